What follows belongs to an exercise in optimizing a design on an open flow for small area; a production flow would make more cautious choices.
At most, simulation tests tie the RTL to the original design; equivalence was not proved.
The runs stand in the order in which they began. Some may have run side by side, so a run need not build on the results above it, and the first need not be the original design.
The series may have gaps, and a smaller design here may also do less where the tests do not look.
For runs 4 and 5, only the layout was checked, not whether the RTL still works.
The clock port is modelled as an ideal driver, which makes a skipped or thinned clock tree look cheaper than it is; a real chip needs a root buffer or a tree.

[flow/design.v]
module sram #(parameter ADDR_WIDTH      =  8,
                        DATA_WIDTH      =  16)
            (
                rddata_o        ,
                wraddr_i        ,
                rdaddr_i        ,
                wrdata_i        ,
                wren_i          ,
                rden_i          ,
                wrclk           ,
                rdclk
            );
    parameter   MEM_DEPTH               =       2 ** ADDR_WIDTH                 ;
    output      [DATA_WIDTH-1           :0]         rddata_o                    ;                    
    input       [DATA_WIDTH-1           :0]         wrdata_i                    ;                    
    input       [ADDR_WIDTH-1           :0]         wraddr_i                    ;                    
    input       [ADDR_WIDTH-1           :0]         rdaddr_i                    ;                    
    input                                           wren_i                      ;                    
    input                                           rden_i                      ;                    
    input                                           wrclk                       ;                    
    input                                           rdclk                       ;                    
    reg         [DATA_WIDTH-1           :0]         rddata_o;
    reg         [DATA_WIDTH-1           :0]         mem         [MEM_DEPTH-1:0] ;                    
    always@(posedge wrclk)  begin
        if(wren_i) begin
            mem[wraddr_i] <= wrdata_i;
        end
    end
    always@(posedge rdclk)  begin
        if(rden_i) begin
            rddata_o <= mem[rdaddr_i];
        end   
    end
endmodule
module min #(parameter DATADEPTH  = 13
            )
            ( op1,
              op2,
              op3,
              op4,
              min);
    input  [DATADEPTH - 1       :0]              op1;
    input  [DATADEPTH - 1       :0]              op2;
    input  [DATADEPTH - 1       :0]              op3;
    input  [DATADEPTH - 1       :0]              op4;
    output [DATADEPTH - 1       :0]              min;
    wire   [DATADEPTH - 1       :0]              comp_result1_w;
    wire   [DATADEPTH - 1       :0]              comp_result2_w;
    assign comp_result1_w = op1 > op2?op2:op1;
    assign comp_result2_w = op3 > op4?op4:op3;
    assign min = comp_result1_w > comp_result2_w ? comp_result2_w : comp_result1_w;
endmodule
`timescale 1ns/1ps
module sram_controller #(parameter   NUM = 5,
                                     DATADEPTH = 12,
                                     IMG_WIDTH = 1920,
                                     IMG_HEIGHT = 1080
                        ) 
                        (                       clk,
                                              rst_n,
                                              vsync,
                                              hsync,
                                             data_i,
                                             data_o,
                                   through_valid_lt,
                                   through_valid_rd,
                                         full_valid,
                                              pos_y,
                                               en_o
                        );
    parameter ADDR        =      $clog2(IMG_WIDTH);                                                
    parameter STATE_NUM   =                      5;                                                
    parameter IDLE        =                 3'b000;                                                
    parameter RW_CORNER   =                 3'b001;                                                
    parameter RW_TURN     =                 3'b010;                                                
    parameter R_TURN      =                 3'b011;                                                
    input                                                             clk  ;                       
    input                                                           rst_n  ;                       
    input                                                           vsync  ;                       
    input                                                           hsync  ;                       
    input   [DATADEPTH - 1             : 0]                         data_i ;                       
    output  reg [NUM*DATADEPTH - 1     : 0]                         data_o ;                       
    output  reg [$clog2(NUM) - 1       : 0]                          pos_y ;                       
    output  reg                                           through_valid_lt ;                       
    output  reg                                           through_valid_rd ;
    output  reg                                                 full_valid ;                       
    output  reg                                                       en_o ;                       
    reg     [$clog2(STATE_NUM) - 1    : 0]               state_r, nstate_r ;                       
    reg     [NUM - 1                  : 0]                     mem_wr_en_r ;                       
    reg     [NUM - 1                  : 0]                     mem_rd_en_r ;                       
    reg     [NUM * ADDR - 1           : 0]                   mem_wr_addr_r ;                       
    reg     [NUM * ADDR - 1           : 0]                   mem_rd_addr_r ;                       
    reg     [NUM * DATADEPTH - 1      : 0]                   mem_wr_data_r ;                       
    wire    [NUM * DATADEPTH - 1      : 0]                   mem_rd_data_r ;                       
    reg     [$clog2(IMG_HEIGHT) - 1   : 0]                       count_y_r ;                       
    reg     [ADDR - 1    : 0]                                    count_x_r ;                       
    always@(posedge clk or negedge rst_n)begin
        if(!rst_n)
            state_r <= IDLE;
        else 
            state_r <= nstate_r;
    end
    always@(*)begin
        case(state_r)
            IDLE: begin
                    if(vsync && hsync)    
                        nstate_r = RW_CORNER;
                    else
                        nstate_r = IDLE;
            end
            RW_CORNER: begin    
                    if((count_y_r == IMG_HEIGHT) && (count_x_r == 0))   
                        nstate_r = R_TURN;
                    else if(state_r != RW_CORNER)   
                        nstate_r = RW_CORNER;
                    else                   
                        nstate_r = RW_TURN;     
            end
            RW_TURN: begin     
                    if((count_x_r == IMG_WIDTH - 1))  
                        nstate_r = RW_CORNER;
                    else       
                        nstate_r = RW_TURN;  
            end
            R_TURN: begin     
                    if((count_x_r == 0) && (count_y_r == IMG_HEIGHT))  
                        nstate_r = IDLE;
                    else
                        nstate_r = R_TURN;  
            end
            default: nstate_r = IDLE;
        endcase
    end
    always@(posedge clk or negedge rst_n)begin
        if(!rst_n)
            count_x_r <= 0;
        else begin
            case(nstate_r)
                IDLE:           
                    count_x_r <= 0;
                RW_CORNER:      
                    count_x_r <= 0;
                R_TURN:begin    
                    if(state_r == RW_CORNER)   
                       count_x_r <= IMG_WIDTH - NUM/2;
                    else if(count_x_r == IMG_WIDTH - 1)   
                       count_x_r <= 0; 
                    else                                  
                       count_x_r <= count_x_r + 1'b1;      
                end
                RW_TURN:begin  
                    if(count_x_r == IMG_WIDTH - 1)        
                       count_x_r <= 0; 
                    else
                       count_x_r <= count_x_r + 1'b1;     
                end
                default: count_x_r <= 0;
            endcase
        end
    end
    always@(posedge clk or negedge rst_n)begin
        if(!rst_n)
            count_y_r <= 0;
        else begin
            case(nstate_r)
                IDLE:       
                     count_y_r <= 0;
                R_TURN: begin   
                     if(state_r == RW_CORNER)
                        count_y_r <= IMG_HEIGHT - 3;
                     else if(count_x_r == IMG_WIDTH - 1)
                        count_y_r <= count_y_r + 1'b1;
                end
                RW_CORNER,RW_TURN: begin  
                     if(count_x_r == IMG_WIDTH - 1)
                        count_y_r <= count_y_r + 1'b1;
                end
                default: count_y_r <= 0;
            endcase
        end
    end
    wire[2:0] write_pos = count_y_r % NUM;   
    always@(*)begin
        if(!rst_n)
            mem_wr_en_r = 0;
        else begin
            case(nstate_r)
                IDLE,R_TURN: mem_wr_en_r = 0;    
                RW_CORNER,RW_TURN:begin          
                    mem_wr_en_r = 1 << write_pos;
                end
                default: mem_wr_en_r = 0;
            endcase
        end
    end
    always@(posedge clk or negedge rst_n)begin
        if(!rst_n)
            mem_rd_en_r <= 0;
        else begin
            case(nstate_r)
                 IDLE:
                      mem_rd_en_r <= 0;  
                 RW_CORNER: begin  
                    if(state_r == IDLE)
                      mem_rd_en_r <= 0;
                 end
                 default: mem_rd_en_r <={NUM{1'b1}};
            endcase
        end
    end
    genvar i,k;
    generate
    for(i = 0; i < NUM ; i = i + 1)begin:mem_rd_addr_loop
        always@(*)begin
            if(!rst_n)begin
                mem_rd_addr_r[i*ADDR+:ADDR] = 0;    
            end
            else begin
                case(nstate_r)
                    IDLE: begin   
                        if(state_r == R_TURN)
                            mem_rd_addr_r[i*ADDR+:ADDR] = 0;
                        else
                            mem_rd_addr_r[i*ADDR+:ADDR] = 0;
                    end
                    RW_CORNER:  
                            mem_rd_addr_r[i*ADDR+:ADDR] = count_x_r - 1'b1;
                    RW_TURN:    
                        if(state_r == RW_CORNER)
                            mem_rd_addr_r[i*ADDR+:ADDR] = IMG_WIDTH - 1'b1;
                        else
                            mem_rd_addr_r[i*ADDR+:ADDR] = count_x_r - 1'b1;
                    R_TURN:     
                        if(state_r == RW_CORNER)
                            mem_rd_addr_r[i*ADDR+:ADDR] = IMG_WIDTH - 1'b1;
                        else
                            mem_rd_addr_r[i*ADDR+:ADDR] = count_x_r;
                    default: mem_rd_addr_r[i*ADDR+:ADDR] = 0;
                endcase
            end
        end
    end
    endgenerate
    generate
        for(i = 0; i < NUM ; i = i + 1)begin:mem_wr_addr_loop
                always@(*)begin
                    if(!rst_n)
                        mem_wr_addr_r[i * ADDR +: ADDR] = 0;
                    else begin
                        case(nstate_r)
                            IDLE: 
                                mem_wr_addr_r[i * ADDR +: ADDR] = 0;  
                            R_TURN: 
                                mem_wr_addr_r[i * ADDR +: ADDR] = 0;  
                            RW_CORNER: 
                                mem_wr_addr_r[i * ADDR +: ADDR] = count_x_r;  
                            RW_TURN:  
                                mem_wr_addr_r[i * ADDR +: ADDR] = count_x_r;  
                            default: mem_wr_addr_r[i * ADDR +: ADDR] = 0;
                        endcase
                    end
                end
        end
    endgenerate
    generate
    for(i = 0; i < NUM ; i = i + 1)begin:mem_wr_data_loop
    always@(posedge clk or negedge rst_n)begin
        if(!rst_n)
                mem_wr_data_r[i * DATADEPTH +: DATADEPTH] <= 0;
        else begin
            case(nstate_r)
                IDLE,R_TURN:  
                    mem_wr_data_r[i * DATADEPTH +: DATADEPTH] <= 0;
                RW_CORNER,RW_TURN:   
                    mem_wr_data_r[i * DATADEPTH +: DATADEPTH] <= data_i;
                default: mem_wr_data_r[i * DATADEPTH +: DATADEPTH] <= 0;
            endcase
        end
    end
    end
    endgenerate
    always@(posedge clk or negedge rst_n)begin
        if(!rst_n)
            en_o <= 0;
        else begin
            case(nstate_r)
                IDLE: en_o <= 1'b0;
                RW_TURN,RW_CORNER: begin
                    if(((count_y_r == 2) && (count_x_r >= 1)) || (count_y_r > 2))         
                        en_o <= 1'b1;
                    else
                        en_o <= 1'b0;
                end
                R_TURN:
                        en_o <= 1'b1;
                default: en_o <= 1'b0;
            endcase
        end
    end
    integer j;
    always@(*)begin
        if(!rst_n)
            for(j = 0 ; j < NUM; j = j + 1)begin
                data_o[j * DATADEPTH +: DATADEPTH] = 0;  
            end
        else begin
            case(nstate_r) 
                IDLE : begin
                    if(state_r == R_TURN)
                        data_o = {mem_rd_data_r[0 * DATADEPTH +: DATADEPTH],mem_rd_data_r[1 * DATADEPTH +: DATADEPTH],
                                    mem_rd_data_r[2 * DATADEPTH +: DATADEPTH],mem_rd_data_r[3 * DATADEPTH +: DATADEPTH],
                                    mem_rd_data_r[4 * DATADEPTH +: DATADEPTH]};
                    else
                        data_o = 0;
                end
                RW_TURN, RW_CORNER: begin   
                    if(count_y_r <= 4)begin    
                            data_o = {mem_rd_data_r[0 * DATADEPTH +: DATADEPTH],mem_rd_data_r[1 * DATADEPTH +: DATADEPTH],
                                                mem_rd_data_r[2 * DATADEPTH +: DATADEPTH],mem_rd_data_r[3 * DATADEPTH +: DATADEPTH],
                                                mem_rd_data_r[4 * DATADEPTH +: DATADEPTH]};
                    end
                    else begin
                        if(count_x_r <= 1)begin  
                            case(write_pos)
                                    3'd1: data_o = {mem_rd_data_r[1 * DATADEPTH +: DATADEPTH],mem_rd_data_r[2 * DATADEPTH +: DATADEPTH],
                                                        mem_rd_data_r[3 * DATADEPTH +: DATADEPTH],mem_rd_data_r[4 * DATADEPTH +: DATADEPTH],
                                                        mem_rd_data_r[0 * DATADEPTH +: DATADEPTH]};
                                    3'd2: data_o = {mem_rd_data_r[2 * DATADEPTH +: DATADEPTH],mem_rd_data_r[3 * DATADEPTH +: DATADEPTH],
                                                        mem_rd_data_r[4 * DATADEPTH +: DATADEPTH],mem_rd_data_r[0 * DATADEPTH +: DATADEPTH],
                                                        mem_rd_data_r[1 * DATADEPTH +: DATADEPTH]};
                                    3'd3: data_o = {mem_rd_data_r[3 * DATADEPTH +: DATADEPTH],mem_rd_data_r[4 * DATADEPTH +: DATADEPTH],
                                                        mem_rd_data_r[0 * DATADEPTH +: DATADEPTH],mem_rd_data_r[1 * DATADEPTH +: DATADEPTH],
                                                        mem_rd_data_r[2 * DATADEPTH +: DATADEPTH]};
                                    3'd4: data_o = {mem_rd_data_r[4 * DATADEPTH +: DATADEPTH],mem_rd_data_r[0 * DATADEPTH +: DATADEPTH],
                                                        mem_rd_data_r[1 * DATADEPTH +: DATADEPTH],mem_rd_data_r[2 * DATADEPTH +: DATADEPTH],
                                                        mem_rd_data_r[3 * DATADEPTH +: DATADEPTH]};
                                    3'd0: data_o = {mem_rd_data_r[0 * DATADEPTH +: DATADEPTH],mem_rd_data_r[ 1 * DATADEPTH +: DATADEPTH],
                                                        mem_rd_data_r[2 * DATADEPTH +: DATADEPTH],mem_rd_data_r[3 * DATADEPTH +: DATADEPTH],
                                                        mem_rd_data_r[4 * DATADEPTH +: DATADEPTH]};
                                    default: data_o = 0;
                            endcase
                        end
                        else begin
                            case(write_pos)
                                    3'd1: data_o = {mem_rd_data_r[2 * DATADEPTH +: DATADEPTH],mem_rd_data_r[3 * DATADEPTH +: DATADEPTH],
                                                        mem_rd_data_r[4 * DATADEPTH +: DATADEPTH],mem_rd_data_r[0 * DATADEPTH +: DATADEPTH],
                                                        mem_rd_data_r[1 * DATADEPTH +: DATADEPTH]};
                                    3'd2: data_o = {mem_rd_data_r[3 * DATADEPTH +: DATADEPTH],mem_rd_data_r[4 * DATADEPTH +: DATADEPTH],
                                                        mem_rd_data_r[0 * DATADEPTH +: DATADEPTH],mem_rd_data_r[1 * DATADEPTH +: DATADEPTH],
                                                        mem_rd_data_r[2 * DATADEPTH +: DATADEPTH]};
                                    3'd3: data_o = {mem_rd_data_r[4 * DATADEPTH +: DATADEPTH],mem_rd_data_r[0 * DATADEPTH +: DATADEPTH],
                                                        mem_rd_data_r[1 * DATADEPTH +: DATADEPTH],mem_rd_data_r[2 * DATADEPTH +: DATADEPTH],
                                                        mem_rd_data_r[3 * DATADEPTH +: DATADEPTH]};
                                    3'd4: data_o = {mem_rd_data_r[0 * DATADEPTH +: DATADEPTH],mem_rd_data_r[1 * DATADEPTH +: DATADEPTH],
                                                        mem_rd_data_r[2 * DATADEPTH +: DATADEPTH],mem_rd_data_r[3 * DATADEPTH +: DATADEPTH],
                                                        mem_rd_data_r[4 * DATADEPTH +: DATADEPTH]};
                                    3'd0: data_o = {mem_rd_data_r[1 * DATADEPTH +: DATADEPTH],mem_rd_data_r[ 2 * DATADEPTH +: DATADEPTH],
                                                        mem_rd_data_r[3 * DATADEPTH +: DATADEPTH],mem_rd_data_r[4 * DATADEPTH +: DATADEPTH],
                                                        mem_rd_data_r[0 * DATADEPTH +: DATADEPTH]};
                                    default: data_o = 0;
                            endcase
                        end
                    end
                end
                R_TURN: begin    
                        data_o = {mem_rd_data_r[0 * DATADEPTH +: DATADEPTH],mem_rd_data_r[1 * DATADEPTH +: DATADEPTH],
                                    mem_rd_data_r[2 * DATADEPTH +: DATADEPTH],mem_rd_data_r[3 * DATADEPTH +: DATADEPTH],
                                    mem_rd_data_r[4 * DATADEPTH +: DATADEPTH]};
                end   
                default:  data_o = 0;
            endcase
        end
    end
    generate 
        for(i = 0;i < NUM ; i = i + 1)begin: mem_inst_loop
            sram #(.ADDR_WIDTH(ADDR),.DATA_WIDTH(DATADEPTH)) inst
            (.rddata_o(mem_rd_data_r[i * DATADEPTH +: DATADEPTH]),.wraddr_i(mem_wr_addr_r[i * ADDR +: ADDR]),
            .rdaddr_i(mem_rd_addr_r[i * ADDR +: ADDR]),.wrdata_i(mem_wr_data_r[i * DATADEPTH +: DATADEPTH]),
            .wren_i(mem_wr_en_r[i]),.rden_i(mem_rd_en_r[i]),.wrclk(clk),.rdclk(clk));
        end
    endgenerate
    always@(posedge clk or negedge rst_n)begin
        if(!rst_n)
            pos_y <= 0;
        else begin
            case(nstate_r)
                IDLE: begin
                    if(state_r == R_TURN)  
                         pos_y <= 4;
                    else  
                         pos_y <= 0;
                end                  
                RW_CORNER,RW_TURN:begin    
                    if(((count_y_r == 2) && (count_x_r > 0))) 
                        pos_y <= 0;
                    else if(((count_y_r == 3) && (count_x_r > 0))) 
                        pos_y <= 1;
                    else if((count_y_r == 4) && (count_x_r > 0))
                        pos_y <= 2;
                end
                R_TURN:begin   
                    if(state_r == RW_CORNER)
                        pos_y <= (IMG_HEIGHT - 1 - NUM/2) % NUM;
                    else
                        pos_y <= count_y_r % NUM;
                end
                default: pos_y <= 0;
            endcase
        end
    end
    always@(*)begin
        if(!rst_n)
            through_valid_lt = 1'b0;
        else begin
            case(nstate_r)
                IDLE: through_valid_lt = 1'b0;
                RW_CORNER,RW_TURN: begin    
                    if(((count_y_r == 2) && (count_x_r >= 1))  || (count_y_r == 3) || ((count_y_r == 4) && (count_x_r <= 2))) begin
                        through_valid_lt = 1'b1; 
                    end
                    else begin
                        through_valid_lt = 1'b0;
                    end
                end
                default: through_valid_lt = 1'b0;
            endcase
        end
    end
    always@(posedge clk or negedge rst_n)begin
        if(!rst_n)
            through_valid_rd <= 1'b0;
        else begin
            case(nstate_r)
                R_TURN:begin
                    if(state_r == RW_CORNER)
                        through_valid_rd <= 1'b0;
                    else
                        through_valid_rd <= 1'b1; 
                end
                default: through_valid_rd <= 1'b0;
            endcase
        end
    end
    always@(posedge clk or negedge rst_n)begin
        if(!rst_n)
            full_valid<=1'b0;
        else begin
            case(nstate_r)
                IDLE,R_TURN: full_valid <= 1'b0;
                RW_TURN,RW_CORNER:begin
                    if((count_y_r > 4) && ((count_x_r <= NUM) && (count_x_r >= 1)))
                        full_valid <= 1'b1; 
                    else
                        full_valid <= 1'b0;
                end
                default: full_valid <= 1'b0;
            endcase
        end
    end
endmodule
`timescale 1ns/1ps
module sp_noise_removal # (parameter  DATADEPTH =    12,
                                      BWIDTH    =     5,
                                      SIGMA     =   160)
                         (
                                      clk              ,
                                      rst_n            ,
                                      en_i             ,
                                      data_i           ,
                                      lt_through       ,
                                      rd_through       ,
                                      center_through   ,
                                      data_o           ,
                                      pos_y            ,
                                      en_o       
                         );
    parameter QUAN_WIDTH = $clog2(68);
    parameter THRE_WIDTH = QUAN_WIDTH + $clog2(SIGMA);
    input                                                                          clk;       
    input                                                                        rst_n;       
    input                                                                         en_i;       
    input           [BWIDTH * DATADEPTH - 1         :0]                         data_i;       
    input                                                                   lt_through;       
    input                                                                   rd_through;       
    input                                                               center_through;       
    input           [2                              :0]                          pos_y;       
    output reg      [DATADEPTH - 1                  :0]                         data_o;       
    output reg                                                                    en_o;      
    reg             [DATADEPTH - 1                          :0]   grad_h_r1, grad_h_r2;       
    reg             [DATADEPTH - 1                          :0]   grad_v_r1, grad_v_r2;       
    reg             [DATADEPTH - 1                          :0]   grad_d_r1, grad_d_r2;       
    reg             [DATADEPTH - 1                          :0]   grad_z_r1, grad_z_r2;       
    reg             [DATADEPTH                              :0]   grad_h_r;                   
    reg             [DATADEPTH                              :0]   grad_v_r;                   
    reg             [DATADEPTH                              :0]   grad_d_r;                   
    reg             [DATADEPTH                              :0]   grad_z_r;                   
    wire            [DATADEPTH                              :0]   grad_min;                   
    reg             [DATADEPTH                              :0]   h_intp1_r1, h_intp1_r2;     
    reg             [DATADEPTH                              :0]   v_intp1_r1, v_intp1_r2;     
    reg             [DATADEPTH                              :0]   d_intp1_r1, d_intp1_r2;     
    reg             [DATADEPTH                              :0]   z_intp1_r1, z_intp1_r2;     
    reg             [DATADEPTH                              :0]   intp_h_r;                   
    reg             [DATADEPTH                              :0]   intp_v_r;                   
    reg             [DATADEPTH                              :0]   intp_d_r;                   
    reg             [DATADEPTH                              :0]   intp_z_r;                   
    reg             [DATADEPTH                              :0]   intp_result;                
    wire            [DATADEPTH  - 1                         :0]   intp_cliped;                
    reg             [DATADEPTH  - 1                         :0]   intp_cliped_r;
    wire            [THRE_WIDTH - 1                         :0]   thre_w;                     
    reg             [BWIDTH * DATADEPTH-1                   :0]   cal_block_r  [0    :BWIDTH - 1];   
    reg                                                           lt_out_valid [0:6];
    reg             [DATADEPTH  - 1                         :0]   lt_out_data  [0:6];
    reg                                                           rd_out_valid [0:3];
    reg             [DATADEPTH  - 1                         :0]   rd_out_data  [0:3];
    reg                                                           center_out_valid[0:2];
    reg             [DATADEPTH  - 1                         :0]   center_out_data[0:2];
    reg             [DATADEPTH  - 1                         :0]   center_out_r6;
    reg             [DATADEPTH  - 1                         :0]   window_out;
    genvar i,j;
        generate 
            for(i = 0; i < BWIDTH; i = i + 1)begin: out_window_refresh_loop     
                for(j = 1; j<= BWIDTH; j = j + 1)begin: inner_wnidow_refresh_loop
                always@(posedge clk or negedge rst_n)begin
                    if(!rst_n)
                        cal_block_r[i][((j + 1) * DATADEPTH - 1)-:DATADEPTH] <= 0;
                    else 
                        cal_block_r[i][((j + 1) * DATADEPTH - 1)-:DATADEPTH] <= cal_block_r[i][(j * DATADEPTH - 1)-:DATADEPTH];
                end
            end
            end
        endgenerate
        generate 
            for(i = 0;i < BWIDTH; i = i + 1)begin
                always@(posedge clk or negedge rst_n)begin
                    if(!rst_n)begin
                        cal_block_r[i][DATADEPTH - 1 :0] <= 0;
                    end
                    else 
                        cal_block_r[i][DATADEPTH - 1 :0] <= data_i[((BWIDTH - i) * DATADEPTH - 1)-:DATADEPTH];
                end
            end
        endgenerate
        always@(posedge clk or negedge rst_n)begin
            if(!rst_n)
                center_out_r6 <= 0;
            else              
                center_out_r6 <= cal_block_r[2][(5 * DATADEPTH - 1)-:DATADEPTH];
        end
        always@(posedge clk or negedge rst_n)begin
            if(!rst_n)begin
                grad_h_r1 <= 0;
                grad_h_r2 <= 0;
            end
            else begin
                grad_h_r1 <= abs (cal_block_r[BWIDTH/2][DATADEPTH - 1:0],cal_block_r[BWIDTH/2][(BWIDTH*DATADEPTH - 1)-:DATADEPTH]);   
                grad_h_r2 <= abs (cal_block_r[BWIDTH/2][(2 * DATADEPTH - 1)-:DATADEPTH],cal_block_r[BWIDTH/2][((BWIDTH - 1) *DATADEPTH - 1)-:DATADEPTH]);  
            end
        end
        always@(posedge clk or negedge rst_n)begin
            if(!rst_n)begin          
                grad_v_r1 <= 0;
                grad_v_r2 <= 0;
            end
            else begin     
                grad_v_r1 <= abs(cal_block_r[0][((BWIDTH/2 + 1) * DATADEPTH - 1)-:DATADEPTH],cal_block_r[BWIDTH - 1][((BWIDTH/2 + 1) * DATADEPTH - 1)-:DATADEPTH]);  
                grad_v_r2 <= abs(cal_block_r[1][((BWIDTH/2 + 1) * DATADEPTH - 1)-:DATADEPTH],cal_block_r[BWIDTH - 2][((BWIDTH/2 + 1) * DATADEPTH - 1)-:DATADEPTH]);  
            end
        end
        always@(posedge clk or negedge rst_n)begin
            if(!rst_n)begin  
                grad_d_r1 <= 0;
                grad_d_r2 <= 0;
            end
            else begin                                                         
                grad_d_r1 <= abs(cal_block_r[0][(DATADEPTH - 1)-:DATADEPTH],cal_block_r[BWIDTH - 1][(BWIDTH * DATADEPTH - 1)-:DATADEPTH]);  
                grad_d_r2 <= abs(cal_block_r[1][(2*DATADEPTH - 1)-:DATADEPTH],cal_block_r[BWIDTH - 2][((BWIDTH - 1) * DATADEPTH - 1)-:DATADEPTH]);  
            end 
        end
        always@(posedge clk or negedge rst_n)begin
            if(!rst_n)begin 
                grad_z_r1 <= 0;
                grad_z_r2 <= 0;
            end
            else begin
                grad_z_r1 <= abs(cal_block_r[0][(BWIDTH*DATADEPTH - 1)-:DATADEPTH],cal_block_r[BWIDTH - 1][(DATADEPTH - 1)-:DATADEPTH]);  
                grad_z_r2 <= abs(cal_block_r[1][((BWIDTH - 1) *DATADEPTH - 1)-:DATADEPTH],cal_block_r[BWIDTH - 2][(2 * DATADEPTH - 1)-:DATADEPTH]);  
            end
        end 
    always@(posedge clk or negedge rst_n)begin
            if(!rst_n)begin
                h_intp1_r1 <= 0;
                h_intp1_r2 <= 0;
            end
            else begin
                h_intp1_r1 <= (cal_block_r[BWIDTH/2][DATADEPTH - 1:0] + cal_block_r[BWIDTH/2][(BWIDTH*DATADEPTH - 1)-:DATADEPTH] + 1)/2;  
                h_intp1_r2 <= (abs(cal_block_r[BWIDTH/2][(2 * DATADEPTH - 1)-:DATADEPTH],cal_block_r[BWIDTH/2][((BWIDTH - 1) *DATADEPTH - 1)-:DATADEPTH]) + 1)/2;  
            end
        end
        always@(posedge clk or negedge rst_n)begin
            if(!rst_n)begin
                v_intp1_r1 <= 0;
                v_intp1_r2 <= 0;
            end
            else begin
                v_intp1_r1 <= (cal_block_r[0][((BWIDTH/2 + 1) * DATADEPTH - 1)-:DATADEPTH] + cal_block_r[BWIDTH - 1][((BWIDTH/2 + 1) * DATADEPTH - 1)-:DATADEPTH] + 1)/2;  
                v_intp1_r2 <= (abs(cal_block_r[1][((BWIDTH/2 + 1) * DATADEPTH - 1)-:DATADEPTH],cal_block_r[BWIDTH - 2][((BWIDTH/2 + 1) * DATADEPTH - 1)-:DATADEPTH]) + 1)/2;   
            end
        end
        always@(posedge clk or negedge rst_n)begin
            if(!rst_n)begin
                d_intp1_r1 <= 0;
                d_intp1_r2 <= 0;
            end
            else begin
                d_intp1_r1 <= (cal_block_r[0][(DATADEPTH - 1)-:DATADEPTH] + cal_block_r[BWIDTH - 1][(BWIDTH * DATADEPTH - 1)-:DATADEPTH] + 1)/2;  
                d_intp1_r2 <= (abs(cal_block_r[1][(2*DATADEPTH - 1)-:DATADEPTH],cal_block_r[BWIDTH - 2][((BWIDTH - 1) * DATADEPTH - 1)-:DATADEPTH]) + 1)/2;   
            end
        end
        always@(posedge clk or negedge rst_n)begin
            if(!rst_n)begin
                z_intp1_r1 <= 0;
                z_intp1_r2 <= 0;
            end
            else begin
                z_intp1_r1 <= (cal_block_r[0][(BWIDTH*DATADEPTH - 1)-:DATADEPTH] + cal_block_r[BWIDTH - 1][(DATADEPTH - 1)-:DATADEPTH] + 1)/2;  
                z_intp1_r2 <= (abs(cal_block_r[1][((BWIDTH - 1) *DATADEPTH - 1)-:DATADEPTH],cal_block_r[BWIDTH - 2][(2 * DATADEPTH - 1)-:DATADEPTH]) + 1)/2;  
            end
        end
        always@(posedge clk or negedge rst_n)begin
            if(!rst_n) begin
                grad_h_r <= 0;
                grad_v_r <= 0;
                grad_d_r <= 0;
                grad_z_r <= 0;
            end
            else  begin
                grad_h_r <= grad_h_r1 + grad_h_r2;
                grad_v_r <= grad_v_r1 + grad_v_r2;
                grad_d_r <= grad_d_r1 + grad_d_r2;
                grad_z_r <= grad_z_r1 + grad_z_r2;
            end
        end
        always@(posedge clk or negedge rst_n)begin
            if(!rst_n) begin
                intp_h_r <= 0;
                intp_v_r <= 0;
                intp_d_r <= 0;
                intp_z_r <= 0;
            end
            else begin
                intp_h_r <= h_intp1_r1 + h_intp1_r2;
                intp_v_r <= v_intp1_r1 + v_intp1_r2;
                intp_d_r <= d_intp1_r1 + d_intp1_r2;
                intp_z_r <= z_intp1_r1 + z_intp1_r2;
            end
        end
        min#(.DATADEPTH(DATADEPTH + 1))inst1(.op1(grad_h_r), .op2(grad_v_r), .op3(grad_d_r),.op4(grad_z_r),.min(grad_min));
        always@(*)begin
            case(grad_min)
            grad_h_r:
                intp_result =   intp_h_r;
            grad_v_r:
                intp_result =   intp_v_r;
            grad_d_r:
                intp_result =   intp_d_r;
            grad_z_r:
                intp_result =   intp_z_r;
            default:
                intp_result =          0;
            endcase
        end
        assign intp_cliped = intp_result > 4095?4095:intp_result;
        assign thre_w = (SIGMA * 68) >> 4;
        always@(posedge clk or negedge rst_n)begin
            if(!rst_n)
                intp_cliped_r <= 0;
            else 
                intp_cliped_r <= intp_cliped;
        end
        always@(*)begin
            window_out = cal_block_r[2][(3*DATADEPTH - 1)-:DATADEPTH];    
        end
        function [DATADEPTH:0]  abs;
            input [DATADEPTH-1:0] op1;
            input [DATADEPTH-1:0] op2;
            abs = op1 > op2 ? op1 - op2:op2 - op1;
        endfunction
        generate
            for(i = 1; i < 7 ; i = i + 1)begin:lt_valid_loop
                always@(posedge clk or negedge rst_n)begin
                    if(!rst_n)begin
                        lt_out_valid[i] <= 0;
                    end
                    else begin
                        lt_out_valid[i] <=  lt_out_valid[i - 1]; 
                    end
                end 
            end
        endgenerate
        always@(posedge clk or negedge rst_n)begin
                if(!rst_n)begin
                    lt_out_valid[0] <= 0;
                end
                else begin
                    lt_out_valid[0] <=  lt_through; 
                end
        end
        generate
            for(i = 1; i < 7; i = i + 1)begin:lt_data_loop
                always@(posedge clk or negedge rst_n)begin
                    if(!rst_n)begin
                        lt_out_data[i][(DATADEPTH - 1)-:DATADEPTH] <= 0;
                    end
                    else begin
                        lt_out_data[i][(DATADEPTH - 1)-:DATADEPTH] <= lt_out_data[i - 1][(DATADEPTH - 1)-:DATADEPTH];
                    end
                end 
            end
        endgenerate
        always@(posedge clk or negedge rst_n)begin
            if(!rst_n)begin
                lt_out_data[0][(DATADEPTH - 1)-:DATADEPTH] <= 0;
            end
            else begin
                lt_out_data[0][(DATADEPTH - 1)-:DATADEPTH] <= data_i[((BWIDTH - pos_y)*DATADEPTH - 1)-:DATADEPTH];
            end
        end
        generate
            for(i = 1; i < 3 ; i = i + 1)begin: center_valid_loop
                always@(posedge clk or negedge rst_n)begin
                    if(!rst_n)begin
                        center_out_valid[i] <= 0;
                    end
                    else begin
                        center_out_valid[i] <=  center_out_valid[i - 1]; 
                    end
                end 
            end
        endgenerate
        always@(posedge clk or negedge rst_n)begin
                if(!rst_n)begin
                    center_out_valid[0] <= 0;
                end
                else begin
                    center_out_valid[0] <=  center_through; 
                end
        end
        generate
            for(i = 1; i < 3; i = i + 1)begin: center_data_loop
                always@(posedge clk or negedge rst_n)begin
                    if(!rst_n)begin
                        center_out_data[i][(DATADEPTH - 1)-:DATADEPTH] <= 0;
                    end
                    else begin
                        center_out_data[i][(DATADEPTH - 1)-:DATADEPTH] <= center_out_data[i - 1][(DATADEPTH - 1)-:DATADEPTH];
                    end
                end 
            end
        endgenerate
        always@(posedge clk or negedge rst_n)begin
            if(!rst_n)begin
                center_out_data[0][(DATADEPTH - 1)-:DATADEPTH] <= 0;
            end
            else begin
                center_out_data[0][(DATADEPTH - 1)-:DATADEPTH] <= cal_block_r[2][(3*DATADEPTH - 1)-:DATADEPTH];
            end
        end
         generate
            for(i = 1; i < 4 ; i = i + 1)begin: rd_valid_loop
                always@(posedge clk or negedge rst_n)begin
                    if(!rst_n)begin
                        rd_out_valid[i] <= 0;
                    end
                    else begin
                        rd_out_valid[i] <=  rd_out_valid[i - 1]; 
                    end
                end 
            end
        endgenerate
        always@(posedge clk or negedge rst_n)begin
                if(!rst_n)begin
                    rd_out_valid[0] <= 0;
                end
                else begin
                    rd_out_valid[0] <= rd_through; 
                end
        end
        generate
            for(i = 1; i < 4; i = i + 1)begin: rd_data_loop
                always@(posedge clk or negedge rst_n)begin
                    if(!rst_n)begin
                        rd_out_data[i][(DATADEPTH - 1)-:DATADEPTH] <= 0;
                    end
                    else begin
                        rd_out_data[i][(DATADEPTH - 1)-:DATADEPTH] <= rd_out_data[i - 1][(DATADEPTH - 1)-:DATADEPTH];
                    end
                end 
            end
        endgenerate
        always@(posedge clk or negedge rst_n)begin
            if(!rst_n)begin
                rd_out_data[0][(DATADEPTH - 1)-:DATADEPTH] <= 0;
            end
            else begin
                rd_out_data[0][(DATADEPTH - 1)-:DATADEPTH] <= data_i[((BWIDTH - pos_y)*DATADEPTH - 1)-:DATADEPTH];
            end
        end
    reg [DATADEPTH - 1 :0] window_out_r1, window_out_r2, window_out_r3;
    always@(posedge clk or negedge rst_n)begin
        if(!rst_n)begin
            {window_out_r1 , window_out_r2, window_out_r3} <= 0;
        end
        else begin
            {window_out_r1 , window_out_r2, window_out_r3} <= {window_out, window_out_r1, window_out_r2};
        end
    end
    reg [DATADEPTH - 1:0] Mux_out;
    always@(*)begin
        if(lt_out_valid[6])  
            Mux_out = lt_out_data[5][(DATADEPTH - 1)-:DATADEPTH];
        else if(rd_out_valid[3]) 
            Mux_out = rd_out_data[3][(DATADEPTH - 1)-:DATADEPTH];
        else if(center_out_valid[2])  
            Mux_out = center_out_data[2][(DATADEPTH - 1)-:DATADEPTH];
        else begin
            if((((center_out_r6 == 4095) || (center_out_r6 == 0)) && (abs(intp_cliped_r,center_out_r6) > thre_w)))
                Mux_out = intp_cliped_r;
            else
                Mux_out = window_out_r3;
        end
    end
    integer k;
    reg en_o_r[0:5];
    always@(posedge clk or negedge rst_n)begin
        if(!rst_n)
            for(k = 0 ;k < 6 ;k = k + 1)begin
                en_o_r[k]<= 0;
            end
        else begin
            en_o_r[0] <= en_i;
            for(k = 1 ;k < 6 ;k = k + 1)begin
                en_o_r[k]<= en_o_r[k - 1];
            end
        end
    end
    reg down;
    wire rd_fall_edge;
    assign rd_fall_edge = ~rd_out_valid[2] && rd_out_valid[3];
    always@(posedge clk or negedge rst_n)begin
            if(!rst_n)
                down <= 0;
            else if(rd_fall_edge)
                down <= 1;
            else if(lt_through)
                down <= 0;
    end
    always@(*)begin
         en_o = en_o_r[5] && !down;
    end
    always@(*)begin
         data_o = en_o?Mux_out:0;
    end
endmodule
`timescale 1ns/1ps
module sp_top #(parameter NUM        = 5,
                          DATADEPTH  = 12,
                          IMG_WIDTH  = 40,
                          IMG_HEIGHT = 30)
               (
                          input                      clk,
                          input                      rst_n,
                          input                      vsync,
                          input                      hsync,
                          input  [DATADEPTH - 1 : 0] data_i,
                          output [DATADEPTH - 1 : 0] data_o,
                          output                     en_o
               );
    wire [NUM * DATADEPTH - 1 : 0] col_data;
    wire [$clog2(NUM) - 1     : 0] pos_y;
    wire                           through_valid_lt;
    wire                           through_valid_rd;
    wire                           full_valid;
    wire                           col_en;
    sram_controller #(.NUM(NUM),
                      .DATADEPTH(DATADEPTH),
                      .IMG_WIDTH(IMG_WIDTH),
                      .IMG_HEIGHT(IMG_HEIGHT))
    u_sram_controller (
                      .clk(clk),
                      .rst_n(rst_n),
                      .vsync(vsync),
                      .hsync(hsync),
                      .data_i(data_i),
                      .data_o(col_data),
                      .through_valid_lt(through_valid_lt),
                      .through_valid_rd(through_valid_rd),
                      .full_valid(full_valid),
                      .pos_y(pos_y),
                      .en_o(col_en)
    );
    sp_noise_removal #(.DATADEPTH(DATADEPTH),
                       .BWIDTH(NUM),
                       .SIGMA(160))
    u_sp_noise_removal (
                      .clk(clk),
                      .rst_n(rst_n),
                      .en_i(col_en),
                      .data_i(col_data),
                      .lt_through(through_valid_lt),
                      .rd_through(through_valid_rd),
                      .center_through(full_valid),
                      .pos_y(pos_y),
                      .data_o(data_o),
                      .en_o(en_o)
    );
endmodule
[flow/run.sh]
#!/bin/bash
# synth_recipe.tcl (not shown) runs the flow's synth.tcl, then flattens the netlist and writes it again
# the make line also repeats each setting of config.mk as NAME=value (left out here)
make -C /OpenROAD-flow-scripts/flow DESIGN_CONFIG=/design/flow/config.mk WORK_HOME=/design/flow/orfs CLKGATE_MAP_FILE= SYNTH_SCRIPT=/design/flow/synth_recipe.tcl finish
[flow/config.mk]
export PLATFORM = sky130hd
export DESIGN_NAME = sp_top
export DESIGN_NICKNAME = sp_top
export VERILOG_FILES = /design/flow/design.v
export SDC_FILE = /design/flow/constraint.sdc
export NUM_CORES = 4
export LEC_CHECK = 0
export CAP_MARGIN = 20
export CORE_MARGIN = 2
export CORE_UTILIZATION = 40
export PLACE_DENSITY = 0.6
export SLEW_MARGIN = 20
[flow/constraint.sdc]
create_clock -name core_clock -period 10.0 [get_ports {clk}]
set_input_delay 2.0000 -clock core_clock [delete_from_list [all_inputs] [get_ports {clk}]]
set_output_delay 2.0000 -clock core_clock [all_outputs]
set_load 0.01 [all_outputs]
==> impl_metrics.toml, run 1 <==
[timing]
period_share_pct = 81.18
rsz0062_at_grt = "no"
report.final.slew_viol_count = 0
hold_viol_final = 0
finClkSkew_ns = 0.1165
slew_headroom_pct = 13.40
timing.fmax_mhz = 123.2
fin_setup_tns_ns = 0
finalSetupViolCount = 0
period_minus_slack_ns = 8.118
whs_ns = 0.3194
worst_pin_slew_ns = 1.288

[placement]
dp_cells = 22980
place.gp.congestion = 0.9396
port_buffers = 28
dp_hpwl_um = 393000

[yosys]
ys_seq_elements = 4629
ys.flop_type = "edfxtp_1"
synth_area_per_cell_um2 = 12.10
synthTopCellsByArea = "edfxtp_1 (57%), dfrtp_1 (9.0%), nand2_1 (4.4%)"
synth_largest_area_cell = "edfxtp_1"
synthArstFlopShare_pct = 15.75
synth_edf_count = 3900
ys_seq_area_share_pct = 66.41
synthCells = 16850
synth_area_um2 = 203800
yosysWarnings = 31
yosysTopAreaCellShare_pct = 57.46
synthDistinctLibCells = 109

[cells_and_area]
fin_cells = 23870
layout-drive-gt1-share_pct = 8.671
fillers = 45750
nets = 17190
multi_input_area_um2 = 62420
regArea_um2 = 135400
synthToLayoutAreaGrowth_pct = 12.31
fin_util_pct = 45.02

[worst_setup_path]
crit_buf_inv = 1
critPathArrivalTime_ns = 8.94
crit_family = "compound AO/OA/AOI/OAI gates"
r2r_start = "u_sp_noise_removal.grad_z_r[5]$_DFF_PN0_"
crit_chain = "inv_1 > ha_1 > nand4_1 > nor2_1 > o31ai_1 > a211oi_1 > nand2_1 > a21oi_1 > ha_1 > nand3_1 > a21oi_1 > o311ai_0 > and3_1 > nor4_4 > a211oi_1 > o21a_1 > nor4_1 > nand4_1 > o2111a_1 > a2111oi_4 > o32ai_1"
cp.required_ns = 10.83
end_kind = "register"
critPathMaxFanout = 17
startpoint = "u_sp_noise_removal.grad_z_r[5]$_DFF_PN0_"
cpPeakStageDelay_ns = 0.94
start_kind = "register"
crit_path_top_delay_cell = "nor4_4"
crit_type = "reg2reg"

[drt]
drt_iter0_markers = 16400
wl_um = 627500
dr.pass1.iters = 7
via_per_inst = 5.886
drc = 0
wl_per_cell_um = 26.29
vias = 140500
ant_nets = 0

[global_routing]
grt_first_pass_wirelength_um = 918100
grt_use_met2_pct = 36.62
grt_start_max_net_pins = 202
use_met3_pct = 4.270
antenna_found_initial = 26
grt_busiest_layer = "met2"
grt_use_total_pct = 23.47
grt_pass1_vias = 132600
grt_overflow = 0
grtUsageMet1_pct = 32.88

[cts]
post_cts_resized = 0
cts_buffers = 471
clk_pin_slew_ns = 0.06
cts_hold_buf = 0
cts_tree = "built"
htreeDepth = 5
post-cts-setup-buffers = 0
worstSkewPairLatency_ns = 1.09
clockBufferDepth = 4
clock-root-buffer = "clkbuf_16"
cts_sinks = 4629

[worst_hold_path]
hold_path_class = "reg2reg"
worstHoldStart = "u_sp_noise_removal.cal_block_r[1][6]$_DFF_PN0_"

[die]
die_y_um = 717.8
dieArea_um2 = 515300
die_x_um = 717.8
rows = 262
core_um2 = 508400
initial_core_util_pct = 40.09
io_pins = 29

[run_status]
status = "timing/DRC/antenna clean"

[job]
max_cap_viol_count = 0
## metal layers
| metal | wire, um | share of wire, % |
|---|---|---|
| met5 | 88 | 0.014 |
| met4 | 25280 | 4.0 |
| met3 | 53740 | 8.6 |
| met2 | 286300 | 46 |
| met1 | 262100 | 42 |
## synthesized netlist by cell type, types with 31 or more instances
cell type / n
a211oi_1: 263
o21ai_0: 256
o21a_1: 32
nor2b_1: 106
nand3_1: 575
xnor2_1: 234
o21bai_1: 55
nand4_1: 81
xor2_1: 73
mux2i_1: 66
a21o_1: 96
a21oi_1: 557
o22ai_1: 49
dfrtp_1: 729
o311ai_0: 244
inv_1: 497
ha_1: 425
and2_1: 71
a2111oi_0: 34
and3_1: 273
or2_2: 31
or3_1: 257
nand2b_1: 68
a21boi_0: 49
edfxtp_1: 3900
o31ai_1: 263
nor2_1: 1334
o221ai_1: 41
a221oi_1: 36
o211ai_1: 356
nand2_1: 2375
buf_2: 44
a22oi_1: 52
nor4_1: 33
a311oi_1: 486
clkbuf_1: 1056
buf_1: 86
nor3_1: 1293
## cells in the final DEF (no fill, tap or decap), drive strengths merged, types with 246 or more instances in the layout
cell	count
a211oi	265
a21oi	559
a311oi	486
and3	273
buf	585
clkbuf	597
dfrtp	729
edfxtp	3900
ha	425
inv	509
nand2	2376
nand3	577
nor2	1335
nor3	1295
o211ai	356
o21ai	264
o311ai	246
o31ai	264
or3	257
## final timing paths
path                                                                       to  slack (ns)  depth (start not counted)
setup / recovery                u_sp_noise_removal.intp_cliped_r[3]$_DFF_PN0_        1.88                         21
hold / removal                u_sp_noise_removal.cal_block_r[1][18]$_DFF_PN0_        0.32                          0
setup reg to reg                u_sp_noise_removal.intp_cliped_r[3]$_DFF_PN0_        1.88                         21
hold reg to reg               u_sp_noise_removal.cal_block_r[1][18]$_DFF_PN0_        0.32                          0
max in group asynchronous       u_sram_controller.mem_wr_data_r[55]$_DFF_PN0_        6.12                          4
min in group asynchronous  u_sp_noise_removal.center_out_data[2][3]$_DFF_PN0_        0.91                          1
## kinds of logic after synthesis
| group | after synthesis | synth area share (%) |
|---|---|---|
| DFF | 4629 | 66.41 |
| muxes | 90 | 0.4899 |
| adders and majority gates | 455 | 2.904 |
| xor gates and xnor gates | 307 | 1.319 |
| and+or+nand+nor | 6552 | 14.49 |
| AOI/OAI and AO/OA | 3108 | 11.18 |
| buffers and inverters | 1704 | 3.211 |
## cell type report
| cell class | instances | area share (%) |
|---|---|---|
| multi-input combinational | 10510 | 27.27 |
| tap | 6732 | 3.680 |
| timing repair buffer | 612 | 2.465 |
| antenna | 11 | 0.01203 |
| inverter | 497 | 0.8150 |
| clock inverter | 280 | 1.131 |
| clock buffer | 597 | 5.473 |
| sequential | 4629 | 59.15 |
## state kept, by name (all words and copies together) (netlist names), 36 cells and up
| signal | count |
|---|---|
| u_sp_noise_removal.center_out_data | 36 |
| u_sp_noise_removal.lt_out_data | 36 |
| u_sram_controller.mem_inst_loop.inst.rddata_o | 60 |
| u_sram_controller.mem_inst_loop.inst.mem | 3840 |
| u_sp_noise_removal.cal_block_r | 252 |
| u_sp_noise_removal.rd_out_data | 36 |
## worst reg2reg max path: stages (launching register included)
cell and delay, ns:
dfrtp_1 0.50, inv_1 0.16, ha_1 0.30, nand4_1 0.12, nor2_1 0.12, o31ai_1 0.10, a211oi_1 0.60, nand2_1 0.60
a21oi_1 0.57, ha_1 0.22, nand3_1 0.10, a21oi_1 0.12, o311ai_0 0.12, and3_1 0.24, nor4_4 0.94, a211oi_1 0.36
o21a_1 0.28, nor4_1 0.50, nand4_1 0.35, o2111a_1 0.53, a2111oi_4 0.81, o32ai_1 0.27
## stage by stage
step                      instance area [um^2]  setup slack [ns]
final                                   228900             1.882
after global routing                    228900             1.423
after CTS                               228700             1.906
after global placement                  213300             1.361
after detailed placement                213600             1.303
after floorplan                         203800             4.302
Power of run 1 is not shown: the default activity estimate is doubtful for this run.
==> inputs of run 2 (changes only) <==
==> flow/design.v (replaced) <==
`timescale 1ns/1ps
module sp_top (
    input             clk,
    input             rst_n,
    input             vsync,
    input             hsync,
    input      [11:0] data_i,
    output reg [11:0] data_o,
    output reg        en_o
);
    localparam W = 40;
    localparam N = 4 * W + 5;           
    reg [11:0] d [0:N-1];
    integer k;
    always @(posedge clk) begin
        d[0] <= data_i;
        for (k = 1; k < N; k = k + 1)
            d[k] <= d[k-1];
    end
    wire [11:0] ta [-2:2][-2:2];
    genvar gy, gx;
    generate
        for (gy = -2; gy <= 2; gy = gy + 1) begin : g_ty
            for (gx = -2; gx <= 2; gx = gx + 1) begin : g_tx
                localparam integer P = 2 * W + 1 - W * gy - gx;
                if (P < 0) begin : g_in
                    assign ta[gy][gx] = data_i;
                end else begin : g_reg
                    assign ta[gy][gx] = d[P];
                end
            end
        end
    endgenerate
    function [11:0] absd;
        input [11:0] a, b;
        absd = (a > b) ? a - b : b - a;
    endfunction
    wire [12:0] gh = absd(ta[0][-2], ta[0][2])  + absd(ta[0][-1], ta[0][1]);
    wire [12:0] gv = absd(ta[-2][0], ta[2][0])  + absd(ta[-1][0], ta[1][0]);
    wire [12:0] gd = absd(ta[-2][2], ta[2][-2]) + absd(ta[-1][1], ta[1][-1]);
    wire [12:0] gz = absd(ta[-2][-2], ta[2][2]) + absd(ta[-1][-1], ta[1][1]);
    wire        s1 = gv < gh;              
    wire        s2 = gz < gd;              
    wire [12:0] m1 = s1 ? gv : gh;
    wire [12:0] m2 = s2 ? gz : gd;
    wire        s3 = m2 < m1;
    reg  [1:0]  dir;                       
    always @(posedge clk)
        dir <= s3 ? {1'b1, s2} : {1'b0, s1};
    localparam C = 2 * W + 2;              
    reg [11:0] p1, p2, q1, q2;
    always @(*) begin
        case (dir)
        2'd0: begin p1 = d[C+2];     p2 = d[C-2];     q1 = d[C+1];     q2 = d[C-1];     end
        2'd1: begin p1 = d[C+2*W];   p2 = d[C-2*W];   q1 = d[C+W];     q2 = d[C-W];     end
        2'd2: begin p1 = d[C+2*W-2]; p2 = d[C-2*W+2]; q1 = d[C+W-1];   q2 = d[C-W+1];   end
        default: begin p1 = d[C+2*W+2]; p2 = d[C-2*W-2]; q1 = d[C+W+1]; q2 = d[C-W-1]; end
        endcase
    end
    wire [12:0] ps  = p1 + p2 + 13'd1;
    wire [11:0] qa  = absd(q1, q2);
    wire [12:0] qh  = {1'b0, qa} + 13'd1;
    wire [12:0] e13 = ps[12:1] + qh[12:1];
    wire [11:0] e   = e13[12] ? 12'd4095 : e13[11:0];
    wire [11:0] c   = d[C];
    wire        hit = (c == 12'd0) ? (e > 12'd680) :
                      (c == 12'd4095) ? (e < 12'd3415) : 1'b0;
    reg        busy;
    reg [5:0]  rowc;
    reg [5:0]  col;
    always @(posedge clk or negedge rst_n) begin
        if (!rst_n)
            busy <= 1'b0;
        else if (!busy)
            busy <= vsync & hsync;
        else if (rowc == 6'd32 && col == 6'd39)
            busy <= 1'b0;
    end
    always @(posedge clk) begin
        if (!busy) begin
            rowc <= 6'd0;
            col  <= 6'd38;
        end else if (col == 6'd39) begin
            rowc <= rowc + 6'd1;
            col  <= 6'd0;
        end else
            col  <= col + 6'd1;
    end
    wire filt = (rowc >= 6'd5 && rowc <= 6'd30 && col >= 6'd2 && col <= 6'd36) ||
                (rowc == 6'd30 && col == 6'd37);
    always @(posedge clk or negedge rst_n) begin
        if (!rst_n)
            en_o <= 1'b0;
        else
            en_o <= busy && rowc >= 6'd3;
    end
    always @(posedge clk)
        data_o <= (filt && hit) ? e : c;
endmodule
==> run 2 against run 1 <==
  * Still clean
  * Wire length shrank 84%
  * Utilization increased by 1.4 points
  * Register-to-register slack got worse by 0.43 ns
  * Non-clock buffer count fell by 570
  * Final area decreased by 72%
  * Clock skew fell by 0.058 ns
  * Worst hold slack got worse by 0.025 ns
  * Sequential share of layout area is 3.2 points higher
  * Highest routed layer unchanged
==> impl_metrics.toml, run 2 <==
[yosys]
ys_seq_elements = 2008
ys.flop_type = "dfxtp_1"
synth_edf_count = 0
ys_seq_area_share_pct = 72.03
synth_largest_area_cell = "dfxtp_1"
synthCells = 4070
synth_area_um2 = 55820
synth.most_common_cell = "dfxtp_1"
synthTopCellsByCount = "dfxtp_1 (2006), ha_1 (323), inv_1 (312)"
synthTopCellsByArea = "dfxtp_1 (72%), ha_1 (7.2%), inv_1 (2.1%)"
synthDistinctLibCells = 91
yosysTopAreaCellShare_pct = 71.94
synth_area_per_cell_um2 = 13.72
synthArstFlopShare_pct = 0.09960
yosysWarnings = 2

[cells_and_area]
nets = 4590
reg_top3 = "d: 1980 flops, data_o: 12 flops"
mostFrequentLayoutCells = "dfxtp_1 (2004), ha_1 (323), inv_1 (312)"
largest-register = "d"
regArea_um2 = 40210
multi_input_area_um2 = 14130
synthToLayoutAreaGrowth_pct = 15.62
fillers = 12220
largest_reg_flops = 1980
layout-drive-gt1-share_pct = 10.32
layout_commonest_cell = "dfxtp_1"

[timing]
worst_pin_slew_ns = 1.101
slew_headroom_pct = 26.60
fin_setup_tns_ns = 0
whs_ns = 0.2943
report.final.slew_viol_count = 0
timing.fmax_mhz = 115.4
finalSetupViolCount = 0
finalWorstSetupSlack_ns = 1.333
rsz0062_at_grt = "no"
finClkSkew_ns = 0.05876
hold_viol_final = 0
period_share_pct = 86.67
period_minus_slack_ns = 8.667

[global_routing]
antenna_found_initial = 18
grt_first_pass_wirelength_um = 158700
grt_use_total_pct = 14.66
grt_pass1_vias = 28030
grt_start_max_net_pins = 37
grt_overflow = 0

[drt]
drt_iter0_markers = 1580
wl_um = 103200
wl_per_cell_um = 16.50
ant_nets = 0
vias = 28040
drc = 0
via_per_inst = 4.482
dr.pass1.iters = 5

[cts]
cts_tree = "built"
worstSkewPairLatency_ns = 0.79
cts_buffers = 179
htreeDepth = 4
cts_hold_buf = 0
cts_sinks = 2008
post_cts_resized = 0
clockBufferDepth = 3
post-cts-setup-buffers = 0
clock-root-buffer = "clkbuf_16"
clk_pin_slew_ns = 0.07

[worst_setup_path]
cp.required_ns = 10.65
start_kind = "input port"
crit_type = "in2reg"
end_kind = "register"
critPathArrivalTime_ns = 9.32
cpPeakStageDelay_ns = 0.53
crit_family = "compound AO/OA/AOI/OAI gates"
cp_common_cell = "a21oi_1"
crit_path_top_delay_cell = "clkdlybuf4s50_1"
crit_buf_inv = 4
critPathMaxFanout = 21

[run_status]
status = "timing/DRC/antenna clean"

[placement]
port_buffers = 28
post-place-ws_ns = 0.5164
dp_hpwl_um = 73300
place.gp.congestion = 0.9081

[die]
initial_core_util_pct = 40.15
die_x_um = 377.6
rows = 137
dieArea_um2 = 142600
io_pins = 29
die_y_um = 377.6
core_um2 = 139000

[job]
max_cap_viol_count = 0

[worst_hold_path]
hold_path_class = "reg2reg"
## run 2: cell types whose count changed in the layout (fill, tap and decap cells not counted), moves of 713 or more
| cell | previous run | this run |
|---|---|---|
| dfxtp_1 | 0 | 2004 |
| dfrtp_1 | 715 | 2 |
| nand2_1 | 2372 | 108 |
| nor2_1 | 1246 | 115 |
| edfxtp_1 | 3900 | 0 |
| nor3_1 | 1291 | 27 |
## run 2: final timing paths
kind | slack [ns] | depth (start not counted) | startpoint | to
worst min-delay path | 0.29 | 0 | d[89][7]$_DFF_P_ | d[90][7]$_DFF_P_
worst min register to register | 0.29 | 0 | d[89][7]$_DFF_P_ | d[90][7]$_DFF_P_
worst max register to register | 1.45 | 30 | d[41][9]$_DFF_P_ | dir[0]$_DFF_P_
worst max-delay path | 1.33 | 33 | data_i[0] | dir[0]$_DFF_P_
max in group asynchronous | 8.46 | 1 | rst_n | busy$_DFF_PN0_
min in group asynchronous | 1.42 | 1 | rst_n | en_o$_DFF_PN0_
## run 2: area by class of cell
class	count	share of cell area (%)
multi-input cells	1684	21.90
diodes	1	0.003877
well taps	1876	3.637
flip-flops and latches	2008	62.30
inverters	312	1.814
clock inverters	95	1.892
clock buffers	237	7.851
repair buffers	42	0.5971
## run 2: logic make-up (layout without fill, tap and decap cells)
group	after synthesis	in the layout	synth area share, %
XOR/XNOR	161	161	2.526
AO/OA/AOI/OAI	577	577	6.809
multiplexers	152	152	3.898
buffers and inverters	378	686	2.658
AND/OR/NAND/NOR	447	447	3.978
adder cells (fa/ha/maj)	347	347	8.100
other	0	1	0
flip-flops	2008	2008	72.03
## run 2: worst reg2reg max path, delay by kind of cell, from the launching register on
kind | cells | cell delay [ns]
adder cells (fa/ha/maj) | 4 | 1.42
AO/OA/AOI/OAI | 16 | 4.19
XOR/XNOR | 2 | 0.43
flip-flops | 1 | 0.41
buffers and inverters | 2 | 0.37
multiplexers | 2 | 0.57
AND/OR/NAND/NOR | 4 | 1.10
## run 2: metrics by stage
stage | cell area, um^2 | std cells | util, %
3_3_place_gp | 58250 | 5922 | 41.90
4_1_cts | 64540 | 6254 | 46.43
3_5_place_dp | 58250 | 5922 | 41.90
6_report | 64540 | 6255 | 46.43
2_1_floorplan | 55820 | 4070 | -
5_1_grt | 64540 | 6254 | 46.43
## run 2: layer usage
layer	wire, um	share of wire, %	vias to the layer above	GRT usage, %
met5	23	0.022	-	0
met4	3252	3.2	4	5.668
met3	6029	5.8	211	3.474
met2	42390	41	611	21.29
met1	51510	50	13330	21.00
li1	-	-	13880	-
Power of run 2 is not shown: the default activity estimate is doubtful for this run.
==> inputs of run 3 (changes only) <==
--- a/flow/config.mk
+++ b/flow/config.mk
@@ -9,4 +9,6 @@
 export CORE_MARGIN = 2
-export CORE_UTILIZATION = 40
-export PLACE_DENSITY = 0.6
+export CORE_UTILIZATION = 60
+export CTS_BUF_LIST = sky130_fd_sc_hd__clkbuf_8
+export CTS_CLUSTER_SIZE = 24
+export PLACE_DENSITY = 0.75
 export SLEW_MARGIN = 20
==> run 3 against run 2 <==
  * Synthesized cell count did not move
  * Critical endpoint unchanged
  * Sequential share of layout area rose by 1.2 points
  * Wire length did not move
  * Still clean on timing, DRC and antenna
  * Cell count fell by 7.4%
==> impl_metrics.toml, run 3 <==
[run_status]
status = "timing/DRC/antenna clean"

[cells_and_area]
fillers = 6211
synthToLayoutAreaGrowth_pct = 13.51
largest-register = "d"
mostFrequentLayoutCells = "dfxtp_1 (2004), inv_1 (401), clkbuf_8 (368)"
layout_commonest_cell = "dfxtp_1"
reg_top3 = "d: 1980 flops, data_o: 12 flops"
largest_reg_flops = 1980
nets = 4710
layout-drive-gt1-share_pct = 12.12

[yosys]
ys_seq_elements = 2008
synthTopCellsByCount = "dfxtp_1 (2006), ha_1 (323), inv_1 (312)"
synthArstFlopShare_pct = 0.09960
synthCells = 4070
yosysTopAreaCellShare_pct = 71.94
synth_area_um2 = 55820
ys.flop_type = "dfxtp_1"
synth_largest_area_cell = "dfxtp_1"
synthDistinctLibCells = 91
synthTopCellsByArea = "dfxtp_1 (72%), ha_1 (7.2%), inv_1 (2.1%)"
yosysWarnings = 2
synth_edf_count = 0
synth_area_per_cell_um2 = 13.72
ys_seq_area_share_pct = 72.03
synth.most_common_cell = "dfxtp_1"

[job]
max_cap_viol_count = 0

[timing]
finClkSkew_ns = 0.05722
fin_setup_tns_ns = 0
timing.fmax_mhz = 116.8
slew_headroom_pct = 31.96
report.final.slew_viol_count = 0
finalSetupViolCount = 0
period_minus_slack_ns = 8.564
hold_viol_final = 0
period_share_pct = 85.64
rsz0062_at_grt = "no"
worst_pin_slew_ns = 1.012

[global_routing]
grt_pass1_vias = 29810
grt_overflow = 0
grt_start_max_net_pins = 48
antenna_found_initial = 9
grt_first_pass_wirelength_um = 161000
grt_use_total_pct = 22.08

[die]
dieArea_um2 = 95490
initial_core_util_pct = 60.72
core_um2 = 91940
io_pins = 29
die_y_um = 309.0
rows = 111
die_x_um = 309.0

[cts]
clockBufferDepth = 4
cts_tree = "built"
worstSkewPairLatency_ns = 0.94
clock-root-buffer = "clkbuf_8"
cts_sinks = 2008
cts_hold_buf = 0
clk_pin_slew_ns = 0.06
post-cts-setup-buffers = 0
htreeDepth = 5
cts_buffers = 303
post_cts_resized = 0

[placement]
place.gp.congestion = 0.9189
dp_hpwl_um = 69500
port_buffers = 28

[worst_setup_path]
crit_type = "reg2reg"
crit_end = "dir[0]$_DFF_P_"
cpPeakStageDelay_ns = 0.67
startpoint = "d[1][9]$_DFF_P_"
rrSetupSlack_ns = 1.44
critPathArrivalTime_ns = 9.37
crit_path_top_delay_cell = "o21ai_0"
r2r_end = "dir[0]$_DFF_P_"
critPathMaxFanout = 21
cp.required_ns = 10.80
r2r_start = "d[1][9]$_DFF_P_"
reg2regPathDepth = 30
start_kind = "register"
end_kind = "register"

[drt]
wl_um = 103200
ant_nets = 0
via_per_inst = 4.998
drt_iter0_markers = 1770
wl_per_cell_um = 17.81
dr.pass1.iters = 5
vias = 28960
drc = 0

[worst_hold_path]
hold_path_class = "reg2reg"
min_path_cells = 0
## run 3: layer usage
layer / global-route usage (%) / vias up / wire length [um]
li1: - / 14150 / -
met5: 0 / - / 0
met3: 4.789 / 211 / 6558
met1: 30.22 / 13800 / 47730
met2: 34.57 / 806 / 46280
met4: 8.320 / 0 / 2633
## run 3: cells by family after synthesis
| logic type | count (synthesis) | synth area share (%) |
|---|---|---|
| AO/OA/AOI/OAI | 577 | 6.809 |
| XOR/XNOR | 161 | 2.526 |
| adder cells (fa/ha/maj) | 347 | 8.100 |
| buffers and inverters | 378 | 2.658 |
| flip-flops | 2008 | 72.03 |
| multiplexers | 152 | 3.898 |
| AND/OR/NAND/NOR | 447 | 3.978 |
## run 3: worst min-delay path by stage
stage,start,end
2_1_floorplan,d[99][0]$_DFF_P_,d[100][0]$_DFF_P_
3_3_place_gp,d[100][4]$_DFF_P_,d[101][4]$_DFF_P_
3_5_place_dp,d[111][11]$_DFF_P_,d[112][11]$_DFF_P_
4_1_cts,d[33][8]$_DFF_P_,d[34][8]$_DFF_P_
5_1_grt,d[33][8]$_DFF_P_,d[34][8]$_DFF_P_
6_report,d[33][8]$_DFF_P_,d[34][8]$_DFF_P_
## run 3: final cells by class
class                   instances  area, um^2  area share (%)
inverters                     312        1171           1.848
multi-input cells            1684       14130           22.31
clock buffers                 368        5065           7.994
repair buffers                 38       355.3          0.5608
clock inverters               135       849.6           1.341
well taps                    1243        1555           2.455
diodes                          7       17.52         0.02765
flip-flops and latches       2008       40210           63.47
## run 3: stage by stage
step | util (%) | area (um^2) | hold WS (ns) | instances | worst slack (ns)
2_1_floorplan | - | 55820 | 0.3096 | 4070 | 1.764
3_3_place_gp | 62.46 | 57430 | 0.3095 | 5285 | 0.8402
3_5_place_dp | 62.46 | 57430 | 0.3121 | 5285 | 0.6848
4_1_cts | 68.90 | 63340 | 0.2544 | 5788 | 1.551
5_1_grt | 68.90 | 63350 | 0.2707 | 5790 | 0.9497
6_report | 68.92 | 63360 | 0.2712 | 5795 | 1.436
## run 3: worst max-delay path, delay by kind of cell (launching register included)
kind | cells | cell delay (ns)
flops | 1 | 0.45
compound gates | 16 | 4.01
mux | 2 | 0.57
simple gates | 4 | 1.20
buf+inv | 2 | 0.36
fa+ha+maj | 4 | 1.44
xor+xnor | 2 | 0.39
Power of run 3 is not shown: the default activity estimate is doubtful for this run.
==> inputs of run 4 (changes only) <==
==> flow/design.v (replaced) <==
`timescale 1ns/1ps
module sp_top (
    input             clk,
    input             rst_n,
    input             vsync,
    input             hsync,
    input      [11:0] data_i,
    output reg [11:0] data_o,
    output            en_o
);
    localparam W  = 40;
    localparam N  = 4 * W + 6;             
    localparam NI = 2 * W + 2;             
    reg [11:0] d [0:N-1];
    integer k;
    always @(posedge clk) begin
        d[0] <= data_i;
        for (k = 1; k < N; k = k + 1)
            d[k] <= (k == NI) ? ~d[k-1] : d[k-1];
    end
    wire [11:0] win [0:2][-2:2][-2:2];
    genvar gs, gy, gx;
    generate
        for (gs = 0; gs < 3; gs = gs + 1) begin : g_st
            for (gy = -2; gy <= 2; gy = gy + 1) begin : g_ty
                for (gx = -2; gx <= 2; gx = gx + 1) begin : g_tx
                    localparam integer P = 2 * W + 1 + gs - W * gy - gx;
                    if (P < 0) begin : g_in
                        assign win[gs][gy][gx] = data_i;
                    end else begin : g_reg
                        assign win[gs][gy][gx] = d[P];
                    end
                end
            end
        end
    endgenerate
    function integer pdy;                  
        input integer j;
        case (j)
        0: pdy = 0;  1: pdy = 0;  2: pdy = -2; 3: pdy = -1;
        4: pdy = -2; 5: pdy = -1; 6: pdy = -2; default: pdy = -1;
        endcase
    endfunction
    function integer pdx;                  
        input integer j;
        case (j)
        0: pdx = -2; 1: pdx = -1; 2: pdx = 0;  3: pdx = 0;
        4: pdx = 2;  5: pdx = 1;  6: pdx = -2; default: pdx = -1;
        endcase
    endfunction
    function [12:0] add12;
        input [11:0] a, b;
        input        cin;
        integer i;
        reg c;
        begin
            c = cin;
            for (i = 0; i < 12; i = i + 1) begin
                add12[i] = a[i] ^ b[i] ^ c;
                c = (a[i] & b[i]) | (a[i] & c) | (b[i] & c);
            end
            add12[12] = c;
        end
    endfunction
    function lt13;
        input [12:0] a, b;
        integer i;
        reg c;
        begin
            c = 1'b0;
            for (i = 0; i < 13; i = i + 1)
                c = (b[i] & ~a[i]) | (b[i] & c) | (~a[i] & c);
            lt13 = c;
        end
    endfunction
    reg  [7:0] gt_b;                       
    genvar gj;
    generate
        for (gj = 0; gj < 8; gj = gj + 1) begin : g_sa
            localparam integer DY = pdy(gj);
            localparam integer DX = pdx(gj);
            wire [12:0] r = add12(win[0][DY][DX], win[0][-DY][-DX], 1'b1);
            always @(posedge clk)
                gt_b[gj] <= ~r[12];
        end
    endgenerate
    wire [11:0] ad [0:7];                  
    generate
        for (gj = 0; gj < 8; gj = gj + 1) begin : g_sb
            localparam integer DY = pdy(gj);
            localparam integer DX = pdx(gj);
            wire [12:0] r = add12(win[1][DY][DX], win[1][-DY][-DX], ~gt_b[gj]);
            assign ad[gj] = r[11:0] ^ {12{gt_b[gj]}};
        end
    endgenerate
    wire [12:0] gh = add12(ad[0], ad[1], 1'b0);
    wire [12:0] gv = add12(ad[2], ad[3], 1'b0);
    wire [12:0] gd = add12(ad[4], ad[5], 1'b0);
    wire [12:0] gz = add12(ad[6], ad[7], 1'b0);
    wire v_h = lt13(gv, gh), d_h = lt13(gd, gh), z_h = lt13(gz, gh);
    wire d_v = lt13(gd, gv), z_v = lt13(gz, gv), z_d = lt13(gz, gd);
    wire sel_v = v_h & ~d_v & ~z_v;
    wire sel_d = d_h & d_v & ~z_d;
    wire sel_z = z_h & z_v & z_d;
    wire [1:0] dir_b = {sel_d | sel_z, sel_v | sel_z};
    reg  [1:0]  dir_c;                     
    reg  [11:0] qa_c;                      
    always @(posedge clk) begin
        dir_c <= dir_b;
        case (dir_b)
        2'd0: qa_c <= ad[1];
        2'd1: qa_c <= ad[3];
        2'd2: qa_c <= ad[5];
        default: qa_c <= ad[7];
        endcase
    end
    reg [11:0] p1, p2;                     
    always @(*) begin
        case (dir_c)
        2'd0: begin p1 = ~win[2][0][-2];  p2 = win[2][0][2];   end
        2'd1: begin p1 = ~win[2][-2][0];  p2 = win[2][2][0];   end
        2'd2: begin p1 = ~win[2][-2][2];  p2 = win[2][2][-2];  end
        default: begin p1 = ~win[2][-2][-2]; p2 = win[2][2][2]; end
        endcase
    end
    reg [12:0] e13;
    reg [11:0] cs_s, cs_c;
    reg        cc;
    integer i;
    always @(*) begin
        cs_c[0] = p1[0] | p2[0];
        for (i = 0; i < 11; i = i + 1) begin
            cs_s[i]   = p1[i+1] ^ p2[i+1] ^ qa_c[i+1];
            cs_c[i+1] = (p1[i+1] & p2[i+1]) | (p1[i+1] & qa_c[i+1]) | (p2[i+1] & qa_c[i+1]);
        end
        cs_s[11] = 1'b0;
        cc = qa_c[0];
        for (i = 0; i < 12; i = i + 1) begin
            e13[i] = cs_s[i] ^ cs_c[i] ^ cc;
            cc = (cs_s[i] & cs_c[i]) | (cs_s[i] & cc) | (cs_c[i] & cc);
        end
        e13[12] = cc;
    end
    wire [11:0] c     = ~win[2][0][0];
    wire        c_lo  = (c == 12'd0);
    wire        c_hi  = (c == 12'd4095);
    wire        e_big = e13 > 13'd680;
    wire        e_sml = e13 < 13'd3415;
    wire [11:0] e     = e13[12] ? 12'd4095 : e13[11:0];
    reg        busy;
    reg [5:0]  rowc;
    reg [5:0]  col;
    always @(posedge clk or negedge rst_n) begin
        if (!rst_n)
            busy <= 1'b0;
        else if (!busy)
            busy <= vsync & hsync;
        else if (rowc == 6'd32 && col == 6'd39)
            busy <= 1'b0;
    end
    always @(posedge clk) begin
        if (!busy) begin
            rowc <= 6'd0;
            col  <= 6'd36;
        end else if (col == 6'd39) begin
            rowc <= rowc + 6'd1;
            col  <= 6'd0;
        end else
            col  <= col + 6'd1;
    end
    wire filt = (rowc >= 6'd5 && rowc <= 6'd30 && col >= 6'd1 && col <= 6'd35) ||
                (rowc == 6'd30 && col == 6'd36);
    assign en_o = busy && rowc >= 6'd3;
    always @(posedge clk)
        data_o <= (filt && ((c_lo && e_big) || (c_hi && e_sml))) ? e : c;
endmodule
--- a/flow/config.mk
+++ b/flow/config.mk
@@ -9,6 +9,6 @@
 export CORE_MARGIN = 2
-export CORE_UTILIZATION = 60
-export CTS_BUF_LIST = sky130_fd_sc_hd__clkbuf_8
-export CTS_CLUSTER_SIZE = 24
-export PLACE_DENSITY = 0.75
+export CORE_UTILIZATION = 55
+export CTS_CLUSTER_DIAMETER = 80
+export CTS_CLUSTER_SIZE = 30
+export PLACE_DENSITY = 0.7
 export SLEW_MARGIN = 20
==> run 4 against run 3 <==
  * Critical endpoint is now qa_c[6]$_DFF_P_
  * Final area decreased by 14%
  * Die area decreased by 1.9%
  * Highest routed layer is now met5
  * Maximum frequency decreased by 7.4%
  * Still clean
==> impl_metrics.toml, run 4 <==
[timing]
finClkSkew_ns = 0.02468
period_minus_slack_ns = 9.253
rsz0062_at_grt = "no"
period_share_pct = 92.53
hold_viol_final = 0
report.final.slew_viol_count = 0
finalSetupViolCount = 0
worst_pin_slew_ns = 0.7548
fin_setup_tns_ns = 0
timing.fmax_mhz = 108.1
slew_headroom_pct = 49.32

[yosys]
synthDistinctLibCells = 77
yosysTopAreaCellShare_pct = 81.29
synthTopCellsByCount = "dfxtp_1 (2038), inv_1 (285), fa_1 (151)"
synth_area_per_cell_um2 = 15.94
synth_edf_count = 0
synth.most_common_cell = "dfxtp_1"
synthTopCellsByArea = "dfxtp_1 (81%), fa_1 (6.0%), inv_1 (2.1%)"
synthCells = 3149
synth_area_um2 = 50190
synth_largest_area_cell = "dfxtp_1"
ys_seq_area_share_pct = 81.34
ys.flop_type = "dfxtp_1"
ys_seq_elements = 2039
synthArstFlopShare_pct = 0.04904
yosysWarnings = 2

[die]
die_y_um = 306.1
dieArea_um2 = 93690
initial_core_util_pct = 55.59
die_x_um = 306.1
io_pins = 29
core_um2 = 90290
rows = 110

[worst_setup_path]
rrSetupSlack_ns = 0.75
start_kind = "register"
cpPeakStageDelay_ns = 0.61
crit_type = "reg2reg"
crit_buf_inv = 4
critPathMaxFanout = 10
end_kind = "register"
crit_path_top_delay_cell = "mux2i_2"
cp.required_ns = 10.59
cp_common_cell = "fa_1"
crit_family = "adder cells"
critPathArrivalTime_ns = 9.84

[drt]
dr.pass1.iters = 7
vias = 20520
via_per_inst = 4.610
drc = 0
ant_nets = 0
wl_um = 82180
drt_iter0_markers = 1185
wl_per_cell_um = 18.47

[global_routing]
grt_pass1_vias = 21630
grt_start_max_net_pins = 31
grt_overflow = 0
grt_first_pass_wirelength_um = 126000
antenna_found_initial = 8
grt_use_total_pct = 17.90

[cts]
htreeDepth = 3
worstSkewPairLatency_ns = 0.68
cts_buffers = 83
cts_sinks = 2039
post-cts-setup-buffers = 0
clockBufferDepth = 3
clk_pin_slew_ns = 0.10
cts_hold_buf = 0
cts_tree = "built"
clock-root-buffer = "clkbuf_16"
post_cts_resized = 0

[run_status]
status = "timing/DRC/antenna clean"

[placement]
port_buffers = 28
dp_hpwl_um = 57380
place.gp.congestion = 0.8531

[worst_hold_path]
hold_path_class = "reg2reg"

[job]
max_cap_viol_count = 0

[cells_and_area]
reg_top3 = "d: 1992 flops, data_o: 12 flops, qa_c: 12 flops"
largest-register = "d"
layout_commonest_cell = "dfxtp_1"
mostFrequentLayoutCells = "dfxtp_1 (2038), inv_1 (285), fa_1 (151)"
layout-drive-gt1-share_pct = 4.736
synthToLayoutAreaGrowth_pct = 8.434
largest_reg_flops = 1992
nets = 3438
fillers = 6652
==> run 4: cells by family after synthesis <==
kind of cell	Yosys count	share of synthesized area, %
flops	2039	81.34
buf+inv	310	2.346
simple gates	213	2.154
compound gates	207	3.106
fa+ha+maj	200	7.083
xor+xnor	126	2.331
mux	54	1.638
==> run 4: area by class of cell <==
| type | count | area [um^2] | share of cell area (%) |
|---|---|---|---|
| diodes | 1 | 2.502 | 0.004598 |
| clock buffers | 86 | 2120 | 3.895 |
| clock inverters | 16 | 335.3 | 0.6162 |
| inverters | 288 | 1081 | 1.986 |
| multi-input cells | 800 | 8187 | 15.04 |
| flip-flops and latches | 2039 | 40820 | 75.02 |
| well taps | 1176 | 1471 | 2.704 |
| repair buffers | 44 | 400.4 | 0.7357 |
==> run 4: path summary, 6_finish.rpt <==
kind	cells past startpoint	end	startpoint
setup / recovery	25	qa_c[6]$_DFF_P_	d[42][0]$_DFF_P_
hold reg to reg	0	d[153][0]$_DFF_P_	d[152][0]$_DFF_P_
setup reg to reg	25	qa_c[6]$_DFF_P_	d[42][0]$_DFF_P_
min in group asynchronous	1	busy$_DFF_PN0_	rst_n
max in group asynchronous	1	busy$_DFF_PN0_	rst_n
hold / removal	0	d[153][0]$_DFF_P_	d[152][0]$_DFF_P_
==> run 4: routing by layer <==
| layer | vias up | share of wire, % | GRT usage, % |
|---|---|---|---|
| met3 | 107 | 3.3 | 2.502 |
| met1 | 10050 | 49 | 25.42 |
| met5 | - | 0.032 | 0 |
| met4 | 4 | 2.1 | 5.039 |
| li1 | 10070 | - | - |
| met2 | 278 | 46 | 28.97 |
==> run 4: metrics by stage <==
step | instances | util (%) | hold slack (ns) | cell area, um^2 | setup slack, ns
finish | 4450 | 60.28 | 0.3134 | 54420 | 0.7473
global route | 4449 | 60.27 | 0.3194 | 54420 | 0.3092
CTS | 4449 | 60.27 | 0.3189 | 54420 | 0.6988
detailed placement | 4347 | 57.55 | 0.3121 | 51960 | 0.7284
global placement | 4347 | 57.55 | 0.3096 | 51960 | 0.8728
floorplan | 3149 | - | 0.3096 | 50190 | 1.367
Power of run 4 is not shown: the default activity estimate is doubtful for this run.
==> inputs of run 5 (changes only) <==
--- a/flow/config.mk
+++ b/flow/config.mk
@@ -9,6 +9,6 @@
 export CORE_MARGIN = 2
-export CORE_UTILIZATION = 55
-export CTS_CLUSTER_DIAMETER = 80
+export CORE_UTILIZATION = 40
+export CTS_CLUSTER_DIAMETER = 100
 export CTS_CLUSTER_SIZE = 30
-export PLACE_DENSITY = 0.7
+export PLACE_DENSITY = 0.6
 export SLEW_MARGIN = 20
==> run 5 against run 4 <==
  * Clock-buffer cell count fell by 5
  * Via count fell by 0.58%
  * Sequential share of layout area fell by 0.52 points
  * Cell count rose by 10%
  * Register-to-register slack improved by 0.14 ns
  * Worst hold slack got worse by 0.0032 ns
  * Synthesized area did not move
  * Clock skew rose by 0.012 ns
  * Critical path type unchanged
  * Critical endpoint is now qa_c[11]$_DFF_P_
  * Largest cell class unchanged
==> impl_metrics.toml, run 5 <==
[run_status]
status = "timing/DRC/antenna clean"

[cells_and_area]
largest_reg_flops = 1992
reg_top3 = "d: 1992 flops, data_o: 12 flops, qa_c: 12 flops"
largest-register = "d"
synthToLayoutAreaGrowth_pct = 9.197
nets = 3436
layout_commonest_cell = "dfxtp_1"
layout-drive-gt1-share_pct = 4.591
mostFrequentLayoutCells = "dfxtp_1 (2038), inv_1 (285), fa_1 (151)"

[global_routing]
grt_overflow = 0
antenna_found_initial = 1
grt_first_pass_wirelength_um = 119800
grt_pass1_vias = 20400
grt_start_max_net_pins = 31
grt_use_total_pct = 12.40

[cts]
cts_buffers = 80
clk_pin_slew_ns = 0.11
cts_hold_buf = 0
clockBufferDepth = 3
cts_tree = "built"
post-cts-setup-buffers = 0
cts_sinks = 2039
htreeDepth = 3
clock-root-buffer = "clkbuf_16"
post_cts_resized = 0
worstSkewPairLatency_ns = 0.69

[worst_setup_path]
cpPeakStageDelay_ns = 0.55
cp.required_ns = 10.57
start_kind = "register"
crit_type = "reg2reg"
reg2regPathDepth = 25
end_kind = "register"
cp_common_cell = "fa_1"
critPathArrivalTime_ns = 9.68
critPathMaxFanout = 10
crit_path_top_delay_cell = "fa_1"

[yosys]
ys_seq_elements = 2039
synthArstFlopShare_pct = 0.04904
ys.flop_type = "dfxtp_1"
synthCells = 3149
synth.most_common_cell = "dfxtp_1"
synthTopCellsByCount = "dfxtp_1 (2038), inv_1 (285), fa_1 (151)"
synth_largest_area_cell = "dfxtp_1"
yosysWarnings = 2
yosysTopAreaCellShare_pct = 81.29
synthTopCellsByArea = "dfxtp_1 (81%), fa_1 (6.0%), inv_1 (2.1%)"
synth_area_per_cell_um2 = 15.94
synthDistinctLibCells = 77
ys_seq_area_share_pct = 81.34
synth_edf_count = 0
synth_area_um2 = 50190

[placement]
place.gp.congestion = 0.8603
dp_hpwl_um = 55390
port_buffers = 28

[drt]
vias = 20400
dr.pass1.iters = 5
ant_nets = 0
via_per_inst = 4.155
wl_per_cell_um = 15.97
drt_iter0_markers = 1255
drc = 0
wl_um = 78420

[timing]
period_share_pct = 91.11
worst_pin_slew_ns = 0.7593
finClkSkew_ns = 0.03635
report.final.slew_viol_count = 0
slew_headroom_pct = 49.02
period_minus_slack_ns = 9.111
hold_viol_final = 0
fin_setup_tns_ns = 0
timing.fmax_mhz = 109.8
rsz0062_at_grt = "no"
finalSetupViolCount = 0

[worst_hold_path]
hold_path_class = "reg2reg"
min_path_cells = 0

[die]
dieArea_um2 = 128300
core_um2 = 124100
rows = 129
initial_core_util_pct = 40.44
die_y_um = 358.2
die_x_um = 358.2
io_pins = 29

[job]
max_cap_viol_count = 0
==> run 5: cell counts after synthesis <==
Identical to the previous run, type by type.
==> run 5: final cells by class <==
class | count | area [um^2]
fillers | 10950 | 69320
multi-input cells | 800 | 8187
well taps | 1637 | 2048
flip-flops and latches | 2039 | 40820
clock inverters | 14 | 216.5
inverters | 288 | 1081
repair buffers | 45 | 407.9
clock buffers | 81 | 2027
diodes | 5 | 12.51
==> run 5: critical path: cells and delay by family, from the launching register on <==
| family | cells | cell delay (ns) |
|---|---|---|
| flops | 1 | 0.45 |
| compound gates | 4 | 1.30 |
| simple gates | 1 | 0.14 |
| buf+inv | 4 | 0.59 |
| mux | 3 | 0.57 |
| fa+ha+maj | 12 | 5.52 |
| xor+xnor | 1 | 0.42 |
==> run 5: routing by layer <==
layer / track usage, % / wire length, um / share of wire, %
met4: 4.167 / 2064 / 2.6
met5: 0 / 0 / 0
met3: 1.929 / 2581 / 3.3
met2: 19.10 / 34130 / 44
met1: 17.85 / 39640 / 51
==> run 5: logic make-up (layout without fill, tap and decap cells) <==
logic type / count (synthesis) / after routing / synth area share, %
AND/OR/NAND/NOR: 213 / 213 / 2.154
AO/OA/AOI/OAI: 207 / 207 / 3.106
XOR/XNOR: 126 / 126 / 2.331
flip-flops: 2039 / 2039 / 81.34
buffers and inverters: 310 / 428 / 2.346
other: 0 / 5 / 0
adder cells (fa/ha/maj): 200 / 200 / 7.083
multiplexers: 54 / 54 / 1.638
==> run 5: path summary, 6_finish.rpt <==
path                                   start                 to  slack (ns)
max                         d[83][0]$_DFF_P_   qa_c[11]$_DFF_P_        0.89
min                        d[154][1]$_DFF_P_  d[155][1]$_DFF_P_        0.31
max reg2reg                 d[83][0]$_DFF_P_   qa_c[11]$_DFF_P_        0.89
min reg2reg                d[154][1]$_DFF_P_  d[155][1]$_DFF_P_        0.31
max in group asynchronous              rst_n     busy$_DFF_PN0_        8.47
min in group asynchronous              rst_n     busy$_DFF_PN0_        1.44
==> run 5: stage by stage <==
stage	area (um^2)	util [%]	hold slack (ns)	cells	setup slack, ns
floorplan	50190	-	0.3096	3149	1.367
global placement	52550	42.34	0.3096	4809	1.009
detailed placement	52550	42.34	0.3121	4809	0.9452
CTS	54790	44.14	0.3084	4904	0.9211
global route	54790	44.14	0.3151	4904	0.3748
finish	54800	44.15	0.3102	4909	0.8892
Power of run 5 is not shown: the default activity estimate is doubtful for this run.
==> inputs of run 6 (changes only) <==
--- a/flow/design.v
+++ b/flow/design.v
@@ -1,2 +1,31 @@
 `timescale 1ns/1ps
+module sp_fa (input a, input b, input c, output s, output co);
+    assign s  = a ^ b ^ c;
+    assign co = (a & b) | (c & (a | b));
+endmodule
+module sp_maj (input a, input b, input c, output y);
+    assign y = (a & b) | (c & (a | b));
+endmodule
+module sp_add12 (input [11:0] a, input [11:0] b, input cin, output [12:0] s);
+    wire [11:0] c;
+    assign c[0] = cin;
+    genvar i;
+    generate
+        for (i = 0; i < 11; i = i + 1) begin : g_bit
+            sp_fa u_fa (.a(a[i]), .b(b[i]), .c(c[i]), .s(s[i]), .co(c[i+1]));
+        end
+    endgenerate
+    sp_fa u_msb (.a(a[11]), .b(b[11]), .c(c[11]), .s(s[11]), .co(s[12]));
+endmodule
+module sp_carry13 (input [12:0] a, input [12:0] b, input cin, output co);
+    wire [12:0] c;
+    assign c[0] = cin;
+    genvar i;
+    generate
+        for (i = 0; i < 12; i = i + 1) begin : g_bit
+            sp_maj u_maj (.a(a[i]), .b(b[i]), .c(c[i]), .y(c[i+1]));
+        end
+    endgenerate
+    sp_maj u_msb (.a(a[12]), .b(b[12]), .c(c[12]), .y(co));
+endmodule
 module sp_top (
@@ -50,29 +79,4 @@
     endfunction
-    function [12:0] add12;
-        input [11:0] a, b;
-        input        cin;
-        integer i;
-        reg c;
-        begin
-            c = cin;
-            for (i = 0; i < 12; i = i + 1) begin
-                add12[i] = a[i] ^ b[i] ^ c;
-                c = (a[i] & b[i]) | (a[i] & c) | (b[i] & c);
-            end
-            add12[12] = c;
-        end
-    endfunction
-    function lt13;
-        input [12:0] a, b;
-        integer i;
-        reg c;
-        begin
-            c = 1'b0;
-            for (i = 0; i < 13; i = i + 1)
-                c = (b[i] & ~a[i]) | (b[i] & c) | (~a[i] & c);
-            lt13 = c;
-        end
-    endfunction
-    reg  [7:0] gt_b;                       
-    genvar gj;
+    reg  [7:0] le_b;                       
+    genvar gj, gb;
     generate
@@ -81,5 +85,11 @@
             localparam integer DX = pdx(gj);
-            wire [12:0] r = add12(win[0][DY][DX], win[0][-DY][-DX], 1'b1);
+            wire [11:0] fi = win[0][DY][DX];
+            wire [11:0] s  = win[0][-DY][-DX];
+            wire [12:0] c;
+            assign c[1] = fi[0] | s[0];
+            for (gb = 1; gb < 12; gb = gb + 1) begin : g_bit
+                sp_maj u_maj (.a(fi[gb]), .b(s[gb]), .c(c[gb]), .y(c[gb+1]));
+            end
             always @(posedge clk)
-                gt_b[gj] <= ~r[12];
+                le_b[gj] <= c[12];
         end
@@ -91,12 +101,20 @@
             localparam integer DX = pdx(gj);
-            wire [12:0] r = add12(win[1][DY][DX], win[1][-DY][-DX], ~gt_b[gj]);
-            assign ad[gj] = r[11:0] ^ {12{gt_b[gj]}};
+            wire [12:0] r;
+            sp_add12 u_sub (.a(win[1][DY][DX]), .b(win[1][-DY][-DX]), .cin(le_b[gj]), .s(r));
+            assign ad[gj] = r[11:0] ^ {12{~le_b[gj]}};
         end
     endgenerate
-    wire [12:0] gh = add12(ad[0], ad[1], 1'b0);
-    wire [12:0] gv = add12(ad[2], ad[3], 1'b0);
-    wire [12:0] gd = add12(ad[4], ad[5], 1'b0);
-    wire [12:0] gz = add12(ad[6], ad[7], 1'b0);
-    wire v_h = lt13(gv, gh), d_h = lt13(gd, gh), z_h = lt13(gz, gh);
-    wire d_v = lt13(gd, gv), z_v = lt13(gz, gv), z_d = lt13(gz, gd);
+    wire [12:0] gh, gd, gz, gvn;
+    sp_add12 u_gh (.a(ad[0]),  .b(ad[1]),  .cin(1'b0), .s(gh));
+    sp_add12 u_gv (.a(~ad[2]), .b(~ad[3]), .cin(1'b1), .s(gvn));
+    sp_add12 u_gd (.a(ad[4]),  .b(ad[5]),  .cin(1'b0), .s(gd));
+    sp_add12 u_gz (.a(ad[6]),  .b(ad[7]),  .cin(1'b0), .s(gz));
+    wire v_h, d_h, z_h, d_vn, z_vn, z_d;
+    sp_carry13 u_vh (.a(gh), .b(gvn), .cin(1'b0), .co(v_h));
+    sp_carry13 u_dh (.a(gh), .b(~gd), .cin(1'b0), .co(d_h));
+    sp_carry13 u_zh (.a(gh), .b(~gz), .cin(1'b0), .co(z_h));
+    sp_carry13 u_dv (.a(gd), .b(gvn), .cin(1'b1), .co(d_vn));
+    sp_carry13 u_zv (.a(gz), .b(gvn), .cin(1'b1), .co(z_vn));
+    sp_carry13 u_zd (.a(gd), .b(~gz), .cin(1'b0), .co(z_d));
+    wire d_v = ~d_vn, z_v = ~z_vn;
     wire sel_v = v_h & ~d_v & ~z_v;
@@ -125,20 +143,12 @@
     end
-    reg [12:0] e13;
-    reg [11:0] cs_s, cs_c;
-    reg        cc;
-    integer i;
-    always @(*) begin
-        cs_c[0] = p1[0] | p2[0];
-        for (i = 0; i < 11; i = i + 1) begin
-            cs_s[i]   = p1[i+1] ^ p2[i+1] ^ qa_c[i+1];
-            cs_c[i+1] = (p1[i+1] & p2[i+1]) | (p1[i+1] & qa_c[i+1]) | (p2[i+1] & qa_c[i+1]);
+    wire [11:0] cs_s, cs_c;
+    assign cs_c[0]  = p1[0] | p2[0];
+    assign cs_s[11] = 1'b0;
+    generate
+        for (gb = 0; gb < 11; gb = gb + 1) begin : g_csa
+            sp_fa u_fa (.a(p1[gb+1]), .b(p2[gb+1]), .c(qa_c[gb+1]), .s(cs_s[gb]), .co(cs_c[gb+1]));
         end
-        cs_s[11] = 1'b0;
-        cc = qa_c[0];
-        for (i = 0; i < 12; i = i + 1) begin
-            e13[i] = cs_s[i] ^ cs_c[i] ^ cc;
-            cc = (cs_s[i] & cs_c[i]) | (cs_s[i] & cc) | (cs_c[i] & cc);
-        end
-        e13[12] = cc;
-    end
+    endgenerate
+    wire [12:0] e13;
+    sp_add12 u_e (.a(cs_s), .b(cs_c), .cin(qa_c[0]), .s(e13));
     wire [11:0] c     = ~win[2][0][0];
--- a/flow/config.mk
+++ b/flow/config.mk
@@ -14 +14,3 @@
 export SLEW_MARGIN = 20
+export SYNTH_HIERARCHICAL = 1
+export SYNTH_MINIMUM_KEEP_SIZE = 0
==> run 6 against run 5 <==
  * Synthesized area shrank 2.6%
  * Clock skew shrank 0.0086 ns
  * Utilization shrank 0.22 points
  * Synthesized cell count shrank 12%
  * Cell count shrank 8.1%
  * Worst setup slack gained 0.35 ns
  * Sequential cell count is the same
  * Register-to-register slack gained 0.35 ns
  * Non-clock buffer count shrank 6
  * First-iteration DRC count shrank 18%
==> impl_metrics.toml, run 6 <==
[run_status]
status = "timing/DRC/antenna clean"

[global_routing]
grt_use_total_pct = 11.37
grt_start_max_net_pins = 32
grt_pass1_vias = 18210
grt_overflow = 0
antenna_found_initial = 10
grt_first_pass_wirelength_um = 108600

[timing]
report.final.slew_viol_count = 0
finClkSkew_ns = 0.02772
period_share_pct = 87.65
slew_headroom_pct = 52.85
fin_setup_tns_ns = 0
finalSetupViolCount = 0
timing.fmax_mhz = 114.1
hold_viol_final = 0
period_minus_slack_ns = 8.765
worst_pin_slew_ns = 0.7063
rsz0062_at_grt = "no"

[worst_setup_path]
cp.required_ns = 10.62
start_kind = "register"
cp_common_cell = "fa_1"
critPathArrivalTime_ns = 9.38
end_kind = "register"
crit_type = "reg2reg"
critPathMaxFanout = 26
reg2regPathDepth = 22
crit_chain = "fa_1 > xnor2_1 > fa_1 > fa_1 > fa_1 > fa_1 > fa_1 > fa_1 > fa_1 > fa_1 > fa_1 > fa_1 > fa_1 > fa_1 > maj3_2 > maj3_2 > nand3b_1 > buf_4 > and2_1 > and2_1 > a21oi_1 > a21oi_1"
startpoint = "le_b[0]$_DFF_P_"
cpPeakStageDelay_ns = 0.79
r2r_start = "le_b[0]$_DFF_P_"
crit_path_top_delay_cell = "dfxtp_1"

[yosys]
synth_largest_area_cell = "dfxtp_1"
synthTopCellsByCount = "dfxtp_1 (2038), fa_1 (167), maj3_2 (166)"
synth_edf_count = 0
synthDistinctLibCells = 46
yosysTopAreaCellShare_pct = 83.42
yosysWarnings = 9
ys_seq_elements = 2039
synthCells = 2765
ys.flop_type = "dfxtp_1"
synth.most_common_cell = "dfxtp_1"
synth_area_um2 = 48910
synthArstFlopShare_pct = 0.04904
synth_area_per_cell_um2 = 17.69
ys_seq_area_share_pct = 83.48
synthTopCellsByArea = "dfxtp_1 (83%), fa_1 (6.8%), maj3_2 (3.8%)"

[drt]
wl_per_cell_um = 15.43
drc = 0
ant_nets = 0
dr.pass1.iters = 5
vias = 17800
drt_iter0_markers = 1025
wl_um = 69660
via_per_inst = 3.944

[cells_and_area]
largest_reg_flops = 1992
mostFrequentLayoutCells = "dfxtp_1 (2038), fa_1 (167), maj3_2 (166)"
reg_top3 = "d: 1992 flops, data_o: 12 flops, qa_c: 12 flops"
synthToLayoutAreaGrowth_pct = 9.197
layout_commonest_cell = "dfxtp_1"
layout-drive-gt1-share_pct = 10.45
nets = 3062
largest-register = "d"

[cts]
clk_pin_slew_ns = 0.12
post-cts-setup-buffers = 0
clock-root-buffer = "clkbuf_16"
htreeDepth = 3
clockBufferDepth = 3
worstSkewPairLatency_ns = 0.67
cts_tree = "built"
cts_hold_buf = 0
post_cts_resized = 0
cts_buffers = 79
cts_sinks = 2039

[die]
die_y_um = 353.7
initial_core_util_pct = 40.23
rows = 128
dieArea_um2 = 125100
io_pins = 29
core_um2 = 121600
die_x_um = 353.7

[worst_hold_path]
hold_path_class = "reg2reg"
min_path_cells = 0
worstHoldStart = "d[142][6]$_DFF_P_"

[placement]
port_buffers = 28
place.gp.congestion = 0.8348
dp_hpwl_um = 48470

[job]
max_cap_viol_count = 0
==> run 6: cell count changes after synthesis, moves of 23 or more <==
cell	before	now
nand2_1	54	15
maj3_2	3	166
nand2b_1	25	2
xor2_1	59	25
inv_1	285	56
a221oi_1	23	0
maj3_1	31	0
==> run 6: cell type report <==
cell class                      instances  area (um^2)
Antenna cell                            7        17.52
Clock buffer                           81         1984
Clock inverter                         11        186.4
Fill cell                           10590        68150
Inverter                               56        210.2
Multi-Input combinational cell        655         7785
Sequential cell                      2039        40820
Tap cell                             1625         2033
Timing Repair Buffer                   39        362.8
==> run 6: modules after synthesis, one instance, submodules excluded, excerpt <==
module  cell area, um^2  flops+latches
sp_fa             20.02              0
sp_maj            11.26              0
sp_top            43690           2039
==> run 6: through the flow <==
stage	hold WS [ns]	setup slack [ns]	util, %	cell area [um^2]	instances
2_1_floorplan	0.3096	2.377	-	48940	2774
4_1_cts	0.3129	1.313	43.92	53390	4506
6_report	0.3095	1.235	43.93	53400	4513
5_1_grt	0.2993	0.7759	43.92	53390	4506
3_5_place_dp	0.3121	1.286	42.13	51220	4414
3_3_place_gp	0.3095	1.426	42.13	51220	4414
==> run 6: layer usage <==
| metal | vias to the layer above | global-route usage [%] | part of all wire (%) |
|---|---|---|---|
| li1 | 8858 | - | - |
| met1 | 8635 | 16.34 | 51 |
| met2 | 195 | 17.43 | 43 |
| met3 | 109 | 1.948 | 3.3 |
| met4 | 4 | 3.821 | 2.8 |
| met5 | - | 0 | 0.039 |
==> run 6: final timing paths <==
check / endpoint / slack, ns
worst max-delay path: qa_c[1]$_DFF_P_ / 1.24
worst min-delay path: d[143][6]$_DFF_P_ / 0.31
worst max register to register: qa_c[1]$_DFF_P_ / 1.24
worst min register to register: d[143][6]$_DFF_P_ / 0.31
max in group asynchronous: busy$_DFF_PN0_ / 8.44
min in group asynchronous: busy$_DFF_PN0_ / 1.46
==> run 6: logic make-up (layout without fill, tap and decap cells) <==
family,after synthesis,after routing,share of synthesized area (%)
other cells,2,18,0.01536
simple gates,109,109,1.138
compound gates,53,53,0.6473
flops,2039,2039,83.48
xor+xnor,105,105,1.880
mux,35,35,1.279
buf+inv,80,187,0.6754
fa+ha+maj,342,342,10.89
==> run 6: worst max-delay path: cells and delay by family (launching register included) <==
kind                       cells  cell delay [ns]
adders and majority gates     15             6.04
and+or+nand+nor                3             1.11
DFF                            1             0.79
AOI/OAI and AO/OA              2             0.32
buffers and inverters          1             0.28
xor gates and xnor gates       1             0.17
Power of run 6 is not shown: the default activity estimate is doubtful for this run.
==> inputs of run 7 (changes only) <==
==> flow/flow/run.sh (new file) <==
#!/bin/bash
# Layout flow: the standard ORFS flow (standard.sh), with three changes
# made through ORFS's own variables and step hooks:
#  - clock tree: sinks clustered 30 to a clkbuf_16, no dummy loads;
#  - port buffers: buf_1 instead of ORFS's default choice;
#  - after floorplan, majority gates that synthesis sized _2 go back to _1
#    (repair steps later upsize whatever timing needs).
# Each tool's output stays in orfs/logs; make's output goes to flow_make.log.
set -euo pipefail
W=$(pwd)
export CTS_ARGS="-sink_clustering_enable -repair_clock_nets -dont_use_dummy_load -sink_clustering_size 30 -sink_clustering_max_diameter 100 -buf_list sky130_fd_sc_hd__clkbuf_16"
export BUFFER_PORTS_ARGS="-buffer_cell sky130_fd_sc_hd__buf_1"
export POST_FLOORPLAN_TCL="$W/flow/post_floorplan.tcl"
bash standard.sh > "$W/flow_make.log" 2>&1
==> flow/flow/post_floorplan.tcl (new file) <==
# Downsize cells that synthesis picked a larger drive for than needed;
# later repair steps size up any that timing needs.
set swaps {sky130_fd_sc_hd__maj3_2 sky130_fd_sc_hd__maj3_1}
set db [ord::get_db]
set n 0
foreach inst [[ord::get_db_block] getInsts] {
  set m [[$inst getMaster] getName]
  if {[dict exists $swaps $m]} {
    $inst swapMaster [$db findMaster [dict get $swaps $m]]
    incr n
  }
}
puts "post_floorplan: downsized $n cells"
==> flow/standard.sh (new file) <==
#!/bin/bash
# synth_recipe.tcl (not shown) runs the flow's synth.tcl, then flattens the netlist and writes it again
# the make line also repeats each setting of config.mk as NAME=value (left out here)
make -C /OpenROAD-flow-scripts/flow DESIGN_CONFIG=/design/flow/config.mk WORK_HOME=/design/flow/orfs CLKGATE_MAP_FILE= SYNTH_SCRIPT=/design/flow/synth_recipe.tcl "${@:-finish}"
removed: flow/run.sh
==> run 7 against run 6 <==
  * First-iteration DRC count shrank 4.2%
  * Worst setup slack gained 0.27 ns
  * Final area shrank 1.1%
  * Worst hold slack lost 0.024 ns
  * Utilization shrank 0.49 points
  * Synthesized area is the same
  * Via count shrank 0.61%
  * Wire length shrank 0.78%
  * Largest cell class unchanged
==> impl_metrics.toml, run 7 <==
[cells_and_area]
largest-register = "d"
fillers = 10650
mostFrequentLayoutCells = "dfxtp_1 (2037), fa_1 (167), maj3_1 (166)"
nets = 3063
layout_commonest_cell = "dfxtp_1"
multi_input_area_um2 = 7577
synthToLayoutAreaGrowth_pct = 7.969
reg_top3 = "d: 1992 flops, data_o: 12 flops, qa_c: 12 flops"
layout-drive-gt1-share_pct = 4.392
largest_reg_flops = 1992
regArea_um2 = 40830

[drt]
wl_per_cell_um = 15.38
drc = 0
ant_nets = 0
via_per_inst = 3.936
vias = 17690
dr.pass1.iters = 6
drt_iter0_markers = 982
wl_um = 69110

[worst_setup_path]
end_kind = "register"
critPathMaxFanout = 26
crit_path_top_delay_cell = "dfxtp_1"
crit_buf_inv = 2
cp_common_cell = "fa_1"
cpPeakStageDelay_ns = 0.52
crit_family = "adder cells"
crit_type = "reg2reg"
crit_chain = "fa_1 > xnor2_1 > fa_1 > fa_1 > fa_1 > fa_1 > fa_1 > fa_1 > fa_1 > fa_1 > fa_1 > fa_1 > fa_1 > fa_1 > maj3_1 > maj3_1 > nand3b_1 > buf_4 > and2_1 > buf_4 > and2_1 > a21oi_1 > a21oi_1"
critPathArrivalTime_ns = 9.07
cp.required_ns = 10.58
start_kind = "register"

[cts]
htreeDepth = 3
clock-root-buffer = "clkbuf_16"
cts_hold_buf = 0
post_cts_resized = 0
cts_sinks = 2039
post-cts-setup-buffers = 0
worstSkewPairLatency_ns = 0.68
cts_tree = "built"
clockBufferDepth = 3
cts_buffers = 78
clk_pin_slew_ns = 0.11

[global_routing]
grt_first_pass_wirelength_um = 106800
grt_use_total_pct = 11.23
grt_start_max_net_pins = 31
antenna_found_initial = 4
grt_pass1_vias = 17990
grt_overflow = 0

[yosys]
synth_area_um2 = 48910
synthCells = 2765
synth_largest_area_cell = "dfxtp_1"
synthDistinctLibCells = 46
yosysTopAreaCellShare_pct = 83.42
ys_seq_elements = 2039
yosysWarnings = 9
synthTopCellsByCount = "dfxtp_1 (2038), fa_1 (167), maj3_2 (166)"
ys.flop_type = "dfxtp_1"
synthArstFlopShare_pct = 0.04904
synthTopCellsByArea = "dfxtp_1 (83%), fa_1 (6.8%), maj3_2 (3.8%)"
synth_area_per_cell_um2 = 17.69
ys_seq_area_share_pct = 83.48
synth_edf_count = 0
synth.most_common_cell = "dfxtp_1"

[timing]
hold_viol_final = 0
rsz0062_at_grt = "no"
whs_ns = 0.2853
finClkSkew_ns = 0.05441
report.final.slew_viol_count = 0
fin_setup_tns_ns = 0
worst_pin_slew_ns = 0.5714
period_minus_slack_ns = 8.495
finalSetupViolCount = 0
timing.fmax_mhz = 117.7
period_share_pct = 84.95
slew_headroom_pct = 61.91

[run_status]
status = "timing/DRC/antenna clean"

[placement]
place.gp.congestion = 0.8595
dp_hpwl_um = 48120
port_buffers = 28

[die]
rows = 128
die_y_um = 353.7
core_um2 = 121600
dieArea_um2 = 125100
io_pins = 29
die_x_um = 353.7
initial_core_util_pct = 40.23

[job]
max_cap_viol_count = 0

[worst_hold_path]
hold_path_class = "reg2reg"
## run 7: cell counts after synthesis
No cell type changed its count.
## run 7: per-layer routing
layer  vias to the layer above  wire length, um  track usage (%)
li1                       8841                -                -
met1                      8524            34780            16.13
met2                       199            29110            16.77
met3                       128             2080            1.727
met4                         0             3139            5.098
met5                         -                0                0
## run 7: logic make-up (layout without fill, tap and decap cells)
| logic type | count (synthesis) | count (layout) | share of synthesized area, % |
|---|---|---|---|
| AO/OA/AOI/OAI | 53 | 53 | 0.6473 |
| AND/OR/NAND/NOR | 109 | 109 | 1.138 |
| multiplexers | 35 | 35 | 1.279 |
| other | 2 | 12 | 0.01536 |
| flip-flops | 2039 | 2039 | 83.48 |
| adder cells (fa/ha/maj) | 342 | 342 | 10.89 |
| XOR/XNOR | 105 | 105 | 1.880 |
| buffers and inverters | 80 | 175 | 0.6754 |
## run 7: Yosys stat by module, one instance, submodules excluded, a selection
module,flops+latches,cells
sp_fa,0,1
sp_maj,0,1
sp_top,2039,2432
## run 7: cell type report
type	instances	area share [%]
multi-input cells	655	14.35
well taps	1625	3.851
clock buffers	78	3.697
flip-flops and latches	2039	77.32
diodes	1	0.004739
inverters	56	0.3981
repair buffers	41	0.3839
## run 7: through the flow
stage | util, % | instance area (um^2) | setup slack (ns) | cells
floorplan | - | 48940 | 2.377 | 2774
global placement | 41.83 | 50850 | 1.244 | 4416
detailed placement | 41.83 | 50850 | 1.197 | 4416
CTS | 43.44 | 52800 | 1.188 | 4494
global route | 43.44 | 52800 | 1.084 | 4494
finish | 43.44 | 52800 | 1.505 | 4495
## run 7: worst reg2reg max path, delay by kind of cell (launching register included)
kind	cells	cell delay (ns)
XOR/XNOR	1	0.21
adder cells (fa/ha/maj)	15	6.16
AND/OR/NAND/NOR	3	0.74
buffers and inverters	2	0.51
AO/OA/AOI/OAI	2	0.29
flip-flops	1	0.52
## run 7: final timing paths
check	startpoint	end	slack [ns]	depth (start not counted)
worst max-delay path	le_b[4]$_DFF_P_	qa_c[9]$_DFF_P_	1.50	23
worst min-delay path	d[25][10]$_DFF_P_	d[26][10]$_DFF_P_	0.29	0
worst max register to register	le_b[4]$_DFF_P_	qa_c[9]$_DFF_P_	1.50	23
worst min register to register	d[25][10]$_DFF_P_	d[26][10]$_DFF_P_	0.29	0
max in group asynchronous	rst_n	busy$_DFF_PN0_	8.81	1
min in group asynchronous	rst_n	busy$_DFF_PN0_	1.09	1
Power of run 7 is not shown: the default activity estimate is doubtful for this run.
==> inputs of run 8 (changes only) <==
--- a/flow/config.mk
+++ b/flow/config.mk
@@ -9,6 +9,4 @@
 export CORE_MARGIN = 2
-export CORE_UTILIZATION = 40
-export CTS_CLUSTER_DIAMETER = 100
-export CTS_CLUSTER_SIZE = 30
-export PLACE_DENSITY = 0.6
+export CORE_UTILIZATION = 70
+export PLACE_DENSITY = 0.85
 export SLEW_MARGIN = 20
==> run 8 against run 7 <==
  * Wire length rose by 28%
  * Still clean on timing, DRC and antenna
  * Global-route usage increased by 14 points
  * Sequential share of layout area up 1.3 points
  * Synthesized cell count unchanged
  * First-iteration DRC count increased by 4.3%
  * Critical path depth unchanged
  * Cell count shrank 15%
==> impl_metrics.toml, run 8 <==
[run_status]
status = "timing/DRC/antenna clean"

[cts]
clk_pin_slew_ns = 0.12
clockBufferDepth = 3
post_cts_resized = 0
clock-root-buffer = "clkbuf_16"
htreeDepth = 3
worstSkewPairLatency_ns = 0.67
post-cts-setup-buffers = 0
cts_hold_buf = 0
cts_buffers = 78
cts_tree = "built"
cts_sinks = 2039

[timing]
period_minus_slack_ns = 8.968
report.final.slew_viol_count = 0
fin_setup_tns_ns = 0
finalSetupViolCount = 0
finClkSkew_ns = 0.07170
timing.fmax_mhz = 111.5
worst_pin_slew_ns = 0.6399
period_share_pct = 89.68
rsz0062_at_grt = "no"
hold_viol_final = 0
slew_headroom_pct = 57.22

[yosys]
ys.flop_type = "dfxtp_1"
yosysTopAreaCellShare_pct = 83.42
synthCells = 2765
synthDistinctLibCells = 46
synth.most_common_cell = "dfxtp_1"
synth_area_per_cell_um2 = 17.69
synthTopCellsByArea = "dfxtp_1 (83%), fa_1 (6.8%), maj3_2 (3.8%)"
synth_largest_area_cell = "dfxtp_1"
ys_seq_elements = 2039
synthTopCellsByCount = "dfxtp_1 (2038), fa_1 (167), maj3_2 (166)"
synth_edf_count = 0
yosysWarnings = 9
synthArstFlopShare_pct = 0.04904
ys_seq_area_share_pct = 83.48
synth_area_um2 = 48910

[die]
dieArea_um2 = 72000
rows = 96
die_y_um = 268.3
core_um2 = 68830
io_pins = 29
initial_core_util_pct = 71.06
die_x_um = 268.3

[cells_and_area]
largest_reg_flops = 1992
nets = 3065
layout_commonest_cell = "dfxtp_1"
largest-register = "d"
mostFrequentLayoutCells = "dfxtp_1 (2038), fa_1 (167), maj3_1 (166)"
synthToLayoutAreaGrowth_pct = 6.227
layout-drive-gt1-share_pct = 4.424
reg_top3 = "d: 1992 flops, data_o: 12 flops, qa_c: 12 flops"

[worst_hold_path]
worstHoldStart = "d[115][7]$_DFF_P_"
hold_path_class = "reg2reg"

[worst_setup_path]
start_kind = "register"
startpoint = "d[121][0]$_DFF_P_"
critPathMaxFanout = 26
r2r_start = "d[121][0]$_DFF_P_"
crit_type = "reg2reg"
cp.required_ns = 10.54
critPathArrivalTime_ns = 9.51
end_kind = "register"

[global_routing]
grt_first_pass_wirelength_um = 132600
grt_pass1_vias = 21040
grt_start_max_net_pins = 31
grt_overflow = 0
grt_use_total_pct = 25.63
antenna_found_initial = 4

[drt]
dr.pass1.iters = 5
drt_iter0_markers = 1024
wl_per_cell_um = 23.20
drc = 0
ant_nets = 0
vias = 18650
wl_um = 88260
via_per_inst = 4.903

[placement]
place.gp.congestion = 0.8599
dp_hpwl_um = 57340
port_buffers = 28

[job]
max_cap_viol_count = 0
## run 8: cell counts after synthesis
No cell type changed its count.
## run 8: final timing paths
check | to | slack [ns] | depth (start not counted)
min in group asynchronous | busy$_DFF_PN0_ | 1.11 | 1
max in group asynchronous | busy$_DFF_PN0_ | 8.79 | 1
hold reg to reg | d[116][7]$_DFF_P_ | 0.29 | 0
setup reg to reg | qa_c[10]$_DFF_P_ | 1.03 | 23
setup / recovery | qa_c[10]$_DFF_P_ | 1.03 | 23
hold / removal | d[116][7]$_DFF_P_ | 0.29 | 0
## run 8: cells by family after synthesis
logic type	count (synthesis)	share of synthesized area, %
adders and majority gates	342	10.89
AOI/OAI and AO/OA	53	0.6473
other	2	0.01536
muxes	35	1.279
xor gates and xnor gates	105	1.880
DFF	2039	83.48
and+or+nand+nor	109	1.138
buffers and inverters	80	0.6754
## run 8: cell type report
class,instances,area (um^2)
inverter,56,210.2
timing repair buffer,43,217.7
tap,931,1165
sequential,2039,40820
antenna,2,5.005
fill,3625,16870
clock buffer,78,1952
multi-input combinational,655,7577
## run 8: modules after synthesis (local to each module, per instance), a selection
module / cells inside / area, um^2 / times used / flip-flops and latches
sp_fa: 1 / 20.02 / 167 / 0
sp_maj: 1 / 11.26 / 166 / 0
sp_top: 2432 / 43690 / 1 / 2039
## run 8: worst max-delay path, stage by stage (launching register included)
cell	delay, ns
dfxtp_1	0.36
fa_1	0.48
fa_1	0.45
fa_1	0.43
fa_1	0.41
fa_1	0.42
fa_1	0.43
fa_1	0.41
fa_1	0.41
fa_1	0.39
fa_1	0.42
fa_1	0.42
fa_1	0.45
xnor2_1	0.48
fa_1	0.60
maj3_1	0.38
maj3_1	0.41
nand3b_1	0.15
buf_4	0.29
and2_1	0.18
buf_4	0.19
and2_1	0.43
a21oi_1	0.12
a21oi_1	0.15
## run 8: per-layer routing
metal  vias up  GRT usage [%]  wire (um)
li1       8860              -          -
met1      9274          30.57      34890
met2       345          46.52      46630
met4         0          9.950       3750
met5         -              0          0
met3       172          4.151       2989
## run 8: per-stage QoR
step           setup WS, ns  hold slack (ns)  cells  instance area [um^2]  util (%)
5_1_grt              0.8119           0.2745   3802                 51950     75.47
3_5_place_dp          1.308           0.3121   3724                 49990     72.64
3_3_place_gp          1.459           0.3096   3724                 49990     72.64
2_1_floorplan         2.377           0.3096   2774                 48940         -
6_report              1.032           0.2857   3804                 51950     75.48
4_1_cts               1.011           0.2742   3802                 51950     75.47
Power of run 8 is not shown: the default activity estimate is doubtful for this run.
==> inputs of run 9 (changes only) <==
--- a/flow/design.v
+++ b/flow/design.v
@@ -19,8 +19,19 @@
 endmodule
-module sp_carry13 (input [12:0] a, input [12:0] b, input cin, output co);
-    wire [12:0] c;
-    assign c[0] = cin;
+module sp_add11 (input [11:1] a, input [11:1] b, input cin, output [12:1] s);
+    wire [11:1] c;
+    assign c[1] = cin;
     genvar i;
     generate
-        for (i = 0; i < 12; i = i + 1) begin : g_bit
+        for (i = 1; i < 11; i = i + 1) begin : g_bit
+            sp_fa u_fa (.a(a[i]), .b(b[i]), .c(c[i]), .s(s[i]), .co(c[i+1]));
+        end
+    endgenerate
+    sp_fa u_msb (.a(a[11]), .b(b[11]), .c(c[11]), .s(s[11]), .co(s[12]));
+endmodule
+module sp_carry12 (input [12:1] a, input [12:1] b, input cin, output co);
+    wire [12:1] c;
+    assign c[1] = cin;
+    genvar i;
+    generate
+        for (i = 1; i < 12; i = i + 1) begin : g_bit
             sp_maj u_maj (.a(a[i]), .b(b[i]), .c(c[i]), .y(c[i+1]));
@@ -107,13 +118,19 @@
     wire [12:0] gh, gd, gz, gvn;
-    sp_add12 u_gh (.a(ad[0]),  .b(ad[1]),  .cin(1'b0), .s(gh));
-    sp_add12 u_gv (.a(~ad[2]), .b(~ad[3]), .cin(1'b1), .s(gvn));
-    sp_add12 u_gd (.a(ad[4]),  .b(ad[5]),  .cin(1'b0), .s(gd));
-    sp_add12 u_gz (.a(ad[6]),  .b(ad[7]),  .cin(1'b0), .s(gz));
+    wire [11:0] a2n = ~ad[2], a3n = ~ad[3];
+    assign gh[0]  = ad[0][0] ^ ad[1][0];
+    assign gd[0]  = ad[4][0] ^ ad[5][0];
+    assign gz[0]  = ad[6][0] ^ ad[7][0];
+    assign gvn[0] = ~(a2n[0] ^ a3n[0]);
+    sp_add11 u_gh (.a(ad[0][11:1]), .b(ad[1][11:1]), .cin(ad[0][0] & ad[1][0]), .s(gh[12:1]));
+    sp_add11 u_gv (.a(a2n[11:1]),   .b(a3n[11:1]),   .cin(a2n[0] | a3n[0]),     .s(gvn[12:1]));
+    sp_add11 u_gd (.a(ad[4][11:1]), .b(ad[5][11:1]), .cin(ad[4][0] & ad[5][0]), .s(gd[12:1]));
+    sp_add11 u_gz (.a(ad[6][11:1]), .b(ad[7][11:1]), .cin(ad[6][0] & ad[7][0]), .s(gz[12:1]));
+    wire [12:0] gdn = ~gd, gzn = ~gz;
     wire v_h, d_h, z_h, d_vn, z_vn, z_d;
-    sp_carry13 u_vh (.a(gh), .b(gvn), .cin(1'b0), .co(v_h));
-    sp_carry13 u_dh (.a(gh), .b(~gd), .cin(1'b0), .co(d_h));
-    sp_carry13 u_zh (.a(gh), .b(~gz), .cin(1'b0), .co(z_h));
-    sp_carry13 u_dv (.a(gd), .b(gvn), .cin(1'b1), .co(d_vn));
-    sp_carry13 u_zv (.a(gz), .b(gvn), .cin(1'b1), .co(z_vn));
-    sp_carry13 u_zd (.a(gd), .b(~gz), .cin(1'b0), .co(z_d));
+    sp_carry12 u_vh (.a(gh[12:1]), .b(gvn[12:1]), .cin(gh[0] & gvn[0]), .co(v_h));
+    sp_carry12 u_dh (.a(gh[12:1]), .b(gdn[12:1]), .cin(gh[0] & gdn[0]), .co(d_h));
+    sp_carry12 u_zh (.a(gh[12:1]), .b(gzn[12:1]), .cin(gh[0] & gzn[0]), .co(z_h));
+    sp_carry12 u_dv (.a(gd[12:1]), .b(gvn[12:1]), .cin(gd[0] | gvn[0]), .co(d_vn));
+    sp_carry12 u_zv (.a(gz[12:1]), .b(gvn[12:1]), .cin(gz[0] | gvn[0]), .co(z_vn));
+    sp_carry12 u_zd (.a(gd[12:1]), .b(gzn[12:1]), .cin(gd[0] & gzn[0]), .co(z_d));
     wire d_v = ~d_vn, z_v = ~z_vn;
@@ -124,3 +141,3 @@
     reg  [1:0]  dir_c;                     
-    reg  [11:0] qa_c;                      
+    reg  [11:0] qn_c;                      
     always @(posedge clk) begin
@@ -128,33 +145,35 @@
         case (dir_b)
-        2'd0: qa_c <= ad[1];
-        2'd1: qa_c <= ad[3];
-        2'd2: qa_c <= ad[5];
-        default: qa_c <= ad[7];
-        endcase
-    end
-    reg [11:0] p1, p2;                     
+        2'd0: qn_c <= ~ad[1];
+        2'd1: qn_c <= a3n;
+        2'd2: qn_c <= ~ad[5];
+        default: qn_c <= ~ad[7];
+        endcase
+    end
+    reg [11:0] p1n, p2;                    
     always @(*) begin
         case (dir_c)
-        2'd0: begin p1 = ~win[2][0][-2];  p2 = win[2][0][2];   end
-        2'd1: begin p1 = ~win[2][-2][0];  p2 = win[2][2][0];   end
-        2'd2: begin p1 = ~win[2][-2][2];  p2 = win[2][2][-2];  end
-        default: begin p1 = ~win[2][-2][-2]; p2 = win[2][2][2]; end
-        endcase
-    end
-    wire [11:0] cs_s, cs_c;
-    assign cs_c[0]  = p1[0] | p2[0];
-    assign cs_s[11] = 1'b0;
+        2'd0: begin p1n = win[2][0][-2];  p2 = win[2][0][2];   end
+        2'd1: begin p1n = win[2][-2][0];  p2 = win[2][2][0];   end
+        2'd2: begin p1n = win[2][-2][2];  p2 = win[2][2][-2];  end
+        default: begin p1n = win[2][-2][-2]; p2 = win[2][2][2]; end
+        endcase
+    end
+    wire [11:0] p2n = ~p2;
+    wire [11:0] sn, cn;
+    assign cn[0]  = p1n[0] & p2n[0];
+    assign sn[11] = 1'b1;
     generate
         for (gb = 0; gb < 11; gb = gb + 1) begin : g_csa
-            sp_fa u_fa (.a(p1[gb+1]), .b(p2[gb+1]), .c(qa_c[gb+1]), .s(cs_s[gb]), .co(cs_c[gb+1]));
-        end
-    endgenerate
-    wire [12:0] e13;
-    sp_add12 u_e (.a(cs_s), .b(cs_c), .cin(qa_c[0]), .s(e13));
-    wire [11:0] c     = ~win[2][0][0];
-    wire        c_lo  = (c == 12'd0);
-    wire        c_hi  = (c == 12'd4095);
+            sp_fa u_fa (.a(p1n[gb+1]), .b(p2n[gb+1]), .c(qn_c[gb+1]), .s(sn[gb]), .co(cn[gb+1]));
+        end
+    endgenerate
+    wire [12:0] en13;
+    sp_add12 u_e (.a(sn), .b(cn), .cin(qn_c[0]), .s(en13));
+    wire [12:0] e13   = ~en13;
+    wire [11:0] cn_   = win[2][0][0];      
+    wire        c_lo  = (cn_ == 12'd4095);
+    wire        c_hi  = (cn_ == 12'd0);
     wire        e_big = e13 > 13'd680;
     wire        e_sml = e13 < 13'd3415;
-    wire [11:0] e     = e13[12] ? 12'd4095 : e13[11:0];
+    wire [11:0] e_n   = e13[12] ? 12'd0 : en13[11:0];    
     reg        busy;
@@ -184,3 +203,3 @@
     always @(posedge clk)
-        data_o <= (filt && ((c_lo && e_big) || (c_hi && e_sml))) ? e : c;
-endmodule
+        data_o <= ~((filt && ((c_lo && e_big) || (c_hi && e_sml))) ? e_n : cn_);
+endmodule
--- a/flow/flow/run.sh
+++ b/flow/flow/run.sh
@@ -3,3 +3,3 @@
 # made through ORFS's own variables and step hooks:
-#  - clock tree: sinks clustered 30 to a clkbuf_16, no dummy loads;
+#  - clock tree: sinks clustered 32 to a clkbuf_16, no dummy loads;
 #  - port buffers: buf_1 instead of ORFS's default choice;
@@ -10,3 +10,3 @@
 W=$(pwd)
-export CTS_ARGS="-sink_clustering_enable -repair_clock_nets -dont_use_dummy_load -sink_clustering_size 30 -sink_clustering_max_diameter 100 -buf_list sky130_fd_sc_hd__clkbuf_16"
+export CTS_ARGS="-sink_clustering_enable -repair_clock_nets -dont_use_dummy_load -sink_clustering_size 32 -sink_clustering_max_diameter 100 -buf_list sky130_fd_sc_hd__clkbuf_16"
 export BUFFER_PORTS_ARGS="-buffer_cell sky130_fd_sc_hd__buf_1"
==> run 9 against run 8 <==
  * Still clean on timing, DRC and antenna
  * Worst hold slack improved by 0.0084 ns
  * Non-clock buffer count fell by 3
  * Synthesized area is essentially flat
  * Critical path depth is the same
  * Clock skew is 0.0030 ns lower
  * Sequential cell count stayed put
  * Clock-buffer cell count down 5
  * Wire length decreased by 3.8%
  * First-iteration DRC count is 7.3% lower
  * Sequential share of layout area is 0.29 points higher
  * Register-to-register slack better by 0.25 ns
  * Critical path type unchanged
  * Largest cell class unchanged
==> impl_metrics.toml, run 9 <==
[run_status]
status = "timing/DRC/antenna clean"

[yosys]
synthCells = 2747
yosysTopAreaCellShare_pct = 83.47
synth_largest_area_cell = "dfxtp_1"
synthTopCellsByArea = "dfxtp_1 (83%), fa_1 (6.7%), maj3_2 (3.7%)"
ys.flop_type = "dfxtp_1"
ys_seq_area_share_pct = 83.52
synth_area_um2 = 48880
synth_edf_count = 0
synthDistinctLibCells = 56
synth_area_per_cell_um2 = 17.79
synth.most_common_cell = "dfxtp_1"
synthArstFlopShare_pct = 0.04904
synthTopCellsByCount = "dfxtp_1 (2038), fa_1 (163), maj3_2 (160)"
yosysWarnings = 9
ys_seq_elements = 2039

[placement]
dp_hpwl_um = 55810
port_buffers = 28
place.gp.congestion = 0.8638

[drt]
drc = 0
vias = 18170
ant_nets = 0
wl_per_cell_um = 22.51
via_per_inst = 4.818
wl_um = 84880
drt_iter0_markers = 949
dr.pass1.iters = 4

[cts]
cts_hold_buf = 0
htreeDepth = 3
cts_sinks = 2039
cts_tree = "built"
post_cts_resized = 0
clockBufferDepth = 3
clock-root-buffer = "clkbuf_16"
worstSkewPairLatency_ns = 0.67
post-cts-setup-buffers = 0
cts_buffers = 73
clk_pin_slew_ns = 0.12

[cells_and_area]
fin_util_pct = 75.21
mostFrequentLayoutCells = "dfxtp_1 (2038), fa_1 (163), maj3_1 (160)"
synthToLayoutAreaGrowth_pct = 5.892
largest_reg_flops = 1992
nets = 3032
reg_top3 = "d: 1992 flops, data_o: 12 flops, qn_c: 12 flops"
largest-register = "d"
layout_commonest_cell = "dfxtp_1"
fillers = 3776
layout-drive-gt1-share_pct = 4.299

[global_routing]
grt_pass1_vias = 20320
grt_busiest_layer = "met2"
grtUsageMet1_pct = 30.61
antenna_found_initial = 8
grt_use_total_pct = 24.74
grt_overflow = 0
grt_use_met2_pct = 45.12
use_met3_pct = 3.363
grt_start_max_net_pins = 33
grt_first_pass_wirelength_um = 128600

[timing]
slew_headroom_pct = 57.14
finalSetupViolCount = 0
rsz0062_at_grt = "no"
worst_pin_slew_ns = 0.6405
timing.fmax_mhz = 114.8
period_minus_slack_ns = 8.714
finClkSkew_ns = 0.06869
fin_setup_tns_ns = 0
hold_viol_final = 0
period_share_pct = 87.14
report.final.slew_viol_count = 0

[worst_setup_path]
end_kind = "register"
crit_buf_inv = 2
crit_family = "adder cells"
critPathArrivalTime_ns = 9.19
cp.depth = 23
crit_path_top_delay_cell = "fa_1"
crit_type = "reg2reg"
cpPeakStageDelay_ns = 0.59
start_kind = "register"
reg2regPathDepth = 23
cp_common_cell = "fa_1"
crit_chain = "buf_4 > fa_1 > fa_1 > fa_1 > fa_1 > fa_1 > fa_1 > fa_1 > fa_1 > fa_1 > fa_1 > fa_1 > fa_1 > xnor2_1 > fa_1 > inv_1 > maj3_1 > maj3_1 > nor2_1 > and2_1 > nor3_1 > a2111oi_0 > a21oi_1"
critPathMaxFanout = 13
cp.required_ns = 10.48

[worst_hold_path]
min_path_cells = 0
hold_path_class = "reg2reg"

[die]
core_um2 = 68830
die_y_um = 268.3
initial_core_util_pct = 71.02
die_x_um = 268.3
io_pins = 29
dieArea_um2 = 71960
rows = 96

[job]
max_cap_viol_count = 0
run 9: cell count changes after synthesis, sizes merged, moves of 7 or more:
cell,change
a21oi,-18
nor2,-17
and2,+16
nand3,-12
o21ai,-12
nand2,+7
run 9: modules after synthesis, one instance, submodules excluded, excerpt:
| module | cells inside | flip-flops and latches |
|---|---|---|
| sp_maj | 1 | 0 |
| sp_fa | 1 | 0 |
| sp_top | 2424 | 2039 |
run 9: per-layer routing:
metal / part of all wire (%) / vias to the layer above
met1: 41 / 9005
li1: - / 8757
met2: 53 / 278
met5: 0.016 / -
met3: 2.7 / 127
met4: 3.1 / 2
run 9: worst paths after layout:
kind                                   from          endpoint  slack (ns)
max reg2reg                 le_b[6]$_DFF_P_   qn_c[6]$_DFF_P_        1.29
max in group asynchronous             rst_n    busy$_DFF_PN0_        8.79
min reg2reg                d[22][5]$_DFF_P_  d[23][5]$_DFF_P_        0.29
min in group asynchronous             rst_n    busy$_DFF_PN0_        1.10
min                        d[22][5]$_DFF_P_  d[23][5]$_DFF_P_        0.29
max                         le_b[6]$_DFF_P_   qn_c[6]$_DFF_P_        1.29
run 9: cell families after synthesis:
kind of cell	count (synthesis)	share of synthesized area [%]
fa+ha+maj	336	10.69
other cells	1	0.007672
xor+xnor	105	1.881
buf+inv	77	0.6502
flops	2039	83.52
mux	35	1.280
compound gates	40	0.6630
simple gates	114	1.305
run 9: through the flow:
step	std cells	hold slack [ns]	area [um^2]	worst slack (ns)
global route	3769	0.2992	51760	1.057
CTS	3769	0.2898	51760	1.306
floorplan	2747	0.3096	48880	2.414
detailed placement	3696	0.3121	49930	1.401
finish	3771	0.2940	51760	1.286
global placement	3696	0.3095	49930	1.289
run 9: final cells by class:
cell class | count | area, um^2 | share of cell area (%)
sequential | 2039 | 40820 | 78.87
multi-input combinational | 631 | 7538 | 14.56
clock buffer | 73 | 1827 | 3.529
tap | 931 | 1165 | 2.250
inverter | 55 | 206.4 | 0.3988
timing repair buffer | 40 | 195.2 | 0.3771
antenna | 2 | 5.005 | 0.009669
Power of run 9 is not shown: the default activity estimate is doubtful for this run.
==> inputs of run 10 (changes only) <==
--- a/flow/design.v
+++ b/flow/design.v
@@ -47,3 +47,3 @@
     input      [11:0] data_i,
-    output reg [11:0] data_o,
+    output     [11:0] data_o,
     output            en_o
@@ -192,3 +192,3 @@
             rowc <= 6'd0;
-            col  <= 6'd36;
+            col  <= 6'd37;
         end else if (col == 6'd39) begin
@@ -199,7 +199,6 @@
     end
-    wire filt = (rowc >= 6'd5 && rowc <= 6'd30 && col >= 6'd1 && col <= 6'd35) ||
-                (rowc == 6'd30 && col == 6'd36);
-    assign en_o = busy && rowc >= 6'd3;
-    always @(posedge clk)
-        data_o <= ~((filt && ((c_lo && e_big) || (c_hi && e_sml))) ? e_n : cn_);
-endmodule
+    wire filt = (rowc >= 6'd5 && rowc <= 6'd30 && col >= 6'd2 && col <= 6'd36) ||
+                (rowc == 6'd30 && col == 6'd37);
+    assign en_o   = busy && rowc >= 6'd3;
+    assign data_o = ~((filt && ((c_lo && e_big) || (c_hi && e_sml))) ? e_n : cn_);
+endmodule
==> run 10 against run 9 <==
  * Still clean on timing, DRC and antenna
  * Synthesized cell count fell by 0.66%
  * Sequential cell count is 12 lower
  * Synthesized area fell by 0.63%
  * Global-route usage increased by 0.32 points
  * Worst hold slack worse by 0.0017 ns
  * Die area down 0.62%
  * First-iteration DRC count increased by 19%
  * Critical endpoint is now data_o[3]
==> impl_metrics.toml, run 10 <==
[worst_setup_path]
start_kind = "register"
cp.required_ns = 8.00
crit_chain = "mux4_2 > inv_1 > fa_1 > fa_2 > fa_2 > fa_2 > fa_2 > fa_2 > fa_2 > fa_2 > fa_1 > fa_2 > fa_2 > fa_2 > fa_2 > o311a_1 > o211ai_1 > a22oi_4 > buf_12 > mux2i_4 > buf_6"
crit_path_top_delay_cell = "fa_2"
end_kind = "primary output"
cpPeakStageDelay_ns = 0.61
cp_common_cell = "fa_2"
critPathMaxFanout = 6
critPathArrivalTime_ns = 7.77
crit_type = "reg2out"

[die]
io_pins = 29
dieArea_um2 = 71510
initial_core_util_pct = 70.70
die_y_um = 267.4
rows = 96
die_x_um = 267.4
core_um2 = 68710

[drt]
ant_nets = 0
vias = 18350
wl_um = 86240
drc = 0
dr.pass1.iters = 4
wl_per_cell_um = 22.96
via_per_inst = 4.884
drt_iter0_markers = 1131

[yosys]
synthDistinctLibCells = 51
muxShareOfSynthArea_pct = 1.267
ys_seq_area_share_pct = 83.55
synth.most_common_cell = "dfxtp_1"
synth_edf_count = 0
yosysWarnings = 9
synth_area_um2 = 48570
ys_seq_elements = 2027
ys.flop_type = "dfxtp_1"
synth_area_per_cell_um2 = 17.80
synth_simple_gate_area_share_pct = 1.043
yosysTopAreaCellShare_pct = 83.50
synthCells = 2729
synth_largest_area_cell = "dfxtp_1"
synth_compound_area_share_pct = 0.8501
synth_xor_xnor_area_share_pct = 1.893
synthTopCellsByCount = "dfxtp_1 (2026), fa_1 (163), maj3_2 (160)"
synthTopCellsByArea = "dfxtp_1 (84%), fa_1 (6.7%), maj3_2 (3.7%)"
synthAdderAreaFrac_pct = 10.74
synthArstFlopShare_pct = 0.04933
synth_top_family_by_area = "adder cells"

[timing]
rsz0062_at_grt = "no"
fin_setup_tns_ns = 0
worst_pin_slew_ns = 0.6046
finClkSkew_ns = 0.05993
hold_viol_final = 0
slew_headroom_pct = 59.64
timing.fmax_mhz = 102.3
period_share_pct = 97.73
finalSetupViolCount = 0
whs_ns = 0.2923
report.final.slew_viol_count = 0
period_minus_slack_ns = 9.773

[run_status]
status = "timing/DRC/antenna clean"

[global_routing]
grt_overflow = 0
antenna_found_initial = 5
grt_pass1_vias = 20830
grt_use_total_pct = 25.05
grt_start_max_net_pins = 33
grt_first_pass_wirelength_um = 129400

[cells_and_area]
fin_util_pct = 75.11
synthToLayoutAreaGrowth_pct = 6.249
mostFrequentLayoutCells = "dfxtp_1 (2025), maj3_1 (160), fa_1 (152)"
fillers = 3783
nets = 3016
largest_reg_flops = 1992
largest-register = "d"
layout-drive-gt1-share_pct = 5.172
fin_cells = 3756
reg_top3 = "d: 1992 flops, qn_c: 12 flops, le_b: 8 flops"
layout_commonest_cell = "dfxtp_1"

[placement]
dp_cells = 3680
dp_hpwl_um = 56250
place.gp.congestion = 0.8882
port_buffers = 28

[cts]
clk_pin_slew_ns = 0.11
cts_sinks = 2027
clock-root-buffer = "clkbuf_16"
cts_tree = "built"
clockBufferDepth = 3
htreeDepth = 3
cts_buffers = 73
worstSkewPairLatency_ns = 0.66

[job]
max_cap_viol_count = 0

[worst_hold_path]
hold_path_class = "reg2reg"
## run 10: changes by cell type after synthesis, moves of 6 or more
| cell | delta |
|---|---|
| dfxtp_1 | -12 |
| a21boi_0 | +9 |
| a21oi_1 | +8 |
| o211ai_1 | +8 |
| nand2_1 | -7 |
| o21ai_0 | +6 |
| or3_1 | -6 |
## run 10: per-layer routing
layer	vias to the layer above	global-route usage (%)	wire [um]
met1	9134	29.90	34540
met5	-	0	0
met3	155	3.531	2659
met4	0	9.376	3263
li1	8739	-	-
met2	317	46.04	45770
## run 10: through the flow
stage / worst slack (ns) / area, um^2
finish: 0.2265 / 51610
global route: 0.001679 / 51600
CTS: 0.04443 / 51560
detailed placement: 0.2240 / 49640
global placement: 0.4101 / 49640
floorplan: 0.4409 / 48570
## run 10: path summary, 6_finish.rpt
path / start / cells past startpoint / slack [ns] / to
min: d[67][6]$_DFF_P_ / 0 / 0.29 / d[68][6]$_DFF_P_
max reg2reg: le_b[3]$_DFF_P_ / 21 / 1.22 / qn_c[0]$_DFF_P_
max: dir_c[0]$_DFF_P_ / 21 / 0.23 / data_o[3]
max in group asynchronous: rst_n / 1 / 8.73 / busy$_DFF_PN0_
min reg2reg: d[67][6]$_DFF_P_ / 0 / 0.29 / d[68][6]$_DFF_P_
min in group asynchronous: rst_n / 1 / 1.13 / busy$_DFF_PN0_
## run 10: area by class of cell
class | count | area [um^2] | area share (%)
multi-input cells | 625 | 7551 | 14.63
flip-flops and latches | 2027 | 40590 | 78.65
repair buffers | 44 | 270.3 | 0.5237
diodes | 2 | 5.005 | 0.009698
clock buffers | 73 | 1827 | 3.540
well taps | 931 | 1165 | 2.257
inverters | 54 | 202.7 | 0.3928
## run 10: worst max-delay path, delay by kind of cell (launching register included)
| kind | cells | cell delay (ns) |
|---|---|---|
| mux | 2 | 0.76 |
| compound gates | 3 | 0.53 |
| buf+inv | 3 | 0.42 |
| flops | 1 | 0.39 |
| fa+ha+maj | 13 | 5.03 |
## run 10: what timing repair did
| item | CTS | global route |
|---|---|---|
| gates resized for setup | 25 | 11 |
| hold buffers | 0 | 0 |
| setup buffers | 0 | 1 |
| pin swaps | 2 | 3 |
| setup endpoints to repair | 12 | 12 |
## run 10: cell families after synthesis
kind of cell / count (synthesis)
flip-flops: 2027
other: 1
adder cells (fa/ha/maj): 335
AO/OA/AOI/OAI: 58
buffers and inverters: 77
XOR/XNOR: 105
multiplexers: 34
AND/OR/NAND/NOR: 92
## run 10: per-module statistics from Yosys, one instance, submodules excluded, a selection
| module | cells inside | flops+latches |
|---|---|---|
| sp_top | 2406 | 2027 |
| sp_maj | 1 | 0 |
| sp_fa | 1 | 0 |
Power of run 10 is not shown: the default activity estimate is doubtful for this run.
==> inputs of run 11 (changes only) <==
--- a/flow/config.mk
+++ b/flow/config.mk
@@ -10,2 +10,3 @@
 export CORE_UTILIZATION = 70
+export GPL_TIMING_DRIVEN = 0
 export PLACE_DENSITY = 0.85
==> run 11 against run 10 <==
  * Now fails the layout checks on setup timing
  * Critical path depth is 3 higher
  * Die area unchanged
  * Synthesized area did not move
  * Wire length decreased by 1.7%
  * Synthesized cell count is the same
  * Critical path type unchanged
  * Largest cell class unchanged
  * Highest routed layer unchanged
==> impl_metrics.toml, run 11 <==
[yosys]
synthTopCellsByCount = "dfxtp_1 (2026), fa_1 (163), maj3_2 (160)"
ys_seq_area_share_pct = 83.55
synthCells = 2729
synth_largest_area_cell = "dfxtp_1"
synth_area_um2 = 48570
yosysTopAreaCellShare_pct = 83.50
ys_seq_elements = 2027
synth_area_per_cell_um2 = 17.80
yosysWarnings = 9
synthArstFlopShare_pct = 0.04933
synth_edf_count = 0
synthTopCellsByArea = "dfxtp_1 (84%), fa_1 (6.7%), maj3_2 (3.7%)"
synthDistinctLibCells = 51
ys.flop_type = "dfxtp_1"
synth.most_common_cell = "dfxtp_1"

[cts]
cts_tree = "built"
clk_pin_slew_ns = 0.12
cts_sinks = 2027
cts_buffers = 73
htreeDepth = 3
clock-root-buffer = "clkbuf_16"
worstSkewPairLatency_ns = 0.68
clockBufferDepth = 3

[drt]
vias = 18170
ant_nets = 0
drc = 0
via_per_inst = 4.817
dr.pass1.iters = 5
drt_iter0_markers = 994
wl_um = 84790
wl_per_cell_um = 22.47

[worst_setup_path]
cp.required_ns = 8.00
r2r_end = "qn_c[8]$_DFF_P_"
critPathMaxFanout = 6
r2r_start = "le_b[4]$_DFF_P_"
critPathArrivalTime_ns = 8.10
end_kind = "primary output"
rrSetupSlack_ns = 0.95
reg2regPathDepth = 23
crit_type = "reg2out"
start_kind = "register"

[placement]
port_buffers = 28
post-place-ws_ns = -1.139
dp_hpwl_um = 55770
place.gp.congestion = 0.8630

[die]
core_um2 = 68710
initial_core_util_pct = 70.70
io_pins = 29
die_x_um = 267.4
die_y_um = 267.4
dieArea_um2 = 71510
rows = 96

[cells_and_area]
mostFrequentLayoutCells = "dfxtp_1 (2024), maj3_1 (160), fa_1 (151)"
layout_commonest_cell = "dfxtp_1"
largest-register = "d"
synthToLayoutAreaGrowth_pct = 6.754
nets = 3031
layout-drive-gt1-share_pct = 5.884
reg_top3 = "d: 1992 flops, qn_c: 12 flops, le_b: 8 flops"
largest_reg_flops = 1992

[global_routing]
antenna_found_initial = 6
grt_start_max_net_pins = 33
grt_use_total_pct = 24.85
grt_pass1_vias = 20800
grt_first_pass_wirelength_um = 128900
grt_overflow = 0

[timing]
period_minus_slack_ns = 10.10
finClkSkew_ns = 0.07018
worst_pin_slew_ns = 0.8062
hold_viol_final = 0
report.final.slew_viol_count = 0
slew_headroom_pct = 46.25
timing.fmax_mhz = 98.99
finalSetupViolCount = 11
rsz0062_at_grt = "yes"
finalWorstSetupSlack_ns = -0.1016
whs_ns = 0.2788
period_share_pct = 101.0

[run_status]
status = "finished with violations"
so.violations = "setup timing"

[job]
max_cap_viol_count = 0

[worst_hold_path]
hold_path_class = "reg2reg"
min_path_cells = 0
worstHoldStart = "d[74][8]$_DFF_P_"
min_to = "d[75][8]$_DFF_P_"
==> run 11: cell counts after synthesis <==
No cell type changed its count.
==> run 11: layout make-up <==
| class | count | area, um^2 |
|---|---|---|
| well taps | 931 | 1165 |
| flip-flops and latches | 2027 | 40590 |
| plain buffers | 22 | 151.4 |
| diodes | 4 | 10.01 |
| inverters | 54 | 202.7 |
| clock buffers | 73 | 1827 |
| repair buffers | 37 | 240.2 |
| fillers | 3747 | 16850 |
| multi-input cells | 625 | 7669 |
==> run 11: layer usage <==
layer / global-route usage [%] / wire, um / vias to the layer above / part of all wire, %
li1: - / - / 8763 / -
met1: 30.42 / 34550 / 8977 / 41
met2: 44.30 / 43990 / 282 / 52
met3: 4.092 / 2859 / 152 / 3.4
met4: 9.452 / 3391 / 0 / 4.0
met5: 0 / 0 / - / 0
==> run 11: worst max-delay path by stage <==
| stage | to | slack, ns | from |
|---|---|---|---|
| after floorplan | data_o[10] | 0.44 | dir_c[0]$_DFF_P_ |
| after global placement | data_o[5] | -1.07 | dir_c[1]$_DFF_P_ |
| after detailed placement | data_o[5] | -1.14 | dir_c[1]$_DFF_P_ |
| after CTS | data_o[5] | -0.20 | dir_c[0]$_DFF_P_ |
| after global routing | data_o[9] | -0.27 | dir_c[0]$_DFF_P_ |
| final | data_o[9] | -0.10 | dir_c[0]$_DFF_P_ |
==> run 11: metrics by stage <==
stage | cells | utilization [%] | instance area, um^2 | setup TNS (ns)
6_report | 3773 | 75.47 | 51850 | -0.8491
5_1_grt | 3769 | 75.46 | 51840 | -2.932
4_1_cts | 3769 | 75.46 | 51840 | -2.079
3_5_place_dp | 3688 | 72.25 | 49640 | -12.70
3_3_place_gp | 3688 | 72.25 | 49640 | -11.94
2_1_floorplan | 2729 | - | 48570 | 0
==> run 11: timing repair <==
action                     CTS  global route
setup endpoints to repair   12            12
gates resized for setup     76             4
gates cloned                 1             0
hold buffers                 0             0
buffers inserted             8             2
pin swaps                    9             2
==> run 11: Yosys stat by module (local to each module, per instance), excerpt <==
| module | copies in the design | flip-flops and latches | cells | area, um^2 |
|---|---|---|---|---|
| sp_fa | 163 | 0 | 1 | 20.02 |
| sp_maj | 160 | 0 | 1 | 11.26 |
| sp_top | 1 | 2027 | 2406 | 43510 |
==> run 11: worst max-delay path: stages, from the launching register on <==
cell and delay (ns):
dfxtp_2 0.36, buf_12 0.13, buf_12 0.12, mux4_2 0.52
fa_1 0.47, fa_2 0.37, fa_2 0.35, fa_2 0.39
fa_2 0.35, fa_2 0.37, fa_2 0.37, fa_2 0.35
fa_2 0.35, fa_2 0.34, fa_2 0.36, fa_2 0.39
fa_2 0.58, nor2_1 0.06, nand3_1 0.15, o211ai_1 0.17
a22oi_4 0.24, buf_6 0.15, buf_12 0.15, mux2i_4 0.25
buf_2 0.16
==> run 11: cell families after synthesis <==
kind of cell,Yosys count,synth area share (%)
buf+inv,77,0.6491
simple gates,92,1.043
xor+xnor,105,1.893
other cells,1,0.007720
flops,2027,83.55
compound gates,58,0.8501
fa+ha+maj,335,10.74
mux,34,1.267
Power of run 11 is not shown: the default activity estimate is doubtful for this run.
==> inputs of run 12 (changes only) <==
==> flow/flow/run.sh (replaced) <==
#!/bin/bash
set -euo pipefail
W=$(pwd)
export CTS_ARGS="-sink_clustering_enable -repair_clock_nets -dont_use_dummy_load -sink_clustering_size 32 -sink_clustering_max_diameter 100 -buf_list sky130_fd_sc_hd__clkbuf_16"
export BUFFER_PORTS_ARGS="-buffer_cell sky130_fd_sc_hd__buf_1"
export POST_FLOORPLAN_TCL="$W/flow/post_floorplan.tcl"
export POST_CTS_TCL="$W/flow/post_cts.tcl"
bash standard.sh > "$W/flow_make.log" 2>&1
==> flow/flow/post_cts.tcl (new file) <==
set block [ord::get_db_block]
set clknet [[$block findBTerm clk] getNet]
proc bt_loads {net} {
  set l {}
  foreach it [$net getITerms] { if {[$it isInputSignal]} { lappend l $it } }
  return $l
}
set port_loads [bt_loads $clknet]
if {[llength $port_loads] == 1} {
  set root [[lindex $port_loads 0] getInst]
  set rootout [[$root findITerm X] getNet]
  set branches {}
  foreach it [bt_loads $rootout] { lappend branches [$it getInst] }
  set ok 1
  foreach b $branches {
    if {![string match "sky130_fd_sc_hd__clkbuf*" [[$b getMaster] getName]]} { set ok 0 }
  }
  if {$ok && [llength $branches] >= 2} {
    while {[llength $branches] > 4} {
      # nearest pair
      set best {}
      set bd 1e18
      for {set i 0} {$i < [llength $branches]} {incr i} {
        for {set j [expr {$i + 1}]} {$j < [llength $branches]} {incr j} {
          set a [lindex [[lindex $branches $i] getLocation] 0]
          set b [lindex [[lindex $branches $i] getLocation] 1]
          set c [lindex [[lindex $branches $j] getLocation] 0]
          set d [lindex [[lindex $branches $j] getLocation] 1]
          set dist [expr {abs($a - $c) + abs($b - $d)}]
          if {$dist < $bd} { set bd $dist; set best [list $i $j] }
        }
      }
      set keep [lindex $branches [lindex $best 0]]
      set drop [lindex $branches [lindex $best 1]]
      set knet [[$keep findITerm X] getNet]
      set dnet [[$drop findITerm X] getNet]
      foreach it [bt_loads $dnet] { $it disconnect; $it connect $knet }
      [$drop findITerm A] disconnect
      [$drop findITerm X] disconnect
      odb::dbInst_destroy $drop
      odb::dbNet_destroy $dnet
      set branches [lreplace $branches [lindex $best 1] [lindex $best 1]]
    }
    foreach b $branches {
      [$b findITerm A] disconnect
      [$b findITerm A] connect $clknet
    }
    [$root findITerm A] disconnect
    [$root findITerm X] disconnect
    odb::dbInst_destroy $root
    odb::dbNet_destroy $rootout
    puts "post_cts: clock port now drives [llength $branches] branch buffers"
  }
}
--- a/flow/config.mk
+++ b/flow/config.mk
@@ -10,3 +10,2 @@
 export CORE_UTILIZATION = 70
-export GPL_TIMING_DRIVEN = 0
 export PLACE_DENSITY = 0.85
==> run 12 against run 11 <==
  * Now clean on timing, DRC and antenna
  * Sequential cell count unchanged
  * Clock skew up 0.0038 ns
  * Via count up 0.62%
  * Register-to-register slack better by 0.33 ns
  * Maximum frequency up 3.3%
  * Wire length up 1.2%
  * Synthesized cell count unchanged
  * Utilization down 0.59 points
  * Sequential share of layout area up 0.61 points
  * Global-route usage about the same
  * Critical endpoint is now data_o[2]
  * Non-clock buffer count down 16
  * Worst setup slack better by 0.33 ns
==> impl_metrics.toml, run 12 <==
[timing]
whs_ns = 0.2661
finClkSkew_ns = 0.07400
period_minus_slack_ns = 9.775
report.final.slew_viol_count = 0
hold_viol_final = 0
fin_setup_tns_ns = 0
finalSetupViolCount = 0
period_share_pct = 97.75
slew_headroom_pct = 59.81
rsz0062_at_grt = "no"
timing.fmax_mhz = 102.3
worst_pin_slew_ns = 0.6020

[global_routing]
grt_first_pass_wirelength_um = 129800
grt_use_total_pct = 24.89
grt_pass1_vias = 20780
grt_start_max_net_pins = 33
grt_overflow = 0
antenna_found_initial = 4

[cts]
worstSkewPairLatency_ns = 0.53
cts_sinks = 2027
clk_pin_slew_ns = 0.11

[yosys]
yosysTopAreaCellShare_pct = 83.50
ys_seq_area_share_pct = 83.55
synth_area_um2 = 48570
synth.most_common_cell = "dfxtp_1"
synthArstFlopShare_pct = 0.04933
ys_seq_elements = 2027
synthTopCellsByCount = "dfxtp_1 (2026), fa_1 (163), maj3_2 (160)"
synthTopCellsByArea = "dfxtp_1 (84%), fa_1 (6.7%), maj3_2 (3.7%)"
synth_edf_count = 0
synthCells = 2729
yosysWarnings = 9
synthDistinctLibCells = 51
synth_area_per_cell_um2 = 17.80
synth_largest_area_cell = "dfxtp_1"
ys.flop_type = "dfxtp_1"

[worst_setup_path]
critPathArrivalTime_ns = 7.78
critPathMaxFanout = 6
start_kind = "register"
crit_type = "reg2out"
end_kind = "primary output"
cp.required_ns = 8.00

[cells_and_area]
largest-register = "d"
layout-drive-gt1-share_pct = 4.757
nets = 3010
layout_commonest_cell = "dfxtp_1"
mostFrequentLayoutCells = "dfxtp_1 (2025), maj3_1 (160), fa_1 (157)"
largest_reg_flops = 1992
reg_top3 = "d: 1992 flops, qn_c: 12 flops, le_b: 8 flops"
regArea_um2 = 40590
multi_input_area_um2 = 7538
fin_cells = 3750
fillers = 3799
stdcell_area_um2 = 51450
synthToLayoutAreaGrowth_pct = 5.922

[placement]
port_buffers = 28
dp_hpwl_um = 56250
dp_cells = 3680
place.gp.congestion = 0.8882
dpl_cell_area_um2 = 49640

[die]
io_pins = 29
rows = 96
die_x_um = 267.4
dieArea_um2 = 71510
die_y_um = 267.4
core_um2 = 68710
initial_core_util_pct = 70.70

[drt]
ant_nets = 0
drt_iter0_markers = 1130
wl_per_cell_um = 22.89
vias = 18290
via_per_inst = 4.877
drc = 0
dr.pass1.iters = 4
wl_um = 85850

[worst_hold_path]
hold_path_class = "reg2reg"

[run_status]
status = "timing/DRC/antenna clean"

[job]
max_cap_viol_count = 0
run 12: layout make-up:
cell class | count | area share [%]
inverter | 54 | 0.3940
clock buffer | 68 | 3.307
timing repair buffer | 43 | 0.4840
multi-input combinational | 625 | 14.65
sequential | 2027 | 78.89
tap | 931 | 2.264
antenna | 2 | 0.009728
run 12: kinds of logic after synthesis:
kind of cell / Yosys count / share of synthesized area, %
mux: 34 / 1.267
xor+xnor: 105 / 1.893
fa+ha+maj: 335 / 10.74
flops: 2027 / 83.55
compound gates: 58 / 0.8501
other cells: 1 / 0.007720
simple gates: 92 / 1.043
buf+inv: 77 / 0.6491
run 12: worst max-delay path, stage by stage, from the launching register on:
cell	delay [ns]
dfxtp_4	0.40
mux4_2	0.49
inv_1	0.09
fa_1	0.44
fa_1	0.45
fa_2	0.36
fa_2	0.35
fa_2	0.35
fa_2	0.35
fa_1	0.39
fa_1	0.39
fa_1	0.38
fa_1	0.39
fa_1	0.40
fa_2	0.36
fa_2	0.57
o311a_1	0.18
o211ai_1	0.13
a22oi_4	0.19
buf_12	0.18
mux2i_4	0.26
buf_2	0.17
run 12: through the flow:
stage                     util [%]  setup WS (ns)
after detailed placement     72.25         0.2240
after global placement       72.25         0.4101
after global routing         74.88       0.001908
after floorplan                  -         0.4409
final                        74.88         0.2250
run 12: Yosys stat by module (local to each module, per instance), excerpt:
module | cells inside | copies in the design
sp_top | 2406 | 1
sp_fa | 1 | 163
sp_maj | 1 | 160
run 12: worst paths after layout:
path / start / to / slack, ns / depth (start not counted)
max: dir_c[0]$_DFF_P_ / data_o[2] / 0.22 / 21
max in group asynchronous: rst_n / busy$_DFF_PN0_ / 8.59 / 1
min: d[18][5]$_DFF_P_ / d[19][5]$_DFF_P_ / 0.27 / 0
min in group asynchronous: rst_n / busy$_DFF_PN0_ / 1.28 / 1
max reg2reg: le_b[7]$_DFF_P_ / qn_c[0]$_DFF_P_ / 1.28 / 22
min reg2reg: d[18][5]$_DFF_P_ / d[19][5]$_DFF_P_ / 0.27 / 0
run 12: layer usage:
layer	up-vias	track usage, %	share of wire (%)
met1	9170	30.59	41
met5	-	0	0
met3	113	2.243	2.4
met2	274	47.03	54
li1	8730	-	-
met4	0	6.538	2.5
Power of run 12 is not shown: the default activity estimate is doubtful for this run.
==> inputs of run 13 (changes only) <==
--- a/flow/flow/run.sh
+++ b/flow/flow/run.sh
@@ -1,2 +1,11 @@
 #!/bin/bash
+# Layout flow: the standard ORFS flow (standard.sh), with four changes
+# made through ORFS's own variables and step hooks:
+#  - clock tree: sinks clustered 32 to a clkbuf_16, no dummy loads;
+#  - port buffers: buf_1 instead of ORFS's default choice;
+#  - after floorplan, majority gates that synthesis sized _2 go back to _1
+#    (repair steps later upsize whatever timing needs);
+#  - after CTS, the tree's lightly loaded branch buffers are merged in
+#    pairs down to 4.
+# Each tool's output stays in orfs/logs; make's output goes to flow_make.log.
 set -euo pipefail
--- a/flow/flow/post_cts.tcl
+++ b/flow/flow/post_cts.tcl
@@ -1 +1,5 @@
+# Clock tree top: CTS makes clk -> one root buffer -> a level of 8 branch
+# buffers -> leaf buffers, where each branch buffer drives only a handful of
+# leaf buffers. Merge the nearest branch buffers in pairs (one takes over the
+# other's leaf buffers) until 4 are left; the tree keeps its three levels.
 set block [ord::get_db_block]
@@ -43,11 +47,3 @@
     }
-    foreach b $branches {
-      [$b findITerm A] disconnect
-      [$b findITerm A] connect $clknet
-    }
-    [$root findITerm A] disconnect
-    [$root findITerm X] disconnect
-    odb::dbInst_destroy $root
-    odb::dbNet_destroy $rootout
-    puts "post_cts: clock port now drives [llength $branches] branch buffers"
+    puts "post_cts: root buffer now drives [llength $branches] branch buffers"
   }
==> run 13 against run 12 <==
  * Largest cell class unchanged
  * Sequential share of layout area is 0.096 points lower
  * Global-route usage up 0.084 points
  * Clock skew fell by 0.0024 ns
  * Register-to-register slack worse by 0.06 ns
  * Sequential cell count did not move
  * Critical path depth decreased by 1
  * Synthesized cell count stayed put
  * Critical endpoint is now data_o[0]
  * Cell count hardly changed
==> impl_metrics.toml, run 13 <==
[timing]
slew_headroom_pct = 57.98
period_minus_slack_ns = 9.790
timing.fmax_mhz = 102.1
report.final.slew_viol_count = 0
period_share_pct = 97.90
hold_viol_final = 0
finClkSkew_ns = 0.07160
worst_pin_slew_ns = 0.6294
finalSetupViolCount = 0
rsz0062_at_grt = "no"
fin_setup_tns_ns = 0

[placement]
port_buffers = 28
place.gp.congestion = 0.8882
dp_hpwl_um = 56250

[die]
io_pins = 29
dieArea_um2 = 71510
initial_core_util_pct = 70.70
core_um2 = 68710
die_y_um = 267.4
rows = 96
die_x_um = 267.4

[drt]
ant_nets = 0
wl_per_cell_um = 22.96
via_per_inst = 4.866
wl_um = 86110
vias = 18250
drc = 0
met1_length_um = 34390
routed-wl-met2_um = 45860
wl_met3_um = 2796
dr.pass1.iters = 5
top_layer_used = "met5"
drt_iter0_markers = 1186

[worst_setup_path]
crit_chain = "mux4_2 > fa_1 > fa_2 > fa_2 > fa_2 > fa_2 > fa_2 > fa_2 > fa_2 > fa_2 > fa_2 > fa_2 > fa_2 > fa_2 > o311a_1 > o211ai_1 > a22oi_4 > buf_12 > mux2i_4 > buf_6"
crit_type = "reg2out"
cp_common_cell = "fa_2"
rrSetupSlack_ns = 1.22
r2r_start = "le_b[3]$_DFF_P_"
cp.depth = 20
cp.required_ns = 8.00
startpoint = "dir_c[0]$_DFF_P_"
critPathArrivalTime_ns = 7.79
crit_path_top_delay_cell = "fa_2"
crit_buf_inv = 2
critPathMaxFanout = 6
r2r_end = "qn_c[1]$_DFF_P_"
start_kind = "register"
reg2regPathDepth = 22
cpPeakStageDelay_ns = 0.61
crit_family = "adder cells"
end_kind = "primary output"
crit_end = "data_o[0]"

[cells_and_area]
layout_commonest_cell = "dfxtp_1"
mostFrequentLayoutCells = "dfxtp_1 (2025), maj3_1 (160), fa_1 (151)"
synthToLayoutAreaGrowth_pct = 6.051
reg_top3 = "d: 1992 flops, qn_c: 12 flops, le_b: 8 flops"
nets = 3012
largest_reg_flops = 1992
layout-drive-gt1-share_pct = 5.073
largest-register = "d"

[cts]
cts_sinks = 2027
clk_pin_slew_ns = 0.11
worstSkewPairLatency_ns = 0.72

[yosys]
synthTopCellsByArea = "dfxtp_1 (84%), fa_1 (6.7%), maj3_2 (3.7%)"
synthCells = 2729
yosysWarnings = 9
ys_seq_area_share_pct = 83.55
synthArstFlopShare_pct = 0.04933
ys.flop_type = "dfxtp_1"
ys_seq_elements = 2027
synth_area_per_cell_um2 = 17.80
synth_area_um2 = 48570
synthTopCellsByCount = "dfxtp_1 (2026), fa_1 (163), maj3_2 (160)"
yosysTopAreaCellShare_pct = 83.50
synthDistinctLibCells = 51
synth.most_common_cell = "dfxtp_1"
synth_largest_area_cell = "dfxtp_1"
synth_edf_count = 0

[global_routing]
grt_start_max_net_pins = 33
grt_use_total_pct = 24.97
grt_first_pass_wirelength_um = 129100
grt_overflow = 0
antenna_found_initial = 5
grt_pass1_vias = 20790

[run_status]
status = "timing/DRC/antenna clean"

[job]
max_cap_viol_count = 0

[worst_hold_path]
hold_path_class = "reg2reg"
==> run 13: cell counts after synthesis <==
Identical to the previous run, type by type.
==> run 13: cell families after synthesis <==
kind of cell / after synthesis / synth area share (%)
other: 1 / 0.007720
flip-flops: 2027 / 83.55
multiplexers: 34 / 1.267
adder cells (fa/ha/maj): 335 / 10.74
buffers and inverters: 77 / 0.6491
AO/OA/AOI/OAI: 58 / 0.8501
XOR/XNOR: 105 / 1.893
AND/OR/NAND/NOR: 92 / 1.043
==> run 13: layout make-up <==
type,instances,area (um^2)
sequential,2027,40590
fill,3795,17190
multi-input combinational,625,7553
clock buffer,69,1727
tap,931,1165
timing repair buffer,44,274.0
inverter,54,202.7
antenna,1,2.502
==> run 13: worst min-delay path by stage <==
stage,cells after the start,start,to,slack [ns]
2_1_floorplan,0,d[99][0]$_DFF_P_,d[100][0]$_DFF_P_,0.31
3_3_place_gp,0,d[156][6]$_DFF_P_,d[157][6]$_DFF_P_,0.31
3_5_place_dp,0,d[109][10]$_DFF_P_,d[110][10]$_DFF_P_,0.31
5_1_grt,0,d[65][6]$_DFF_P_,d[66][6]$_DFF_P_,0.27
6_report,0,d[18][5]$_DFF_P_,d[19][5]$_DFF_P_,0.27
==> run 13: Yosys stat by module (local to each module, per instance), excerpt <==
| module | flops+latches | cells inside | area, um^2 | copies in the design |
|---|---|---|---|---|
| sp_top | 2027 | 2406 | 43510 | 1 |
| sp_fa | 0 | 1 | 20.02 | 163 |
| sp_maj | 0 | 1 | 11.26 | 160 |
==> run 13: metrics by stage <==
step	worst slack [ns]	util, %	cell area, um^2	cells	hold slack (ns)
6_report	0.2099	74.97	51510	3751	0.2675
2_1_floorplan	0.4409	-	48570	2729	0.3096
5_1_grt	0.01783	74.97	51510	3750	0.2659
3_3_place_gp	0.4101	72.25	49640	3680	0.3098
3_5_place_dp	0.2240	72.25	49640	3680	0.3121
==> run 13: layer usage <==
| metal | vias up | GRT usage, % |
|---|---|---|
| li1 | 8722 | - |
| met1 | 9072 | 29.93 |
| met3 | 154 | 3.328 |
| met5 | - | 0 |
| met4 | 2 | 8.878 |
| met2 | 302 | 46.13 |
Power of run 13 is not shown: the default activity estimate is doubtful for this run.

-- what the ideal ports hide --
The results above use ideal ports. As a check the final layouts listed here were re-extracted and re-timed, cells and wires unchanged. Step 1 (the two cells are an assumption about what drives the block):
set clk [get_ports {clk}]
set_driving_cell -lib_cell sky130_fd_sc_hd__clkbuf_16 $clk
set_driving_cell -lib_cell sky130_fd_sc_hd__buf_2 [delete_from_list [all_inputs] $clk]
Step 2 times the ports against the registers' clock, not the clock port: input delays grow and output delays shrink by t, the midpoint of the rising clock arrivals with the driver on. Three values: no drivers, after step 1, after step 2; two values: the first two.
| run | t (ns) | setup WS [ns] | worst register clock-pin slew, ns | worst data-port slew with drivers (ns) | pins driven straight from the clock port |
|---|---|---|---|---|---|
| run 1 | 1.146 | 1.882 / 1.882 / 1.067 | 0.07 / 0.07 | 0.09 | 1 |
| run 2 | 0.833 | 1.333 / 1.343 / 0.511 | 0.07 / 0.07 | 0.08 | 1 |
| run 3 | 0.976 | 1.436 / 1.436 / 0.638 | 0.07 / 0.07 | 0.04 | 1 |
| run 4 | 0.727 | 0.747 / 0.747 / 0.747 | 0.11 / 0.11 | 0.11 | 1 |
| run 5 | 0.732 | 0.889 / 0.889 / 0.889 | 0.11 / 0.11 | 0.09 | 1 |
| run 6 | 0.726 | 1.235 / 1.235 / 1.235 | 0.12 / 0.12 | 0.05 | 1 |
| run 7 | 0.719 | 1.505 / 1.505 / 1.505 | 0.12 / 0.12 | 0.05 | 1 |
| run 8 | 0.704 | 1.032 / 1.032 / 1.032 | 0.12 / 0.12 | 0.04 | 1 |
| run 9 | 0.707 | 1.286 / 1.286 / 1.286 | 0.12 / 0.12 | 0.07 | 1 |
| run 10 | 0.686 | 0.227 / 0.165 / 0.851 | 0.12 / 0.12 | 0.07 | 1 |
| run 11 | 0.705 | -0.102 / -0.166 / 0.539 | 0.12 / 0.12 | 0.07 | 1 |
| run 12 | 0.618 | 0.225 / 0.094 / 0.712 | 0.12 / 0.12 | 0.07 | 4 |
| run 13 | 0.747 | 0.210 / 0.149 / 0.896 | 0.12 / 0.12 | 0.06 | 1 |
For run 2, which loses most, drivers alone change the setup slack by +0.010 ns; drivers and shift together by -0.822 ns.
